This is an optimization exercise on Yosys and OpenROAD, whose aim is small area, a short achievable clock period and few clock cycles, not a production implementation.
RTL that was checked went through simulation tests only; none was proved equivalent to the original.
Runs are listed by start time; runs that overlapped did not see each other's results, and the first one shown may already differ from the original design.
Some runs may be left out. An edit can pass the tests and still lose a function that they never use.
The RTL of run 2 was laid out without a check of its function.
No driver is modelled on the clock port, so clocking that relies on it looks cheaper here than on a real chip.
Power and IR drop assume default switching activity.

==> design.v <==
module IMC(
    clk,
    rst_n,
    IN_VALID,
    IN,
    OUT_VALID,
    OUT
    );
input           clk, rst_n, IN_VALID;
input [ 3:0]  IN;
output  reg OUT_VALID;
output  reg [13:0]  OUT;
parameter 
	s_HOLD = 4'b1111,
	s_RN_0 = 4'b0000,
	s_RN_1 = 4'b0001,
	s_RN_2 = 4'b0010,
	s_RN_3 = 4'b0011,
	s_CALC = 4'b0100,
	s_DET_INVALID = 4'b0101,
	s_ON_0 = 4'b0110,
	s_ON_1 = 4'b0111,
	s_ON_2 = 4'b1000,
	s_ON_3 = 4'b1001;
reg [3:0] current_state, next_state;
reg signed [3:0] a, b, c, d;
wire signed [8:0] det;
wire signed [13:0] e, f, g, h;
assign det = (a*d - b*c);
assign e = $signed({d, 10'b0}) / det;
assign f = -($signed({b, 10'b0}) / det);
assign g = -($signed({c, 10'b0}) / det);
assign h = $signed({a, 10'b0}) / det;
always @(posedge clk) begin
	if(~rst_n) begin
		current_state <= s_RN_0;			
	end else begin
		current_state <= next_state;
	end
end
always @(*) begin
	if(~rst_n) begin
		next_state <= s_RN_0;
	end else begin
		case (current_state)
			s_RN_0:				
				if (IN_VALID) begin
					next_state <= s_RN_1;			
				end else begin
					next_state <= s_RN_0;
				end
			s_RN_1:
				next_state <= s_RN_2;
			s_RN_2:
				next_state <= s_RN_3;				
			s_RN_3:
				next_state <= s_CALC;
			s_CALC:				
				if (det == 0) begin
					next_state <= s_DET_INVALID;	
				end else begin
					next_state <= s_ON_0;
				end
			s_DET_INVALID:
				next_state <= s_RN_0;
			s_ON_0:
				next_state <= s_ON_1;
			s_ON_1:
				next_state <= s_ON_2;
			s_ON_2:
				next_state <= s_ON_3;	
			s_ON_3:
				next_state <= s_RN_0;	
			default : next_state <= s_RN_0;
		endcase
	end
end
always @(posedge clk) begin
	OUT_VALID <= 1'b0;
	OUT <= 14'b0;
	case (current_state)
		s_RN_0:			
			a <= IN;
		s_RN_1:
			b <= IN;
		s_RN_2:
			c <= IN;			
		s_RN_3:
			d <= IN;
		s_CALC: begin				
		end
		s_DET_INVALID: begin
			OUT_VALID <= 1'b1;
			OUT <= 14'b0;
		end
		s_ON_0: begin
			OUT_VALID <= 1'b1;
			OUT <= e[13:0];
		end
		s_ON_1: begin
			OUT_VALID <= 1'b1;
			OUT <= f[13:0];				
		end				
		s_ON_2: begin
			OUT_VALID <= 1'b1;				
			OUT <= g[13:0];
		end				
		s_ON_3: begin
			OUT_VALID <= 1'b1;	
			OUT <= h[13:0];
		end
		default: begin  
			OUT_VALID <= 1'b0;
			OUT <= 0;
		end
	endcase
end
endmodule
==> run.sh <==
#!/bin/bash
# synth_recipe.tcl (not shown) runs the flow's synth.tcl, then flattens the netlist and writes it again
# the make line also repeats each setting of config.mk as NAME=value (left out here)
make -C /OpenROAD-flow-scripts/flow DESIGN_CONFIG=/design/flow/config.mk WORK_HOME=/design/flow/orfs CLKGATE_MAP_FILE= SYNTH_SCRIPT=/design/flow/synth_recipe.tcl finish
==> config.mk <==
export PLATFORM = sky130hd
export DESIGN_NAME = IMC
export DESIGN_NICKNAME = IMC
export VERILOG_FILES = /design/flow/design.v
export SDC_FILE = /design/flow/constraint.sdc
export NUM_CORES = 4
export LEC_CHECK = 0
export CAP_MARGIN = 20
export CORE_MARGIN = 2
export CORE_UTILIZATION = 40
export SLEW_MARGIN = 20
==> constraint.sdc <==
create_clock -name core_clock -period 33.0 [get_ports {clk}]
set_input_delay 6.6000 -clock core_clock [delete_from_list [all_inputs] [get_ports {clk}]]
set_output_delay 6.6000 -clock core_clock [all_outputs]
set_load 0.01 [all_outputs]
==> flow_summary.yaml, run 1 <==
global_route:
  grt_overflow: 0
  grt_max_degree: 79
  antenna_found_initial: 0
  grt_pass1_vias: 18570
  grt_pass1_wl_mm: 98.19
  grt_usage_pct: 24.23
floorplanning:
  coreArea_um2: 47450
  die_area_um2: 49570
  die_x_um: 222.7
  num_rows: 80
  chipHeight_um: 222.7
  num_io_pins: 22
  initial_utilization_pct: 40.31
clock_tree:
  worstSkewPairLatency_ps: 290
  clockBufferDepth: 2
  tritoncts: "done"
  cts_root_buf: "clkbuf_16"
  path_clk_slew_ps: 60
  clock-sinks: 35
  cts-buffers-inserted: 5
  htreeDepth: 2
cells_and_area:
  nets: 3057
  fillCellCount: 4846
  multiInputGateArea_um2: 17910
  diodes: 0
  postLayoutCoreUtil_pct: 44.63
  seq_area_um2: 860.8
  layout.cells.most_common_list: "321 x ha_1, 234 x nand2_1, 234 x nor2_1, 183 x a21oi_1, 161 x o21ai_0"
  final_common_cell: "ha_1"
  stdcell_area_um2: 21170
  areaGrowthSynthToFinish_pct: 10.72
  drive_gt1_share_pct: 10.27
setup_path:
  max_stage_delay_ps: 670
  worst-setup-path-type: "register to register"
  crit_arrival_ps: 31000
  cp_top_family: "compound AO/OA/AOI/OAI gates"
  worst-path-max-fanout: 17
  path_buf_inv: 7
  critPathMostFrequentCell: "ha_1"
  slowest_stage: "fa_2"
  required_ps: 33100
  crit_path_start_kind: "register"
  crit_path_end_kind: "register"
placed_design:
  placed_area_um2: 20510
  place.gp.congestion: 0.9358
  place_hpwl_mm: 48.55
  port_buffers: 21
synth:
  netlist.area_leader.share_pct: 21.13
  synthTopCellsByArea: "ha_1 21%, xnor2_1 6.9%, a21oi_1 4.9%, nor2_1 4.7%, nand2_1 4.6%"
  synth_edf_count: 16
  synthSimpleGateAreaFrac_pct: 21.48
  syn-mean-instance-area_um2: 7.321
  ys_seq_area_share_pct: 4.501
  synth_top_area_cell: "ha_1"
  ys_ff_latch: 35
  synth-compound-area-share_pct: 28.98
  synthArstFlopShare_pct: 0
  synth_adder_area_share_pct: 24.38
  muxShareOfSynthArea_pct: 5.241
  yosysWarnings: 1
  syn_inst: 2612
  ys.flop_type: "dfxtp_1"
  synth_top_family_by_area: "compound AO/OA/AOI/OAI gates"
  synth_cell_types: 110
  netlist_area_um2: 19120
  synth_xor_area_share_pct: 10.74
timing:
  report.final.slew_viol_count: 0
  max_freq_mhz: 32.36
  finalCritPeriodShare_pct: 93.64
  setup_viol_count_final: 0
  worstMarginPinSlew_ps: 1166
  period_needed_ps: 30900
  slew_headroom_pct: 21.55
  hold_viol: 0
  skew_ps: 7.662
status:
  status: "timing/DRC/antenna clean"
route:
  met3WireLength_mm: 2.375
  routed_wirelength_mm: 62.49
  met1_length_mm: 29.38
  ant_nets: 0
  wl_per_cell_um: 18.87
  drc: 0
  routed.top_layer: "met4"
  wl_met2_mm: 28.88
  first_pass_iters: 5
  vias: 19600
  drtIter0Drc: 1275
  viasPerCell: 5.918
job:
  maxCapViolCount: 0
min_path:
  hp-class: "register to register"
[worst register-to-register path: cells and delay by family, from the launching register on]
| family | cells | cell delay [ps] |
|---|---|---|
| XOR/XNOR | 1 | 200 |
| AO/OA/AOI/OAI | 65 | 13720 |
| buffers and inverters | 7 | 1100 |
| adder cells (fa/ha/maj) | 21 | 7320 |
| multiplexers | 1 | 380 |
| AND/OR/NAND/NOR | 39 | 7520 |
| flip-flops | 1 | 480 |
[metal layers]
metal / vias to the layer above / GRT usage (%)
li1: 9736 / -
met4: 0 / 6.950
met3: 80 / 1.322
met5: - / 0
met1: 9329 / 32.77
met2: 455 / 41.58
[through the flow]
step | cells | hold slack [ps] | TNS [ps] | worst slack, ps
floorplan | 2656 | 564.1 | 0 | 2212
global placement | 3277 | 599.2 | 0 | 1562
detailed placement | 3277 | 620.6 | 0 | 786.4
CTS | 3285 | 632.9 | 0 | 625.2
global route | 3312 | 665.0 | -367.5 | -111.4
finish | 3312 | 632.5 | 0 | 2098
[worst paths after layout]
kind                         start                to  slack [ps]  cells past startpoint
setup / recovery              a[3]           OUT[13]        2100                    134
hold reg to reg   current_state[1]  current_state[0]         630                      2
hold / removal    current_state[1]  current_state[0]         630                      2
setup reg to reg              a[3]           OUT[13]        2100                    134
[kinds of logic after synthesis]
| logic type | Yosys count |
|---|---|
| and+or+nand+nor | 853 |
| xor gates and xnor gates | 228 |
| buffers and inverters | 226 |
| other | 1 |
| DFF | 35 |
| muxes | 91 |
| AOI/OAI and AO/OA | 824 |
| adders and majority gates | 354 |
[layout make-up]
| type | instances | area share (%) |
|---|---|---|
| clock buffer | 5 | 0.5909 |
| clock inverter | 3 | 0.2068 |
| inverter | 152 | 2.730 |
| multi-input combinational | 2395 | 84.61 |
| sequential | 35 | 4.066 |
| tap | 615 | 3.634 |
| timing repair buffer | 107 | 4.160 |
[cells in the mapped netlist (all sizes together) (59+ instances only)]
cell type  count
ha           323
nor2         239
nand2        237
a21oi        190
o21ai        177
xnor2        151
inv          149
a21o         110
xor2          75
nor3          73
o21a          62
mux2          60
nand3         59
[flip-flops by register name, indices dropped and copies added (netlist names)]
name and flops:
current_state 4, d 4, OUT 14, a 4, OUT_VALID 1, b 4, c 4
[repair_timing]
item	4_1_cts	5_1_grt
resized for setup	0	63
setup endpoints to repair	0	14
hold buffers	0	0
buffers inserted	0	26
Testbench counts, summed over its fixed seeds: cycles 119,046.
Power of run 1 is not shown: default switching activity piles up to over one toggle a cycle in this logic, so the estimate is an artifact.
==> run 2: changes to the inputs <==
==> design.v (replaced) <==
module IMC(
    clk,
    rst_n,
    IN_VALID,
    IN,
    OUT_VALID,
    OUT
    );
input           clk, rst_n, IN_VALID;
input  [ 3:0]   IN;
output reg      OUT_VALID;
output reg [13:0] OUT;
localparam J1 = 3;             
localparam J2 = 4;             
localparam J3 = 10 - J1 - J2;  
reg  [3:0] t;                  
reg  signed [3:0] a, b, c, d;  
wire signed [8:0] det = a * d - b * c;
wire        dneg = det[8];
wire [6:0]  dmag = dneg ? (~det[6:0] + 7'd1) : det[6:0];
wire        nonsing = |det;
reg  [3:0] x;
always @(*) begin
    case (t[1:0])
        2'd0: x = d;
        2'd1: x = b;
        2'd2: x = c;
        default: x = a;
    endcase
end
wire [3:0] xmag = x[3] ? (~x + 4'd1) : x;
wire       xneg = x[3] ^ dneg ^ (t[1:0] == 2'd1 || t[1:0] == 2'd2);
reg  [6:0] D;                  
reg  [7:0] ra;
reg  [3+J1:0] qa;
reg  [7:0] r_s;
integer i;
always @(*) begin
    r_s = 8'd0;
    for (i = 0; i < 4 + J1; i = i + 1) begin
        r_s = {r_s[6:0], (i < 4) ? xmag[3 - i] : 1'b0};
        qa[3 + J1 - i] = (r_s >= {1'b0, dmag});
        if (qa[3 + J1 - i]) r_s = r_s - {1'b0, dmag};
    end
    ra = r_s;
end
reg  [6:0]  rA;
reg  [3+J1:0] qA;
reg         nA;
reg  [7:0] rb;
reg  [J2-1:0] qb;
reg  [7:0] s_b;
always @(*) begin
    s_b = {1'b0, rA};
    for (i = 0; i < J2; i = i + 1) begin
        s_b = {s_b[6:0], 1'b0};
        qb[J2 - 1 - i] = (s_b >= {1'b0, D});
        if (qb[J2 - 1 - i]) s_b = s_b - {1'b0, D};
    end
    rb = s_b;
end
reg  [6:0]  rB;
reg  [3+J1+J2:0] qB;
reg         nB;
reg  [J3-1:0] qc;
reg  [7:0] s_c;
always @(*) begin
    s_c = {1'b0, rB};
    for (i = 0; i < J3; i = i + 1) begin
        s_c = {s_c[6:0], 1'b0};
        qc[J3 - 1 - i] = (s_c >= {1'b0, D});
        if (qc[J3 - 1 - i]) s_c = s_c - {1'b0, D};
    end
end
wire [13:0] qmag = {qB, qc};
wire [13:0] qout = nB ? (~qmag + 14'd1) : qmag;
always @(posedge clk) begin
    if (IN_VALID) begin
        a <= b; b <= c; c <= d; d <= IN;
    end
    D  <= dmag;
    rA <= ra[6:0]; qA <= qa; nA <= xneg;
    rB <= rb[6:0]; qB <= {qA, qb}; nB <= nA;
end
always @(posedge clk) begin
    if (!rst_n) begin
        t <= 4'd0;
        OUT_VALID <= 1'b0;
        OUT <= 14'd0;
    end else begin
        OUT_VALID <= 1'b0;
        OUT <= 14'd0;
        case (t)
            4'd0: t <= IN_VALID ? 4'd1 : 4'd0;
            4'd4: begin
                t <= nonsing ? 4'd5 : 4'd0;
                OUT_VALID <= ~nonsing;
            end
            4'd6, 4'd7, 4'd8, 4'd9: begin
                t <= (t == 4'd9) ? 4'd0 : t + 4'd1;
                OUT_VALID <= 1'b1;
                OUT <= qout;
            end
            default: t <= t + 4'd1;
        endcase
    end
end
endmodule
==> run 2 against run 1 <==
  * Global-route usage decreased by 6.3 points
  * Synthesized cell count shrank 65%
  * Synthesized area shrank 57%
  * Worst setup slack improved by 13000 ps
  * First-iteration DRC count down 76%
  * Utilization grew 0.25 points
  * Largest cell class unchanged
==> flow_summary.yaml, run 2 <==
synth:
  ys_ff_latch: 76
  ys_seq_area_share_pct: 20.39
  synth-compound-area-share_pct: 18.67
  synth_top_area_cell: "ha_1"
  synth_top_cells_by_count: "116 x ha_1, 99 x inv_1, 68 x nor2_1"
  synth_top_family_by_area: "adder cells"
  synthSimpleGateAreaFrac_pct: 13.74
  netlist_area_um2: 8248
  netlist.area_leader.share_pct: 17.60
  synthArstFlopShare_pct: 0
  syn-mean-instance-area_um2: 8.946
  syn_inst: 922
  synth_xor_area_share_pct: 9.724
  yosysWarnings: 1
  synth_adder_area_share_pct: 25.85
  synthTopCellsByArea: "ha_1 18%, dfxtp_1 15%, fa_1 8.3%, edfxtp_1 5.8%, xnor2_1 5.4%"
  synthMostInstantiatedCell: "ha_1"
  muxShareOfSynthArea_pct: 6.174
  ys.flop_type: "dfxtp_1"
  synth_cell_types: 75
  synth_edf_count: 16
clock_tree:
  tritoncts: "done"
  path_clk_slew_ps: 60
  worstSkewPairLatency_ps: 350
  clock-sinks: 76
  clockBufferDepth: 2
  cts-buffers-inserted: 9
  cts_setup_buffers: 0
  ctsResizeCount: 0
  htreeDepth: 3
  ctsHoldBuffers: 0
  cts_root_buf: "clkbuf_16"
route:
  ant_nets: 0
  viasPerCell: 5.189
  drtIter0Drc: 304
  drc: 0
  routed_wirelength_mm: 18.53
  wl_per_cell_um: 15.10
  vias: 6367
  first_pass_iters: 5
cells_and_area:
  layout.cells.most_common_list: "116 x ha_1, 99 x inv_1, 68 x nor2_1, 60 x dfxtp_1, 53 x a21oi_1"
  areaGrowthSynthToFinish_pct: 10.09
  stdcell_count: 1227
  diodes: 0
  reg_top3: "OUT (14), qB (11)"
  largest_reg_flops: 14
  regMostFlops: "OUT"
  fillCellCount: 1971
  drive_gt1_share_pct: 8.464
  final_common_cell: "ha_1"
  nets: 1109
floorplanning:
  coreArea_um2: 20230
  die_x_um: 147.6
  num_io_pins: 22
  num_rows: 52
  die_area_um2: 21780
  chipHeight_um: 147.6
  initial_utilization_pct: 40.76
setup_path:
  critPathMostFrequentCell: "a21o_1"
  max_stage_delay_ps: 560
  crit_arrival_ps: 18470
  worstSetupStartpoint: "b[3]"
  crit_path_end_kind: "register"
  r2r-start: "b[3]"
  r2r_slack_ps: 14750
  r2r-end: "rA[1]"
  worst-path-max-fanout: 11
  slowest_stage: "fa_1"
  worst-setup-path-type: "register to register"
  required_ps: 33230
  crit_path_start_kind: "register"
  ff2ff_path_depth: 77
timing:
  fin_setup_tns_ps: 0
  grt_setup_unrepaired: "no"
  setup_viol_count_final: 0
  skew_ps: 9.694
  report.final.slew_viol_count: 0
  worstMarginPinSlew_ps: 834.0
  period_needed_ps: 18250
  hold_viol: 0
  timing.final.ws_setup_ps: 14750
  slew_headroom_pct: 44.23
  finalCritPeriodShare_pct: 55.29
  max_freq_mhz: 54.81
global_route:
  grt_overflow: 0
  grt_pass1_vias: 6355
  grt_pass1_wl_mm: 31.73
  grt_max_degree: 18
  grt_usage_pct: 17.93
  antenna_found_initial: 0
placed_design:
  place_hpwl_mm: 14.77
  pre_cts_ws_ps: 14540
  port_buffers: 21
  place.gp.congestion: 0.8740
  dp.cells: 1211
min_path:
  min_from: "qA[1]"
  min_to: "qB[5]"
  hp-class: "register to register"
  hold_depth: 0
status:
  status: "timing/DRC/antenna clean"
job:
  maxCapViolCount: 0
==> run 2: metal layers <==
metal | global-route usage [%] | vias to the layer above | share of wire, %
met5 | 0 | - | 0
met4 | 2.788 | 0 | 0.89
met3 | 3.241 | 16 | 3.8
met2 | 28.98 | 116 | 44
met1 | 25.53 | 2934 | 51
li1 | - | 3301 | -
==> run 2: per-stage QoR <==
step                instance area (µm²)  utilization (%)  hold WS, ps
floorplan                          8248                -        309.6
global placement                   8803            43.51        311.0
detailed placement                 8803            43.51        313.5
CTS                                9072            44.84        328.2
global route                       9080            44.87        334.5
finish                             9080            44.87        329.2
==> run 2: area by class of cell <==
class	instances	area (µm²)	area share, %
multi-input combinational	733	6125	67.45
sequential	76	1682	18.52
inverter	103	396.6	4.368
clock inverter	6	40.04	0.4410
clock buffer	10	229.0	2.522
tap	270	337.8	3.721
timing repair buffer	29	270.3	2.976
==> run 2: worst max-delay path by stage <==
stage	end	cells after the start
final	rA[1]	77
after global routing	rA[1]	77
after CTS	rA[1]	77
after detailed placement	rA[6]	77
after global placement	rA[2]	77
after floorplan	rA[1]	79
==> run 2: critical path, delay by kind of cell, from the launching register on <==
kind	cells	cell delay (ps)
and+or+nand+nor	17	2950
muxes	6	1760
adders and majority gates	12	4620
DFF	1	490
xor gates and xnor gates	1	500
AOI/OAI and AO/OA	36	7490
buffers and inverters	5	340
==> run 2: cells by family (layout without fill, tap and decap cells) <==
group	Yosys count	after routing
buf+inv	113	148
simple gates	228	228
mux	44	44
fa+ha+maj	150	150
compound gates	222	222
xor+xnor	89	89
flops	76	76
Power of run 2 is left out for the same reason.
==> run 3: changes to the inputs <==
==> design.v (replaced) <==
module IMC(
    clk,
    rst_n,
    IN_VALID,
    IN,
    OUT_VALID,
    OUT
    );
input           clk, rst_n, IN_VALID;
input  [ 3:0]   IN;
output reg      OUT_VALID;
output reg [13:0] OUT;
reg  [3:0] t;                    
reg  signed [3:0] p3, p2, p1, p0;
wire signed [8:0] det = p3 * p0 - p2 * p1;
wire [6:0]  dmag = det[8] ? (~det[6:0] + 7'd1) : det[6:0];
reg  [16:0] rom;
always @(*) begin
    case (dmag)
        7'd0: rom = 17'd0;
        7'd1: rom = 17'd65536;
        7'd2: rom = 17'd32768;
        7'd3: rom = 17'd21846;
        7'd4: rom = 17'd16384;
        7'd5: rom = 17'd13108;
        7'd6: rom = 17'd10924;
        7'd7: rom = 17'd9364;
        7'd8: rom = 17'd8192;
        7'd9: rom = 17'd7280;
        7'd10: rom = 17'd6554;
        7'd11: rom = 17'd5952;
        7'd12: rom = 17'd5462;
        7'd13: rom = 17'd5040;
        7'd14: rom = 17'd4682;
        7'd15: rom = 17'd4368;
        7'd16: rom = 17'd4096;
        7'd17: rom = 17'd3854;
        7'd18: rom = 17'd3640;
        7'd19: rom = 17'd3448;
        7'd20: rom = 17'd3278;
        7'd21: rom = 17'd3120;
        7'd22: rom = 17'd2976;
        7'd23: rom = 17'd2848;
        7'd24: rom = 17'd2732;
        7'd25: rom = 17'd2616;
        7'd26: rom = 17'd2520;
        7'd27: rom = 17'd2424;
        7'd28: rom = 17'd2342;
        7'd29: rom = 17'd2260;
        7'd30: rom = 17'd2184;
        7'd31: rom = 17'd2112;
        7'd32: rom = 17'd2048;
        7'd33: rom = 17'd1984;
        7'd34: rom = 17'd1920;
        7'd35: rom = 17'd1872;
        7'd36: rom = 17'd1820;
        7'd37: rom = 17'd1772;
        7'd38: rom = 17'd1720;
        7'd39: rom = 17'd1680;
        7'd40: rom = 17'd1639;
        7'd41: rom = 17'd1592;
        7'd42: rom = 17'd1560;
        7'd43: rom = 17'd1524;
        7'd44: rom = 17'd1488;
        7'd45: rom = 17'd1456;
        7'd46: rom = 17'd1424;
        7'd47: rom = 17'd1392;
        7'd48: rom = 17'd1366;
        7'd49: rom = 17'd1336;
        7'd50: rom = 17'd1308;
        7'd51: rom = 17'd1280;
        7'd52: rom = 17'd1260;
        7'd53: rom = 17'd1236;
        7'd54: rom = 17'd1208;
        7'd55: rom = 17'd1191;
        7'd56: rom = 17'd1172;
        7'd57: rom = 17'd1144;
        7'd58: rom = 17'd1128;
        7'd59: rom = 17'd1110;
        7'd60: rom = 17'd1088;
        7'd61: rom = 17'd1072;
        7'd62: rom = 17'd1056;
        7'd63: rom = 17'd1040;
        7'd64: rom = 17'd1024;
        7'd65: rom = 17'd1008;
        7'd66: rom = 17'd992;
        7'd67: rom = 17'd976;
        7'd68: rom = 17'd960;
        7'd69: rom = 17'd950;
        7'd70: rom = 17'd936;
        7'd71: rom = 17'd922;
        7'd72: rom = 17'd910;
        7'd73: rom = 17'd896;
        7'd74: rom = 17'd886;
        7'd75: rom = 17'd872;
        7'd76: rom = 17'd860;
        7'd77: rom = 17'd852;
        7'd78: rom = 17'd840;
        7'd79: rom = 17'd824;
        7'd80: rom = 17'd820;
        7'd81: rom = 17'd808;
        7'd82: rom = 17'd796;
        7'd83: rom = 17'd790;
        7'd84: rom = 17'd780;
        7'd85: rom = 17'd768;
        7'd86: rom = 17'd760;
        7'd87: rom = 17'd752;
        7'd88: rom = 17'd744;
        7'd89: rom = 17'd736;
        7'd90: rom = 17'd728;
        7'd91: rom = 17'd720;
        7'd92: rom = 17'd712;
        7'd93: rom = 17'd704;
        7'd94: rom = 17'd696;
        7'd95: rom = 17'd688;
        7'd96: rom = 17'd684;
        7'd97: rom = 17'd672;
        7'd98: rom = 17'd668;
        7'd99: rom = 17'd662;
        7'd100: rom = 17'd654;
        7'd101: rom = 17'd648;
        7'd102: rom = 17'd640;
        7'd103: rom = 17'd632;
        7'd104: rom = 17'd630;
        7'd105: rom = 17'd624;
        7'd106: rom = 17'd616;
        7'd107: rom = 17'd608;
        7'd108: rom = 17'd604;
        7'd109: rom = 17'd600;
        7'd110: rom = 17'd596;
        7'd111: rom = 17'd590;
        7'd112: rom = 17'd586;
        7'd113: rom = 17'd576;
        7'd114: rom = 17'd568;
        7'd115: rom = 17'd568;
        7'd116: rom = 17'd564;
        7'd117: rom = 17'd560;
        7'd118: rom = 17'd556;
        7'd119: rom = 17'd551;
        7'd120: rom = 17'd544;
        7'd121: rom = 17'd0;
        7'd122: rom = 17'd0;
        7'd123: rom = 17'd0;
        7'd124: rom = 17'd0;
        7'd125: rom = 17'd0;
        7'd126: rom = 17'd0;
        7'd127: rom = 17'd0;
        default: rom = 19'd0;
    endcase
end
reg  [16:0] R;                   
reg         sd;                  
wire [3:0]  m = p3[3] ? (~p3 + 4'd1) : p3;
wire        neg = p3[3] ^ sd ^ (t == 4'd6 || t == 4'd7);
wire [19:0] prod = m * R;
wire [19:0] prod_n = prod - {13'd0, neg, 6'd0};
wire [13:0] qout = prod_n[19:6] ^ {14{neg}};
always @(posedge clk) begin
    if (IN_VALID) begin
        p3 <= p2; p2 <= p1; p1 <= p0; p0 <= IN;
    end else begin
        p3 <= p0; p2 <= p1; p1 <= p3; p0 <= p2;
    end
    if (t == 4'd4) begin
        R  <= rom;
        sd <= det[8];
    end
end
always @(posedge clk) begin
    if (!rst_n) begin
        t <= 4'd0;
        OUT_VALID <= 1'b0;
        OUT <= 14'd0;
    end else begin
        OUT_VALID <= 1'b0;
        OUT <= 14'd0;
        case (t)
            4'd0: t <= IN_VALID ? 4'd1 : 4'd0;
            4'd4: begin
                t <= (|det) ? 4'd5 : 4'd0;
                OUT_VALID <= ~(|det);
            end
            4'd5, 4'd6, 4'd7, 4'd8: begin
                t <= (t == 4'd8) ? 4'd0 : t + 4'd1;
                OUT_VALID <= 1'b1;
                OUT <= qout;
            end
            default: t <= t + 4'd1;
        endcase
    end
end
endmodule
==> run 3 against run 2 <==
  * Critical path type is now input port to register
  * Via count is 3.4% lower
  * Maximum frequency increased by 130%
  * Still clean on timing, DRC and antenna
  * Die area decreased by 9.1%
==> flow_summary.yaml, run 3 <==
clock_tree:
  htreeDepth: 2
  cts_root_buf: "clkbuf_16"
  cts_setup_buffers: 0
  tritoncts: "done"
  ctsResizeCount: 0
  path_clk_slew_ps: 70
  clockBufferDepth: 2
  cts-buffers-inserted: 5
  worstSkewPairLatency_ps: 300
  clock-sinks: 53
  ctsHoldBuffers: 0
setup_path:
  max_stage_delay_ps: 980
  worst-setup-path-type: "input port to register"
  cp_top_family: "buffers and inverters"
  crit_chain: "clkdlybuf4s50_1 -> mux2_2"
  crit_arrival_ps: 8000
  crit_path_end_kind: "register"
  slowest_stage: "clkdlybuf4s50_1"
  required_ps: 33190
  crit_path_start_kind: "input port"
  path_buf_inv: 1
  worst-path-max-fanout: 15
synth:
  synth_top_cells_by_count: "93 x nand2_1, 87 x inv_1, 80 x ha_1"
  synth-compound-area-share_pct: 16.36
  synth_adder_area_share_pct: 28.91
  muxShareOfSynthArea_pct: 4.634
  synth_top_family_by_area: "adder cells"
  yosysWarnings: 1
  syn-mean-instance-area_um2: 8.606
  synthArstFlopShare_pct: 0
  syn_inst: 869
  synth_cell_types: 78
  netlist_area_um2: 7478
  ys_seq_area_share_pct: 16.60
  synthSimpleGateAreaFrac_pct: 17.78
  synth_top_area_cell: "fa_1"
  ys_ff_latch: 53
  synth_xor_area_share_pct: 8.081
  netlist.area_leader.share_pct: 15.53
  synth_edf_count: 18
  ys.flop_type: "dfxtp_1"
  synthMostInstantiatedCell: "nand2_1"
  synthTopCellsByArea: "fa_1 16%, ha_1 13%, dfxtp_1 9.4%, edfxtp_1 7.2%, xnor2_1 4.8%"
cells_and_area:
  diodes: 0
  final_common_cell: "nand2_1"
  drive_gt1_share_pct: 6.845
  reg_top3: "R (17), OUT (14)"
  largest_reg_flops: 17
  nets: 1006
  fillCellCount: 1878
  areaGrowthSynthToFinish_pct: 7.462
  postLayoutCoreUtil_pct: 43.40
  regMostFlops: "R"
  layout.cells.most_common_list: "93 x nand2_1, 87 x inv_1, 80 x ha_1, 58 x fa_1, 57 x nor2_1"
  stdcell_area_um2: 8036
timing:
  period_needed_ps: 7814
  worstMarginPinSlew_ps: 988.9
  grt_setup_unrepaired: "no"
  slew_headroom_pct: 33.85
  fin_setup_tns_ps: 0
  hold_viol: 0
  setup_viol_count_final: 0
  whs_ps: 403.3
  finalCritPeriodShare_pct: 23.68
  max_freq_mhz: 128.0
  skew_ps: 7.294
  report.final.slew_viol_count: 0
floorplanning:
  num_rows: 50
  num_io_pins: 22
  chipHeight_um: 140.7
  die_area_um2: 19810
  die_x_um: 140.7
  coreArea_um2: 18520
  initial_utilization_pct: 40.39
route:
  vias: 6151
  first_pass_iters: 5
  drtIter0Drc: 521
  ant_nets: 0
  viasPerCell: 5.612
  routed_wirelength_mm: 17.65
  wl_per_cell_um: 16.10
  drc: 0
job:
  maxCapViolCount: 0
global_route:
  grt_pass1_wl_mm: 29.98
  grt_overflow: 0
  antenna_found_initial: 0
  grt_pass1_vias: 5815
  grt_max_degree: 52
  grt_usage_pct: 18.40
placed_design:
  placed_area_um2: 7879
  place_hpwl_mm: 13.16
  port_buffers: 21
  place.gp.congestion: 0.8867
status:
  status: "timing/DRC/antenna clean"
min_path:
  hp-class: "register to register"
==> run 3: stage by stage <==
stage	instances	setup WS, ps
final	1096	25190
after global routing	1096	24850
after CTS	1096	25100
after detailed placement	1088	24800
after global placement	1088	24810
after floorplan	869	25400
==> run 3: cell type report <==
type | instances | area [µm²] | area share [%]
Inverter | 89 | 334.1 | 4.157
Clock inverter | 3 | 28.78 | 0.3581
Clock buffer | 5 | 125.1 | 1.557
Sequential cell | 53 | 1241 | 15.44
Tap cell | 234 | 292.8 | 3.643
Multi-Input combinational cell | 679 | 5714 | 71.10
Timing Repair Buffer | 33 | 300.3 | 3.737
==> run 3: per-layer routing <==
metal  track usage, %  vias up  wire length [µm]
met5                0        -                 0
met4            5.737        0               407
met3            2.412       31              1079
met2            29.19      210              7860
met1            26.20     2931              8303
li1                 -     2979                 -
==> run 3: logic make-up (layout without fill, tap and decap cells) <==
logic type | after synthesis | in the layout
and+or+nand+nor | 277 | 277
AOI/OAI and AO/OA | 176 | 176
adders and majority gates | 138 | 138
buffers and inverters | 137 | 130
xor gates and xnor gates | 60 | 60
DFF | 53 | 53
muxes | 28 | 28
==> run 3: path summary, 6_finish.rpt <==
path | from | endpoint | slack (ps) | cells after the start
setup reg to reg | p3[3] | R[7] | 25290 | 22
hold reg to reg | p1[0] | p2[0] | 400 | 0
hold / removal | p1[0] | p2[0] | 400 | 0
setup / recovery | IN_VALID | p0[3] | 25190 | 2
Testbench counts for the RTL of run 3, summed over its fixed seeds: cycles 118,728.
Power of run 3 is left out for the same reason.
==> run 4: changes to the inputs <==
==> design.v (replaced) <==
module IMC(
    clk,
    rst_n,
    IN_VALID,
    IN,
    OUT_VALID,
    OUT
    );
input           clk, rst_n, IN_VALID;
input  [ 3:0]   IN;
output reg      OUT_VALID;
output reg [13:0] OUT;
reg  [3:0] t;                    
reg  [3:0] p3, p2, p1, p0;
wire dt1;
wire dt2;
wire dt3;
wire dt4;
wire dt5;
wire dt6;
wire dt7;
wire dt8;
wire dt9;
wire dt10;
wire dt11;
wire dt12;
wire dt13;
wire dt14;
wire dt15;
wire dt16;
wire dt17;
wire dt18;
wire dt19;
wire dt20;
wire dt21;
wire dt22;
wire dt23;
wire dt24;
wire dt25;
wire dt26;
wire dt27;
wire dt28;
wire dt29;
wire dt30;
wire dt31;
wire dt32;
wire dt33;
wire dt34;
wire dt35;
wire dt36;
wire dt37;
wire dt38;
wire dt39;
wire dt40;
wire dt41;
wire dt42;
wire dt43;
wire dt44;
wire dt45;
wire dt46;
wire dt47;
wire dt48;
wire dt49;
wire dt50;
assign dt1 = ((p3[0] & p0[2])) ^ ((p3[1] & p0[1])) ^ ((p3[2] & p0[0]));
assign dt2 = (((p3[0] & p0[2])) & ((p3[1] & p0[1]))) | (((p3[0] & p0[2])) & ((p3[2] & p0[0]))) | (((p3[1] & p0[1])) & ((p3[2] & p0[0])));
assign dt3 = (~(p3[0] & p0[3])) ^ ((p3[1] & p0[2])) ^ ((p3[2] & p0[1]));
assign dt4 = ((~(p3[0] & p0[3])) & ((p3[1] & p0[2]))) | ((~(p3[0] & p0[3])) & ((p3[2] & p0[1]))) | (((p3[1] & p0[2])) & ((p3[2] & p0[1])));
assign dt5 = (~(p3[3] & p0[0])) ^ ((p2[0] & p1[3])) ^ (~(p2[1] & p1[2]));
assign dt6 = ((~(p3[3] & p0[0])) & ((p2[0] & p1[3]))) | ((~(p3[3] & p0[0])) & (~(p2[1] & p1[2]))) | (((p2[0] & p1[3])) & (~(p2[1] & p1[2])));
assign dt7 = (~(p3[1] & p0[3])) ^ ((p3[2] & p0[2])) ^ (~(p3[3] & p0[1]));
assign dt8 = ((~(p3[1] & p0[3])) & ((p3[2] & p0[2]))) | ((~(p3[1] & p0[3])) & (~(p3[3] & p0[1]))) | (((p3[2] & p0[2])) & (~(p3[3] & p0[1])));
assign dt9 = ((p2[1] & p1[3])) ^ (~(p2[2] & p1[2])) ^ ((p2[3] & p1[1]));
assign dt10 = (((p2[1] & p1[3])) & (~(p2[2] & p1[2]))) | (((p2[1] & p1[3])) & ((p2[3] & p1[1]))) | ((~(p2[2] & p1[2])) & ((p2[3] & p1[1])));
assign dt11 = ((p3[0] & p0[1])) ^ ((p3[1] & p0[0])) ^ (~(p2[0] & p1[1]));
assign dt12 = (((p3[0] & p0[1])) & ((p3[1] & p0[0]))) | (((p3[0] & p0[1])) & (~(p2[0] & p1[1]))) | (((p3[1] & p0[0])) & (~(p2[0] & p1[1])));
assign dt13 = (~(p2[0] & p1[2])) ^ (~(p2[1] & p1[1])) ^ (~(p2[2] & p1[0]));
assign dt14 = ((~(p2[0] & p1[2])) & (~(p2[1] & p1[1]))) | ((~(p2[0] & p1[2])) & (~(p2[2] & p1[0]))) | ((~(p2[1] & p1[1])) & (~(p2[2] & p1[0])));
assign dt15 = (~(p2[2] & p1[1])) ^ ((p2[3] & p1[0])) ^ (1'b1);
assign dt16 = ((~(p2[2] & p1[1])) & ((p2[3] & p1[0]))) | ((~(p2[2] & p1[1])) & (1'b1)) | (((p2[3] & p1[0])) & (1'b1));
assign dt17 = (dt2) ^ (dt3) ^ (dt5);
assign dt18 = ((dt2) & (dt3)) | ((dt2) & (dt5)) | ((dt3) & (dt5));
assign dt19 = (1'b1) ^ (dt4) ^ (dt6);
assign dt20 = ((1'b1) & (dt4)) | ((1'b1) & (dt6)) | ((dt4) & (dt6));
assign dt21 = (dt7) ^ (dt9) ^ (dt16);
assign dt22 = ((dt7) & (dt9)) | ((dt7) & (dt16)) | ((dt9) & (dt16));
assign dt23 = (~(p3[2] & p0[3])) ^ (~(p3[3] & p0[2])) ^ ((p2[2] & p1[3]));
assign dt24 = ((~(p3[2] & p0[3])) & (~(p3[3] & p0[2]))) | ((~(p3[2] & p0[3])) & ((p2[2] & p1[3]))) | ((~(p3[3] & p0[2])) & ((p2[2] & p1[3])));
assign dt25 = ((p2[3] & p1[2])) ^ (dt8) ^ (dt10);
assign dt26 = (((p2[3] & p1[2])) & (dt8)) | (((p2[3] & p1[2])) & (dt10)) | ((dt8) & (dt10));
assign dt27 = (1'b1) ^ (dt1) ^ (dt12);
assign dt28 = ((1'b1) & (dt1)) | ((1'b1) & (dt12)) | ((dt1) & (dt12));
assign dt29 = (dt14) ^ (dt15) ^ (dt17);
assign dt30 = ((dt14) & (dt15)) | ((dt14) & (dt17)) | ((dt15) & (dt17));
assign dt31 = (dt18) ^ (dt19) ^ (dt21);
assign dt32 = ((dt18) & (dt19)) | ((dt18) & (dt21)) | ((dt19) & (dt21));
assign dt33 = (dt20) ^ (dt22) ^ (dt23);
assign dt34 = ((dt20) & (dt22)) | ((dt20) & (dt23)) | ((dt22) & (dt23));
assign dt35 = ((p3[3] & p0[3])) ^ (~(p2[3] & p1[3])) ^ (dt24);
assign dt36 = (((p3[3] & p0[3])) & (~(p2[3] & p1[3]))) | (((p3[3] & p0[3])) & (dt24)) | ((~(p2[3] & p1[3])) & (dt24));
assign dt37 = ((p3[0] & p0[0])) ^ (~(p2[0] & p1[0])) ^ (1'b1);
assign dt38 = (((p3[0] & p0[0])) & (~(p2[0] & p1[0]))) | (((p3[0] & p0[0])) & (1'b1)) | ((~(p2[0] & p1[0])) & (1'b1));
assign dt39 = (~(p2[1] & p1[0])) ^ (1'b1) ^ (dt11);
assign dt40 = ((~(p2[1] & p1[0])) & (1'b1)) | ((~(p2[1] & p1[0])) & (dt11)) | ((1'b1) & (dt11));
assign dt41 = (dt13) ^ (dt27) ^ (dt40);
assign dt42 = ((dt13) & (dt27)) | ((dt13) & (dt40)) | ((dt27) & (dt40));
assign dt43 = (dt28) ^ (dt29) ^ (dt42);
assign dt44 = ((dt28) & (dt29)) | ((dt28) & (dt42)) | ((dt29) & (dt42));
assign dt45 = (dt30) ^ (dt31) ^ (dt44);
assign dt46 = ((dt30) & (dt31)) | ((dt30) & (dt44)) | ((dt31) & (dt44));
assign dt47 = (dt25) ^ (dt32) ^ (dt33);
assign dt48 = ((dt25) & (dt32)) | ((dt25) & (dt33)) | ((dt32) & (dt33));
assign dt49 = (dt26) ^ (dt34) ^ (dt35);
assign dt50 = ((dt26) & (dt34)) | ((dt26) & (dt35)) | ((dt34) & (dt35));
wire [7:0] det = {dt36,dt48,dt46,dt45,dt43,dt41,dt38,dt37} + {dt50,dt49,dt47,1'b0,1'b0,1'b0,dt39,1'b0};
wire [6:0]  dmag = det[7] ? (~det[6:0] + 7'd1) : det[6:0];
wire        nonsing = |det;
reg  [6:0]  D;                   
reg         sd;                  
wire [16:0] R;                   
wire rg0;
wire rg1;
wire rg2;
wire rg3;
wire rg4;
wire rg5;
wire rg6;
wire rg7;
wire rg8;
wire rg9;
wire rg10;
wire rg11;
wire rg12;
wire rg13;
wire rg14;
wire rg15;
wire rg16;
wire rg17;
wire rg18;
wire rg19;
wire rg20;
wire rg21;
wire rg22;
wire rg23;
wire rg24;
wire rg25;
wire rg26;
wire rg27;
wire rg28;
wire rg29;
wire rg30;
wire rg31;
wire rg32;
wire rg33;
wire rg34;
wire rg35;
wire rg36;
wire rg37;
wire rg38;
wire rg39;
wire rg40;
wire rg41;
wire rg42;
wire rg43;
wire rg44;
wire rg45;
wire rg46;
wire rg47;
wire rg48;
wire rg49;
wire rg50;
wire rg51;
wire rg52;
wire rg53;
wire rg54;
wire rg55;
wire rg56;
wire rg57;
wire rg58;
wire rg59;
wire rg60;
wire rg61;
wire rg62;
wire rg63;
wire rg64;
wire rg65;
wire rg66;
wire rg67;
wire rg68;
wire rg69;
wire rg70;
wire rg71;
wire rg72;
wire rg73;
wire rg74;
wire rg75;
wire rg76;
wire rg77;
wire rg78;
wire rg79;
wire rg80;
wire rg81;
wire rg82;
wire rg83;
wire rg84;
wire rg85;
wire rg86;
wire rg87;
wire rg88;
wire rg89;
wire rg90;
wire rg91;
wire rg92;
wire rg93;
wire rg94;
wire rg95;
wire rg96;
wire rg97;
wire rg98;
wire rg99;
wire rg100;
wire rg101;
wire rg102;
wire rg103;
wire rg104;
wire rg105;
wire rg106;
wire rg107;
wire rg108;
wire rg109;
wire rg110;
wire rg111;
wire rg112;
wire rg113;
wire rg114;
wire rg115;
wire rg116;
wire rg117;
wire rg118;
wire rg119;
wire rg120;
wire rg121;
wire rg122;
wire rg123;
wire rg124;
wire rg125;
wire rg126;
wire rg127;
wire rg128;
wire rg129;
wire rg130;
wire rg131;
wire rg132;
wire rg133;
wire rg134;
wire rg135;
wire rg136;
wire rg137;
wire rg138;
wire rg139;
wire rg140;
wire rg141;
wire rg142;
wire rg143;
wire rg144;
wire rg145;
wire rg146;
wire rg147;
wire rg148;
wire rg149;
wire rg150;
wire rg151;
wire rg152;
wire rg153;
wire rg154;
wire rg155;
wire rg156;
wire rg157;
wire rg158;
wire rg159;
wire rg160;
wire rg161;
wire rg162;
wire rg163;
wire rg164;
wire rg165;
wire rg166;
wire rg167;
wire rg168;
wire rg169;
wire rg170;
wire rg171;
wire rg172;
wire rg173;
wire rg174;
wire rg175;
wire rg176;
wire rg177;
wire rg178;
wire rg179;
wire rg180;
wire rg181;
wire rg182;
wire rg183;
wire rg184;
wire rg185;
wire rg186;
wire rg187;
wire rg188;
wire rg189;
wire rg190;
wire rg191;
wire rg192;
wire rg193;
wire rg194;
wire rg195;
wire rg196;
wire rg197;
wire rg198;
wire rg199;
wire rg200;
wire rg201;
wire rg202;
wire rg203;
wire rg204;
wire rg205;
wire rg206;
wire rg207;
wire rg208;
wire rg209;
wire rg210;
wire rg211;
wire rg212;
wire rg213;
wire rg214;
wire rg215;
wire rg216;
wire rg217;
wire rg218;
wire rg219;
wire rg220;
wire rg221;
wire rg222;
wire rg223;
wire rg224;
wire rg225;
wire rg226;
wire rg227;
wire rg228;
wire rg229;
wire rg230;
wire rg231;
wire rg232;
wire rg233;
wire rg234;
wire rg235;
wire rg236;
wire rg237;
wire rg238;
wire rg239;
wire rg240;
wire rg241;
wire rg242;
wire rg243;
wire rg244;
wire rg245;
wire rg246;
wire rg247;
wire rg248;
wire rg249;
wire rg250;
wire rg251;
wire rg252;
wire rg253;
wire rg254;
wire rg255;
wire rg256;
wire rg257;
wire rg258;
wire rg259;
wire rg260;
wire rg261;
wire rg262;
wire rg263;
wire rg264;
wire rg265;
wire rg266;
wire rg267;
wire rg268;
wire rg269;
wire rg270;
wire rg271;
wire rg272;
wire rg273;
wire rg274;
wire rg275;
wire rg276;
wire rg277;
wire rg278;
wire rg279;
wire rg280;
wire rg281;
wire rg282;
wire rg283;
wire rg284;
wire rg285;
wire rg286;
wire rg287;
wire rg288;
wire rg289;
wire rg290;
wire rg291;
wire rg292;
wire rg293;
wire rg294;
wire rg295;
wire rg296;
wire rg297;
wire rg298;
wire rg299;
wire rg300;
wire rg301;
wire rg302;
wire rg303;
wire rg304;
wire rg305;
wire rg306;
wire rg307;
wire rg308;
wire rg309;
wire rg310;
wire rg311;
wire rg312;
wire rg313;
wire rg314;
wire rg315;
wire rg316;
assign rg292 = ~D[4];
assign rg291 = ~D[3];
assign rg290 = D[0] | ~(D[1]);
assign rg289 = D[2] | ~(D[1]);
assign rg288 = ~(D[2] | rg290);
assign rg287 = ~(D[5] | D[6]);
assign rg286 = ~(D[4] | D[3]);
assign rg285 = rg292 & rg287;
assign rg284 = rg287 & rg286;
assign R[15] = rg288 & rg284;
assign rg283 = D[2] | D[3];
assign rg282 = ~(D[0] & D[2]);
assign rg281 = ~(D[1] | D[3]);
assign rg280 = D[0] | D[1];
assign rg279 = D[1] | D[2];
assign rg278 = ~rg279;
assign rg277 = ~(rg282 & rg281);
assign rg276 = ~(D[1] & D[2]);
assign rg275 = ~(rg291 & rg276);
assign rg274 = D[2] & rg280;
assign rg273 = rg291 & ~(rg274);
assign rg272 = D[0] | D[2];
assign rg271 = D[0] & D[1];
assign rg270 = D[2] | rg271;
assign rg269 = ~(rg273 & rg270);
assign rg268 = D[4] | rg269;
assign R[14] = rg285 & ~(rg269);
assign rg267 = ~(rg291 & rg274);
assign rg266 = D[3] & ~(D[2]);
assign rg265 = D[3] & ~(D[0]);
assign rg264 = D[0] | ~(D[3]);
assign rg263 = rg279 | rg264;
assign rg262 = ~(rg267 & rg263);
assign R[13] = rg285 & rg262;
assign rg261 = D[2] | rg280;
assign rg260 = D[3] & rg261;
assign rg259 = D[0] & ~(D[3]);
assign rg258 = ~(rg291 & rg271);
assign rg257 = ~(D[2] & rg259);
assign rg256 = rg279 & rg259;
assign rg255 = ~(rg279 & rg276);
assign rg254 = ~(rg276 & rg256);
assign rg253 = rg292 & rg254;
assign rg252 = rg292 & ~(rg260);
assign rg251 = rg260 | ~(rg253);
assign rg250 = ~(D[0] | D[3]);
assign rg249 = rg283 | rg280;
assign rg248 = ~(D[4] & rg249);
assign rg247 = rg287 & rg248;
assign R[12] = rg251 & rg247;
assign rg246 = D[4] | rg249;
assign rg245 = D[5] & rg246;
assign rg244 = ~(D[6] | rg245);
assign rg243 = D[1] | ~(D[0]);
assign rg242 = ~(rg290 & rg243);
assign rg241 = ~(rg266 & rg242);
assign rg240 = D[0] | ~(D[2]);
assign rg239 = D[3] | rg240;
assign rg238 = rg276 | ~(rg250);
assign rg237 = ~(rg241 & rg238);
assign rg236 = rg292 ? rg237 : rg249;
assign rg235 = D[5] | rg236;
assign R[11] = rg244 & rg235;
assign rg234 = rg282 & rg272;
assign rg233 = D[3] & rg234;
assign rg232 = ~(rg276 & rg233);
assign rg231 = ~(rg258 & rg232);
assign rg230 = ~(rg292 & rg231);
assign rg229 = D[4] & ~(D[3]);
assign rg228 = rg276 & rg229;
assign rg227 = ~(rg261 & rg228);
assign rg226 = rg230 & rg227;
assign rg225 = D[5] | rg226;
assign rg224 = ~(rg244 & rg225);
assign rg223 = ~(D[6] & rg246);
assign rg222 = ~(D[5] & D[6]);
assign rg221 = rg223 & rg222;
assign R[10] = rg224 & rg221;
assign rg220 = rg283 | ~(rg242);
assign rg219 = rg291 | rg279;
assign rg218 = D[2] ? D[1] : rg242;
assign rg217 = ~(D[2] & rg242);
assign rg216 = ~(rg271 & rg266);
assign rg215 = rg217 & rg216;
assign rg214 = ~(rg229 & rg218);
assign rg213 = rg292 ? rg215 : rg219;
assign rg212 = ~(rg214 & rg213);
assign rg211 = ~(rg287 & rg212);
assign rg210 = D[3] & rg279;
assign rg209 = ~(D[3] & rg270);
assign rg208 = rg292 & rg209;
assign rg207 = D[5] & ~(D[6]);
assign rg206 = rg249 & rg207;
assign rg205 = ~(rg208 & rg206);
assign rg204 = rg221 & rg205;
assign R[9] = ~(rg211 & rg204);
assign rg203 = D[2] & ~(D[1]);
assign rg202 = D[1] | ~(D[2]);
assign rg201 = D[2] ? D[1] : D[0];
assign rg200 = rg265 | rg201;
assign rg199 = ~(D[3] & rg255);
assign rg198 = ~(rg200 & rg199);
assign rg197 = ~(D[4] & rg198);
assign rg196 = D[1] & rg240;
assign rg195 = D[1] ? rg240 : D[2];
assign rg194 = ~(D[3] & rg195);
assign rg193 = ~(rg253 & rg194);
assign rg192 = rg287 & rg197;
assign rg191 = ~(rg193 & rg192);
assign rg190 = ~(rg273 & rg261);
assign rg189 = ~(rg208 & rg190);
assign rg188 = ~(D[4] & rg283);
assign rg187 = rg207 & rg188;
assign rg186 = ~(rg189 & rg187);
assign rg185 = D[4] & rg275;
assign rg184 = ~(D[5] | rg185);
assign rg183 = rg223 | ~(rg184);
assign rg182 = rg186 & rg183;
assign R[8] = ~(rg191 & rg182);
assign rg181 = ~(D[2] & rg271);
assign rg180 = ~(rg210 & rg181);
assign rg179 = ~(rg257 & rg180);
assign rg178 = rg292 & rg272;
assign rg177 = ~(rg179 & rg178);
assign rg176 = ~(rg286 & rg242);
assign rg175 = rg260 | rg188;
assign rg174 = rg176 & rg175;
assign rg173 = ~(rg177 & rg174);
assign rg172 = ~(rg207 & rg173);
assign rg171 = ~(D[3] & rg201);
assign rg170 = rg280 & rg171;
assign rg169 = rg275 & rg170;
assign rg168 = D[2] | rg264;
assign rg167 = D[3] ? rg217 : rg240;
assign rg166 = ~(rg168 & rg167);
assign rg165 = D[4] & rg287;
assign rg164 = D[4] ? rg166 : rg169;
assign rg163 = ~(rg287 & rg164);
assign rg162 = rg291 ? rg261 : rg278;
assign rg161 = ~(rg292 & rg162);
assign rg160 = ~(rg184 & rg161);
assign rg159 = ~(rg286 & rg181);
assign rg158 = ~(D[5] & rg159);
assign rg157 = D[6] & rg158;
assign rg156 = ~(rg160 & rg157);
assign rg155 = rg172 & rg163;
assign R[7] = ~(rg156 & rg155);
assign rg154 = ~(rg190 & rg180);
assign rg153 = ~(rg292 & rg154);
assign rg152 = rg291 | rg276;
assign rg151 = ~(rg185 & rg152);
assign rg150 = rg153 & rg151;
assign rg149 = D[5] | rg150;
assign rg148 = ~(D[1] & D[4]);
assign rg147 = rg188 & rg148;
assign rg146 = D[6] & ~(rg147);
assign rg145 = rg157 | rg146;
assign rg144 = ~(rg149 & rg145);
assign rg143 = D[2] ^ rg280;
assign rg142 = ~(rg280 & rg202);
assign rg141 = rg291 ? rg142 : rg143;
assign rg140 = ~(rg240 & rg210);
assign rg139 = ~(rg269 & rg140);
assign rg138 = D[5] ? rg141 : rg139;
assign rg137 = ~(rg276 & rg259);
assign rg136 = rg291 | rg242;
assign rg135 = ~(rg137 & rg136);
assign rg134 = rg283 | ~(rg271);
assign rg133 = rg233 | ~(rg134);
assign rg132 = D[5] ? rg135 : rg133;
assign rg131 = rg292 ? rg132 : rg138;
assign rg130 = D[6] | rg131;
assign R[6] = rg144 & rg130;
assign rg129 = D[5] | ~(rg176);
assign rg128 = D[3] & ~(D[4]);
assign rg127 = ~(rg196 & rg128);
assign rg126 = D[4] & rg289;
assign rg125 = ~(rg202 & rg126);
assign rg124 = ~(rg127 & rg125);
assign rg123 = rg129 | rg124;
assign rg122 = D[2] & ~(rg271);
assign rg121 = ~(rg289 & rg286);
assign rg120 = rg122 | rg121;
assign rg119 = rg128 & ~(D[2]);
assign rg118 = D[5] & ~(rg119);
assign rg117 = rg120 & rg118;
assign rg116 = ~(rg147 & rg117);
assign rg115 = D[6] & rg116;
assign rg114 = ~(rg123 & rg115);
assign rg113 = ~(rg279 & rg265);
assign rg112 = rg292 & rg113;
assign rg111 = ~(rg291 & rg217);
assign rg110 = ~(rg112 & rg111);
assign rg109 = D[2] & rg243;
assign rg108 = D[0] & ~(rg279);
assign rg107 = rg109 | rg108;
assign rg106 = D[3] | rg107;
assign rg105 = D[4] & rg136;
assign rg104 = ~(rg106 & rg105);
assign rg103 = ~(rg110 & rg104);
assign rg102 = ~(rg207 & rg103);
assign rg101 = D[0] ? D[2] : D[1];
assign rg100 = ~(D[3] & rg101);
assign rg99 = ~(rg165 & rg100);
assign rg98 = rg283 & ~(rg271);
assign rg97 = rg264 & rg98;
assign rg96 = ~(rg285 & rg97);
assign rg95 = ~(rg99 & rg96);
assign rg94 = ~(rg277 & rg95);
assign rg93 = rg114 & rg94;
assign R[5] = ~(rg102 & rg93);
assign rg92 = ~(rg229 | rg128);
assign rg91 = rg292 & ~(rg250);
assign rg90 = ~(D[2] & rg290);
assign rg89 = ~(D[3] & rg90);
assign rg88 = rg288 | rg89;
assign rg87 = ~(rg91 & rg88);
assign rg86 = rg272 | ~(rg229);
assign rg85 = rg148 & rg86;
assign rg84 = rg87 & rg85;
assign rg83 = D[5] | rg84;
assign rg82 = rg196 ? D[3] : rg92;
assign rg81 = D[5] & ~(rg82);
assign rg80 = ~(rg125 & rg81);
assign rg79 = ~(rg83 & rg80);
assign rg78 = ~(D[6] & rg79);
assign rg77 = ~(D[1] & rg234);
assign rg76 = ~(rg260 & rg77);
assign rg75 = rg292 & ~(rg256);
assign rg74 = ~(rg76 & rg75);
assign rg73 = rg243 | ~(rg283);
assign rg72 = ~(rg126 & rg73);
assign rg293 = rg287 & rg72;
assign rg294 = ~(rg74 & rg293);
assign rg295 = rg258 & rg239;
assign rg296 = ~(rg252 & rg295);
assign rg297 = rg264 & ~(rg259);
assign rg298 = ~(D[1] & rg297);
assign rg299 = D[4] & rg243;
assign rg300 = rg279 & rg299;
assign rg301 = ~(rg298 & rg300);
assign rg302 = rg207 & rg301;
assign rg303 = ~(rg296 & rg302);
assign rg304 = rg294 & rg303;
assign R[4] = ~(rg78 & rg304);
assign rg305 = ~(rg190 & rg89);
assign rg306 = ~(rg287 & rg305);
assign rg307 = ~(rg239 & rg220);
assign rg308 = ~(rg207 & rg307);
assign rg309 = ~(rg306 & rg308);
assign rg310 = ~(D[4] & rg309);
assign rg311 = ~(D[4] & rg264);
assign rg312 = rg307 | rg311;
assign rg313 = rg292 & rg276;
assign rg314 = ~(rg136 & rg313);
assign rg315 = D[6] & rg314;
assign rg316 = ~(rg312 & rg315);
assign rg0 = ~(rg222 & rg316);
assign rg1 = ~(rg282 & rg201);
assign rg2 = D[3] | rg1;
assign rg3 = rg88 & rg2;
assign rg4 = ~(rg292 & rg3);
assign rg5 = rg229 & ~(rg108);
assign rg6 = ~(rg90 & rg5);
assign rg7 = D[5] & rg6;
assign rg8 = ~(rg4 & rg7);
assign rg9 = ~(rg0 & rg8);
assign rg10 = ~(rg286 & rg122);
assign rg11 = ~(rg241 & rg10);
assign rg12 = ~(rg207 & rg11);
assign rg13 = ~(rg285 & rg283);
assign rg14 = rg290 | rg13;
assign rg15 = rg12 & rg14;
assign rg16 = rg9 & rg15;
assign R[3] = ~(rg310 & rg16);
assign rg17 = rg275 | ~(rg299);
assign rg18 = rg201 | ~(rg91);
assign rg19 = ~(rg17 & rg18);
assign rg20 = D[5] | rg19;
assign rg21 = rg291 ? rg276 : rg289;
assign rg22 = rg292 & rg243;
assign rg23 = ~(rg21 & rg22);
assign rg24 = ~(rg229 & rg109);
assign rg25 = D[5] & rg23;
assign rg26 = ~(rg24 & rg25);
assign rg27 = D[6] & rg26;
assign rg28 = ~(rg20 & rg27);
assign rg29 = ~(rg229 & rg1);
assign rg30 = ~(rg286 & rg203);
assign rg31 = D[2] | rg136;
assign rg32 = rg29 & rg30;
assign rg33 = ~(rg31 & rg32);
assign rg34 = ~(rg207 & rg33);
assign rg35 = ~(D[3] & rg142);
assign rg36 = rg277 | ~(rg272);
assign rg37 = D[4] & rg36;
assign rg38 = ~(rg35 & rg37);
assign rg39 = ~(rg265 & rg203);
assign rg40 = rg292 & rg134;
assign rg41 = rg39 & rg40;
assign rg42 = ~(rg267 & rg41);
assign rg43 = rg287 & rg38;
assign rg44 = ~(rg42 & rg43);
assign rg45 = rg28 & rg44;
assign R[2] = ~(rg34 & rg45);
assign rg46 = D[1] ? rg282 : rg272;
assign rg47 = rg92 | rg46;
assign rg48 = ~(rg268 & rg47);
assign rg49 = ~(D[5] & rg48);
assign rg50 = D[4] | ~(D[6]);
assign rg51 = D[2] ? rg259 : rg265;
assign rg52 = rg50 | rg51;
assign rg53 = D[4] & D[6];
assign rg54 = ~(rg134 & rg53);
assign rg55 = rg52 & rg54;
assign rg56 = ~(rg222 & rg55);
assign rg57 = ~(rg49 & rg56);
assign rg58 = D[3] | rg46;
assign rg59 = D[4] & rg216;
assign rg60 = ~(rg58 & rg59);
assign rg61 = ~(rg292 & rg263);
assign rg62 = D[5] & rg61;
assign rg63 = ~(rg60 & rg62);
assign rg64 = ~(rg37 & rg39);
assign rg65 = rg134 & rg112;
assign rg66 = ~(D[5] | rg65);
assign rg67 = ~(rg64 & rg66);
assign rg68 = ~(rg63 & rg67);
assign rg69 = D[6] | rg68;
assign R[1] = rg57 & rg69;
assign rg70 = rg276 | ~(rg259);
assign rg71 = D[4] ? rg70 : D[6];
assign R[0] = rg62 & ~(rg71);
assign R[16] = rg284 & rg278;
wire        res = (t != 4'd4);   
wire [3:0]  m = (p3[3] ? (~p3 + 4'd1) : p3) & {4{res}};
wire        neg = res & (p3[3] ^ sd ^ (t == 4'd6 || t == 4'd7));
wire mu1;
wire mu2;
wire mu3;
wire mu4;
wire mu5;
wire mu6;
wire mu7;
wire mu8;
wire mu9;
wire mu10;
wire mu11;
wire mu12;
wire mu13;
wire mu14;
wire mu15;
wire mu16;
wire mu17;
wire mu18;
wire mu19;
wire mu20;
wire mu21;
wire mu22;
wire mu23;
wire mu24;
wire mu25;
wire mu26;
wire mu27;
wire mu28;
wire mu29;
wire mu30;
wire mu31;
wire mu32;
wire mu33;
wire mu34;
wire mu35;
wire mu36;
wire mu37;
wire mu38;
wire mu39;
wire mu40;
wire mu41;
wire mu42;
wire mu43;
wire mu44;
wire mu45;
wire mu46;
wire mu47;
wire mu48;
wire mu49;
wire mu50;
wire mu51;
wire mu52;
wire mu53;
wire mu54;
wire mu55;
wire mu56;
wire mu57;
wire mu58;
wire mu59;
wire mu60;
assign mu1 = ((m[1] & R[5])) ^ ((m[0] & R[6])) ^ ((m[2] & R[4]) | (m[3] & R[3]));
assign mu2 = (((m[1] & R[5])) & ((m[0] & R[6]))) | (((m[1] & R[5])) & ((m[2] & R[4]) | (m[3] & R[3]))) | (((m[0] & R[6])) & ((m[2] & R[4]) | (m[3] & R[3])));
assign mu3 = ((m[1] & R[6])) ^ ((m[0] & R[7])) ^ ((m[2] & R[5]) | (m[3] & R[4]));
assign mu4 = (((m[1] & R[6])) & ((m[0] & R[7]))) | (((m[1] & R[6])) & ((m[2] & R[5]) | (m[3] & R[4]))) | (((m[0] & R[7])) & ((m[2] & R[5]) | (m[3] & R[4])));
assign mu5 = ((m[1] & R[7])) ^ ((m[0] & R[8])) ^ ((m[2] & R[6]) | (m[3] & R[5]));
assign mu6 = (((m[1] & R[7])) & ((m[0] & R[8]))) | (((m[1] & R[7])) & ((m[2] & R[6]) | (m[3] & R[5]))) | (((m[0] & R[8])) & ((m[2] & R[6]) | (m[3] & R[5])));
assign mu7 = ((m[1] & R[8])) ^ ((m[0] & R[9])) ^ ((m[2] & R[7]) | (m[3] & R[6]));
assign mu8 = (((m[1] & R[8])) & ((m[0] & R[9]))) | (((m[1] & R[8])) & ((m[2] & R[7]) | (m[3] & R[6]))) | (((m[0] & R[9])) & ((m[2] & R[7]) | (m[3] & R[6])));
assign mu9 = ((m[1] & R[9])) ^ ((m[0] & R[10])) ^ ((m[2] & R[8]) | (m[3] & R[7]));
assign mu10 = (((m[1] & R[9])) & ((m[0] & R[10]))) | (((m[1] & R[9])) & ((m[2] & R[8]) | (m[3] & R[7]))) | (((m[0] & R[10])) & ((m[2] & R[8]) | (m[3] & R[7])));
assign mu11 = ((m[1] & R[10])) ^ ((m[0] & R[11])) ^ ((m[2] & R[9]) | (m[3] & R[8]));
assign mu12 = (((m[1] & R[10])) & ((m[0] & R[11]))) | (((m[1] & R[10])) & ((m[2] & R[9]) | (m[3] & R[8]))) | (((m[0] & R[11])) & ((m[2] & R[9]) | (m[3] & R[8])));
assign mu13 = ((m[1] & R[11])) ^ ((m[0] & R[12])) ^ ((m[2] & R[10]) | (m[3] & R[9]));
assign mu14 = (((m[1] & R[11])) & ((m[0] & R[12]))) | (((m[1] & R[11])) & ((m[2] & R[10]) | (m[3] & R[9]))) | (((m[0] & R[12])) & ((m[2] & R[10]) | (m[3] & R[9])));
assign mu15 = ((m[1] & R[12])) ^ ((m[0] & R[13])) ^ ((m[2] & R[11]) | (m[3] & R[10]));
assign mu16 = (((m[1] & R[12])) & ((m[0] & R[13]))) | (((m[1] & R[12])) & ((m[2] & R[11]) | (m[3] & R[10]))) | (((m[0] & R[13])) & ((m[2] & R[11]) | (m[3] & R[10])));
assign mu17 = ((m[1] & R[13])) ^ ((m[0] & R[14])) ^ ((m[2] & R[12]) | (m[3] & R[11]));
assign mu18 = (((m[1] & R[13])) & ((m[0] & R[14]))) | (((m[1] & R[13])) & ((m[2] & R[12]) | (m[3] & R[11]))) | (((m[0] & R[14])) & ((m[2] & R[12]) | (m[3] & R[11])));
assign mu19 = ((m[1] & R[14])) ^ ((m[0] & R[15])) ^ ((m[2] & R[13]) | (m[3] & R[12]));
assign mu20 = (((m[1] & R[14])) & ((m[0] & R[15]))) | (((m[1] & R[14])) & ((m[2] & R[13]) | (m[3] & R[12]))) | (((m[0] & R[15])) & ((m[2] & R[13]) | (m[3] & R[12])));
assign mu21 = ((m[1] & R[15])) ^ ((m[0] & R[16])) ^ ((m[2] & R[14]) | (m[3] & R[13]));
assign mu22 = (((m[1] & R[15])) & ((m[0] & R[16]))) | (((m[1] & R[15])) & ((m[2] & R[14]) | (m[3] & R[13]))) | (((m[0] & R[16])) & ((m[2] & R[14]) | (m[3] & R[13])));
assign mu23 = ((m[1] & R[16])) ^ ((m[2] & R[15]) | (m[3] & R[14])) ^ (neg);
assign mu24 = (((m[1] & R[16])) & ((m[2] & R[15]) | (m[3] & R[14]))) | (((m[1] & R[16])) & (neg)) | (((m[2] & R[15]) | (m[3] & R[14])) & (neg));
assign mu25 = ((m[1] & R[1])) ^ ((m[0] & R[2])) ^ ((m[2] & R[0]));
assign mu26 = (((m[1] & R[1])) & ((m[0] & R[2]))) | (((m[1] & R[1])) & ((m[2] & R[0]))) | (((m[0] & R[2])) & ((m[2] & R[0])));
assign mu27 = ((m[1] & R[2])) ^ ((m[0] & R[3])) ^ ((m[2] & R[1]) | (m[3] & R[0]));
assign mu28 = (((m[1] & R[2])) & ((m[0] & R[3]))) | (((m[1] & R[2])) & ((m[2] & R[1]) | (m[3] & R[0]))) | (((m[0] & R[3])) & ((m[2] & R[1]) | (m[3] & R[0])));
assign mu29 = ((m[1] & R[3])) ^ ((m[0] & R[4])) ^ ((m[2] & R[2]) | (m[3] & R[1]));
assign mu30 = (((m[1] & R[3])) & ((m[0] & R[4]))) | (((m[1] & R[3])) & ((m[2] & R[2]) | (m[3] & R[1]))) | (((m[0] & R[4])) & ((m[2] & R[2]) | (m[3] & R[1])));
assign mu31 = ((m[1] & R[4])) ^ ((m[0] & R[5])) ^ ((m[2] & R[3]) | (m[3] & R[2]));
assign mu32 = (((m[1] & R[4])) & ((m[0] & R[5]))) | (((m[1] & R[4])) & ((m[2] & R[3]) | (m[3] & R[2]))) | (((m[0] & R[5])) & ((m[2] & R[3]) | (m[3] & R[2])));
assign mu33 = (neg) ^ (mu1) ^ (mu32);
assign mu34 = ((neg) & (mu1)) | ((neg) & (mu32)) | ((mu1) & (mu32));
assign mu35 = (neg) ^ (mu2) ^ (mu3);
assign mu36 = ((neg) & (mu2)) | ((neg) & (mu3)) | ((mu2) & (mu3));
assign mu37 = (neg) ^ (mu4) ^ (mu5);
assign mu38 = ((neg) & (mu4)) | ((neg) & (mu5)) | ((mu4) & (mu5));
assign mu39 = (neg) ^ (mu6) ^ (mu7);
assign mu40 = ((neg) & (mu6)) | ((neg) & (mu7)) | ((mu6) & (mu7));
assign mu41 = (neg) ^ (mu8) ^ (mu9);
assign mu42 = ((neg) & (mu8)) | ((neg) & (mu9)) | ((mu8) & (mu9));
assign mu43 = (neg) ^ (mu10) ^ (mu11);
assign mu44 = ((neg) & (mu10)) | ((neg) & (mu11)) | ((mu10) & (mu11));
assign mu45 = (neg) ^ (mu12) ^ (mu13);
assign mu46 = ((neg) & (mu12)) | ((neg) & (mu13)) | ((mu12) & (mu13));
assign mu47 = (neg) ^ (mu14) ^ (mu15);
assign mu48 = ((neg) & (mu14)) | ((neg) & (mu15)) | ((mu14) & (mu15));
assign mu49 = (neg) ^ (mu16) ^ (mu17);
assign mu50 = ((neg) & (mu16)) | ((neg) & (mu17)) | ((mu16) & (mu17));
assign mu51 = (neg) ^ (mu18) ^ (mu19);
assign mu52 = ((neg) & (mu18)) | ((neg) & (mu19)) | ((mu18) & (mu19));
assign mu53 = (neg) ^ (mu20) ^ (mu21);
assign mu54 = ((neg) & (mu20)) | ((neg) & (mu21)) | ((mu20) & (mu21));
assign mu55 = (mu22) ^ (mu23) ^ (mu54);
assign mu56 = ((mu22) & (mu23)) | ((mu22) & (mu54)) | ((mu23) & (mu54));
assign mu57 = ((m[2] & R[16]) | (m[3] & R[15])) ^ (neg) ^ (mu24);
assign mu58 = (((m[2] & R[16]) | (m[3] & R[15])) & (neg)) | (((m[2] & R[16]) | (m[3] & R[15])) & (mu24)) | ((neg) & (mu24));
assign mu59 = ((m[3] & R[16])) ^ (neg) ^ (mu58);
assign mu60 = (((m[3] & R[16])) & (neg)) | (((m[3] & R[16])) & (mu58)) | ((neg) & (mu58));
wire [19:0] prod = {mu59,mu56,mu55,mu52,mu50,mu48,mu46,mu44,mu42,mu40,mu38,mu36,mu34,mu33,mu30,mu28,mu26,mu25,(m[1] & R[0]),(m[0] & R[0])} + {1'b0,mu57,1'b0,mu53,mu51,mu49,mu47,mu45,mu43,mu41,mu39,mu37,mu35,1'b0,mu31,mu29,mu27,1'b0,(m[0] & R[1]),1'b0};
wire [13:0] qout = prod[19:6] ^ {14{neg}};
always @(posedge clk) begin
    if (IN_VALID) begin
        p3 <= p2; p2 <= p1; p1 <= p0; p0 <= IN;
    end else begin
        p3 <= p0; p2 <= p1; p1 <= p3; p0 <= p2;
    end
    if (t == 4'd4) begin
        D  <= dmag;
        sd <= det[7];
    end
    OUT <= qout;
end
always @(posedge clk) begin
    if (!rst_n) begin
        t <= 4'd0;
        OUT_VALID <= 1'b0;
    end else begin
        OUT_VALID <= 1'b0;
        case (t)
            4'd0: t <= IN_VALID ? 4'd1 : 4'd0;
            4'd4: begin
                t <= nonsing ? 4'd5 : 4'd0;
                OUT_VALID <= ~nonsing;
            end
            4'd5, 4'd6, 4'd7, 4'd8: begin
                t <= (t == 4'd8) ? 4'd0 : t + 4'd1;
                OUT_VALID <= 1'b1;
            end
            default: t <= t + 4'd1;
        endcase
    end
end
endmodule
==> run 4 against run 3 <==
  * Global-route usage increased by 1.4 points
  * Sequential share of layout area increased by 0.18 points
  * Non-clock buffer count decreased by 9
  * Worst setup slack improved by 75 ps
  * Final area decreased by 25%
  * Wire length decreased by 22%
  * Flip-flop and latch count decreased by 10
  * Maximum frequency increased by 0.97%
  * Worst hold slack improved by 1.9 ps
  * Cell count decreased by 23%
  * Register-to-register slack improved by 1400 ps
  * Synthesized area decreased by 26%
  * Critical endpoint is now OUT_VALID
==> flow_summary.yaml, run 4 <==
setup_path:
  path_buf_inv: 1
  worst-setup-path-type: "register to output port"
  crit_chain: "clkdlybuf4s50_1"
  worst-path-max-fanout: 1
  worstSetupStartpoint: "OUT_VALID"
  crit_path_end_kind: "output port"
  cp_top_family: "buffers and inverters"
  slowest_stage: "clkdlybuf4s50_1"
  required_ps: 26400
  max_stage_delay_ps: 530
  crit_path_start_kind: "register"
  crit_arrival_ps: 1140
  r2r-start: "D[1]"
route:
  first_pass_iters: 5
  viasPerCell: 5.664
  drtIter0Drc: 402
  ant_nets: 0
  vias: 4775
  routed_wirelength_mm: 13.86
  drc: 0
  wl_per_cell_um: 16.44
timing:
  whs_ps: 405.3
  finalCritPeriodShare_pct: 23.45
  skew_ps: 5.805
  period_needed_ps: 7739
  grt_setup_unrepaired: "no"
  fin_setup_tns_ps: 0
  setup_viol_count_final: 0
  worstMarginPinSlew_ps: 1036
  max_freq_mhz: 129.2
  report.final.slew_viol_count: 0
  hold_viol: 0
  slew_headroom_pct: 30.95
floorplanning:
  die_x_um: 121.4
  chipHeight_um: 121.4
  initial_utilization_pct: 41.28
  coreArea_um2: 13350
  die_area_um2: 14730
  num_io_pins: 22
  num_rows: 42
synth:
  synth-compound-area-share_pct: 18.55
  synthTopCellsByArea: "fa_1 18%, dfxtp_1 13%, ha_1 12%, xnor2_1 5.2%, nor2_1 4.8%"
  netlist_area_um2: 5510
  ys_ff_latch: 43
  yosysWarnings: 1
  synth_edf_count: 8
  synth_top_family_by_area: "adder cells"
  synth_top_area_cell: "fa_1"
  synth_xor_area_share_pct: 6.835
  synthSimpleGateAreaFrac_pct: 18.98
  ys.flop_type: "dfxtp_1"
  synthArstFlopShare_pct: 0
  muxShareOfSynthArea_pct: 3.202
  synth_top_cells_by_count: "70 x nor2_1, 64 x nand2_1, 55 x inv_1"
  syn-mean-instance-area_um2: 8.299
  synth_cell_types: 73
  synthMostInstantiatedCell: "nor2_1"
  ys_seq_area_share_pct: 17.08
  synth_adder_area_share_pct: 29.38
  netlist.area_leader.share_pct: 17.80
  syn_inst: 664
global_route:
  gr-max-usage-layer: "met2"
  antenna_found_initial: 0
  grt_max_degree: 51
  grt_usage_pct: 19.78
  use_met3_pct: 2.914
  grt.met2_usage_pct: 32.58
  grt_pass1_wl_mm: 23.18
  use_met1_pct: 26.49
  grt_overflow: 0
  grt_pass1_vias: 4681
cells_and_area:
  largest_reg_flops: 14
  drive_gt1_share_pct: 5.847
  layout.cells.most_common_list: "70 x nor2_1, 64 x nand2_1, 55 x inv_1, 51 x ha_1, 49 x fa_1"
  reg_top3: "OUT (14), D (7)"
  diodes: 0
  fillCellCount: 1340
  stdcell_area_um2: 6023
  nets: 773
  final_common_cell: "nor2_1"
  stdcell_count: 843
  areaGrowthSynthToFinish_pct: 9.310
  regMostFlops: "OUT"
placed_design:
  placed_area_um2: 5856
  port_buffers: 21
  place_hpwl_mm: 10.42
  place.gp.congestion: 0.9455
  dp.cells: 835
clock_tree:
  ctsHoldBuffers: 0
  clock-sinks: 43
  cts-buffers-inserted: 5
  cts_setup_buffers: 0
  ctsResizeCount: 0
  tritoncts: "done"
  cts_root_buf: "clkbuf_16"
  worstSkewPairLatency_ps: 300
  htreeDepth: 2
  path_clk_slew_ps: 70
  clockBufferDepth: 2
min_path:
  min_from: "p1[0]"
  hp-class: "register to register"
job:
  maxCapViolCount: 0
status:
  status: "timing/DRC/antenna clean"
-- run 4: cell count changes in the layout (fill, tap and decap cells not counted), sizes merged, moves of 12 or more --
cell	previous run	this run
nand3	16	4
and2	36	19
xnor2	45	33
ha	80	51
inv	91	58
a21oi	36	49
nand2	94	64
-- run 4: metal layers --
layer,vias up,routed length (µm)
met5,-,0
met3,30,701
met1,2323,6164
met2,138,6627
li1,2284,-
met4,0,362
-- run 4: final timing paths --
check             cells past startpoint  slack [ps]   endpoint
setup / recovery                      1       25260  OUT_VALID
hold / removal                        0         410      p2[0]
setup reg to reg                     21       26680    OUT[13]
hold reg to reg                       0         410      p2[0]
-- run 4: through the flow --
step | util [%] | setup WS, ps
final | 45.13 | 25260
after global routing | 45.13 | 25220
after CTS | 45.13 | 25240
after detailed placement | 43.87 | 25020
after global placement | 43.87 | 25060
after floorplan | - | 25400
-- run 4: layout make-up --
type | count | area (µm²) | area share [%]
Sequential cell | 43 | 940.9 | 15.62
Inverter | 58 | 217.7 | 3.614
Clock inverter | 2 | 17.52 | 0.2908
Clock buffer | 6 | 150.1 | 2.493
Timing Repair Buffer | 24 | 232.7 | 3.864
Tap cell | 176 | 220.2 | 3.656
Multi-Input combinational cell | 534 | 4244 | 70.46
-- run 4: logic make-up after synthesis --
kind of cell,count (synthesis)
AOI/OAI and AO/OA,157
DFF,43
adders and majority gates,100
and+or+nand+nor,219
muxes,15
xor gates and xnor gates,43
buffers and inverters,87
Testbench counts for the RTL of run 4, summed over its fixed seeds: cycles 118,728.
Power of run 4 is not shown: the default activity estimate is doubtful for this run.
==> run 5: changes to the inputs <==
==> design.v (replaced) <==
module IMC(
    clk,
    rst_n,
    IN_VALID,
    IN,
    OUT_VALID,
    OUT
    );
input           clk, rst_n, IN_VALID;
input  [ 3:0]   IN;
output reg      OUT_VALID;
output reg [13:0] OUT;
reg  [3:0] t;                    
reg  [3:0] p3, p2, p1, p0;
wire dt1;
wire dt2;
wire dt3;
wire dt4;
wire dt5;
wire dt6;
wire dt7;
wire dt8;
wire dt9;
wire dt10;
wire dt11;
wire dt12;
wire dt13;
wire dt14;
wire dt15;
wire dt16;
wire dt17;
wire dt18;
wire dt19;
wire dt20;
wire dt21;
wire dt22;
wire dt23;
wire dt24;
wire dt25;
wire dt26;
wire dt27;
wire dt28;
wire dt29;
wire dt30;
wire dt31;
wire dt32;
wire dt33;
wire dt34;
wire dt35;
wire dt36;
wire dt37;
wire dt38;
wire dt39;
wire dt40;
wire dt41;
wire dt42;
wire dt43;
wire dt44;
wire dt45;
wire dt46;
wire dt47;
wire dt48;
wire dt49;
wire dt50;
wire dt51;
wire dt52;
wire dt53;
wire dt54;
wire dt55;
wire dt56;
wire dt57;
wire dt58;
wire dt59;
wire dt60;
wire dt61;
wire dt62;
wire dt63;
wire dt64;
wire dt65;
wire dt66;
wire dt67;
wire dt68;
wire dt69;
wire dt70;
wire dt71;
wire dt72;
wire dt73;
wire dt74;
wire dt75;
wire dt76;
wire dt77;
wire dt78;
wire dt79;
wire dt80;
wire dt81;
wire dt82;
assign dt1 = ((p3[0] & p0[2])) ^ ((p3[1] & p0[1])) ^ ((p3[2] & p0[0]));
assign dt2 = (((p3[0] & p0[2])) & ((p3[1] & p0[1]))) | (((p3[0] & p0[2])) & ((p3[2] & p0[0]))) | (((p3[1] & p0[1])) & ((p3[2] & p0[0])));
assign dt3 = (~(p3[0] & p0[3])) ^ ((p3[1] & p0[2])) ^ ((p3[2] & p0[1]));
assign dt4 = ((~(p3[0] & p0[3])) & ((p3[1] & p0[2]))) | ((~(p3[0] & p0[3])) & ((p3[2] & p0[1]))) | (((p3[1] & p0[2])) & ((p3[2] & p0[1])));
assign dt5 = (~(p3[3] & p0[0])) ^ ((p2[0] & p1[3])) ^ (~(p2[1] & p1[2]));
assign dt6 = ((~(p3[3] & p0[0])) & ((p2[0] & p1[3]))) | ((~(p3[3] & p0[0])) & (~(p2[1] & p1[2]))) | (((p2[0] & p1[3])) & (~(p2[1] & p1[2])));
assign dt7 = (~(p3[1] & p0[3])) ^ ((p3[2] & p0[2])) ^ (~(p3[3] & p0[1]));
assign dt8 = ((~(p3[1] & p0[3])) & ((p3[2] & p0[2]))) | ((~(p3[1] & p0[3])) & (~(p3[3] & p0[1]))) | (((p3[2] & p0[2])) & (~(p3[3] & p0[1])));
assign dt9 = ((p2[1] & p1[3])) ^ (~(p2[2] & p1[2])) ^ ((p2[3] & p1[1]));
assign dt10 = (((p2[1] & p1[3])) & (~(p2[2] & p1[2]))) | (((p2[1] & p1[3])) & ((p2[3] & p1[1]))) | ((~(p2[2] & p1[2])) & ((p2[3] & p1[1])));
assign dt11 = ((p3[0] & p0[1])) ^ ((p3[1] & p0[0])) ^ (~(p2[0] & p1[1]));
assign dt12 = (((p3[0] & p0[1])) & ((p3[1] & p0[0]))) | (((p3[0] & p0[1])) & (~(p2[0] & p1[1]))) | (((p3[1] & p0[0])) & (~(p2[0] & p1[1])));
assign dt13 = (~(p2[0] & p1[2])) ^ (~(p2[1] & p1[1])) ^ (~(p2[2] & p1[0]));
assign dt14 = ((~(p2[0] & p1[2])) & (~(p2[1] & p1[1]))) | ((~(p2[0] & p1[2])) & (~(p2[2] & p1[0]))) | ((~(p2[1] & p1[1])) & (~(p2[2] & p1[0])));
assign dt15 = (~(p2[2] & p1[1])) ^ ((p2[3] & p1[0])) ^ (1'b1);
assign dt16 = ((~(p2[2] & p1[1])) & ((p2[3] & p1[0]))) | ((~(p2[2] & p1[1])) & (1'b1)) | (((p2[3] & p1[0])) & (1'b1));
assign dt17 = (dt2) ^ (dt3) ^ (dt5);
assign dt18 = ((dt2) & (dt3)) | ((dt2) & (dt5)) | ((dt3) & (dt5));
assign dt19 = (1'b1) ^ (dt4) ^ (dt6);
assign dt20 = ((1'b1) & (dt4)) | ((1'b1) & (dt6)) | ((dt4) & (dt6));
assign dt21 = (dt7) ^ (dt9) ^ (dt16);
assign dt22 = ((dt7) & (dt9)) | ((dt7) & (dt16)) | ((dt9) & (dt16));
assign dt23 = (~(p3[2] & p0[3])) ^ (~(p3[3] & p0[2])) ^ ((p2[2] & p1[3]));
assign dt24 = ((~(p3[2] & p0[3])) & (~(p3[3] & p0[2]))) | ((~(p3[2] & p0[3])) & ((p2[2] & p1[3]))) | ((~(p3[3] & p0[2])) & ((p2[2] & p1[3])));
assign dt25 = ((p2[3] & p1[2])) ^ (dt8) ^ (dt10);
assign dt26 = (((p2[3] & p1[2])) & (dt8)) | (((p2[3] & p1[2])) & (dt10)) | ((dt8) & (dt10));
assign dt27 = (1'b1) ^ (dt1) ^ (dt12);
assign dt28 = ((1'b1) & (dt1)) | ((1'b1) & (dt12)) | ((dt1) & (dt12));
assign dt29 = (dt14) ^ (dt15) ^ (dt17);
assign dt30 = ((dt14) & (dt15)) | ((dt14) & (dt17)) | ((dt15) & (dt17));
assign dt31 = (dt18) ^ (dt19) ^ (dt21);
assign dt32 = ((dt18) & (dt19)) | ((dt18) & (dt21)) | ((dt19) & (dt21));
assign dt33 = (dt20) ^ (dt22) ^ (dt23);
assign dt34 = ((dt20) & (dt22)) | ((dt20) & (dt23)) | ((dt22) & (dt23));
assign dt35 = ((p3[3] & p0[3])) ^ (~(p2[3] & p1[3])) ^ (dt24);
assign dt36 = (((p3[3] & p0[3])) & (~(p2[3] & p1[3]))) | (((p3[3] & p0[3])) & (dt24)) | ((~(p2[3] & p1[3])) & (dt24));
assign dt37 = ((p3[0] & p0[0])) ^ (~(p2[0] & p1[0])) ^ (1'b1);
assign dt38 = (((p3[0] & p0[0])) & (~(p2[0] & p1[0]))) | (((p3[0] & p0[0])) & (1'b1)) | ((~(p2[0] & p1[0])) & (1'b1));
assign dt39 = (~(p2[1] & p1[0])) ^ (1'b1) ^ (dt11);
assign dt40 = ((~(p2[1] & p1[0])) & (1'b1)) | ((~(p2[1] & p1[0])) & (dt11)) | ((1'b1) & (dt11));
assign dt41 = (dt13) ^ (dt27) ^ (dt40);
assign dt42 = ((dt13) & (dt27)) | ((dt13) & (dt40)) | ((dt27) & (dt40));
assign dt43 = (dt28) ^ (dt29) ^ (dt42);
assign dt44 = ((dt28) & (dt29)) | ((dt28) & (dt42)) | ((dt29) & (dt42));
assign dt45 = (dt30) ^ (dt31) ^ (dt44);
assign dt46 = ((dt30) & (dt31)) | ((dt30) & (dt44)) | ((dt31) & (dt44));
assign dt47 = (dt25) ^ (dt32) ^ (dt33);
assign dt48 = ((dt25) & (dt32)) | ((dt25) & (dt33)) | ((dt32) & (dt33));
assign dt49 = (dt26) ^ (dt34) ^ (dt35);
assign dt50 = ((dt26) & (dt34)) | ((dt26) & (dt35)) | ((dt34) & (dt35));
assign dt51 = (dt37) & (1'b0);
assign dt52 = (dt38) & (dt39);
assign dt53 = (dt41) & (1'b0);
assign dt54 = (dt43) & (1'b0);
assign dt55 = (dt45) & (1'b0);
assign dt56 = (dt46) & (dt47);
assign dt57 = (dt48) & (dt49);
assign dt58 = (dt36) & (dt50);
assign dt59 = (dt37) ^ (1'b0);
assign dt60 = (dt38) ^ (dt39);
assign dt61 = (dt41) ^ (1'b0);
assign dt62 = (dt43) ^ (1'b0);
assign dt63 = (dt45) ^ (1'b0);
assign dt64 = (dt46) ^ (dt47);
assign dt65 = (dt48) ^ (dt49);
assign dt66 = (dt36) ^ (dt50);
assign dt67 = (dt51) | (1'b0 & dt59);
assign dt68 = (dt51 & dt60) | (dt52) | (1'b0 & dt59 & dt60);
assign dt69 = (dt51 & dt60 & dt61) | (dt52 & dt61) | (dt53) | (1'b0 & dt59 & dt60 & dt61);
assign dt70 = (dt51 & dt60 & dt61 & dt62) | (dt52 & dt61 & dt62) | (dt53 & dt62) | (dt54) | (1'b0 & dt59 & dt60 & dt61 & dt62);
assign dt71 = dt59 ^ (1'b0);
assign dt72 = dt60 ^ (dt67);
assign dt73 = dt61 ^ (dt68);
assign dt74 = dt62 ^ (dt69);
assign dt75 = (dt55) | (dt70 & dt63);
assign dt76 = (dt55 & dt64) | (dt56) | (dt70 & dt63 & dt64);
assign dt77 = (dt55 & dt64 & dt65) | (dt56 & dt65) | (dt57) | (dt70 & dt63 & dt64 & dt65);
assign dt78 = (dt55 & dt64 & dt65 & dt66) | (dt56 & dt65 & dt66) | (dt57 & dt66) | (dt58) | (dt70 & dt63 & dt64 & dt65 & dt66);
assign dt79 = dt63 ^ (dt70);
assign dt80 = dt64 ^ (dt75);
assign dt81 = dt65 ^ (dt76);
assign dt82 = dt66 ^ (dt77);
wire [7:0] det = {dt82,dt81,dt80,dt79,dt74,dt73,dt72,dt71};
wire [6:0]  dlow = {|det[5:0], |det[4:0], |det[3:0], |det[2:0], |det[1:0], det[0], 1'b0};
wire [6:0]  dmag = det[6:0] ^ ({7{det[7]}} & dlow);
wire        nonsing = |det;
reg  [6:0]  D;                   
reg         sd;                  
wire [16:0] R;                   
wire rg0;
wire rg1;
wire rg2;
wire rg3;
wire rg4;
wire rg5;
wire rg6;
wire rg7;
wire rg8;
wire rg9;
wire rg10;
wire rg11;
wire rg12;
wire rg13;
wire rg14;
wire rg15;
wire rg16;
wire rg17;
wire rg18;
wire rg19;
wire rg20;
wire rg21;
wire rg22;
wire rg23;
wire rg24;
wire rg25;
wire rg26;
wire rg27;
wire rg28;
wire rg29;
wire rg30;
wire rg31;
wire rg32;
wire rg33;
wire rg34;
wire rg35;
wire rg36;
wire rg37;
wire rg38;
wire rg39;
wire rg40;
wire rg41;
wire rg42;
wire rg43;
wire rg44;
wire rg45;
wire rg46;
wire rg47;
wire rg48;
wire rg49;
wire rg50;
wire rg51;
wire rg52;
wire rg53;
wire rg54;
wire rg55;
wire rg56;
wire rg57;
wire rg58;
wire rg59;
wire rg60;
wire rg61;
wire rg62;
wire rg63;
wire rg64;
wire rg65;
wire rg66;
wire rg67;
wire rg68;
wire rg69;
wire rg70;
wire rg71;
wire rg72;
wire rg73;
wire rg74;
wire rg75;
wire rg76;
wire rg77;
wire rg78;
wire rg79;
wire rg80;
wire rg81;
wire rg82;
wire rg83;
wire rg84;
wire rg85;
wire rg86;
wire rg87;
wire rg88;
wire rg89;
wire rg90;
wire rg91;
wire rg92;
wire rg93;
wire rg94;
wire rg95;
wire rg96;
wire rg97;
wire rg98;
wire rg99;
wire rg100;
wire rg101;
wire rg102;
wire rg103;
wire rg104;
wire rg105;
wire rg106;
wire rg107;
wire rg108;
wire rg109;
wire rg110;
wire rg111;
wire rg112;
wire rg113;
wire rg114;
wire rg115;
wire rg116;
wire rg117;
wire rg118;
wire rg119;
wire rg120;
wire rg121;
wire rg122;
wire rg123;
wire rg124;
wire rg125;
wire rg126;
wire rg127;
wire rg128;
wire rg129;
wire rg130;
wire rg131;
wire rg132;
wire rg133;
wire rg134;
wire rg135;
wire rg136;
wire rg137;
wire rg138;
wire rg139;
wire rg140;
wire rg141;
wire rg142;
wire rg143;
wire rg144;
wire rg145;
wire rg146;
wire rg147;
wire rg148;
wire rg149;
wire rg150;
wire rg151;
wire rg152;
wire rg153;
wire rg154;
wire rg155;
wire rg156;
wire rg157;
wire rg158;
wire rg159;
wire rg160;
wire rg161;
wire rg162;
wire rg163;
wire rg164;
wire rg165;
wire rg166;
wire rg167;
wire rg168;
wire rg169;
wire rg170;
wire rg171;
wire rg172;
wire rg173;
wire rg174;
wire rg175;
wire rg176;
wire rg177;
wire rg178;
wire rg179;
wire rg180;
wire rg181;
wire rg182;
wire rg183;
wire rg184;
wire rg185;
wire rg186;
wire rg187;
wire rg188;
wire rg189;
wire rg190;
wire rg191;
wire rg192;
wire rg193;
wire rg194;
wire rg195;
wire rg196;
wire rg197;
wire rg198;
wire rg199;
wire rg200;
wire rg201;
wire rg202;
wire rg203;
wire rg204;
wire rg205;
wire rg206;
wire rg207;
wire rg208;
wire rg209;
wire rg210;
wire rg211;
wire rg212;
wire rg213;
wire rg214;
wire rg215;
wire rg216;
wire rg217;
wire rg218;
wire rg219;
wire rg220;
wire rg221;
wire rg222;
wire rg223;
wire rg224;
wire rg225;
wire rg226;
wire rg227;
wire rg228;
wire rg229;
wire rg230;
wire rg231;
wire rg232;
wire rg233;
wire rg234;
wire rg235;
wire rg236;
wire rg237;
wire rg238;
wire rg239;
wire rg240;
wire rg241;
wire rg242;
wire rg243;
wire rg244;
wire rg245;
wire rg246;
wire rg247;
wire rg248;
wire rg249;
wire rg250;
wire rg251;
wire rg252;
wire rg253;
wire rg254;
wire rg255;
wire rg256;
wire rg257;
wire rg258;
wire rg259;
wire rg260;
wire rg261;
wire rg262;
wire rg263;
wire rg264;
wire rg265;
wire rg266;
wire rg267;
wire rg268;
wire rg269;
wire rg270;
wire rg271;
wire rg272;
wire rg273;
wire rg274;
wire rg275;
wire rg276;
wire rg277;
wire rg278;
wire rg279;
wire rg280;
wire rg281;
wire rg282;
wire rg283;
wire rg284;
wire rg285;
wire rg286;
wire rg287;
wire rg288;
wire rg289;
wire rg290;
wire rg291;
wire rg292;
wire rg293;
wire rg294;
wire rg295;
wire rg296;
wire rg297;
wire rg298;
wire rg299;
wire rg300;
wire rg301;
wire rg302;
wire rg303;
wire rg304;
wire rg305;
wire rg306;
wire rg307;
wire rg308;
wire rg309;
wire rg310;
wire rg311;
wire rg312;
wire rg313;
wire rg314;
wire rg315;
wire rg316;
wire rg317;
wire rg318;
wire rg319;
wire rg320;
wire rg321;
wire rg322;
wire rg323;
wire rg324;
wire rg325;
wire rg326;
wire rg327;
wire rg328;
wire rg329;
wire rg330;
assign rg306 = ~D[2];
assign rg305 = ~D[1];
assign rg304 = ~(D[4] | D[5]);
assign rg303 = ~(D[5] | D[6]);
assign rg302 = rg304 & ~(D[6]);
assign rg301 = D[0] | ~(D[1]);
assign rg300 = ~(D[3] | D[2]);
assign rg299 = D[1] & ~(D[2]);
assign rg298 = D[3] | D[0];
assign rg297 = rg299 & ~(rg298);
assign rg296 = ~(D[3] | D[4]);
assign R[15] = rg302 & rg297;
assign rg295 = D[0] & D[1];
assign rg294 = D[2] | rg295;
assign rg293 = D[0] | D[1];
assign rg292 = ~(D[2] & rg293);
assign rg291 = D[0] & ~(D[2]);
assign rg290 = ~(D[1] & rg291);
assign rg289 = D[0] | ~(D[2]);
assign rg288 = D[2] & ~(rg293);
assign rg287 = rg290 & ~(rg288);
assign rg286 = D[3] | rg287;
assign R[14] = rg302 & ~(rg286);
assign rg285 = D[2] | ~(D[3]);
assign rg284 = D[2] | D[1];
assign rg283 = D[3] & ~(D[0]);
assign rg282 = rg293 | rg285;
assign rg281 = D[2] & D[1];
assign rg280 = ~(D[2] & D[1]);
assign rg279 = D[3] | rg280;
assign rg278 = D[0] & ~(D[3]);
assign rg277 = D[2] & D[0];
assign rg276 = ~(D[2] & rg278);
assign rg275 = D[3] | rg292;
assign rg274 = ~(rg282 & rg275);
assign R[13] = rg302 & rg274;
assign rg273 = ~(D[3] | D[1]);
assign rg272 = ~(D[3] | rg281);
assign rg271 = rg280 & rg278;
assign rg270 = D[3] | ~(rg295);
assign rg269 = ~(rg284 & rg278);
assign rg268 = rg281 | rg269;
assign rg267 = D[0] | rg284;
assign rg266 = D[3] & rg267;
assign rg265 = ~(D[4] | rg266);
assign rg264 = ~(rg268 & rg265);
assign rg263 = rg300 & ~(rg293);
assign rg262 = rg263 | ~(D[4]);
assign rg261 = rg303 & rg262;
assign R[12] = rg264 & rg261;
assign rg260 = D[4] | ~(rg263);
assign rg259 = D[5] & rg260;
assign rg258 = ~(D[6] | rg259);
assign rg257 = D[1] | ~(D[0]);
assign rg256 = rg301 & rg257;
assign rg255 = rg285 | rg256;
assign rg254 = rg298 | rg280;
assign rg253 = rg304 & rg254;
assign rg252 = ~(rg255 & rg253);
assign rg251 = D[4] & ~(D[5]);
assign rg250 = ~(rg263 & rg251);
assign rg249 = rg252 & rg250;
assign R[11] = rg258 & rg249;
assign rg248 = ~(rg304 & rg263);
assign rg247 = ~(D[6] & rg248);
assign rg246 = rg291 | ~(rg289);
assign rg245 = D[3] & rg280;
assign rg244 = ~(rg246 & rg245);
assign rg243 = ~(rg270 & rg244);
assign rg242 = ~(rg304 & rg243);
assign rg241 = rg272 & rg267;
assign rg240 = ~(rg251 & rg241);
assign rg239 = rg242 & rg240;
assign rg238 = ~(rg258 & rg239);
assign R[10] = rg247 & rg238;
assign rg237 = ~(D[4] | rg263);
assign rg236 = ~(D[3] & rg294);
assign rg235 = rg237 & rg236;
assign rg234 = ~(D[5] & rg235);
assign rg233 = D[2] & ~(rg295);
assign rg232 = D[2] & ~(rg256);
assign rg231 = rg295 ? rg285 : rg292;
assign rg230 = rg231 | ~(rg304);
assign rg229 = ~(D[3] | rg291);
assign rg228 = D[1] | rg291;
assign rg227 = rg284 | ~(rg298);
assign rg226 = ~(D[1] & rg229);
assign rg225 = ~(rg227 & rg226);
assign rg224 = ~(rg251 & rg225);
assign rg223 = rg230 & rg224;
assign rg222 = ~(rg234 & rg223);
assign R[9] = D[6] ? rg248 : rg222;
assign rg221 = ~(rg284 & rg280);
assign rg220 = D[0] | ~(rg284);
assign rg219 = D[0] ? D[2] : rg221;
assign rg218 = ~(D[3] | rg219);
assign rg217 = ~(D[4] | rg218);
assign rg216 = ~(rg236 & rg217);
assign rg215 = rg300 | ~(D[4]);
assign rg214 = D[5] & rg215;
assign rg213 = ~(rg216 & rg214);
assign rg212 = D[3] & rg284;
assign rg211 = D[0] | rg280;
assign rg210 = ~(rg212 & rg211);
assign rg209 = ~(rg268 & rg210);
assign rg208 = ~(rg304 & rg209);
assign rg207 = ~(D[3] & rg221);
assign rg206 = D[2] ? D[1] : D[0];
assign rg205 = rg283 | rg206;
assign rg204 = rg251 & rg205;
assign rg203 = ~(rg207 & rg204);
assign rg202 = rg208 & rg203;
assign rg201 = ~(rg213 & rg202);
assign rg200 = D[4] & ~(rg272);
assign rg199 = ~(D[5] | rg200);
assign rg198 = rg260 & rg199;
assign R[8] = D[6] ? rg198 : rg201;
assign rg197 = rg266 | rg215;
assign rg196 = ~(D[0] & rg281);
assign rg195 = rg236 | ~(rg196);
assign rg194 = D[3] | rg256;
assign rg193 = rg276 & rg194;
assign rg192 = rg195 & rg193;
assign rg191 = D[4] | rg192;
assign rg190 = ~(rg197 & rg191);
assign rg189 = ~(D[5] & rg190);
assign rg188 = D[3] | rg289;
assign rg187 = D[3] & ~(rg291);
assign rg186 = D[2] & rg301;
assign rg185 = ~(D[2] & rg256);
assign rg184 = ~(rg187 & rg185);
assign rg183 = ~(rg188 & rg184);
assign rg182 = ~(rg251 & rg183);
assign rg181 = ~(rg304 & rg293);
assign rg180 = D[3] ? rg206 : rg280;
assign rg179 = rg181 | rg180;
assign rg178 = rg182 & rg179;
assign rg177 = rg189 & rg178;
assign rg176 = D[6] | rg177;
assign rg175 = rg212 | ~(rg237);
assign rg174 = ~(rg199 & rg175);
assign rg173 = ~(rg296 & rg196);
assign rg172 = ~(D[5] & rg173);
assign rg171 = D[6] & rg172;
assign rg170 = ~(rg174 & rg171);
assign R[7] = ~(rg176 & rg170);
assign rg169 = ~(rg212 & rg196);
assign rg168 = ~(rg217 & rg169);
assign rg167 = D[4] & rg279;
assign rg166 = rg167 & ~(rg245);
assign rg165 = ~(D[5] | rg166);
assign rg164 = ~(rg168 & rg165);
assign rg163 = D[3] | rg284;
assign rg162 = ~(D[4] & rg163);
assign rg161 = rg172 | ~(rg162);
assign rg160 = D[6] & rg161;
assign rg159 = ~(rg164 & rg160);
assign rg158 = D[3] ? rg219 : rg228;
assign rg157 = ~(D[4] & rg158);
assign rg156 = ~(D[3] & rg257);
assign rg155 = ~(D[3] & rg256);
assign rg154 = ~(D[4] | rg271);
assign rg153 = ~(rg155 & rg154);
assign rg152 = D[5] & rg157;
assign rg151 = ~(rg153 & rg152);
assign rg150 = ~(rg289 & rg212);
assign rg149 = ~(rg286 & rg150);
assign rg148 = ~(rg251 & rg149);
assign rg147 = D[3] | rg299;
assign rg146 = rg304 & rg246;
assign rg145 = rg147 & rg146;
assign rg144 = ~(D[6] | rg145);
assign rg143 = rg148 & rg144;
assign rg142 = ~(rg151 & rg143);
assign R[6] = rg159 & rg142;
assign rg141 = rg306 ? rg257 : D[0];
assign rg140 = ~(rg272 & rg141);
assign rg139 = D[4] & rg140;
assign rg138 = ~(rg155 & rg139);
assign rg137 = D[3] | rg232;
assign rg136 = rg284 & rg283;
assign rg135 = ~(D[4] | rg136);
assign rg134 = ~(rg137 & rg135);
assign rg133 = ~(rg138 & rg134);
assign rg132 = ~(D[5] & rg133);
assign rg131 = rg304 & rg156;
assign rg130 = ~(rg137 & rg131);
assign rg129 = ~(rg293 & rg187);
assign rg128 = rg277 | ~(rg273);
assign rg127 = rg251 & rg128;
assign rg126 = ~(rg129 & rg127);
assign rg125 = rg130 & rg126;
assign rg124 = rg132 & rg125;
assign rg123 = D[6] | rg124;
assign rg122 = rg233 | rg147;
assign rg121 = rg285 & rg122;
assign rg120 = D[4] | rg121;
assign rg119 = D[5] & rg162;
assign rg118 = ~(rg120 & rg119);
assign rg117 = D[1] & rg289;
assign rg116 = ~(D[3] & rg117);
assign rg115 = rg194 & rg116;
assign rg114 = ~(rg304 & rg115);
assign rg113 = rg251 & ~(rg221);
assign rg112 = D[6] & ~(rg113);
assign rg111 = rg114 & rg112;
assign rg110 = ~(rg118 & rg111);
assign R[5] = ~(rg123 & rg110);
assign rg109 = rg270 & rg188;
assign rg108 = ~(rg265 & rg109);
assign rg107 = ~(D[3] & rg220);
assign rg106 = D[0] | ~(rg300);
assign rg105 = D[4] & rg106;
assign rg104 = rg194 & rg105;
assign rg103 = ~(rg107 & rg104);
assign rg102 = D[5] & rg103;
assign rg101 = ~(rg108 & rg102);
assign rg100 = ~(rg293 & rg280);
assign rg99 = D[5] | rg100;
assign rg98 = ~(rg162 | rg99);
assign rg97 = ~(D[6] | rg98);
assign rg96 = ~(D[3] & rg186);
assign rg95 = rg269 & rg96;
assign rg94 = ~(rg255 & rg95);
assign rg93 = ~(rg304 & rg94);
assign rg92 = rg97 & rg93;
assign rg91 = ~(rg101 & rg92);
assign rg90 = D[3] | rg221;
assign rg89 = ~(D[4] & rg90);
assign rg88 = rg117 | ~(rg296);
assign rg87 = D[5] & rg88;
assign rg86 = rg89 & rg87;
assign rg85 = ~(rg116 & rg86);
assign rg307 = ~(D[2] ^ rg301);
assign rg308 = ~(D[3] & rg307);
assign rg309 = D[3] ? rg307 : D[0];
assign rg310 = ~(rg304 & rg298);
assign rg311 = ~(rg304 & rg309);
assign rg312 = ~(rg305 & rg106);
assign rg313 = ~(rg251 & rg312);
assign rg314 = D[6] & rg313;
assign rg315 = rg311 & rg314;
assign rg316 = ~(rg85 & rg315);
assign R[4] = rg91 & rg316;
assign rg317 = ~(rg229 & rg211);
assign rg318 = rg308 & rg317;
assign rg319 = D[4] | rg318;
assign rg320 = D[4] & ~(D[3]);
assign rg321 = ~(rg257 & rg320);
assign rg322 = rg186 | rg321;
assign rg323 = ~(rg319 & rg322);
assign rg324 = ~(D[5] & rg323);
assign rg325 = ~(rg280 & rg155);
assign rg326 = ~(rg304 & rg325);
assign rg327 = D[6] & rg326;
assign rg328 = rg306 ? rg194 : rg298;
assign rg329 = rg283 | ~(rg328);
assign rg330 = ~(rg251 & rg329);
assign rg0 = rg327 & rg330;
assign rg1 = ~(rg324 & rg0);
assign rg2 = rg328 | ~(D[4]);
assign rg3 = ~(rg296 & rg233);
assign rg4 = rg255 & rg3;
assign rg5 = ~(rg2 & rg4);
assign rg6 = ~(D[5] & rg5);
assign rg7 = D[3] ? rg186 : rg219;
assign rg8 = rg7 | ~(rg251);
assign rg9 = ~(rg301 | rg300);
assign rg10 = rg304 & rg9;
assign rg11 = ~(D[6] | rg10);
assign rg12 = rg8 & rg11;
assign rg13 = ~(rg6 & rg12);
assign R[3] = rg1 & rg13;
assign rg14 = rg320 & ~(rg291);
assign rg15 = ~(rg211 & rg14);
assign rg16 = ~(D[1] | D[4]);
assign rg17 = ~(rg296 & rg288);
assign rg18 = rg306 & ~(rg155);
assign rg19 = ~(rg15 & rg17);
assign rg20 = rg18 | rg19;
assign rg21 = ~(D[5] & rg20);
assign rg22 = ~(rg300 & rg295);
assign rg23 = ~(D[3] & rg288);
assign rg24 = rg275 & rg23;
assign rg25 = ~(rg22 & rg24);
assign rg26 = ~(rg304 & rg25);
assign rg27 = ~(rg273 & rg246);
assign rg28 = ~(rg305 & rg187);
assign rg29 = ~(rg27 & rg28);
assign rg30 = rg251 & rg29;
assign rg31 = ~(D[6] | rg30);
assign rg32 = rg26 & rg31;
assign rg33 = ~(rg21 & rg32);
assign rg34 = rg272 & rg257;
assign rg35 = D[3] & rg100;
assign rg36 = ~(rg34 | rg35);
assign rg37 = D[4] | rg36;
assign rg38 = rg306 | rg321;
assign rg39 = ~(rg37 & rg38);
assign rg40 = ~(D[5] & rg39);
assign rg41 = ~(rg251 & rg34);
assign rg42 = rg206 | rg310;
assign rg43 = D[6] & rg42;
assign rg44 = rg41 & rg43;
assign rg45 = ~(rg40 & rg44);
assign R[2] = rg33 & rg45;
assign rg46 = D[0] ? rg280 : rg284;
assign rg47 = D[3] ? rg46 : rg287;
assign rg48 = D[4] | ~(rg47);
assign rg49 = D[5] & rg262;
assign rg50 = ~(rg48 & rg49);
assign rg51 = D[2] ? rg278 : rg283;
assign rg52 = ~(rg304 & rg51);
assign rg53 = rg251 & ~(rg22);
assign rg54 = rg277 & rg320;
assign rg55 = ~(D[5] & rg54);
assign rg56 = D[6] & rg55;
assign rg57 = rg52 & ~(rg53);
assign rg58 = rg56 & rg57;
assign rg59 = ~(rg50 & rg58);
assign rg60 = ~(rg16 & rg51);
assign rg61 = D[3] ? rg290 : rg46;
assign rg62 = rg61 | ~(D[4]);
assign rg63 = ~(rg60 & rg62);
assign rg64 = ~(D[5] & rg63);
assign rg65 = rg287 | ~(D[3]);
assign rg66 = ~(rg27 & rg65);
assign rg67 = ~(rg251 & rg66);
assign rg68 = rg136 | ~(rg22);
assign rg69 = rg304 & rg68;
assign rg70 = ~(D[6] | rg69);
assign rg71 = rg67 & rg70;
assign rg72 = ~(rg64 & rg71);
assign R[1] = rg59 & rg72;
assign rg73 = ~(rg254 & rg23);
assign rg74 = ~(rg304 & rg73);
assign rg75 = ~(rg56 & rg74);
assign rg76 = D[3] | rg257;
assign rg77 = rg282 & rg76;
assign rg78 = D[4] | rg77;
assign rg79 = ~(rg117 & rg14);
assign rg80 = ~(rg78 & rg79);
assign rg81 = D[5] & rg80;
assign rg82 = rg282 | ~(rg251);
assign rg83 = D[6] | ~(rg82);
assign rg84 = rg81 | rg83;
assign R[0] = rg75 & rg84;
assign R[16] = rg302 & ~(rg163);
wire        res = (t != 4'd4);   
wire [3:0]  xlow = {|p3[2:0], |p3[1:0], p3[0], 1'b0};
wire [3:0]  m = (p3 ^ ({4{p3[3]}} & xlow)) & {4{res}};
wire        neg = res & (p3[3] ^ sd ^ (t == 4'd6 || t == 4'd7));
wire        s8 = m[3] | (m[2] & m[1] & m[0]);
wire        s4 = m[2] ^ (m[1] & m[0]);
wire        s1 = m[0];
wire        s2 = m[1] & ~m[0];
wire        n0 = m[1] & m[0];
wire mu1;
wire mu2;
wire mu3;
wire mu4;
wire mu5;
wire mu6;
wire mu7;
wire mu8;
wire mu9;
wire mu10;
wire mu11;
wire mu12;
wire mu13;
wire mu14;
wire mu15;
wire mu16;
wire mu17;
wire mu18;
wire mu19;
wire mu20;
wire mu21;
wire mu22;
wire mu23;
wire mu24;
wire mu25;
wire mu26;
wire mu27;
wire mu28;
wire mu29;
wire mu30;
wire mu31;
wire mu32;
wire mu33;
wire mu34;
wire mu35;
wire mu36;
wire mu37;
wire mu38;
wire mu39;
wire mu40;
wire mu41;
wire mu42;
wire mu43;
wire mu44;
wire mu45;
wire mu46;
wire mu47;
wire mu48;
wire mu49;
wire mu50;
wire mu51;
wire mu52;
wire mu53;
wire mu54;
wire mu55;
wire mu56;
wire mu57;
wire mu58;
wire mu59;
wire mu60;
wire mu61;
wire mu62;
wire mu63;
wire mu64;
wire mu65;
wire mu66;
wire mu67;
wire mu68;
wire mu69;
wire mu70;
wire mu71;
wire mu72;
wire mu73;
wire mu74;
wire mu75;
wire mu76;
wire mu77;
wire mu78;
wire mu79;
wire mu80;
wire mu81;
wire mu82;
wire mu83;
wire mu84;
wire mu85;
wire mu86;
wire mu87;
wire mu88;
wire mu89;
wire mu90;
wire mu91;
wire mu92;
wire mu93;
wire mu94;
wire mu95;
wire mu96;
wire mu97;
wire mu98;
wire mu99;
wire mu100;
wire mu101;
wire mu102;
wire mu103;
wire mu104;
wire mu105;
wire mu106;
wire mu107;
wire mu108;
assign mu1 = ((((s1 & R[6]) | (s2 & R[5])) ^ n0)) ^ ((s4 & R[4]) | (s8 & R[3])) ^ (neg);
assign mu2 = (((((s1 & R[6]) | (s2 & R[5])) ^ n0)) & ((s4 & R[4]) | (s8 & R[3]))) | (((((s1 & R[6]) | (s2 & R[5])) ^ n0)) & (neg)) | (((s4 & R[4]) | (s8 & R[3])) & (neg));
assign mu3 = ((((s1 & R[7]) | (s2 & R[6])) ^ n0)) ^ ((s4 & R[5]) | (s8 & R[4])) ^ (neg);
assign mu4 = (((((s1 & R[7]) | (s2 & R[6])) ^ n0)) & ((s4 & R[5]) | (s8 & R[4]))) | (((((s1 & R[7]) | (s2 & R[6])) ^ n0)) & (neg)) | (((s4 & R[5]) | (s8 & R[4])) & (neg));
assign mu5 = ((((s1 & R[8]) | (s2 & R[7])) ^ n0)) ^ ((s4 & R[6]) | (s8 & R[5])) ^ (neg);
assign mu6 = (((((s1 & R[8]) | (s2 & R[7])) ^ n0)) & ((s4 & R[6]) | (s8 & R[5]))) | (((((s1 & R[8]) | (s2 & R[7])) ^ n0)) & (neg)) | (((s4 & R[6]) | (s8 & R[5])) & (neg));
assign mu7 = ((((s1 & R[9]) | (s2 & R[8])) ^ n0)) ^ ((s4 & R[7]) | (s8 & R[6])) ^ (neg);
assign mu8 = (((((s1 & R[9]) | (s2 & R[8])) ^ n0)) & ((s4 & R[7]) | (s8 & R[6]))) | (((((s1 & R[9]) | (s2 & R[8])) ^ n0)) & (neg)) | (((s4 & R[7]) | (s8 & R[6])) & (neg));
assign mu9 = ((((s1 & R[10]) | (s2 & R[9])) ^ n0)) ^ ((s4 & R[8]) | (s8 & R[7])) ^ (neg);
assign mu10 = (((((s1 & R[10]) | (s2 & R[9])) ^ n0)) & ((s4 & R[8]) | (s8 & R[7]))) | (((((s1 & R[10]) | (s2 & R[9])) ^ n0)) & (neg)) | (((s4 & R[8]) | (s8 & R[7])) & (neg));
assign mu11 = ((((s1 & R[11]) | (s2 & R[10])) ^ n0)) ^ ((s4 & R[9]) | (s8 & R[8])) ^ (neg);
assign mu12 = (((((s1 & R[11]) | (s2 & R[10])) ^ n0)) & ((s4 & R[9]) | (s8 & R[8]))) | (((((s1 & R[11]) | (s2 & R[10])) ^ n0)) & (neg)) | (((s4 & R[9]) | (s8 & R[8])) & (neg));
assign mu13 = ((((s1 & R[12]) | (s2 & R[11])) ^ n0)) ^ ((s4 & R[10]) | (s8 & R[9])) ^ (neg);
assign mu14 = (((((s1 & R[12]) | (s2 & R[11])) ^ n0)) & ((s4 & R[10]) | (s8 & R[9]))) | (((((s1 & R[12]) | (s2 & R[11])) ^ n0)) & (neg)) | (((s4 & R[10]) | (s8 & R[9])) & (neg));
assign mu15 = ((((s1 & R[13]) | (s2 & R[12])) ^ n0)) ^ ((s4 & R[11]) | (s8 & R[10])) ^ (neg);
assign mu16 = (((((s1 & R[13]) | (s2 & R[12])) ^ n0)) & ((s4 & R[11]) | (s8 & R[10]))) | (((((s1 & R[13]) | (s2 & R[12])) ^ n0)) & (neg)) | (((s4 & R[11]) | (s8 & R[10])) & (neg));
assign mu17 = ((((s1 & R[14]) | (s2 & R[13])) ^ n0)) ^ ((s4 & R[12]) | (s8 & R[11])) ^ (neg);
assign mu18 = (((((s1 & R[14]) | (s2 & R[13])) ^ n0)) & ((s4 & R[12]) | (s8 & R[11]))) | (((((s1 & R[14]) | (s2 & R[13])) ^ n0)) & (neg)) | (((s4 & R[12]) | (s8 & R[11])) & (neg));
assign mu19 = ((((s1 & R[15]) | (s2 & R[14])) ^ n0)) ^ ((s4 & R[13]) | (s8 & R[12])) ^ (neg);
assign mu20 = (((((s1 & R[15]) | (s2 & R[14])) ^ n0)) & ((s4 & R[13]) | (s8 & R[12]))) | (((((s1 & R[15]) | (s2 & R[14])) ^ n0)) & (neg)) | (((s4 & R[13]) | (s8 & R[12])) & (neg));
assign mu21 = ((((s1 & R[16]) | (s2 & R[15])) ^ n0)) ^ ((s4 & R[14]) | (s8 & R[13])) ^ (neg);
assign mu22 = (((((s1 & R[16]) | (s2 & R[15])) ^ n0)) & ((s4 & R[14]) | (s8 & R[13]))) | (((((s1 & R[16]) | (s2 & R[15])) ^ n0)) & (neg)) | (((s4 & R[14]) | (s8 & R[13])) & (neg));
assign mu23 = ((((s2 & R[16])) ^ n0)) ^ ((s4 & R[15]) | (s8 & R[14])) ^ (neg);
assign mu24 = (((((s2 & R[16])) ^ n0)) & ((s4 & R[15]) | (s8 & R[14]))) | (((((s2 & R[16])) ^ n0)) & (neg)) | (((s4 & R[15]) | (s8 & R[14])) & (neg));
assign mu25 = (n0) ^ ((s4 & R[16]) | (s8 & R[15])) ^ (neg);
assign mu26 = ((n0) & ((s4 & R[16]) | (s8 & R[15]))) | ((n0) & (neg)) | (((s4 & R[16]) | (s8 & R[15])) & (neg));
assign mu27 = (n0) ^ ((s8 & R[16])) ^ (neg);
assign mu28 = ((n0) & ((s8 & R[16]))) | ((n0) & (neg)) | (((s8 & R[16])) & (neg));
assign mu29 = ((((s1 & R[0])) ^ n0)) & (1'b0);
assign mu30 = ((((s1 & R[1]) | (s2 & R[0])) ^ n0)) & (1'b0);
assign mu31 = ((((s1 & R[2]) | (s2 & R[1])) ^ n0)) & ((s4 & R[0]));
assign mu32 = ((((s1 & R[3]) | (s2 & R[2])) ^ n0)) & ((s4 & R[1]) | (s8 & R[0]));
assign mu33 = ((((s1 & R[4]) | (s2 & R[3])) ^ n0)) & ((s4 & R[2]) | (s8 & R[1]));
assign mu34 = ((((s1 & R[5]) | (s2 & R[4])) ^ n0)) & ((s4 & R[3]) | (s8 & R[2]));
assign mu35 = (mu1) & (1'b0);
assign mu36 = (mu2) & (mu3);
assign mu37 = (mu4) & (mu5);
assign mu38 = (mu6) & (mu7);
assign mu39 = (mu8) & (mu9);
assign mu40 = (mu10) & (mu11);
assign mu41 = (mu12) & (mu13);
assign mu42 = (mu14) & (mu15);
assign mu43 = (mu16) & (mu17);
assign mu44 = (mu18) & (mu19);
assign mu45 = (mu20) & (mu21);
assign mu46 = (mu22) & (mu23);
assign mu47 = (mu24) & (mu25);
assign mu48 = (mu26) & (mu27);
assign mu49 = ((((s1 & R[0])) ^ n0)) ^ (1'b0);
assign mu50 = ((((s1 & R[1]) | (s2 & R[0])) ^ n0)) ^ (1'b0);
assign mu51 = ((((s1 & R[2]) | (s2 & R[1])) ^ n0)) ^ ((s4 & R[0]));
assign mu52 = ((((s1 & R[3]) | (s2 & R[2])) ^ n0)) ^ ((s4 & R[1]) | (s8 & R[0]));
assign mu53 = ((((s1 & R[4]) | (s2 & R[3])) ^ n0)) ^ ((s4 & R[2]) | (s8 & R[1]));
assign mu54 = ((((s1 & R[5]) | (s2 & R[4])) ^ n0)) ^ ((s4 & R[3]) | (s8 & R[2]));
assign mu55 = (mu1) ^ (1'b0);
assign mu56 = (mu2) ^ (mu3);
assign mu57 = (mu4) ^ (mu5);
assign mu58 = (mu6) ^ (mu7);
assign mu59 = (mu8) ^ (mu9);
assign mu60 = (mu10) ^ (mu11);
assign mu61 = (mu12) ^ (mu13);
assign mu62 = (mu14) ^ (mu15);
assign mu63 = (mu16) ^ (mu17);
assign mu64 = (mu18) ^ (mu19);
assign mu65 = (mu20) ^ (mu21);
assign mu66 = (mu22) ^ (mu23);
assign mu67 = (mu24) ^ (mu25);
assign mu68 = (mu26) ^ (mu27);
assign mu69 = (mu29) | (n0 & mu49);
assign mu70 = (mu29 & mu50) | (mu30) | (n0 & mu49 & mu50);
assign mu71 = (mu29 & mu50 & mu51) | (mu30 & mu51) | (mu31) | (n0 & mu49 & mu50 & mu51);
assign mu72 = (mu29 & mu50 & mu51 & mu52) | (mu30 & mu51 & mu52) | (mu31 & mu52) | (mu32) | (n0 & mu49 & mu50 & mu51 & mu52);
assign mu73 = mu49 ^ (n0);
assign mu74 = mu50 ^ (mu69);
assign mu75 = mu51 ^ (mu70);
assign mu76 = mu52 ^ (mu71);
assign mu77 = (mu33) | (mu72 & mu53);
assign mu78 = (mu33 & mu54) | (mu34) | (mu72 & mu53 & mu54);
assign mu79 = (mu33 & mu54 & mu55) | (mu34 & mu55) | (mu35) | (mu72 & mu53 & mu54 & mu55);
assign mu80 = (mu33 & mu54 & mu55 & mu56) | (mu34 & mu55 & mu56) | (mu35 & mu56) | (mu36) | (mu72 & mu53 & mu54 & mu55 & mu56);
assign mu81 = mu53 ^ (mu72);
assign mu82 = mu54 ^ (mu77);
assign mu83 = mu55 ^ (mu78);
assign mu84 = mu56 ^ (mu79);
assign mu85 = (mu37) | (mu80 & mu57);
assign mu86 = (mu37 & mu58) | (mu38) | (mu80 & mu57 & mu58);
assign mu87 = (mu37 & mu58 & mu59) | (mu38 & mu59) | (mu39) | (mu80 & mu57 & mu58 & mu59);
assign mu88 = (mu37 & mu58 & mu59 & mu60) | (mu38 & mu59 & mu60) | (mu39 & mu60) | (mu40) | (mu80 & mu57 & mu58 & mu59 & mu60);
assign mu89 = mu57 ^ (mu80);
assign mu90 = mu58 ^ (mu85);
assign mu91 = mu59 ^ (mu86);
assign mu92 = mu60 ^ (mu87);
assign mu93 = (mu41) | (mu88 & mu61);
assign mu94 = (mu41 & mu62) | (mu42) | (mu88 & mu61 & mu62);
assign mu95 = (mu41 & mu62 & mu63) | (mu42 & mu63) | (mu43) | (mu88 & mu61 & mu62 & mu63);
assign mu96 = (mu41 & mu62 & mu63 & mu64) | (mu42 & mu63 & mu64) | (mu43 & mu64) | (mu44) | (mu88 & mu61 & mu62 & mu63 & mu64);
assign mu97 = mu61 ^ (mu88);
assign mu98 = mu62 ^ (mu93);
assign mu99 = mu63 ^ (mu94);
assign mu100 = mu64 ^ (mu95);
assign mu101 = (mu45) | (mu96 & mu65);
assign mu102 = (mu45 & mu66) | (mu46) | (mu96 & mu65 & mu66);
assign mu103 = (mu45 & mu66 & mu67) | (mu46 & mu67) | (mu47) | (mu96 & mu65 & mu66 & mu67);
assign mu104 = (mu45 & mu66 & mu67 & mu68) | (mu46 & mu67 & mu68) | (mu47 & mu68) | (mu48) | (mu96 & mu65 & mu66 & mu67 & mu68);
assign mu105 = mu65 ^ (mu96);
assign mu106 = mu66 ^ (mu101);
assign mu107 = mu67 ^ (mu102);
assign mu108 = mu68 ^ (mu103);
wire [19:0] prod = {mu108,mu107,mu106,mu105,mu100,mu99,mu98,mu97,mu92,mu91,mu90,mu89,mu84,mu83,mu82,mu81,mu76,mu75,mu74,mu73};
wire [13:0] qout = prod[19:6] ^ {14{neg}};
wire        shift = ~t[2] & ~t[3];  
always @(posedge clk) begin
    if (shift) begin
        p3 <= p2; p2 <= p1; p1 <= p0; p0 <= IN;
    end else begin
        p3 <= p0; p2 <= p1; p1 <= p3; p0 <= p2;
    end
    if (t == 4'd4) begin
        D  <= dmag;
        sd <= det[7];
    end
    OUT <= qout;
end
always @(posedge clk) begin
    if (!rst_n) begin
        t <= 4'd0;
        OUT_VALID <= 1'b0;
    end else begin
        OUT_VALID <= 1'b0;
        case (t)
            4'd0: t <= IN_VALID ? 4'd1 : 4'd0;
            4'd4: begin
                t <= nonsing ? 4'd5 : 4'd0;
                OUT_VALID <= ~nonsing;
            end
            4'd5, 4'd6, 4'd7, 4'd8: begin
                t <= (t == 4'd8) ? 4'd0 : t + 4'd1;
                OUT_VALID <= 1'b1;
            end
            default: t <= t + 4'd1;
        endcase
    end
end
endmodule
--- a/config.mk
+++ b/config.mk
@@ -5,6 +5,7 @@
 export SDC_FILE = /design/flow/constraint.sdc
 export NUM_CORES = 4
 export LEC_CHECK = 0
+export ABC_AREA = 1
 export CAP_MARGIN = 20
 export CORE_MARGIN = 2
 export CORE_UTILIZATION = 40
==> run 5 against run 4 <==
  * Count of clock-buffer cells in the layout is the same
  * Non-clock buffer count is the same
  * Utilization shrank 0.65 points
  * Global-route usage shrank 0.35 points
  * Synthesized area shrank 3.0%
  * Critical path type unchanged
  * Maximum frequency is essentially flat
  * Wire length shrank 1.6%
==> flow_summary.yaml, run 5 <==
floorplanning:
  die_area_um2: 14300
  die_x_um: 119.6
  coreArea_um2: 13140
  initial_utilization_pct: 40.67
  num_rows: 42
  num_io_pins: 22
  chipHeight_um: 119.6
cells_and_area:
  postLayoutCoreUtil_pct: 44.48
  regMostFlops: "OUT"
  layout.cells.most_common_list: "149 x nand2_1, 122 x inv_1, 65 x nor2_1, 49 x ha_1"
  fillCellCount: 1375
  nets: 838
  drive_gt1_share_pct: 5.898
  areaGrowthSynthToFinish_pct: 9.368
  stdcell_area_um2: 5843
  final_common_cell: "nand2_1"
  stdcell_count: 922
  reg_top3: "OUT (14), D (7)"
  diodes: 0
  largest_reg_flops: 14
timing:
  finalCritPeriodShare_pct: 23.43
  slew_headroom_pct: 35.49
  fin_setup_tns_ps: 0
  skew_ps: 3.166
  setup_viol_count_final: 0
  worstMarginPinSlew_ps: 964.0
  max_freq_mhz: 129.3
  report.final.slew_viol_count: 0
  grt_setup_unrepaired: "no"
  timing.final.ws_setup_ps: 25270
  period_needed_ps: 7733
  hold_viol: 0
route:
  routed_wirelength_mm: 13.64
  drtIter0Drc: 434
  drc: 0
  wl_per_cell_um: 14.79
  ant_nets: 0
  first_pass_iters: 7
  vias: 5002
  viasPerCell: 5.425
min_path:
  hold_depth: 0
  hp-class: "register to register"
  min_from: "p1[0]"
clock_tree:
  tritoncts: "done"
  clockBufferDepth: 2
  ctsHoldBuffers: 0
  cts-buffers-inserted: 5
  cts_setup_buffers: 0
  path_clk_slew_ps: 60
  cts_root_buf: "clkbuf_16"
  htreeDepth: 2
  clock-sinks: 43
  ctsResizeCount: 0
  worstSkewPairLatency_ps: 290
setup_path:
  ff2ff_path_depth: 33
  crit_chain: "clkdlybuf4s50_1"
  path_depth: 1
  crit_path_start_kind: "register"
  required_ps: 26400
  crit_path_end_kind: "output port"
  cp_top_family: "buffers and inverters"
  worstSetupStartpoint: "OUT_VALID"
  worst-path-max-fanout: 1
  crit_arrival_ps: 1130
  worst-setup-path-type: "register to output port"
  r2r-start: "D[2]"
  max_stage_delay_ps: 530
  slowest_stage: "clkdlybuf4s50_1"
  path_buf_inv: 1
synth:
  ys.flop_type: "dfxtp_1"
  ys_ff_latch: 43
  netlist_area_um2: 5343
  ys_seq_area_share_pct: 17.61
  synth_top_area_cell: "fa_1"
  synth_cell_types: 48
  syn_inst: 737
  syn-mean-instance-area_um2: 7.249
  synthTopCellsByArea: "fa_1 14%, dfxtp_1 13%, ha_1 11%, nand2_1 10%, inv_1 8.6%"
  yosysWarnings: 1
  synthMostInstantiatedCell: "nand2_1"
  synth_top_cells_by_count: "149 x nand2_1, 122 x inv_1, 66 x nor2_1"
  synthArstFlopShare_pct: 0
  synth_edf_count: 8
  netlist.area_leader.share_pct: 13.86
status:
  status: "timing/DRC/antenna clean"
placed_design:
  dp.cells: 914
  port_buffers: 21
  place.gp.congestion: 1.006
  placed_area_um2: 5674
  place_hpwl_mm: 10.53
  pre_cts_ws_ps: 25520
global_route:
  grt_usage_pct: 19.43
  grt_pass1_vias: 4852
  grt_pass1_wl_mm: 22.63
  antenna_found_initial: 0
  grt_max_degree: 32
  grt_overflow: 0
power:
  p_leak_nw: 2.862
  power.density_nw_per_um2: 70.48
  ir_worst_vdd_mv: 0.04258
job:
  maxCapViolCount: 0
run 5: cell count changes in the layout (fill, tap and decap cells not counted), moves of 11 or more:
cell,before,now
fa_1,49,37
nand2_1,64,149
nor3_1,15,4
nor2b_1,12,0
xor2_1,10,24
xnor2_1,33,12
nand3_1,4,39
and2_1,19,0
a21oi_1,48,32
inv_1,55,122
run 5: power by group:
group | internal (mW) | leakage, nW | switching [mW]
combinational | 0.122 | 2.42 | 0.148
clock | 0.0330 | 0.0786 | 0.0229
sequential | 0.0784 | 0.366 | 0.00755
total | 0.233 | 2.86 | 0.179
run 5: path summary, 6_finish.rpt:
| path | to | slack (ps) |
|---|---|---|
| max | OUT_VALID | 25270 |
| min | p2[0] | 410 |
| max reg2reg | OUT[13] | 26000 |
| min reg2reg | p2[0] | 410 |
run 5: cells by family after synthesis:
family                   count (synthesis)  synth area share, %
adder cells (fa/ha/maj)                 86                25.34
XOR/XNOR                                36                5.902
AND/OR/NAND/NOR                        283                23.07
AO/OA/AOI/OAI                          129                14.92
buffers and inverters                  151                11.26
multiplexers                             9                1.897
flip-flops                              43                17.61
run 5: stage by stage:
stage / hold WS [ps] / total power [mW]
after detailed placement: 409.4 / 0.3605
after floorplan: 375.8 / 0.2981
after global routing: 429.5 / 0.4563
after global placement: 403.5 / 0.3532
after CTS: 414.6 / 0.4180
final: 412.3 / 0.4118
run 5: final cells by class:
type                            instances  area (µm²)  share of cell area, %
Tap cell                              176       220.2                  3.769
Multi-Input combinational cell        543        3802                  65.08
Timing Repair Buffer                   24       232.7                  3.983
Inverter                              128       480.5                  8.223
Clock buffer                            6       150.1                  2.570
Clock inverter                          2       16.27                 0.2784
Sequential cell                        43       940.9                  16.10
run 5: layer usage:
| layer | vias to the layer above | wire length, µm | track usage [%] | share of wire, % |
|---|---|---|---|---|
| li1 | 2403 | - | - | - |
| met1 | 2310 | 5809 | 24.44 | 43 |
| met2 | 239 | 6274 | 32.18 | 46 |
| met3 | 50 | 994 | 3.565 | 7.3 |
| met4 | 0 | 560 | 9.265 | 4.1 |
| met5 | - | 0 | 0 | 0 |
Testbench counts for the RTL of run 5, summed over its fixed seeds: cycles 118,728.
==> run 6: changes to the inputs <==
==> flow/run.sh (new file) <==
#!/bin/bash
# Layout flow: the standard synthesis, then the combinational logic between
# the (unchanged) flip-flops is mapped again by ABC for area; the rest is the
# standard ORFS layout, with the port buffers made of buf_2 cells.
set -euo pipefail
HERE=$(pwd)
F=$HERE/flow
LIB=$FLOW_HOME/platforms/sky130hd/lib/sky130_fd_sc_hd__tt_025C_1v80.lib
RES=$HERE/orfs/results/sky130hd/IMC/base
YOSYS=$FLOW_HOME/../tools/install/yosys/bin/yosys
[[ -x $YOSYS ]] || YOSYS=yosys

# 1. standard synthesis
bash standard.sh synth > synth.log 2>&1

# 2. re-map the combinational logic
cp $RES/1_2_yosys.v $HERE/standard_netlist.v
{
  echo "read_liberty -ignore_miss_func $LIB"
  echo "blackbox $(tr '\n' ' ' < $F/seq_cells.txt)"
  echo "read_verilog $HERE/standard_netlist.v"
  echo "hierarchy -top $FLOW_TOP"
  echo "flatten"
  echo "hierarchy -top $FLOW_TOP"
  echo "opt -purge"
  echo "abc -liberty $LIB -script $F/area.abc $(sed 's/^/-dont_use /' $F/dont_use.txt | tr '\n' ' ')"
  echo "opt_clean -purge"
  echo "hilomap -singleton -hicell sky130_fd_sc_hd__conb_1 HI -locell sky130_fd_sc_hd__conb_1 LO"
  echo "splitnets"
  echo "opt_clean -purge"
  echo "stat -liberty $LIB"
  echo "write_verilog -noattr -noexpr -nohex -nodec $HERE/resynth.v"
} > $HERE/resynth.ys
$YOSYS -s $HERE/resynth.ys > resynth.log 2>&1
cp $HERE/resynth.v $RES/1_2_yosys.v
rm -f $RES/1_synth.odb $RES/1_synth.sdc
touch $RES/1_2_yosys.v

# 3. the standard layout from the new netlist
bash standard.sh BUFFER_PORTS_ARGS="-buffer_cell sky130_fd_sc_hd__buf_2" finish > layout.log 2>&1
==> flow/area.abc (new file) <==
strash
dc2
dch -f
amap
==> flow/dont_use.txt (new file) <==
sky130_fd_sc_hd__lpflow_bleeder_1
sky130_fd_sc_hd__lpflow_clkbufkapwr_1
sky130_fd_sc_hd__lpflow_clkbufkapwr_16
sky130_fd_sc_hd__lpflow_clkbufkapwr_2
sky130_fd_sc_hd__lpflow_clkbufkapwr_4
sky130_fd_sc_hd__lpflow_clkbufkapwr_8
sky130_fd_sc_hd__lpflow_clkinvkapwr_1
sky130_fd_sc_hd__lpflow_clkinvkapwr_16
sky130_fd_sc_hd__lpflow_clkinvkapwr_2
sky130_fd_sc_hd__lpflow_clkinvkapwr_4
sky130_fd_sc_hd__lpflow_clkinvkapwr_8
sky130_fd_sc_hd__lpflow_decapkapwr_12
sky130_fd_sc_hd__lpflow_decapkapwr_3
sky130_fd_sc_hd__lpflow_decapkapwr_4
sky130_fd_sc_hd__lpflow_decapkapwr_6
sky130_fd_sc_hd__lpflow_decapkapwr_8
sky130_fd_sc_hd__lpflow_inputiso0n_1
sky130_fd_sc_hd__lpflow_inputiso0p_1
sky130_fd_sc_hd__lpflow_inputiso1n_1
sky130_fd_sc_hd__lpflow_inputiso1p_1
sky130_fd_sc_hd__lpflow_inputisolatch_1
sky130_fd_sc_hd__lpflow_isobufsrc_1
sky130_fd_sc_hd__lpflow_isobufsrc_16
sky130_fd_sc_hd__lpflow_isobufsrc_2
sky130_fd_sc_hd__lpflow_isobufsrc_4
sky130_fd_sc_hd__lpflow_isobufsrc_8
sky130_fd_sc_hd__lpflow_isobufsrckapwr_16
sky130_fd_sc_hd__lpflow_lsbuf_lh_hl_isowell_tap_1
sky130_fd_sc_hd__lpflow_lsbuf_lh_hl_isowell_tap_2
sky130_fd_sc_hd__lpflow_lsbuf_lh_hl_isowell_tap_4
sky130_fd_sc_hd__lpflow_lsbuf_lh_isowell_4
sky130_fd_sc_hd__lpflow_lsbuf_lh_isowell_tap_1
sky130_fd_sc_hd__lpflow_lsbuf_lh_isowell_tap_2
sky130_fd_sc_hd__lpflow_lsbuf_lh_isowell_tap_4
sky130_fd_sc_hd__probe_p_8
sky130_fd_sc_hd__probec_p_8
==> flow/seq_cells.txt (new file) <==
sky130_fd_sc_hd__dfbbn_1
sky130_fd_sc_hd__dfbbn_2
sky130_fd_sc_hd__dfbbp_1
sky130_fd_sc_hd__dfrbp_1
sky130_fd_sc_hd__dfrbp_2
sky130_fd_sc_hd__dfrtn_1
sky130_fd_sc_hd__dfrtp_1
sky130_fd_sc_hd__dfrtp_2
sky130_fd_sc_hd__dfrtp_4
sky130_fd_sc_hd__dfsbp_1
sky130_fd_sc_hd__dfsbp_2
sky130_fd_sc_hd__dfstp_1
sky130_fd_sc_hd__dfstp_2
sky130_fd_sc_hd__dfstp_4
sky130_fd_sc_hd__dfxbp_1
sky130_fd_sc_hd__dfxbp_2
sky130_fd_sc_hd__dfxtp_1
sky130_fd_sc_hd__dfxtp_2
sky130_fd_sc_hd__dfxtp_4
sky130_fd_sc_hd__dlclkp_1
sky130_fd_sc_hd__dlclkp_2
sky130_fd_sc_hd__dlclkp_4
sky130_fd_sc_hd__dlrbn_1
sky130_fd_sc_hd__dlrbn_2
sky130_fd_sc_hd__dlrbp_1
sky130_fd_sc_hd__dlrbp_2
sky130_fd_sc_hd__dlrtn_1
sky130_fd_sc_hd__dlrtn_2
sky130_fd_sc_hd__dlrtn_4
sky130_fd_sc_hd__dlrtp_1
sky130_fd_sc_hd__dlrtp_2
sky130_fd_sc_hd__dlrtp_4
sky130_fd_sc_hd__dlxbn_1
sky130_fd_sc_hd__dlxbn_2
sky130_fd_sc_hd__dlxbp_1
sky130_fd_sc_hd__dlxtn_1
sky130_fd_sc_hd__dlxtn_2
sky130_fd_sc_hd__dlxtn_4
sky130_fd_sc_hd__dlxtp_1
sky130_fd_sc_hd__edfxbp_1
sky130_fd_sc_hd__edfxtp_1
sky130_fd_sc_hd__lpflow_inputisolatch_1
sky130_fd_sc_hd__sdfbbn_1
sky130_fd_sc_hd__sdfbbn_2
sky130_fd_sc_hd__sdfbbp_1
sky130_fd_sc_hd__sdfrbp_1
sky130_fd_sc_hd__sdfrbp_2
sky130_fd_sc_hd__sdfrtn_1
sky130_fd_sc_hd__sdfrtp_1
sky130_fd_sc_hd__sdfrtp_2
sky130_fd_sc_hd__sdfrtp_4
sky130_fd_sc_hd__sdfsbp_1
sky130_fd_sc_hd__sdfsbp_2
sky130_fd_sc_hd__sdfstp_1
sky130_fd_sc_hd__sdfstp_2
sky130_fd_sc_hd__sdfstp_4
sky130_fd_sc_hd__sdfxbp_1
sky130_fd_sc_hd__sdfxbp_2
sky130_fd_sc_hd__sdfxtp_1
sky130_fd_sc_hd__sdfxtp_2
sky130_fd_sc_hd__sdfxtp_4
sky130_fd_sc_hd__sdlclkp_1
sky130_fd_sc_hd__sdlclkp_2
sky130_fd_sc_hd__sdlclkp_4
sky130_fd_sc_hd__sedfxbp_1
sky130_fd_sc_hd__sedfxbp_2
sky130_fd_sc_hd__sedfxtp_1
sky130_fd_sc_hd__sedfxtp_2
sky130_fd_sc_hd__sedfxtp_4
==> standard.sh (new file) <==
#!/bin/bash
# synth_recipe.tcl (not shown) runs the flow's synth.tcl, then flattens the netlist and writes it again
# the make line also repeats each setting of config.mk as NAME=value (left out here)
make -C /OpenROAD-flow-scripts/flow DESIGN_CONFIG=/design/flow/config.mk WORK_HOME=/design/flow/orfs CLKGATE_MAP_FILE= SYNTH_SCRIPT=/design/flow/synth_recipe.tcl "${@:-finish}"
--- a/config.mk
+++ b/config.mk
@@ -5,8 +5,7 @@
 export SDC_FILE = /design/flow/constraint.sdc
 export NUM_CORES = 4
 export LEC_CHECK = 0
-export ABC_AREA = 1
 export CAP_MARGIN = 20
 export CORE_MARGIN = 2
-export CORE_UTILIZATION = 40
+export CORE_UTILIZATION = 70
 export SLEW_MARGIN = 20
removed: run.sh
==> run 6 against run 5 <==
  * Critical path depth up 33
  * Synthesized area down 12%
  * Critical endpoint is now OUT[13]
  * First-iteration DRC count up 91%
  * Critical path type is now register to register
  * Global-route usage rose by 19 points
  * Largest cell class unchanged
  * Flip-flop and latch count unchanged
  * Clock skew grew 9.5 ps
  * Count of clock-buffer cells in the layout decreased by 1
  * Non-clock buffer count unchanged
  * Still clean on timing, DRC and antenna
  * Sequential share of layout area increased by 2.5 points
==> flow_summary.yaml, run 6 <==
status:
  status: "timing/DRC/antenna clean"
setup_path:
  worst-path-max-fanout: 27
  required_ps: 33200
  crit_path_end_kind: "register"
  max_stage_delay_ps: 930
  slowest_stage: "edfxtp_1"
  critPathMostFrequentCell: "nor2_1"
  worst-setup-path-type: "register to register"
  crit_path_start_kind: "register"
  crit_arrival_ps: 7630
timing:
  skew_ps: 12.67
  grt_setup_unrepaired: "no"
  setup_viol_count_final: 0
  hold_viol: 0
  report.final.slew_viol_count: 0
  fin_setup_tns_ps: 0
  worstMarginPinSlew_ps: 1019
  whs_ps: 362.5
  max_freq_mhz: 134.5
  finalCritPeriodShare_pct: 22.52
  slew_headroom_pct: 31.78
  period_needed_ps: 7432
cells_and_area:
  drive_gt1_share_pct: 3.837
  stdcell_area_um2: 5049
  reg_top3: "OUT (14), D (7)"
  regMostFlops: "OUT"
  layout.cells.most_common_list: "248 x nor2_1, 100 x o21ai_0, 91 x clkinv_1, 89 x nand2_1, 72 x a21oi_1"
  nets: 866
  final_common_cell: "nor2_1"
  diodes: 0
  largest_reg_flops: 14
  areaGrowthSynthToFinish_pct: 7.171
min_path:
  hp-class: "register to register"
clock_tree:
  cts_setup_buffers: 0
  cts-buffers-inserted: 5
  worstSkewPairLatency_ps: 310
  tritoncts: "done"
  path_clk_slew_ps: 100
  htreeDepth: 2
  clockBufferDepth: 2
  ctsResizeCount: 0
  ctsHoldBuffers: 0
  cts_root_buf: "clkbuf_8"
  clock-sinks: 43
global_route:
  gr-max-usage-layer: "met2"
  grt_pass1_vias: 5481
  grt.met2_usage_pct: 62.72
  grt_max_degree: 36
  grt_usage_pct: 38.81
  grt_pass1_wl_mm: 23.71
  antenna_found_initial: 0
  use_met1_pct: 46.36
  grt_overflow: 0
  use_met3_pct: 10.39
floorplanning:
  num_rows: 29
  die_area_um2: 7402
  die_x_um: 86.04
  initial_utilization_pct: 73.35
  chipHeight_um: 86.04
  num_io_pins: 22
  coreArea_um2: 6422
route:
  drtIter0Drc: 829
  vias: 6169
  first_pass_iters: 12
  viasPerCell: 6.584
  routed_wirelength_mm: 14.23
  wl_per_cell_um: 15.19
  drc: 0
  ant_nets: 0
placed_design:
  place_hpwl_mm: 10.23
  place.gp.congestion: 1.246
  port_buffers: 21
  placed_area_um2: 4954
job:
  maxCapViolCount: 0
synth:
  netlist_area_um2: 4711
  yosysWarnings: 1
  syn_inst: 828
  syn-mean-instance-area_um2: 5.689
-- run 6: layout make-up --
type                            count  area [µm²]
Sequential cell                    43       940.9
Clock inverter                      3       26.28
Multi-Input combinational cell    694        3447
Tap cell                           77       96.34
Timing Repair Buffer               24       127.6
Clock buffer                        5       68.82
Fill cell                         529        1374
Inverter                           91       341.6
-- run 6: per-stage QoR --
stage	setup WS (ps)	instances	util (%)
6_report	25570	937	78.61
5_1_grt	24880	937	78.61
4_1_cts	25630	937	78.61
3_5_place_dp	25410	929	77.13
3_3_place_gp	25490	929	77.13
2_1_floorplan	25660	828	-
-- run 6: worst paths after layout --
path         startpoint  endpoint  slack (ps)  cells after the start
max reg2reg        D[3]   OUT[13]       25570                     34
max                D[3]   OUT[13]       25570                     34
min               p1[1]     p2[1]         360                      0
min reg2reg       p1[1]     p2[1]         360                      0
-- run 6: metal layers --
metal  part of all wire, %  vias to the layer above  wire length (µm)
met5                     0                        -                 0
met4                   7.1                        0              1009
met3                    12                      128              1702
met2                    43                      460              6100
met1                    38                     2558              5417
li1                      -                     3023                 -
-- run 6: worst max-delay path: cells and delay by family (launching register included) --
kind	cells	cell delay (ps)
compound gates	14	2940
flops	1	930
simple gates	17	2290
buf+inv	3	1190
Power of run 6 is not shown: the default activity estimate is doubtful for this run.
==> run 7: changes to the inputs <==
--- a/config.mk
+++ b/config.mk
@@ -8,4 +8,5 @@
 export CAP_MARGIN = 20
 export CORE_MARGIN = 2
 export CORE_UTILIZATION = 70
+export CTS_BUF_LIST = sky130_fd_sc_hd__clkbuf_8
 export SLEW_MARGIN = 20
==> run 7 against run 6 <==
  * Global-route usage stayed put
  * Still clean
  * Flip-flop and latch count stayed put
  * Worst hold slack stayed put
  * Utilization stayed put
  * Sequential share of layout area stayed put
  * Final area stayed put
  * Count of clock-buffer cells in the layout stayed put
==> flow_summary.yaml, run 7 <==
cells_and_area:
  nets: 866
  drive_gt1_share_pct: 3.837
  largest_reg_flops: 14
  areaGrowthSynthToFinish_pct: 7.171
  final_common_cell: "nor2_1"
  reg_top3: "OUT (14), D (7)"
  stdcell_count: 937
  layout.cells.most_common_list: "248 x nor2_1, 100 x o21ai_0, 91 x clkinv_1, 89 x nand2_1, 72 x a21oi_1"
  regMostFlops: "OUT"
  diodes: 0
timing:
  max_freq_mhz: 134.5
  report.final.slew_viol_count: 0
  hold_viol: 0
  grt_setup_unrepaired: "no"
  finalCritPeriodShare_pct: 22.52
  setup_viol_count_final: 0
  period_needed_ps: 7432
  slew_headroom_pct: 31.78
  worstMarginPinSlew_ps: 1019
  fin_setup_tns_ps: 0
  skew_ps: 12.67
min_path:
  hp-class: "register to register"
  min_from: "p1[1]"
setup_path:
  max_stage_delay_ps: 930
  crit_arrival_ps: 7630
  r2r-start: "D[3]"
  worst-path-max-fanout: 27
  critPathMostFrequentCell: "nor2_1"
  crit_path_start_kind: "register"
  slowest_stage: "edfxtp_1"
  worst-setup-path-type: "register to register"
  worstSetupStartpoint: "D[3]"
  required_ps: 33200
  crit_path_end_kind: "register"
floorplanning:
  num_rows: 29
  die_area_um2: 7402
  num_io_pins: 22
  coreArea_um2: 6422
  initial_utilization_pct: 73.35
  chipHeight_um: 86.04
  die_x_um: 86.04
route:
  viasPerCell: 6.584
  drtIter0Drc: 829
  ant_nets: 0
  drc: 0
  routed_wirelength_mm: 14.23
  vias: 6169
  first_pass_iters: 12
  wl_per_cell_um: 15.19
clock_tree:
  tritoncts: "done"
  ctsResizeCount: 0
  htreeDepth: 2
  cts_setup_buffers: 0
  cts-buffers-inserted: 5
  worstSkewPairLatency_ps: 310
  cts_root_buf: "clkbuf_8"
  clockBufferDepth: 2
  ctsHoldBuffers: 0
  clock-sinks: 43
  path_clk_slew_ps: 100
global_route:
  grt_overflow: 0
  grt_usage_pct: 38.81
  grt_pass1_wl_mm: 23.71
  antenna_found_initial: 0
  grt_pass1_vias: 5481
  grt_max_degree: 36
placed_design:
  place_hpwl_mm: 10.23
  dp.cells: 929
  place.gp.congestion: 1.246
  port_buffers: 21
status:
  status: "timing/DRC/antenna clean"
synth:
  syn_inst: 828
  yosysWarnings: 1
  syn-mean-instance-area_um2: 5.689
  netlist_area_um2: 4711
job:
  maxCapViolCount: 0
[run 7: final cells by class]
class	instances	area, µm²
clock buffers	5	68.82
clock inverters	3	26.28
fillers	529	1374
inverters	91	341.6
multi-input cells	694	3447
flip-flops and latches	43	940.9
well taps	77	96.34
repair buffers	24	127.6
[run 7: path summary, 6_finish.rpt]
check             endpoint  slack, ps  depth (start not counted)
hold / removal       p2[1]        360                          0
hold reg to reg      p2[1]        360                          0
setup reg to reg   OUT[13]      25570                         34
setup / recovery   OUT[13]      25570                         34
[run 7: critical path: cells and delay by family, from the launching register on]
kind,cells,cell delay (ps)
AOI/OAI and AO/OA,14,2940
buffers and inverters,3,1190
DFF,1,930
and+or+nand+nor,17,2290
[run 7: per-layer routing]
layer | vias to the layer above | global-route usage [%] | part of all wire (%)
met5 | - | 0 | 0
met4 | 0 | 22.08 | 7.1
met3 | 128 | 10.39 | 12
met2 | 460 | 62.72 | 43
met1 | 2558 | 46.36 | 38
li1 | 3023 | - | -
[run 7: through the flow]
stage                     area [µm²]  util, %  hold slack [ps]  worst slack (ps)
final                           5049    78.61            362.5             25570
after global routing            5049    78.61            375.2             24880
after CTS                       5049    78.61            362.1             25630
after detailed placement        4954    77.13            351.0             25410
after global placement          4954    77.13            342.6             25490
after floorplan                 4711        -            338.0             25660
Power of run 7 is not shown: the default activity estimate is doubtful for this run.
==> run 8: changes to the inputs <==
--- a/config.mk
+++ b/config.mk
@@ -7,6 +7,5 @@
 export LEC_CHECK = 0
 export CAP_MARGIN = 20
 export CORE_MARGIN = 2
-export CORE_UTILIZATION = 70
-export CTS_BUF_LIST = sky130_fd_sc_hd__clkbuf_8
+export CORE_UTILIZATION = 40
 export SLEW_MARGIN = 20
==> run 8 against run 7 <==
  * Worst hold slack got worse by 6.0 ps
  * Sequential share of layout area shrank 0.66 points
  * Global-route usage down 15 points
  * Register-to-register slack better by 360 ps
  * Flip-flop and latch count is the same
  * Cell count grew 7.3%
  * Clock skew fell by 1.3 ps
  * Non-clock buffer count rose by 2
  * Largest cell class unchanged
  * Critical endpoint is now OUT[10]
  * Worst setup slack gained 96 ps
  * Final area grew 3.7%
==> flow_summary.yaml, run 8 <==
cells_and_area:
  final_common_cell: "nor2_1"
  regMostFlops: "OUT"
  areaGrowthSynthToFinish_pct: 11.10
  diodes: 0
  largest_reg_flops: 14
  stdcell_area_um2: 5234
  nets: 868
  reg_top3: "OUT (14), D (7)"
  drive_gt1_share_pct: 4.060
  postLayoutCoreUtil_pct: 45.64
  layout.cells.most_common_list: "248 x nor2_1, 100 x o21ai_0, 91 x clkinv_1, 89 x nand2_1, 72 x a21oi_1"
min_path:
  min_to: "p2[2]"
  hold_depth: 0
  min_from: "p1[2]"
  hp-class: "register to register"
timing:
  setup_viol_count_final: 0
  slew_headroom_pct: 39.35
  hold_viol: 0
  worstMarginPinSlew_ps: 900.3
  period_needed_ps: 7336
  max_freq_mhz: 136.3
  report.final.slew_viol_count: 0
  finalCritPeriodShare_pct: 22.23
  fin_setup_tns_ps: 0
  grt_setup_unrepaired: "no"
  skew_ps: 11.34
floorplanning:
  coreArea_um2: 11470
  num_io_pins: 22
  die_area_um2: 12660
  initial_utilization_pct: 41.08
  num_rows: 39
  chipHeight_um: 112.5
  die_x_um: 112.5
global_route:
  use_met3_pct: 4.050
  grt_overflow: 0
  use_met1_pct: 32.32
  grt_max_degree: 36
  gr-max-usage-layer: "met2"
  grt_pass1_wl_mm: 24.64
  grt_usage_pct: 23.73
  antenna_found_initial: 0
  grt.met2_usage_pct: 37.47
  grt_pass1_vias: 5145
job:
  maxCapViolCount: 0
route:
  routed_wirelength_mm: 14.83
  drc: 0
  wl_per_cell_um: 14.75
  vias: 5827
  ant_nets: 0
  first_pass_iters: 8
  viasPerCell: 5.798
  drtIter0Drc: 658
setup_path:
  cp_top_family: "flip-flops"
  crit_path_end_kind: "output port"
  max_stage_delay_ps: 320
  crit_arrival_ps: 740
  r2r_slack_ps: 25930
  r2r-end: "OUT[12]"
  required_ps: 26400
  ff2ff_path_depth: 35
  crit_chain: "buf_2"
  r2r-start: "D[0]"
  worst-setup-path-type: "register to output port"
  path_buf_inv: 1
  slowest_stage: "dfxtp_1"
  crit_path_start_kind: "register"
  worst-path-max-fanout: 1
clock_tree:
  htreeDepth: 2
  clockBufferDepth: 2
  cts-buffers-inserted: 5
  cts_root_buf: "clkbuf_16"
  path_clk_slew_ps: 60
  ctsHoldBuffers: 0
  ctsResizeCount: 0
  worstSkewPairLatency_ps: 300
  cts_setup_buffers: 0
  tritoncts: "done"
  clock-sinks: 43
placed_design:
  port_buffers: 21
  place_hpwl_mm: 11.24
  placed_area_um2: 5051
  place.gp.congestion: 0.9843
synth:
  netlist_area_um2: 4711
  syn_inst: 828
  yosysWarnings: 1
  syn-mean-instance-area_um2: 5.689
status:
  status: "timing/DRC/antenna clean"
## run 8: per-layer routing
layer	wire length [µm]	up-vias	part of all wire [%]
met4	509	0	3.4
met1	6546	2489	44
met3	1338	45	9.0
li1	-	3020	-
met2	6435	273	43
met5	0	-	0
## run 8: area by class of cell
cell class / count / area [µm²]
clock buffers: 7 / 175.2
clock inverters: 1 / 7.507
fillers: 1232 / 6233
inverters: 91 / 341.6
multi-input cells: 694 / 3447
flip-flops and latches: 43 / 940.9
well taps: 143 / 178.9
repair buffers: 26 / 142.6
## run 8: worst max-delay path by stage
stage | start | end | slack [ps] | cells past startpoint
3_5_place_dp | rst_n | t[3] | 25420 | 5
5_1_grt | D[0] | OUT[13] | 25260 | 35
2_1_floorplan | rst_n | t[3] | 25660 | 4
6_report | OUT[10] | OUT[10] | 25660 | 1
4_1_cts | OUT[10] | OUT[10] | 25640 | 1
3_3_place_gp | rst_n | t[3] | 25470 | 5
## run 8: metrics by stage
| stage | std cells | hold WS, ps | setup slack, ps |
|---|---|---|---|
| CTS | 1005 | 358.1 | 25640 |
| detailed placement | 997 | 349.3 | 25420 |
| finish | 1005 | 356.5 | 25660 |
| global placement | 997 | 345.1 | 25470 |
| floorplan | 828 | 338.0 | 25660 |
| global route | 1005 | 370.4 | 25260 |
Power of run 8 is not shown: the default activity estimate is doubtful for this run.
==> run 9: changes to the inputs <==
--- a/design.v
+++ b/design.v
@@ -62,38 +62,6 @@
 wire dt48;
 wire dt49;
 wire dt50;
-wire dt51;
-wire dt52;
-wire dt53;
-wire dt54;
-wire dt55;
-wire dt56;
-wire dt57;
-wire dt58;
-wire dt59;
-wire dt60;
-wire dt61;
-wire dt62;
-wire dt63;
-wire dt64;
-wire dt65;
-wire dt66;
-wire dt67;
-wire dt68;
-wire dt69;
-wire dt70;
-wire dt71;
-wire dt72;
-wire dt73;
-wire dt74;
-wire dt75;
-wire dt76;
-wire dt77;
-wire dt78;
-wire dt79;
-wire dt80;
-wire dt81;
-wire dt82;
 assign dt1 = ((p3[0] & p0[2])) ^ ((p3[1] & p0[1])) ^ ((p3[2] & p0[0]));
 assign dt2 = (((p3[0] & p0[2])) & ((p3[1] & p0[1]))) | (((p3[0] & p0[2])) & ((p3[2] & p0[0]))) | (((p3[1] & p0[1])) & ((p3[2] & p0[0])));
 assign dt3 = (~(p3[0] & p0[3])) ^ ((p3[1] & p0[2])) ^ ((p3[2] & p0[1]));
@@ -144,39 +112,7 @@
 assign dt48 = ((dt25) & (dt32)) | ((dt25) & (dt33)) | ((dt32) & (dt33));
 assign dt49 = (dt26) ^ (dt34) ^ (dt35);
 assign dt50 = ((dt26) & (dt34)) | ((dt26) & (dt35)) | ((dt34) & (dt35));
-assign dt51 = (dt37) & (1'b0);
-assign dt52 = (dt38) & (dt39);
-assign dt53 = (dt41) & (1'b0);
-assign dt54 = (dt43) & (1'b0);
-assign dt55 = (dt45) & (1'b0);
-assign dt56 = (dt46) & (dt47);
-assign dt57 = (dt48) & (dt49);
-assign dt58 = (dt36) & (dt50);
-assign dt59 = (dt37) ^ (1'b0);
-assign dt60 = (dt38) ^ (dt39);
-assign dt61 = (dt41) ^ (1'b0);
-assign dt62 = (dt43) ^ (1'b0);
-assign dt63 = (dt45) ^ (1'b0);
-assign dt64 = (dt46) ^ (dt47);
-assign dt65 = (dt48) ^ (dt49);
-assign dt66 = (dt36) ^ (dt50);
-assign dt67 = (dt51) | (1'b0 & dt59);
-assign dt68 = (dt51 & dt60) | (dt52) | (1'b0 & dt59 & dt60);
-assign dt69 = (dt51 & dt60 & dt61) | (dt52 & dt61) | (dt53) | (1'b0 & dt59 & dt60 & dt61);
-assign dt70 = (dt51 & dt60 & dt61 & dt62) | (dt52 & dt61 & dt62) | (dt53 & dt62) | (dt54) | (1'b0 & dt59 & dt60 & dt61 & dt62);
-assign dt71 = dt59 ^ (1'b0);
-assign dt72 = dt60 ^ (dt67);
-assign dt73 = dt61 ^ (dt68);
-assign dt74 = dt62 ^ (dt69);
-assign dt75 = (dt55) | (dt70 & dt63);
-assign dt76 = (dt55 & dt64) | (dt56) | (dt70 & dt63 & dt64);
-assign dt77 = (dt55 & dt64 & dt65) | (dt56 & dt65) | (dt57) | (dt70 & dt63 & dt64 & dt65);
-assign dt78 = (dt55 & dt64 & dt65 & dt66) | (dt56 & dt65 & dt66) | (dt57 & dt66) | (dt58) | (dt70 & dt63 & dt64 & dt65 & dt66);
-assign dt79 = dt63 ^ (dt70);
-assign dt80 = dt64 ^ (dt75);
-assign dt81 = dt65 ^ (dt76);
-assign dt82 = dt66 ^ (dt77);
-wire [7:0] det = {dt82,dt81,dt80,dt79,dt74,dt73,dt72,dt71};
+wire [7:0] det = {dt36,dt48,dt46,dt45,dt43,dt41,dt38,dt37} + {dt50,dt49,dt47,1'b0,1'b0,1'b0,dt39,1'b0};
 wire [6:0]  dlow = {|det[5:0], |det[4:0], |det[3:0], |det[2:0], |det[1:0], det[0], 1'b0};
 wire [6:0]  dmag = det[6:0] ^ ({7{det[7]}} & dlow);
 wire        nonsing = |det;
@@ -951,144 +887,88 @@
 wire mu78;
 wire mu79;
 wire mu80;
-wire mu81;
-wire mu82;
-wire mu83;
-wire mu84;
-wire mu85;
-wire mu86;
-wire mu87;
-wire mu88;
-wire mu89;
-wire mu90;
-wire mu91;
-wire mu92;
-wire mu93;
-wire mu94;
-wire mu95;
-wire mu96;
-wire mu97;
-wire mu98;
-wire mu99;
-wire mu100;
-wire mu101;
-wire mu102;
-wire mu103;
-wire mu104;
-wire mu105;
-wire mu106;
-wire mu107;
-wire mu108;
-assign mu1 = ((((s1 & R[6]) | (s2 & R[5])) ^ n0)) ^ ((s4 & R[4]) | (s8 & R[3])) ^ (neg);
-assign mu2 = (((((s1 & R[6]) | (s2 & R[5])) ^ n0)) & ((s4 & R[4]) | (s8 & R[3]))) | (((((s1 & R[6]) | (s2 & R[5])) ^ n0)) & (neg)) | (((s4 & R[4]) | (s8 & R[3])) & (neg));
-assign mu3 = ((((s1 & R[7]) | (s2 & R[6])) ^ n0)) ^ ((s4 & R[5]) | (s8 & R[4])) ^ (neg);
-assign mu4 = (((((s1 & R[7]) | (s2 & R[6])) ^ n0)) & ((s4 & R[5]) | (s8 & R[4]))) | (((((s1 & R[7]) | (s2 & R[6])) ^ n0)) & (neg)) | (((s4 & R[5]) | (s8 & R[4])) & (neg));
-assign mu5 = ((((s1 & R[8]) | (s2 & R[7])) ^ n0)) ^ ((s4 & R[6]) | (s8 & R[5])) ^ (neg);
-assign mu6 = (((((s1 & R[8]) | (s2 & R[7])) ^ n0)) & ((s4 & R[6]) | (s8 & R[5]))) | (((((s1 & R[8]) | (s2 & R[7])) ^ n0)) & (neg)) | (((s4 & R[6]) | (s8 & R[5])) & (neg));
-assign mu7 = ((((s1 & R[9]) | (s2 & R[8])) ^ n0)) ^ ((s4 & R[7]) | (s8 & R[6])) ^ (neg);
-assign mu8 = (((((s1 & R[9]) | (s2 & R[8])) ^ n0)) & ((s4 & R[7]) | (s8 & R[6]))) | (((((s1 & R[9]) | (s2 & R[8])) ^ n0)) & (neg)) | (((s4 & R[7]) | (s8 & R[6])) & (neg));
-assign mu9 = ((((s1 & R[10]) | (s2 & R[9])) ^ n0)) ^ ((s4 & R[8]) | (s8 & R[7])) ^ (neg);
-assign mu10 = (((((s1 & R[10]) | (s2 & R[9])) ^ n0)) & ((s4 & R[8]) | (s8 & R[7]))) | (((((s1 & R[10]) | (s2 & R[9])) ^ n0)) & (neg)) | (((s4 & R[8]) | (s8 & R[7])) & (neg));
-assign mu11 = ((((s1 & R[11]) | (s2 & R[10])) ^ n0)) ^ ((s4 & R[9]) | (s8 & R[8])) ^ (neg);
-assign mu12 = (((((s1 & R[11]) | (s2 & R[10])) ^ n0)) & ((s4 & R[9]) | (s8 & R[8]))) | (((((s1 & R[11]) | (s2 & R[10])) ^ n0)) & (neg)) | (((s4 & R[9]) | (s8 & R[8])) & (neg));
-assign mu13 = ((((s1 & R[12]) | (s2 & R[11])) ^ n0)) ^ ((s4 & R[10]) | (s8 & R[9])) ^ (neg);
-assign mu14 = (((((s1 & R[12]) | (s2 & R[11])) ^ n0)) & ((s4 & R[10]) | (s8 & R[9]))) | (((((s1 & R[12]) | (s2 & R[11])) ^ n0)) & (neg)) | (((s4 & R[10]) | (s8 & R[9])) & (neg));
-assign mu15 = ((((s1 & R[13]) | (s2 & R[12])) ^ n0)) ^ ((s4 & R[11]) | (s8 & R[10])) ^ (neg);
-assign mu16 = (((((s1 & R[13]) | (s2 & R[12])) ^ n0)) & ((s4 & R[11]) | (s8 & R[10]))) | (((((s1 & R[13]) | (s2 & R[12])) ^ n0)) & (neg)) | (((s4 & R[11]) | (s8 & R[10])) & (neg));
-assign mu17 = ((((s1 & R[14]) | (s2 & R[13])) ^ n0)) ^ ((s4 & R[12]) | (s8 & R[11])) ^ (neg);
-assign mu18 = (((((s1 & R[14]) | (s2 & R[13])) ^ n0)) & ((s4 & R[12]) | (s8 & R[11]))) | (((((s1 & R[14]) | (s2 & R[13])) ^ n0)) & (neg)) | (((s4 & R[12]) | (s8 & R[11])) & (neg));
-assign mu19 = ((((s1 & R[15]) | (s2 & R[14])) ^ n0)) ^ ((s4 & R[13]) | (s8 & R[12])) ^ (neg);
-assign mu20 = (((((s1 & R[15]) | (s2 & R[14])) ^ n0)) & ((s4 & R[13]) | (s8 & R[12]))) | (((((s1 & R[15]) | (s2 & R[14])) ^ n0)) & (neg)) | (((s4 & R[13]) | (s8 & R[12])) & (neg));
-assign mu21 = ((((s1 & R[16]) | (s2 & R[15])) ^ n0)) ^ ((s4 & R[14]) | (s8 & R[13])) ^ (neg);
-assign mu22 = (((((s1 & R[16]) | (s2 & R[15])) ^ n0)) & ((s4 & R[14]) | (s8 & R[13]))) | (((((s1 & R[16]) | (s2 & R[15])) ^ n0)) & (neg)) | (((s4 & R[14]) | (s8 & R[13])) & (neg));
-assign mu23 = ((((s2 & R[16])) ^ n0)) ^ ((s4 & R[15]) | (s8 & R[14])) ^ (neg);
-assign mu24 = (((((s2 & R[16])) ^ n0)) & ((s4 & R[15]) | (s8 & R[14]))) | (((((s2 & R[16])) ^ n0)) & (neg)) | (((s4 & R[15]) | (s8 & R[14])) & (neg));
-assign mu25 = (n0) ^ ((s4 & R[16]) | (s8 & R[15])) ^ (neg);
-assign mu26 = ((n0) & ((s4 & R[16]) | (s8 & R[15]))) | ((n0) & (neg)) | (((s4 & R[16]) | (s8 & R[15])) & (neg));
-assign mu27 = (n0) ^ ((s8 & R[16])) ^ (neg);
-assign mu28 = ((n0) & ((s8 & R[16]))) | ((n0) & (neg)) | (((s8 & R[16])) & (neg));
-assign mu29 = ((((s1 & R[0])) ^ n0)) & (1'b0);
-assign mu30 = ((((s1 & R[1]) | (s2 & R[0])) ^ n0)) & (1'b0);
-assign mu31 = ((((s1 & R[2]) | (s2 & R[1])) ^ n0)) & ((s4 & R[0]));
-assign mu32 = ((((s1 & R[3]) | (s2 & R[2])) ^ n0)) & ((s4 & R[1]) | (s8 & R[0]));
-assign mu33 = ((((s1 & R[4]) | (s2 & R[3])) ^ n0)) & ((s4 & R[2]) | (s8 & R[1]));
-assign mu34 = ((((s1 & R[5]) | (s2 & R[4])) ^ n0)) & ((s4 & R[3]) | (s8 & R[2]));
-assign mu35 = (mu1) & (1'b0);
-assign mu36 = (mu2) & (mu3);
-assign mu37 = (mu4) & (mu5);
-assign mu38 = (mu6) & (mu7);
-assign mu39 = (mu8) & (mu9);
-assign mu40 = (mu10) & (mu11);
-assign mu41 = (mu12) & (mu13);
-assign mu42 = (mu14) & (mu15);
-assign mu43 = (mu16) & (mu17);
-assign mu44 = (mu18) & (mu19);
-assign mu45 = (mu20) & (mu21);
-assign mu46 = (mu22) & (mu23);
-assign mu47 = (mu24) & (mu25);
-assign mu48 = (mu26) & (mu27);
-assign mu49 = ((((s1 & R[0])) ^ n0)) ^ (1'b0);
-assign mu50 = ((((s1 & R[1]) | (s2 & R[0])) ^ n0)) ^ (1'b0);
-assign mu51 = ((((s1 & R[2]) | (s2 & R[1])) ^ n0)) ^ ((s4 & R[0]));
-assign mu52 = ((((s1 & R[3]) | (s2 & R[2])) ^ n0)) ^ ((s4 & R[1]) | (s8 & R[0]));
-assign mu53 = ((((s1 & R[4]) | (s2 & R[3])) ^ n0)) ^ ((s4 & R[2]) | (s8 & R[1]));
-assign mu54 = ((((s1 & R[5]) | (s2 & R[4])) ^ n0)) ^ ((s4 & R[3]) | (s8 & R[2]));
-assign mu55 = (mu1) ^ (1'b0);
-assign mu56 = (mu2) ^ (mu3);
-assign mu57 = (mu4) ^ (mu5);
-assign mu58 = (mu6) ^ (mu7);
-assign mu59 = (mu8) ^ (mu9);
-assign mu60 = (mu10) ^ (mu11);
-assign mu61 = (mu12) ^ (mu13);
-assign mu62 = (mu14) ^ (mu15);
-assign mu63 = (mu16) ^ (mu17);
-assign mu64 = (mu18) ^ (mu19);
-assign mu65 = (mu20) ^ (mu21);
-assign mu66 = (mu22) ^ (mu23);
-assign mu67 = (mu24) ^ (mu25);
-assign mu68 = (mu26) ^ (mu27);
-assign mu69 = (mu29) | (n0 & mu49);
-assign mu70 = (mu29 & mu50) | (mu30) | (n0 & mu49 & mu50);
-assign mu71 = (mu29 & mu50 & mu51) | (mu30 & mu51) | (mu31) | (n0 & mu49 & mu50 & mu51);
-assign mu72 = (mu29 & mu50 & mu51 & mu52) | (mu30 & mu51 & mu52) | (mu31 & mu52) | (mu32) | (n0 & mu49 & mu50 & mu51 & mu52);
-assign mu73 = mu49 ^ (n0);
-assign mu74 = mu50 ^ (mu69);
-assign mu75 = mu51 ^ (mu70);
-assign mu76 = mu52 ^ (mu71);
-assign mu77 = (mu33) | (mu72 & mu53);
-assign mu78 = (mu33 & mu54) | (mu34) | (mu72 & mu53 & mu54);
-assign mu79 = (mu33 & mu54 & mu55) | (mu34 & mu55) | (mu35) | (mu72 & mu53 & mu54 & mu55);
-assign mu80 = (mu33 & mu54 & mu55 & mu56) | (mu34 & mu55 & mu56) | (mu35 & mu56) | (mu36) | (mu72 & mu53 & mu54 & mu55 & mu56);
-assign mu81 = mu53 ^ (mu72);
-assign mu82 = mu54 ^ (mu77);
-assign mu83 = mu55 ^ (mu78);
-assign mu84 = mu56 ^ (mu79);
-assign mu85 = (mu37) | (mu80 & mu57);
-assign mu86 = (mu37 & mu58) | (mu38) | (mu80 & mu57 & mu58);
-assign mu87 = (mu37 & mu58 & mu59) | (mu38 & mu59) | (mu39) | (mu80 & mu57 & mu58 & mu59);
-assign mu88 = (mu37 & mu58 & mu59 & mu60) | (mu38 & mu59 & mu60) | (mu39 & mu60) | (mu40) | (mu80 & mu57 & mu58 & mu59 & mu60);
-assign mu89 = mu57 ^ (mu80);
-assign mu90 = mu58 ^ (mu85);
-assign mu91 = mu59 ^ (mu86);
-assign mu92 = mu60 ^ (mu87);
-assign mu93 = (mu41) | (mu88 & mu61);
-assign mu94 = (mu41 & mu62) | (mu42) | (mu88 & mu61 & mu62);
-assign mu95 = (mu41 & mu62 & mu63) | (mu42 & mu63) | (mu43) | (mu88 & mu61 & mu62 & mu63);
-assign mu96 = (mu41 & mu62 & mu63 & mu64) | (mu42 & mu63 & mu64) | (mu43 & mu64) | (mu44) | (mu88 & mu61 & mu62 & mu63 & mu64);
-assign mu97 = mu61 ^ (mu88);
-assign mu98 = mu62 ^ (mu93);
-assign mu99 = mu63 ^ (mu94);
-assign mu100 = mu64 ^ (mu95);
-assign mu101 = (mu45) | (mu96 & mu65);
-assign mu102 = (mu45 & mu66) | (mu46) | (mu96 & mu65 & mu66);
-assign mu103 = (mu45 & mu66 & mu67) | (mu46 & mu67) | (mu47) | (mu96 & mu65 & mu66 & mu67);
-assign mu104 = (mu45 & mu66 & mu67 & mu68) | (mu46 & mu67 & mu68) | (mu47 & mu68) | (mu48) | (mu96 & mu65 & mu66 & mu67 & mu68);
-assign mu105 = mu65 ^ (mu96);
-assign mu106 = mu66 ^ (mu101);
-assign mu107 = mu67 ^ (mu102);
-assign mu108 = mu68 ^ (mu103);
-wire [19:0] prod = {mu108,mu107,mu106,mu105,mu100,mu99,mu98,mu97,mu92,mu91,mu90,mu89,mu84,mu83,mu82,mu81,mu76,mu75,mu74,mu73};
-wire [13:0] qout = prod[19:6] ^ {14{neg}};
+assign mu1 = ((((s1 & R[0])) ^ n0)) & (1'b0);
+assign mu2 = ((((s1 & R[1]) | (s2 & R[0])) ^ n0)) & (1'b0);
+assign mu3 = ((((s1 & R[2]) | (s2 & R[1])) ^ n0)) & ((s4 & R[0]));
+assign mu4 = ((((s1 & R[3]) | (s2 & R[2])) ^ n0)) & ((s4 & R[1]) | (s8 & R[0]));
+assign mu5 = ((((s1 & R[4]) | (s2 & R[3])) ^ n0)) & ((s4 & R[2]) | (s8 & R[1]));
+assign mu6 = ((((s1 & R[5]) | (s2 & R[4])) ^ n0)) & ((s4 & R[3]) | (s8 & R[2]));
+assign mu7 = ((((s1 & R[6]) | (s2 & R[5])) ^ n0)) & ((s4 & R[4]) | (s8 & R[3]));
+assign mu8 = ((((s1 & R[7]) | (s2 & R[6])) ^ n0)) & ((s4 & R[5]) | (s8 & R[4]));
+assign mu9 = ((((s1 & R[8]) | (s2 & R[7])) ^ n0)) & ((s4 & R[6]) | (s8 & R[5]));
+assign mu10 = ((((s1 & R[9]) | (s2 & R[8])) ^ n0)) & ((s4 & R[7]) | (s8 & R[6]));
+assign mu11 = ((((s1 & R[10]) | (s2 & R[9])) ^ n0)) & ((s4 & R[8]) | (s8 & R[7]));
+assign mu12 = ((((s1 & R[11]) | (s2 & R[10])) ^ n0)) & ((s4 & R[9]) | (s8 & R[8]));
+assign mu13 = ((((s1 & R[12]) | (s2 & R[11])) ^ n0)) & ((s4 & R[10]) | (s8 & R[9]));
+assign mu14 = ((((s1 & R[13]) | (s2 & R[12])) ^ n0)) & ((s4 & R[11]) | (s8 & R[10]));
+assign mu15 = ((((s1 & R[14]) | (s2 & R[13])) ^ n0)) & ((s4 & R[12]) | (s8 & R[11]));
+assign mu16 = ((((s1 & R[15]) | (s2 & R[14])) ^ n0)) & ((s4 & R[13]) | (s8 & R[12]));
+assign mu17 = ((((s1 & R[16]) | (s2 & R[15])) ^ n0)) & ((s4 & R[14]) | (s8 & R[13]));
+assign mu18 = ((((s2 & R[16])) ^ n0)) & ((s4 & R[15]) | (s8 & R[14]));
+assign mu19 = (n0) & ((s4 & R[16]) | (s8 & R[15]));
+assign mu20 = (n0) & ((s8 & R[16]));
+assign mu21 = ((((s1 & R[0])) ^ n0)) ^ (1'b0);
+assign mu22 = ((((s1 & R[1]) | (s2 & R[0])) ^ n0)) ^ (1'b0);
+assign mu23 = ((((s1 & R[2]) | (s2 & R[1])) ^ n0)) ^ ((s4 & R[0]));
+assign mu24 = ((((s1 & R[3]) | (s2 & R[2])) ^ n0)) ^ ((s4 & R[1]) | (s8 & R[0]));
+assign mu25 = ((((s1 & R[4]) | (s2 & R[3])) ^ n0)) ^ ((s4 & R[2]) | (s8 & R[1]));
+assign mu26 = ((((s1 & R[5]) | (s2 & R[4])) ^ n0)) ^ ((s4 & R[3]) | (s8 & R[2]));
+assign mu27 = ((((s1 & R[6]) | (s2 & R[5])) ^ n0)) ^ ((s4 & R[4]) | (s8 & R[3]));
+assign mu28 = ((((s1 & R[7]) | (s2 & R[6])) ^ n0)) ^ ((s4 & R[5]) | (s8 & R[4]));
+assign mu29 = ((((s1 & R[8]) | (s2 & R[7])) ^ n0)) ^ ((s4 & R[6]) | (s8 & R[5]));
+assign mu30 = ((((s1 & R[9]) | (s2 & R[8])) ^ n0)) ^ ((s4 & R[7]) | (s8 & R[6]));
+assign mu31 = ((((s1 & R[10]) | (s2 & R[9])) ^ n0)) ^ ((s4 & R[8]) | (s8 & R[7]));
+assign mu32 = ((((s1 & R[11]) | (s2 & R[10])) ^ n0)) ^ ((s4 & R[9]) | (s8 & R[8]));
+assign mu33 = ((((s1 & R[12]) | (s2 & R[11])) ^ n0)) ^ ((s4 & R[10]) | (s8 & R[9]));
+assign mu34 = ((((s1 & R[13]) | (s2 & R[12])) ^ n0)) ^ ((s4 & R[11]) | (s8 & R[10]));
+assign mu35 = ((((s1 & R[14]) | (s2 & R[13])) ^ n0)) ^ ((s4 & R[12]) | (s8 & R[11]));
+assign mu36 = ((((s1 & R[15]) | (s2 & R[14])) ^ n0)) ^ ((s4 & R[13]) | (s8 & R[12]));
+assign mu37 = ((((s1 & R[16]) | (s2 & R[15])) ^ n0)) ^ ((s4 & R[14]) | (s8 & R[13]));
+assign mu38 = ((((s2 & R[16])) ^ n0)) ^ ((s4 & R[15]) | (s8 & R[14]));
+assign mu39 = (n0) ^ ((s4 & R[16]) | (s8 & R[15]));
+assign mu40 = (n0) ^ ((s8 & R[16]));
+assign mu41 = (mu1) | (n0 & mu21);
+assign mu42 = (mu1 & mu22) | (mu2) | (n0 & mu21 & mu22);
+assign mu43 = (mu1 & mu22 & mu23) | (mu2 & mu23) | (mu3) | (n0 & mu21 & mu22 & mu23);
+assign mu44 = mu21 ^ (n0);
+assign mu45 = mu22 ^ (mu41);
+assign mu46 = mu23 ^ (mu42);
+assign mu47 = (mu4) | (mu43 & mu24);
+assign mu48 = (mu4 & mu25) | (mu5) | (mu43 & mu24 & mu25);
+assign mu49 = (mu4 & mu25 & mu26) | (mu5 & mu26) | (mu6) | (mu43 & mu24 & mu25 & mu26);
+assign mu50 = mu24 ^ (mu43);
+assign mu51 = mu25 ^ (mu47);
+assign mu52 = mu26 ^ (mu48);
+assign mu53 = (mu7) | (mu49 & mu27);
+assign mu54 = (mu7 & mu28) | (mu8) | (mu49 & mu27 & mu28);
+assign mu55 = (mu7 & mu28 & mu29) | (mu8 & mu29) | (mu9) | (mu49 & mu27 & mu28 & mu29);
+assign mu56 = mu27 ^ (mu49);
+assign mu57 = mu28 ^ (mu53);
+assign mu58 = mu29 ^ (mu54);
+assign mu59 = (mu10) | (mu55 & mu30);
+assign mu60 = (mu10 & mu31) | (mu11) | (mu55 & mu30 & mu31);
+assign mu61 = (mu10 & mu31 & mu32) | (mu11 & mu32) | (mu12) | (mu55 & mu30 & mu31 & mu32);
+assign mu62 = mu30 ^ (mu55);
+assign mu63 = mu31 ^ (mu59);
+assign mu64 = mu32 ^ (mu60);
+assign mu65 = (mu13) | (mu61 & mu33);
+assign mu66 = (mu13 & mu34) | (mu14) | (mu61 & mu33 & mu34);
+assign mu67 = (mu13 & mu34 & mu35) | (mu14 & mu35) | (mu15) | (mu61 & mu33 & mu34 & mu35);
+assign mu68 = mu33 ^ (mu61);
+assign mu69 = mu34 ^ (mu65);
+assign mu70 = mu35 ^ (mu66);
+assign mu71 = (mu16) | (mu67 & mu36);
+assign mu72 = (mu16 & mu37) | (mu17) | (mu67 & mu36 & mu37);
+assign mu73 = (mu16 & mu37 & mu38) | (mu17 & mu38) | (mu18) | (mu67 & mu36 & mu37 & mu38);
+assign mu74 = mu36 ^ (mu67);
+assign mu75 = mu37 ^ (mu71);
+assign mu76 = mu38 ^ (mu72);
+assign mu77 = (mu19) | (mu73 & mu39);
+assign mu78 = (mu19 & mu40) | (mu20) | (mu73 & mu39 & mu40);
+assign mu79 = mu39 ^ (mu73);
+assign mu80 = mu40 ^ (mu77);
+wire [19:0] prod = {mu80,mu79,mu76,mu75,mu74,mu70,mu69,mu68,mu64,mu63,mu62,mu58,mu57,mu56,mu52,mu51,mu50,mu46,mu45,mu44};
+wire [13:0] qout = (prod[19:6] ^ {14{neg}}) + {13'd0, neg};
 wire        shift = ~t[2] & ~t[3];  
 always @(posedge clk) begin
     if (shift) begin
==> run 9 against run 8 <==
  * Flip-flop and latch count is the same
  * Critical path depth grew 28
  * Utilization shrank 1.1 points
  * Cell count shrank 6.4%
  * Worst setup slack lost 210 ps
  * Wire length grew 5.6%
  * Count of clock-buffer cells in the layout shrank 2
  * Worst hold slack gained 29 ps
  * Die area shrank 6.4%
  * Register-to-register slack lost 480 ps
  * Final area shrank 8.1%
  * Critical endpoint is now OUT[12]
==> flow_summary.yaml, run 9 <==
status:
  status: "timing/DRC/antenna clean"
floorplanning:
  coreArea_um2: 10790
  num_rows: 38
  chipHeight_um: 108.9
  initial_utilization_pct: 40.76
  die_area_um2: 11850
  num_io_pins: 22
  die_x_um: 108.9
timing:
  max_freq_mhz: 132.5
  whs_ps: 385.1
  worstMarginPinSlew_ps: 935.5
  period_needed_ps: 7547
  slew_headroom_pct: 37.44
  fin_setup_tns_ps: 0
  skew_ps: 6.623
  grt_setup_unrepaired: "no"
  hold_viol: 0
  timing.final.ws_setup_ps: 25450
  report.final.slew_viol_count: 0
  finalCritPeriodShare_pct: 22.87
  setup_viol_count_final: 0
global_route:
  grt_max_degree: 23
  grt.met2_usage_pct: 42.50
  grt_usage_pct: 26.83
  grt_pass1_wl_mm: 24.94
  use_met3_pct: 3.586
  grt_pass1_vias: 5095
  antenna_found_initial: 0
  grt_overflow: 0
  use_met1_pct: 35.35
  gr-max-usage-layer: "met2"
placed_design:
  place.gp.congestion: 1.054
  dp.cells: 933
  place_hpwl_mm: 12.15
  placed_area_um2: 4717
  port_buffers: 21
  pre_cts_ws_ps: 25580
setup_path:
  r2r_slack_ps: 25450
  r2r-end: "OUT[12]"
  ff2ff_path_depth: 29
  cp_top_family: "compound AO/OA/AOI/OAI gates"
  required_ps: 33190
  worst-setup-path-type: "register to register"
  slowest_stage: "edfxtp_1"
  crit_arrival_ps: 7740
  crit_path_end_kind: "register"
  max_stage_delay_ps: 900
  critPathMostFrequentCell: "nor2_1"
  worst-path-max-fanout: 22
  crit_path_start_kind: "register"
  r2r-start: "D[3]"
  path_buf_inv: 2
cells_and_area:
  areaGrowthSynthToFinish_pct: 9.329
  layout.cells.most_common_list: "209 x nor2_1, 111 x o21ai_0, 97 x nand2_1, 79 x clkinv_1, 62 x a21oi_1"
  final_common_cell: "nor2_1"
  fillCellCount: 1151
  drive_gt1_share_pct: 4.245
  reg_top3: "OUT (14), D (7)"
  diodes: 0
  postLayoutCoreUtil_pct: 44.56
  seq_area_um2: 940.9
  nets: 807
  multiInputGateArea_um2: 3162
  stdcell_count: 941
  stdcell_area_um2: 4810
  regMostFlops: "OUT"
  largest_reg_flops: 14
route:
  viasPerCell: 6.071
  ant_nets: 0
  first_pass_iters: 9
  routed_wirelength_mm: 15.66
  drc: 0
  drtIter0Drc: 511
  wl_per_cell_um: 16.64
  vias: 5713
min_path:
  min_to: "p2[0]"
  hp-class: "register to register"
  hold_depth: 0
  min_from: "p1[0]"
synth:
  syn-mean-instance-area_um2: 5.736
  syn_inst: 767
  yosysWarnings: 1
  netlist_area_um2: 4399
clock_tree:
  cts-buffers-inserted: 5
  cts_setup_buffers: 0
  htreeDepth: 2
  clockBufferDepth: 2
  ctsResizeCount: 0
  cts_root_buf: "clkbuf_8"
  ctsHoldBuffers: 0
  worstSkewPairLatency_ps: 310
  clock-sinks: 43
  tritoncts: "done"
  path_clk_slew_ps: 100
power:
  total_power_uw: 431.5
  power.density_nw_per_um2: 89.71
  ir_worst_vdd_mv: 0.08201
  p_leak_nw: 1.698
job:
  maxCapViolCount: 0
## run 9: layer usage
metal	vias to the layer above	wire length (µm)
li1	2831	-
met4	0	748
met1	2513	6886
met2	303	6716
met3	66	1309
met5	-	0
## run 9: cell type report
cell class              instances  area share (%)
clock buffers                   5           1.431
clock inverters                 3          0.4943
inverters                      79           6.165
multi-input cells             645           65.74
flip-flops and latches         43           19.56
well taps                     140           3.642
repair buffers                 26           2.966
## run 9: worst max-delay path by stage
stage / to / startpoint / cells past startpoint
final: OUT[12] / D[3] / 29
after global routing: OUT[12] / D[2] / 30
after CTS: OUT[8] / OUT[8] / 1
after detailed placement: t[3] / rst_n / 4
after global placement: t[3] / rst_n / 4
after floorplan: t[3] / rst_n / 3
## run 9: power breakdown
| group | total, mW | internal, mW | switching, mW |
|---|---|---|---|
| clock | 0.0371 | 0.0152 | 0.0219 |
| sequential | 0.0879 | 0.0770 | 0.0109 |
| combinational | 0.307 | 0.0989 | 0.208 |
| total | 0.431 | 0.191 | 0.240 |
Testbench counts for the RTL of run 9, summed over its fixed seeds: cycles 118,728.
==> run 10: changes to the inputs <==
--- a/config.mk
+++ b/config.mk
@@ -8,4 +8,6 @@
 export CAP_MARGIN = 20
 export CORE_MARGIN = 2
 export CORE_UTILIZATION = 40
+export CTS_CLUSTER_DIAMETER = 200
+export CTS_CLUSTER_SIZE = 50
 export SLEW_MARGIN = 20
==> run 10 against run 9 <==
  * Worst setup slack is the same
  * Worst hold slack unchanged
  * Count of clock-buffer cells in the layout unchanged
  * Die area is the same
  * Power is the same
  * Cell count stayed put
  * Register-to-register slack barely moved
  * Combinational power is essentially flat
  * Non-clock buffer count unchanged
  * Final area is the same
  * Synthesized cell count is the same
  * Critical endpoint unchanged
  * Largest power group unchanged
==> flow_summary.yaml, run 10 <==
power:
  combPwrFrac_pct: 71.0
  p_leak_nw: 1.698
  p_switching_uw: 240.4
  p_int_uw: 191.1
  p_clk_share_pct: 8.6
  power.density_nw_per_um2: 89.71
  total_power_uw: 431.5
  ir_worst_vdd_mv: 0.08201
  pwr-share-seq_pct: 20.4
  swShare_pct: 55.71
cells_and_area:
  diodes: 0
  reg_top3: "OUT (14), D (7)"
  layout.cells.most_common_list: "209 x nor2_1, 111 x o21ai_0, 97 x nand2_1, 79 x clkinv_1, 62 x a21oi_1"
  nets: 807
  fillCellCount: 1151
  areaGrowthSynthToFinish_pct: 9.329
  final_common_cell: "nor2_1"
  multiInputGateArea_um2: 3162
  regMostFlops: "OUT"
  drive_gt1_share_pct: 4.245
  seq_area_um2: 940.9
  largest_reg_flops: 14
setup_path:
  crit_path_start_kind: "register"
  crit_path_end_kind: "register"
  crit_arrival_ps: 7740
  critPathMostFrequentCell: "nor2_1"
  worst-path-max-fanout: 22
  slowest_stage: "edfxtp_1"
  max_stage_delay_ps: 900
  required_ps: 33190
  worst-setup-path-type: "register to register"
route:
  vias: 5713
  first_pass_iters: 9
  drtIter0Drc: 511
  wl_per_cell_um: 16.64
  routed_wirelength_mm: 15.66
  viasPerCell: 6.071
  ant_nets: 0
  drc: 0
timing:
  finalCritPeriodShare_pct: 22.87
  setup_viol_count_final: 0
  fin_setup_tns_ps: 0
  worstMarginPinSlew_ps: 935.5
  period_needed_ps: 7547
  max_freq_mhz: 132.5
  grt_setup_unrepaired: "no"
  slew_headroom_pct: 37.44
  skew_ps: 6.623
  report.final.slew_viol_count: 0
  hold_viol: 0
floorplanning:
  initial_utilization_pct: 40.76
  die_area_um2: 11850
  num_io_pins: 22
  die_x_um: 108.9
  coreArea_um2: 10790
  chipHeight_um: 108.9
  num_rows: 38
global_route:
  grt_pass1_wl_mm: 24.94
  grt_overflow: 0
  antenna_found_initial: 0
  grt_usage_pct: 26.83
  grt_max_degree: 23
  grt_pass1_vias: 5095
synth:
  syn-mean-instance-area_um2: 5.736
  yosysWarnings: 1
  syn_inst: 767
  netlist_area_um2: 4399
min_path:
  hp-class: "register to register"
clock_tree:
  clock-sinks: 43
  ctsHoldBuffers: 0
  tritoncts: "done"
  cts_setup_buffers: 0
  htreeDepth: 2
  ctsResizeCount: 0
  worstSkewPairLatency_ps: 310
  clockBufferDepth: 2
  cts_root_buf: "clkbuf_8"
  path_clk_slew_ps: 100
  cts-buffers-inserted: 5
placed_design:
  port_buffers: 21
  place.gp.congestion: 1.054
  place_hpwl_mm: 12.15
status:
  status: "timing/DRC/antenna clean"
job:
  maxCapViolCount: 0
[run 10: cell counts in the layout (fill, tap and decap cells not counted)]
No cell type changed its count.
[run 10: critical path: cells and delay by family (launching register included)]
family / cells / cell delay [ps]
simple gates: 12 / 2440
compound gates: 15 / 3010
flops: 1 / 900
buf+inv: 2 / 1070
[run 10: final timing paths]
check / from / to / slack [ps] / depth (start not counted)
worst min-delay path: p1[0] / p2[0] / 390 / 0
worst min register to register: p1[0] / p2[0] / 390 / 0
worst max register to register: D[3] / OUT[12] / 25450 / 29
worst max-delay path: D[3] / OUT[12] / 25450 / 29
[run 10: cell type report]
| type | count | share of cell area (%) |
|---|---|---|
| inverters | 79 | 6.165 |
| clock buffers | 5 | 1.431 |
| well taps | 140 | 3.642 |
| clock inverters | 3 | 0.4943 |
| flip-flops and latches | 43 | 19.56 |
| multi-input cells | 645 | 65.74 |
| repair buffers | 26 | 2.966 |
[run 10: metal layers]
metal	share of wire, %	wire [µm]	GRT usage (%)	up-vias
met4	4.8	748	14.19	0
li1	-	-	-	2831
met5	0	0	0	-
met1	44	6886	35.35	2513
met3	8.4	1309	3.586	66
met2	43	6716	42.50	303
[run 10: through the flow]
step | area, µm² | hold slack (ps) | setup WS [ps] | instances | util (%)
3_5_place_dp | 4717 | 371.2 | 25580 | 933 | 43.71
5_1_grt | 4810 | 395.0 | 24820 | 941 | 44.56
3_3_place_gp | 4717 | 366.5 | 25710 | 933 | 43.71
4_1_cts | 4810 | 385.6 | 25620 | 941 | 44.56
6_report | 4810 | 385.1 | 25450 | 941 | 44.56
2_1_floorplan | 4399 | 350.8 | 25860 | 767 | -
[run 10: power by group through the flow]
| stage | registers [mW] | logic, mW | clock network [mW] |
|---|---|---|---|
| 5_1_grt | 0.0895 | 0.353 | 0.0392 |
| 6_report | 0.0879 | 0.307 | 0.0371 |
| 3_5_place_dp | 0.0887 | 0.301 | 0 |
| 4_1_cts | 0.0876 | 0.302 | 0.0371 |
| 3_3_place_gp | 0.0890 | 0.296 | 0 |
| 2_1_floorplan | 0.0908 | 0.223 | 0 |
==> run 11: changes to the inputs <==
==> config.mk (replaced) <==
export PLATFORM = sky130hd
export DESIGN_NAME = IMC
export DESIGN_NICKNAME = IMC
export VERILOG_FILES = /design/flow/design.v
export SDC_FILE = /design/flow/constraint.sdc
export NUM_CORES = 4
export LEC_CHECK = 0
export CAP_MARGIN = 70
export CORE_MARGIN = 2
export CORE_UTILIZATION = 40
export SLEW_MARGIN = 70
==> run 11 against run 10 <==
  * Still clean
  * Die area stayed put
  * Synthesized area stayed put
  * Sequential share of layout area is 1.4 points lower
  * Non-clock buffer count is 15 higher
  * Via count is 1.1% higher
==> flow_summary.yaml, run 11 <==
status:
  status: "timing/DRC/antenna clean"
synth:
  syn-mean-instance-area_um2: 5.736
  syn_inst: 767
  netlist_area_um2: 4399
  yosysWarnings: 1
power:
  p_leak_nw: 1.818
  ir_worst_vdd_mv: 0.07900
  power.density_nw_per_um2: 86.70
  total_power_uw: 448.9
setup_path:
  crit_chain: "buf_2"
  cp_top_family: "flip-flops"
  worst-setup-path-type: "register to output port"
  required_ps: 26400
  slowest_stage: "dfxtp_1"
  crit_path_end_kind: "output port"
  crit_path_start_kind: "register"
  path_buf_inv: 1
  crit_arrival_ps: 770
  max_stage_delay_ps: 340
  worst-path-max-fanout: 1
placed_design:
  pre_cts_ws_ps: 25600
  place_hpwl_mm: 12.62
  place.gp.congestion: 1.054
  port_buffers: 21
floorplanning:
  die_x_um: 108.9
  initial_utilization_pct: 40.76
  coreArea_um2: 10790
  chipHeight_um: 108.9
  die_area_um2: 11850
  num_rows: 38
  num_io_pins: 22
route:
  routed_wirelength_mm: 15.97
  first_pass_iters: 6
  drc: 0
  vias: 5776
  drtIter0Drc: 434
  wl_per_cell_um: 16.71
  viasPerCell: 6.042
  ant_nets: 0
cells_and_area:
  drive_gt1_share_pct: 11.40
  areaGrowthSynthToFinish_pct: 17.69
  nets: 822
  diodes: 0
  largest_reg_flops: 14
  layout.cells.most_common_list: "196 x nor2_1, 103 x o21ai_0, 97 x nand2_1, 74 x clkinv_1, 62 x a21oi_1"
  regMostFlops: "OUT"
  final_common_cell: "nor2_1"
  reg_top3: "OUT (14), D (7)"
clock_tree:
  tritoncts: "done"
  ctsHoldBuffers: 0
  cts-buffers-inserted: 5
  cts_root_buf: "clkbuf_8"
  clockBufferDepth: 2
  clock-sinks: 43
  ctsResizeCount: 0
  htreeDepth: 2
  cts_setup_buffers: 0
  worstSkewPairLatency_ps: 300
  path_clk_slew_ps: 90
global_route:
  grt_pass1_wl_mm: 26.05
  grt_usage_pct: 27.82
  grt_overflow: 0
  grt_max_degree: 23
  grt_pass1_vias: 5197
  antenna_found_initial: 0
timing:
  hold_viol: 0
  skew_ps: 7.735
  setup_viol_count_final: 0
  worstMarginPinSlew_ps: 447.2
  timing.final.ws_setup_ps: 25630
  grt_setup_unrepaired: "no"
  fin_setup_tns_ps: 0
  finalCritPeriodShare_pct: 22.33
  period_needed_ps: 7367
  slew_headroom_pct: 70.16
  report.final.slew_viol_count: 0
  max_freq_mhz: 135.7
  whs_ps: 383.3
min_path:
  hp-class: "register to register"
job:
  maxCapViolCount: 0
-- run 11: final cells by class --
type                    instances  area, µm²
clock buffers                   5      68.82
clock inverters                 3      20.02
well taps                     140      175.2
repair buffers                 41      232.7
multi-input cells             645       3435
fillers                      1135       5615
inverters                      79      305.3
flip-flops and latches         43      940.9
-- run 11: final timing paths --
path	startpoint	to	slack, ps	depth (start not counted)
max	OUT[8]	OUT[8]	25630	1
min	p1[0]	p2[0]	380	0
max reg2reg	D[0]	OUT[12]	26430	33
min reg2reg	p1[0]	p2[0]	380	0
-- run 11: per-layer routing --
| metal | track usage (%) | share of wire [%] | vias to the layer above |
|---|---|---|---|
| met4 | 12.45 | 5.4 | 0 |
| li1 | - | - | 2862 |
| met5 | 0 | 0 | - |
| met3 | 3.467 | 6.6 | 78 |
| met2 | 45.25 | 44 | 279 |
| met1 | 36.77 | 44 | 2557 |
-- run 11: through the flow --
step / std cells / util, % / cell area (µm²)
after floorplan: 767 / - / 4399
final: 956 / 47.97 / 5177
after detailed placement: 946 / 46.10 / 4976
after CTS: 954 / 46.93 / 5065
after global placement: 933 / 43.71 / 4717
after global routing: 956 / 47.97 / 5177
-- run 11: power by group --
group	switching (mW)	total, mW	internal (mW)
Clock	0.0198	0.0345	0.0148
Sequential	0.00899	0.0859	0.0769
Combinational	0.220	0.328	0.108
Total	0.249	0.449	0.200
==> run 12: changes to the inputs <==
--- a/design.v
+++ b/design.v
@@ -450,354 +450,366 @@
 wire rg328;
 wire rg329;
 wire rg330;
-assign rg306 = ~D[2];
-assign rg305 = ~D[1];
-assign rg304 = ~(D[4] | D[5]);
-assign rg303 = ~(D[5] | D[6]);
-assign rg302 = rg304 & ~(D[6]);
-assign rg301 = D[0] | ~(D[1]);
-assign rg300 = ~(D[3] | D[2]);
-assign rg299 = D[1] & ~(D[2]);
-assign rg298 = D[3] | D[0];
-assign rg297 = rg299 & ~(rg298);
-assign rg296 = ~(D[3] | D[4]);
-assign R[15] = rg302 & rg297;
-assign rg295 = D[0] & D[1];
-assign rg294 = D[2] | rg295;
-assign rg293 = D[0] | D[1];
-assign rg292 = ~(D[2] & rg293);
-assign rg291 = D[0] & ~(D[2]);
-assign rg290 = ~(D[1] & rg291);
-assign rg289 = D[0] | ~(D[2]);
-assign rg288 = D[2] & ~(rg293);
-assign rg287 = rg290 & ~(rg288);
-assign rg286 = D[3] | rg287;
-assign R[14] = rg302 & ~(rg286);
-assign rg285 = D[2] | ~(D[3]);
-assign rg284 = D[2] | D[1];
-assign rg283 = D[3] & ~(D[0]);
-assign rg282 = rg293 | rg285;
-assign rg281 = D[2] & D[1];
-assign rg280 = ~(D[2] & D[1]);
-assign rg279 = D[3] | rg280;
-assign rg278 = D[0] & ~(D[3]);
-assign rg277 = D[2] & D[0];
-assign rg276 = ~(D[2] & rg278);
-assign rg275 = D[3] | rg292;
-assign rg274 = ~(rg282 & rg275);
-assign R[13] = rg302 & rg274;
-assign rg273 = ~(D[3] | D[1]);
-assign rg272 = ~(D[3] | rg281);
-assign rg271 = rg280 & rg278;
-assign rg270 = D[3] | ~(rg295);
-assign rg269 = ~(rg284 & rg278);
-assign rg268 = rg281 | rg269;
-assign rg267 = D[0] | rg284;
-assign rg266 = D[3] & rg267;
-assign rg265 = ~(D[4] | rg266);
-assign rg264 = ~(rg268 & rg265);
-assign rg263 = rg300 & ~(rg293);
-assign rg262 = rg263 | ~(D[4]);
-assign rg261 = rg303 & rg262;
-assign R[12] = rg264 & rg261;
-assign rg260 = D[4] | ~(rg263);
-assign rg259 = D[5] & rg260;
-assign rg258 = ~(D[6] | rg259);
-assign rg257 = D[1] | ~(D[0]);
-assign rg256 = rg301 & rg257;
-assign rg255 = rg285 | rg256;
-assign rg254 = rg298 | rg280;
-assign rg253 = rg304 & rg254;
-assign rg252 = ~(rg255 & rg253);
-assign rg251 = D[4] & ~(D[5]);
-assign rg250 = ~(rg263 & rg251);
-assign rg249 = rg252 & rg250;
-assign R[11] = rg258 & rg249;
-assign rg248 = ~(rg304 & rg263);
-assign rg247 = ~(D[6] & rg248);
-assign rg246 = rg291 | ~(rg289);
-assign rg245 = D[3] & rg280;
-assign rg244 = ~(rg246 & rg245);
-assign rg243 = ~(rg270 & rg244);
-assign rg242 = ~(rg304 & rg243);
-assign rg241 = rg272 & rg267;
-assign rg240 = ~(rg251 & rg241);
-assign rg239 = rg242 & rg240;
-assign rg238 = ~(rg258 & rg239);
-assign R[10] = rg247 & rg238;
-assign rg237 = ~(D[4] | rg263);
-assign rg236 = ~(D[3] & rg294);
-assign rg235 = rg237 & rg236;
-assign rg234 = ~(D[5] & rg235);
-assign rg233 = D[2] & ~(rg295);
-assign rg232 = D[2] & ~(rg256);
-assign rg231 = rg295 ? rg285 : rg292;
-assign rg230 = rg231 | ~(rg304);
-assign rg229 = ~(D[3] | rg291);
-assign rg228 = D[1] | rg291;
-assign rg227 = rg284 | ~(rg298);
-assign rg226 = ~(D[1] & rg229);
-assign rg225 = ~(rg227 & rg226);
-assign rg224 = ~(rg251 & rg225);
-assign rg223 = rg230 & rg224;
-assign rg222 = ~(rg234 & rg223);
-assign R[9] = D[6] ? rg248 : rg222;
-assign rg221 = ~(rg284 & rg280);
-assign rg220 = D[0] | ~(rg284);
-assign rg219 = D[0] ? D[2] : rg221;
-assign rg218 = ~(D[3] | rg219);
-assign rg217 = ~(D[4] | rg218);
-assign rg216 = ~(rg236 & rg217);
-assign rg215 = rg300 | ~(D[4]);
-assign rg214 = D[5] & rg215;
-assign rg213 = ~(rg216 & rg214);
-assign rg212 = D[3] & rg284;
-assign rg211 = D[0] | rg280;
-assign rg210 = ~(rg212 & rg211);
-assign rg209 = ~(rg268 & rg210);
-assign rg208 = ~(rg304 & rg209);
-assign rg207 = ~(D[3] & rg221);
-assign rg206 = D[2] ? D[1] : D[0];
-assign rg205 = rg283 | rg206;
-assign rg204 = rg251 & rg205;
-assign rg203 = ~(rg207 & rg204);
-assign rg202 = rg208 & rg203;
-assign rg201 = ~(rg213 & rg202);
-assign rg200 = D[4] & ~(rg272);
-assign rg199 = ~(D[5] | rg200);
-assign rg198 = rg260 & rg199;
-assign R[8] = D[6] ? rg198 : rg201;
-assign rg197 = rg266 | rg215;
-assign rg196 = ~(D[0] & rg281);
-assign rg195 = rg236 | ~(rg196);
-assign rg194 = D[3] | rg256;
-assign rg193 = rg276 & rg194;
-assign rg192 = rg195 & rg193;
-assign rg191 = D[4] | rg192;
-assign rg190 = ~(rg197 & rg191);
-assign rg189 = ~(D[5] & rg190);
-assign rg188 = D[3] | rg289;
-assign rg187 = D[3] & ~(rg291);
-assign rg186 = D[2] & rg301;
-assign rg185 = ~(D[2] & rg256);
-assign rg184 = ~(rg187 & rg185);
-assign rg183 = ~(rg188 & rg184);
-assign rg182 = ~(rg251 & rg183);
-assign rg181 = ~(rg304 & rg293);
-assign rg180 = D[3] ? rg206 : rg280;
-assign rg179 = rg181 | rg180;
-assign rg178 = rg182 & rg179;
-assign rg177 = rg189 & rg178;
-assign rg176 = D[6] | rg177;
-assign rg175 = rg212 | ~(rg237);
-assign rg174 = ~(rg199 & rg175);
-assign rg173 = ~(rg296 & rg196);
-assign rg172 = ~(D[5] & rg173);
-assign rg171 = D[6] & rg172;
-assign rg170 = ~(rg174 & rg171);
-assign R[7] = ~(rg176 & rg170);
-assign rg169 = ~(rg212 & rg196);
-assign rg168 = ~(rg217 & rg169);
-assign rg167 = D[4] & rg279;
-assign rg166 = rg167 & ~(rg245);
-assign rg165 = ~(D[5] | rg166);
-assign rg164 = ~(rg168 & rg165);
-assign rg163 = D[3] | rg284;
-assign rg162 = ~(D[4] & rg163);
-assign rg161 = rg172 | ~(rg162);
-assign rg160 = D[6] & rg161;
-assign rg159 = ~(rg164 & rg160);
-assign rg158 = D[3] ? rg219 : rg228;
-assign rg157 = ~(D[4] & rg158);
-assign rg156 = ~(D[3] & rg257);
-assign rg155 = ~(D[3] & rg256);
-assign rg154 = ~(D[4] | rg271);
-assign rg153 = ~(rg155 & rg154);
-assign rg152 = D[5] & rg157;
-assign rg151 = ~(rg153 & rg152);
-assign rg150 = ~(rg289 & rg212);
-assign rg149 = ~(rg286 & rg150);
-assign rg148 = ~(rg251 & rg149);
-assign rg147 = D[3] | rg299;
-assign rg146 = rg304 & rg246;
-assign rg145 = rg147 & rg146;
-assign rg144 = ~(D[6] | rg145);
-assign rg143 = rg148 & rg144;
-assign rg142 = ~(rg151 & rg143);
-assign R[6] = rg159 & rg142;
-assign rg141 = rg306 ? rg257 : D[0];
-assign rg140 = ~(rg272 & rg141);
-assign rg139 = D[4] & rg140;
-assign rg138 = ~(rg155 & rg139);
-assign rg137 = D[3] | rg232;
-assign rg136 = rg284 & rg283;
-assign rg135 = ~(D[4] | rg136);
-assign rg134 = ~(rg137 & rg135);
-assign rg133 = ~(rg138 & rg134);
-assign rg132 = ~(D[5] & rg133);
-assign rg131 = rg304 & rg156;
-assign rg130 = ~(rg137 & rg131);
-assign rg129 = ~(rg293 & rg187);
-assign rg128 = rg277 | ~(rg273);
-assign rg127 = rg251 & rg128;
-assign rg126 = ~(rg129 & rg127);
-assign rg125 = rg130 & rg126;
-assign rg124 = rg132 & rg125;
-assign rg123 = D[6] | rg124;
-assign rg122 = rg233 | rg147;
-assign rg121 = rg285 & rg122;
-assign rg120 = D[4] | rg121;
-assign rg119 = D[5] & rg162;
-assign rg118 = ~(rg120 & rg119);
-assign rg117 = D[1] & rg289;
-assign rg116 = ~(D[3] & rg117);
-assign rg115 = rg194 & rg116;
-assign rg114 = ~(rg304 & rg115);
-assign rg113 = rg251 & ~(rg221);
-assign rg112 = D[6] & ~(rg113);
-assign rg111 = rg114 & rg112;
-assign rg110 = ~(rg118 & rg111);
-assign R[5] = ~(rg123 & rg110);
-assign rg109 = rg270 & rg188;
-assign rg108 = ~(rg265 & rg109);
-assign rg107 = ~(D[3] & rg220);
-assign rg106 = D[0] | ~(rg300);
-assign rg105 = D[4] & rg106;
-assign rg104 = rg194 & rg105;
-assign rg103 = ~(rg107 & rg104);
-assign rg102 = D[5] & rg103;
-assign rg101 = ~(rg108 & rg102);
-assign rg100 = ~(rg293 & rg280);
-assign rg99 = D[5] | rg100;
-assign rg98 = ~(rg162 | rg99);
-assign rg97 = ~(D[6] | rg98);
-assign rg96 = ~(D[3] & rg186);
-assign rg95 = rg269 & rg96;
-assign rg94 = ~(rg255 & rg95);
-assign rg93 = ~(rg304 & rg94);
-assign rg92 = rg97 & rg93;
-assign rg91 = ~(rg101 & rg92);
-assign rg90 = D[3] | rg221;
-assign rg89 = ~(D[4] & rg90);
-assign rg88 = rg117 | ~(rg296);
-assign rg87 = D[5] & rg88;
-assign rg86 = rg89 & rg87;
-assign rg85 = ~(rg116 & rg86);
-assign rg307 = ~(D[2] ^ rg301);
-assign rg308 = ~(D[3] & rg307);
-assign rg309 = D[3] ? rg307 : D[0];
-assign rg310 = ~(rg304 & rg298);
-assign rg311 = ~(rg304 & rg309);
-assign rg312 = ~(rg305 & rg106);
-assign rg313 = ~(rg251 & rg312);
-assign rg314 = D[6] & rg313;
-assign rg315 = rg311 & rg314;
-assign rg316 = ~(rg85 & rg315);
-assign R[4] = rg91 & rg316;
-assign rg317 = ~(rg229 & rg211);
-assign rg318 = rg308 & rg317;
-assign rg319 = D[4] | rg318;
-assign rg320 = D[4] & ~(D[3]);
-assign rg321 = ~(rg257 & rg320);
-assign rg322 = rg186 | rg321;
-assign rg323 = ~(rg319 & rg322);
-assign rg324 = ~(D[5] & rg323);
-assign rg325 = ~(rg280 & rg155);
-assign rg326 = ~(rg304 & rg325);
-assign rg327 = D[6] & rg326;
-assign rg328 = rg306 ? rg194 : rg298;
-assign rg329 = rg283 | ~(rg328);
-assign rg330 = ~(rg251 & rg329);
-assign rg0 = rg327 & rg330;
-assign rg1 = ~(rg324 & rg0);
-assign rg2 = rg328 | ~(D[4]);
-assign rg3 = ~(rg296 & rg233);
-assign rg4 = rg255 & rg3;
-assign rg5 = ~(rg2 & rg4);
-assign rg6 = ~(D[5] & rg5);
-assign rg7 = D[3] ? rg186 : rg219;
-assign rg8 = rg7 | ~(rg251);
-assign rg9 = ~(rg301 | rg300);
-assign rg10 = rg304 & rg9;
-assign rg11 = ~(D[6] | rg10);
-assign rg12 = rg8 & rg11;
-assign rg13 = ~(rg6 & rg12);
-assign R[3] = rg1 & rg13;
-assign rg14 = rg320 & ~(rg291);
-assign rg15 = ~(rg211 & rg14);
-assign rg16 = ~(D[1] | D[4]);
-assign rg17 = ~(rg296 & rg288);
-assign rg18 = rg306 & ~(rg155);
-assign rg19 = ~(rg15 & rg17);
-assign rg20 = rg18 | rg19;
-assign rg21 = ~(D[5] & rg20);
-assign rg22 = ~(rg300 & rg295);
-assign rg23 = ~(D[3] & rg288);
-assign rg24 = rg275 & rg23;
-assign rg25 = ~(rg22 & rg24);
-assign rg26 = ~(rg304 & rg25);
-assign rg27 = ~(rg273 & rg246);
-assign rg28 = ~(rg305 & rg187);
-assign rg29 = ~(rg27 & rg28);
-assign rg30 = rg251 & rg29;
-assign rg31 = ~(D[6] | rg30);
-assign rg32 = rg26 & rg31;
-assign rg33 = ~(rg21 & rg32);
-assign rg34 = rg272 & rg257;
-assign rg35 = D[3] & rg100;
-assign rg36 = ~(rg34 | rg35);
-assign rg37 = D[4] | rg36;
-assign rg38 = rg306 | rg321;
-assign rg39 = ~(rg37 & rg38);
-assign rg40 = ~(D[5] & rg39);
-assign rg41 = ~(rg251 & rg34);
-assign rg42 = rg206 | rg310;
-assign rg43 = D[6] & rg42;
-assign rg44 = rg41 & rg43;
-assign rg45 = ~(rg40 & rg44);
-assign R[2] = rg33 & rg45;
-assign rg46 = D[0] ? rg280 : rg284;
-assign rg47 = D[3] ? rg46 : rg287;
-assign rg48 = D[4] | ~(rg47);
-assign rg49 = D[5] & rg262;
-assign rg50 = ~(rg48 & rg49);
-assign rg51 = D[2] ? rg278 : rg283;
-assign rg52 = ~(rg304 & rg51);
-assign rg53 = rg251 & ~(rg22);
-assign rg54 = rg277 & rg320;
-assign rg55 = ~(D[5] & rg54);
-assign rg56 = D[6] & rg55;
-assign rg57 = rg52 & ~(rg53);
-assign rg58 = rg56 & rg57;
-assign rg59 = ~(rg50 & rg58);
-assign rg60 = ~(rg16 & rg51);
-assign rg61 = D[3] ? rg290 : rg46;
-assign rg62 = rg61 | ~(D[4]);
-assign rg63 = ~(rg60 & rg62);
-assign rg64 = ~(D[5] & rg63);
-assign rg65 = rg287 | ~(D[3]);
-assign rg66 = ~(rg27 & rg65);
-assign rg67 = ~(rg251 & rg66);
-assign rg68 = rg136 | ~(rg22);
-assign rg69 = rg304 & rg68;
-assign rg70 = ~(D[6] | rg69);
-assign rg71 = rg67 & rg70;
-assign rg72 = ~(rg64 & rg71);
-assign R[1] = rg59 & rg72;
-assign rg73 = ~(rg254 & rg23);
-assign rg74 = ~(rg304 & rg73);
-assign rg75 = ~(rg56 & rg74);
-assign rg76 = D[3] | rg257;
-assign rg77 = rg282 & rg76;
-assign rg78 = D[4] | rg77;
-assign rg79 = ~(rg117 & rg14);
-assign rg80 = ~(rg78 & rg79);
-assign rg81 = D[5] & rg80;
-assign rg82 = rg282 | ~(rg251);
-assign rg83 = D[6] | ~(rg82);
-assign rg84 = rg81 | rg83;
-assign R[0] = rg75 & rg84;
-assign R[16] = rg302 & ~(rg163);
+wire rg331;
+wire rg332;
+wire rg333;
+wire rg334;
+wire rg335;
+wire rg336;
+assign rg312 = ~D[5];
+assign rg311 = ~D[3];
+assign rg310 = D[0] | ~(D[1]);
+assign rg309 = ~(D[4] | D[5]);
+assign rg308 = ~(D[5] | D[6]);
+assign rg307 = rg308 & ~(D[4]);
+assign rg306 = D[2] | D[3];
+assign rg305 = D[1] & ~(D[2]);
+assign rg304 = ~(D[0] | D[3]);
+assign rg303 = rg305 & rg304;
+assign rg302 = D[0] | ~(rg305);
+assign rg301 = ~(D[4] | D[3]);
+assign R[15] = rg307 & rg303;
+assign rg300 = D[0] | ~(D[2]);
+assign rg299 = D[0] & ~(D[2]);
+assign rg298 = D[2] | ~(D[0]);
+assign rg297 = ~(rg300 & rg298);
+assign rg296 = D[1] & D[2];
+assign rg295 = D[1] | D[2];
+assign rg294 = rg296 | ~(rg295);
+assign rg293 = rg311 & ~(rg294);
+assign rg292 = D[0] & D[1];
+assign rg291 = rg311 & ~(rg296);
+assign rg290 = D[0] & D[2];
+assign rg289 = ~(rg297 & rg293);
+assign R[14] = rg307 & ~(rg289);
+assign rg288 = D[0] | D[1];
+assign rg287 = D[3] & ~(D[2]);
+assign rg286 = D[0] | ~(D[3]);
+assign rg285 = rg288 | ~(rg287);
+assign rg284 = D[2] & ~(D[3]);
+assign rg283 = ~rg284;
+assign rg282 = ~(rg311 & rg296);
+assign rg281 = D[0] & ~(D[3]);
+assign rg280 = ~(rg311 & rg290);
+assign rg279 = rg288 & rg284;
+assign rg278 = rg288 ? rg284 : rg287;
+assign R[13] = rg307 & rg278;
+assign rg277 = rg304 & ~(rg295);
+assign rg276 = D[0] | D[2];
+assign rg275 = D[0] | rg295;
+assign rg274 = D[4] & ~(D[3]);
+assign rg273 = ~(D[4] & rg277);
+assign rg272 = D[3] & rg295;
+assign rg271 = ~(D[0] & D[3]);
+assign rg270 = ~(D[3] & rg275);
+assign rg269 = rg294 | ~(rg281);
+assign rg268 = ~(rg270 & rg269);
+assign rg267 = D[4] ? rg277 : rg268;
+assign R[12] = rg308 & rg267;
+assign rg266 = ~(rg304 & rg296);
+assign rg265 = D[0] & ~(D[1]);
+assign rg264 = rg310 & ~(rg265);
+assign rg263 = rg264 | ~(rg287);
+assign rg262 = D[4] | ~(rg263);
+assign rg261 = rg262 | ~(rg266);
+assign rg260 = ~(rg273 & rg261);
+assign rg259 = ~(rg312 & rg260);
+assign rg258 = D[4] | ~(rg277);
+assign rg257 = D[5] & rg258;
+assign rg256 = ~(D[6] | rg257);
+assign R[11] = rg259 & rg256;
+assign rg255 = rg309 & rg277;
+assign rg254 = D[6] & rg258;
+assign rg253 = rg255 | ~(D[6]);
+assign rg252 = D[1] | ~(D[3]);
+assign rg251 = D[3] & ~(rg296);
+assign rg250 = ~(rg297 & rg251);
+assign rg249 = ~(D[1] & rg281);
+assign rg248 = ~(rg250 & rg249);
+assign rg247 = ~(rg309 & rg248);
+assign rg246 = D[4] & ~(D[5]);
+assign rg245 = rg291 & rg246;
+assign rg244 = ~(rg275 & rg245);
+assign rg243 = rg256 & rg244;
+assign rg242 = ~(rg247 & rg243);
+assign R[10] = rg253 & rg242;
+assign rg241 = D[1] | ~(rg287);
+assign rg240 = D[1] | rg299;
+assign rg239 = rg311 & rg240;
+assign rg238 = ~(D[0] & rg305);
+assign rg237 = rg239 & rg238;
+assign rg236 = ~(rg239 & rg238);
+assign rg235 = ~(rg241 & rg236);
+assign rg234 = D[2] & ~(rg292);
+assign rg233 = D[2] & ~(rg264);
+assign rg232 = D[1] & D[3];
+assign rg231 = ~(rg292 & rg287);
+assign rg230 = rg233 | ~(rg231);
+assign rg229 = D[4] ? rg235 : rg230;
+assign rg228 = ~(rg308 & rg229);
+assign rg227 = rg276 & rg272;
+assign rg226 = D[5] & ~(D[4]);
+assign rg225 = rg227 | ~(rg226);
+assign rg224 = rg277 | rg225;
+assign rg223 = D[6] ? rg255 : rg224;
+assign R[9] = ~(rg228 & rg223);
+assign rg222 = D[0] ? D[2] : rg294;
+assign rg221 = D[3] | rg222;
+assign rg220 = ~(D[4] | rg227);
+assign rg219 = ~(rg221 & rg220);
+assign rg218 = D[4] & rg306;
+assign rg217 = D[5] & ~(rg218);
+assign rg216 = ~(rg219 & rg217);
+assign rg215 = ~(D[3] & rg294);
+assign rg214 = D[2] ? D[1] : D[0];
+assign rg213 = rg214 | ~(rg286);
+assign rg212 = rg246 & rg213;
+assign rg211 = ~(rg215 & rg212);
+assign rg210 = ~(rg296 & rg271);
+assign rg209 = rg309 & ~(rg304);
+assign rg208 = rg295 & rg210;
+assign rg207 = ~(rg209 & rg208);
+assign rg206 = rg211 & rg207;
+assign rg205 = rg216 & rg206;
+assign rg204 = D[6] | rg205;
+assign rg203 = rg312 & rg291;
+assign rg202 = rg309 | rg203;
+assign rg201 = ~(rg254 & rg202);
+assign R[8] = ~(rg204 & rg201);
+assign rg200 = D[5] & ~(D[6]);
+assign rg199 = ~(rg270 & rg218);
+assign rg198 = ~(D[2] & rg292);
+assign rg197 = ~(rg227 & rg198);
+assign rg196 = D[3] | rg264;
+assign rg195 = rg280 & rg196;
+assign rg194 = rg197 & rg195;
+assign rg193 = D[4] | rg194;
+assign rg192 = ~(rg199 & rg193);
+assign rg191 = ~(rg200 & rg192);
+assign rg190 = rg300 | ~(rg274);
+assign rg189 = D[4] & D[3];
+assign rg188 = D[2] ? rg264 : D[0];
+assign rg187 = rg188 | ~(rg189);
+assign rg186 = ~(rg190 & rg187);
+assign rg185 = ~(rg308 & rg186);
+assign rg184 = rg295 ? D[3] : rg304;
+assign rg183 = D[4] | rg184;
+assign rg182 = ~(rg202 & rg183);
+assign rg181 = ~(rg301 & rg198);
+assign rg180 = ~(D[5] & rg181);
+assign rg179 = D[6] & rg180;
+assign rg178 = ~(rg182 & rg179);
+assign rg177 = D[3] & rg302;
+assign rg176 = ~(D[2] & rg265);
+assign rg175 = ~(rg177 & rg176);
+assign rg174 = rg307 & ~(rg291);
+assign rg173 = ~(rg175 & rg174);
+assign rg172 = rg178 & rg173;
+assign rg171 = rg185 & rg172;
+assign R[7] = ~(rg191 & rg171);
+assign rg170 = D[3] | rg295;
+assign rg169 = D[4] & D[6];
+assign rg168 = rg170 & rg169;
+assign rg167 = rg179 | rg168;
+assign rg166 = ~(rg272 & rg198);
+assign rg165 = rg221 & rg166;
+assign rg164 = rg282 & ~(rg251);
+assign rg163 = D[4] ? rg164 : rg165;
+assign rg162 = D[5] | rg163;
+assign rg161 = ~(rg167 & rg162);
+assign rg160 = ~(rg300 & rg272);
+assign rg159 = D[4] & rg160;
+assign rg158 = ~(rg289 & rg159);
+assign rg157 = D[3] | rg305;
+assign rg156 = rg297 & rg157;
+assign rg155 = D[4] | rg156;
+assign rg154 = rg312 & rg155;
+assign rg153 = ~(rg158 & rg154);
+assign rg152 = D[4] & D[5];
+assign rg151 = D[3] ? rg222 : rg240;
+assign rg150 = rg152 & ~(rg151);
+assign rg149 = ~(D[3] & rg264);
+assign rg148 = rg296 | ~(rg281);
+assign rg147 = ~(rg149 & rg148);
+assign rg146 = rg226 & rg147;
+assign rg145 = ~(rg150 | rg146);
+assign rg144 = ~(rg153 & rg145);
+assign rg143 = D[6] | rg144;
+assign R[6] = rg161 & rg143;
+assign rg142 = ~(rg300 & rg232);
+assign rg141 = ~(rg196 & rg142);
+assign rg140 = rg234 | rg157;
+assign rg139 = rg287 | ~(rg140);
+assign rg138 = ~(rg226 & rg139);
+assign rg137 = ~(rg170 & rg152);
+assign rg136 = ~(D[4] & rg294);
+assign rg135 = D[4] ? rg294 : rg141;
+assign rg134 = ~(rg312 & rg135);
+assign rg133 = rg138 & rg137;
+assign rg132 = ~(rg134 & rg133);
+assign rg131 = ~(D[6] & rg132);
+assign rg130 = ~(rg306 & rg265);
+assign rg129 = rg266 & rg130;
+assign rg128 = D[4] | rg129;
+assign rg127 = rg310 & rg189;
+assign rg126 = rg290 | ~(rg127);
+assign rg125 = D[1] | rg290;
+assign rg124 = ~(rg274 & rg125);
+assign rg123 = rg126 & rg124;
+assign rg122 = ~(rg128 & rg123);
+assign rg121 = ~(rg308 & rg122);
+assign rg120 = ~(rg311 & rg265);
+assign rg119 = ~(rg284 & rg265);
+assign rg118 = rg265 ? rg283 : rg306;
+assign rg117 = D[4] & rg118;
+assign rg116 = ~(rg149 & rg117);
+assign rg115 = rg271 & rg241;
+assign rg114 = D[4] | rg115;
+assign rg113 = ~(rg301 & rg233);
+assign rg112 = rg114 & rg113;
+assign rg111 = ~(rg116 & rg112);
+assign rg110 = ~(rg200 & rg111);
+assign rg109 = rg121 & rg110;
+assign R[5] = ~(rg131 & rg109);
+assign rg108 = ~(D[2] & rg310);
+assign rg107 = rg177 & rg108;
+assign rg106 = ~(rg304 | rg107);
+assign rg105 = D[4] | rg106;
+assign rg104 = D[3] | rg276;
+assign rg103 = D[4] & rg104;
+assign rg102 = D[1] | ~(rg103);
+assign rg101 = rg312 & rg102;
+assign rg100 = ~(rg105 & rg101);
+assign rg99 = ~(D[4] | rg292);
+assign rg98 = rg99 & ~(rg305);
+assign rg97 = ~(D[3] & rg305);
+assign rg96 = ~(D[3] ^ rg98);
+assign rg95 = D[5] & rg136;
+assign rg94 = ~(rg96 & rg95);
+assign rg93 = ~(rg100 & rg94);
+assign rg92 = ~(D[6] & rg93);
+assign rg91 = ~(rg295 & rg281);
+assign rg90 = rg311 | rg108;
+assign rg89 = ~(rg91 & rg90);
+assign rg88 = rg262 | rg89;
+assign rg87 = D[4] & ~(rg305);
+assign rg86 = ~(rg130 & rg87);
+assign rg85 = rg308 & rg86;
+assign rg313 = ~(rg88 & rg85);
+assign rg314 = rg196 & rg115;
+assign rg315 = ~(rg103 & rg314);
+assign rg316 = ~(rg276 & rg120);
+assign rg317 = ~(D[4] | rg232);
+assign rg318 = ~(rg316 & rg317);
+assign rg319 = rg200 & rg318;
+assign rg320 = ~(rg315 & rg319);
+assign rg321 = rg313 & rg320;
+assign R[4] = ~(rg92 & rg321);
+assign rg322 = ~(D[4] | rg296);
+assign rg323 = ~(rg149 & rg322);
+assign rg324 = ~(D[4] & rg286);
+assign rg325 = ~(rg323 & rg324);
+assign rg326 = D[2] ? D[0] : rg264;
+assign rg327 = rg326 | ~(rg274);
+assign rg328 = ~(rg325 & rg327);
+assign rg329 = ~(rg312 & rg328);
+assign rg330 = rg274 & ~(rg265);
+assign rg331 = ~(rg108 & rg330);
+assign rg332 = rg312 | rg331;
+assign rg333 = rg276 | ~(rg252);
+assign rg334 = ~(rg108 & rg333);
+assign rg335 = ~(rg226 & rg334);
+assign rg336 = rg332 & rg335;
+assign rg0 = ~(rg329 & rg336);
+assign rg1 = ~(D[6] & rg0);
+assign rg2 = ~(D[3] & rg108);
+assign rg3 = D[4] & rg2;
+assign rg4 = ~(rg221 & rg3);
+assign rg5 = rg306 & ~(rg310);
+assign rg6 = D[4] | rg5;
+assign rg7 = rg308 & rg6;
+assign rg8 = ~(rg4 & rg7);
+assign rg9 = ~(rg284 & rg99);
+assign rg10 = rg263 & rg9;
+assign rg11 = ~(rg327 & rg10);
+assign rg12 = ~(rg200 & rg11);
+assign rg13 = rg8 & rg12;
+assign R[3] = ~(rg1 & rg13);
+assign rg14 = rg214 | ~(rg209);
+assign rg15 = D[5] ? rg284 : rg291;
+assign rg16 = ~(D[4] & rg15);
+assign rg17 = rg226 & rg97;
+assign rg18 = ~(rg282 & rg17);
+assign rg19 = rg16 & rg18;
+assign rg20 = rg265 | rg19;
+assign rg21 = ~(rg14 & rg20);
+assign rg22 = ~(D[6] & rg21);
+assign rg23 = D[2] | rg149;
+assign rg24 = ~(D[1] & rg297);
+assign rg25 = D[4] | ~(rg300);
+assign rg26 = rg311 & rg25;
+assign rg27 = ~(rg24 & rg26);
+assign rg28 = ~(rg23 & rg27);
+assign rg29 = ~(rg200 & rg28);
+assign rg30 = D[1] | rg300;
+assign rg31 = rg300 | rg252;
+assign rg32 = ~(rg305 & rg281);
+assign rg33 = ~(D[4] | rg279);
+assign rg34 = rg31 & rg32;
+assign rg35 = ~(rg33 & rg34);
+assign rg36 = rg297 | ~(rg274);
+assign rg37 = ~(rg240 & rg189);
+assign rg38 = rg308 & rg37;
+assign rg39 = rg35 & rg38;
+assign rg40 = ~(rg36 & rg39);
+assign rg41 = rg29 & rg40;
+assign R[2] = ~(rg22 & rg41);
+assign rg42 = ~(rg299 & rg252);
+assign rg43 = D[4] & rg30;
+assign rg44 = rg298 & rg295;
+assign rg45 = ~(rg301 & rg44);
+assign rg46 = ~(rg42 & rg43);
+assign rg47 = rg45 & rg46;
+assign rg48 = rg312 & rg114;
+assign rg49 = ~(rg47 & rg48);
+assign rg50 = ~(rg290 & rg232);
+assign rg51 = rg285 & rg50;
+assign rg52 = ~(rg119 & rg51);
+assign rg53 = rg226 & rg52;
+assign rg54 = ~(rg231 & rg140);
+assign rg55 = ~(rg152 & rg54);
+assign rg56 = ~(D[6] | rg53);
+assign rg57 = rg49 & rg56;
+assign rg58 = ~(rg55 & rg57);
+assign rg59 = D[0] | ~(rg287);
+assign rg60 = rg280 & rg59;
+assign rg61 = D[4] ? rg32 : rg60;
+assign rg62 = ~(rg290 & rg274);
+assign rg63 = D[4] | rg50;
+assign rg64 = rg273 & rg63;
+assign rg65 = rg62 & rg64;
+assign rg66 = D[5] ? rg65 : rg61;
+assign rg67 = ~(rg289 & rg59);
+assign rg68 = ~(rg226 & rg67);
+assign rg69 = D[6] & rg66;
+assign rg70 = ~(rg68 & rg69);
+assign R[1] = rg58 & rg70;
+assign rg71 = rg237 & rg152;
+assign rg72 = ~(D[6] | rg71);
+assign rg73 = ~(rg120 & rg51);
+assign rg74 = ~(rg226 & rg73);
+assign rg75 = ~(rg294 & rg127);
+assign rg76 = ~(rg63 & rg75);
+assign rg77 = ~(rg312 & rg76);
+assign rg78 = rg74 & rg77;
+assign rg79 = ~(rg72 & rg78);
+assign rg80 = ~(rg282 & rg31);
+assign rg81 = ~(rg309 & rg80);
+assign rg82 = rg312 | rg62;
+assign rg83 = D[6] & rg82;
+assign rg84 = ~(rg81 & rg83);
+assign R[0] = rg79 & rg84;
+assign R[16] = rg307 & ~(rg170);
 wire        res = (t != 4'd4);   
 wire [3:0]  xlow = {|p3[2:0], |p3[1:0], p3[0], 1'b0};
 wire [3:0]  m = (p3 ^ ({4{p3[3]}} & xlow)) & {4{res}};
--- a/flow/run.sh
+++ b/flow/run.sh
@@ -23,7 +23,7 @@
   echo "flatten"
   echo "hierarchy -top $FLOW_TOP"
   echo "opt -purge"
-  echo "abc -liberty $LIB -script $F/area.abc $(sed 's/^/-dont_use /' $F/dont_use.txt | tr '\n' ' ')"
+  echo "abc -liberty $LIB -D 7000 -script $F/area.abc $(sed 's/^/-dont_use /' $F/dont_use.txt | tr '\n' ' ')"
   echo "opt_clean -purge"
   echo "hilomap -singleton -hicell sky130_fd_sc_hd__conb_1 HI -locell sky130_fd_sc_hd__conb_1 LO"
   echo "splitnets"
==> flow/area.abc (replaced) <==
strash
dc2
dch -f
amap
topo
buffer -c
upsize -c
dnsize -c
--- a/config.mk
+++ b/config.mk
@@ -5,7 +5,7 @@
 export SDC_FILE = /design/flow/constraint.sdc
 export NUM_CORES = 4
 export LEC_CHECK = 0
-export CAP_MARGIN = 70
+export CAP_MARGIN = 20
 export CORE_MARGIN = 2
 export CORE_UTILIZATION = 40
-export SLEW_MARGIN = 70
+export SLEW_MARGIN = 20
==> run 12 against run 11 <==
  * Clock power is 79% higher
  * Synthesized cell count is 4.6% higher
  * Die area is 13% higher
  * Maximum frequency is 0.40% higher
  * Synthesized area is 14% higher
  * Utilization is 3.0 points lower
  * Power is 23% lower
  * Largest power group unchanged
  * Highest routed layer unchanged
==> flow_summary.yaml, run 12 <==
status:
  status: "timing/DRC/antenna clean"
synth:
  netlist_area_um2: 4997
  yosysWarnings: 1
  syn-mean-instance-area_um2: 6.231
  syn_inst: 802
power:
  ir_worst_vdd_mv: 0.05225
  p_switching_uw: 164.2
  combPwrFrac_pct: 60.3
  p_clk_share_pct: 17.8
  power.density_nw_per_um2: 63.52
  swShare_pct: 47.43
  p_int_uw: 182.1
  p_leak_nw: 2.140
  pwr-share-seq_pct: 21.8
setup_path:
  crit_arrival_ps: 740
  cp_top_family: "flip-flops"
  path_buf_inv: 1
  r2r_slack_ps: 26760
  crit_path_start_kind: "register"
  worst-path-max-fanout: 1
  crit_chain: "buf_2"
  slowest_stage: "dfxtp_1"
  required_ps: 26400
  max_stage_delay_ps: 320
  worst-setup-path-type: "register to output port"
  crit_path_end_kind: "output port"
cells_and_area:
  fillCellCount: 1285
  final_common_cell: "nor2_1"
  stdcell_count: 986
  areaGrowthSynthToFinish_pct: 9.089
  reg_top3: "OUT (14), D (7)"
  drive_gt1_share_pct: 13.81
  largest_reg_flops: 14
  regMostFlops: "OUT"
  nets: 824
  layout.cells.most_common_list: "189 x nor2_1, 84 x nand2_1, 81 x o21ai_0, 64 x a21oi_1, 59 x inv_1"
  diodes: 0
route:
  met1_length_mm: 7.203
  first_pass_iters: 5
  routed_wirelength_mm: 15.87
  ant_nets: 0
  drc: 0
  drtIter0Drc: 471
  wl_per_cell_um: 16.10
  wl_met2_mm: 7.122
  met3WireLength_um: 838
  routed.top_layer: "met4"
  vias: 5640
  viasPerCell: 5.720
timing:
  hold_viol: 0
  worstMarginPinSlew_ps: 1121
  fin_setup_tns_ps: 0
  setup_viol_count_final: 0
  grt_setup_unrepaired: "no"
  report.final.slew_viol_count: 0
  max_freq_mhz: 136.3
  skew_ps: 5.903
  period_needed_ps: 7338
  slew_headroom_pct: 25.26
  finalCritPeriodShare_pct: 22.24
global_route:
  grt_pass1_vias: 4984
  grt_pass1_wl_mm: 26.00
  grt_max_degree: 33
  antenna_found_initial: 0
  grt_usage_pct: 24.60
  grt_overflow: 0
placed_design:
  dp.cells: 978
  port_buffers: 21
  place.gp.congestion: 0.9821
  place_hpwl_mm: 12.52
clock_tree:
  clock-sinks: 43
  cts-buffers-inserted: 5
  cts_root_buf: "clkbuf_16"
  path_clk_slew_ps: 60
  clockBufferDepth: 2
  htreeDepth: 2
  ctsResizeCount: 0
  tritoncts: "done"
  ctsHoldBuffers: 0
  cts_setup_buffers: 0
  worstSkewPairLatency_ps: 290
job:
  maxCapViolCount: 0
floorplanning:
  initial_utilization_pct: 41.26
  die_x_um: 115.8
  die_area_um2: 13400
  num_io_pins: 22
  coreArea_um2: 12110
  chipHeight_um: 115.8
  num_rows: 40
min_path:
  hp-class: "register to register"
## run 12: cell type report
cell class	instances	area, µm²	share of cell area (%)
tap	168	210.2	3.856
inverter	84	361.6	6.633
timing repair buffer	24	127.6	2.341
clock inverter	1	30.03	0.5508
multi-input combinational	659	3627	66.54
clock buffer	7	153.9	2.823
sequential	43	940.9	17.26
## run 12: power groups by stage
stage               clock network (mW)  logic [mW]  registers, mW
finish                          0.0618       0.209         0.0756
global route                    0.0649       0.239         0.0770
CTS                             0.0627       0.208         0.0755
detailed placement                   0       0.207         0.0765
global placement                     0       0.204         0.0762
floorplan                            0       0.158         0.0810
## run 12: metrics by stage
stage	worst slack, ps	utilization (%)	total power [mW]	hold WS [ps]	instance area [µm²]
2_1_floorplan	25780	-	0.2390	330.8	4997
3_3_place_gp	25630	43.46	0.2801	357.2	5264
3_5_place_dp	25620	43.46	0.2839	344.7	5264
4_1_cts	25650	44.98	0.3465	362.6	5448
5_1_grt	25630	45.01	0.3807	372.1	5451
6_report	25660	45.01	0.3463	361.7	5451
## run 12: path summary, 6_finish.rpt
path,to,start,cells past startpoint
setup reg to reg,OUT[13],D[2],35
hold / removal,p2[1],p1[1],0
hold reg to reg,p2[1],p1[1],0
setup / recovery,OUT[11],OUT[11],1
## run 12: layer usage
layer  vias up  track usage (%)
met5         -                0
met4         0            11.83
met3        48            3.504
met2       210            38.71
met1      2519            33.21
li1       2863                -
Testbench counts for the RTL of run 12, summed over its fixed seeds: cycles 118,728.
==> run 13: changes to the inputs <==
==> design.v: back to that of run 9 <==
--- a/flow/run.sh
+++ b/flow/run.sh
@@ -23,7 +23,7 @@
   echo "flatten"
   echo "hierarchy -top $FLOW_TOP"
   echo "opt -purge"
-  echo "abc -liberty $LIB -D 7000 -script $F/area.abc $(sed 's/^/-dont_use /' $F/dont_use.txt | tr '\n' ' ')"
+  echo "abc -liberty $LIB -D 6000 -script $F/area.abc $(sed 's/^/-dont_use /' $F/dont_use.txt | tr '\n' ' ')"
   echo "opt_clean -purge"
   echo "hilomap -singleton -hicell sky130_fd_sc_hd__conb_1 HI -locell sky130_fd_sc_hd__conb_1 LO"
   echo "splitnets"
==> run 13 against run 12 <==
  * Global-route usage shrank 0.30 points
  * Count of clock-buffer cells in the layout unchanged
  * Synthesized cell count decreased by 3.0%
  * Combinational power increased by 48%
  * Flip-flop and latch count did not move
  * Largest cell class unchanged
==> flow_summary.yaml, run 13 <==
route:
  wl_per_cell_um: 16.38
  routed_wirelength_mm: 15.43
  ant_nets: 0
  drc: 0
  viasPerCell: 5.980
  drtIter0Drc: 723
  first_pass_iters: 7
  vias: 5633
timing:
  max_freq_mhz: 136.5
  period_needed_ps: 7328
  grt_setup_unrepaired: "no"
  report.final.slew_viol_count: 0
  setup_viol_count_final: 0
  fin_setup_tns_ps: 0
  hold_viol: 0
  skew_ps: 5.747
  finalCritPeriodShare_pct: 22.21
  worstMarginPinSlew_ps: 1048
  slew_headroom_pct: 29.39
cells_and_area:
  postLayoutCoreUtil_pct: 44.50
  reg_top3: "OUT (14), D (7)"
  nets: 805
  areaGrowthSynthToFinish_pct: 8.710
  diodes: 0
  final_common_cell: "nor2_1"
  layout.cells.most_common_list: "190 x nor2_1, 106 x o21ai_0, 97 x nand2_1, 68 x inv_1, 58 x a21oi_1"
  regMostFlops: "OUT"
  largest_reg_flops: 14
  drive_gt1_share_pct: 9.637
setup_path:
  required_ps: 26400
  worst-setup-path-type: "register to output port"
  crit_path_end_kind: "output port"
  crit_chain: "buf_2"
  path_buf_inv: 1
  crit_path_start_kind: "register"
  cp_top_family: "flip-flops"
  max_stage_delay_ps: 320
  worst-path-max-fanout: 1
  slowest_stage: "dfxtp_1"
  crit_arrival_ps: 730
synth:
  syn_inst: 778
  yosysWarnings: 1
  netlist_area_um2: 4654
  syn-mean-instance-area_um2: 5.983
clock_tree:
  clock-sinks: 43
  tritoncts: "done"
  path_clk_slew_ps: 60
  htreeDepth: 2
  worstSkewPairLatency_ps: 290
  ctsResizeCount: 0
  ctsHoldBuffers: 0
  cts_root_buf: "clkbuf_16"
  cts-buffers-inserted: 5
  clockBufferDepth: 2
  cts_setup_buffers: 0
global_route:
  antenna_found_initial: 0
  grt_overflow: 0
  use_met3_pct: 3.157
  grt_max_degree: 23
  grt_usage_pct: 24.30
  grt_pass1_wl_mm: 25.02
  grt.met2_usage_pct: 39.64
  use_met1_pct: 31.20
  gr-max-usage-layer: "met2"
  grt_pass1_vias: 5141
placed_design:
  place_hpwl_mm: 11.93
  place.gp.congestion: 1.007
  port_buffers: 21
floorplanning:
  num_rows: 39
  chipHeight_um: 111.9
  die_x_um: 111.9
  initial_utilization_pct: 40.94
  num_io_pins: 22
  coreArea_um2: 11370
  die_area_um2: 12510
power:
  total_power_uw: 450.9
  power.density_nw_per_um2: 89.12
  ir_worst_vdd_mv: 0.06532
  p_leak_nw: 2.024
status:
  status: "timing/DRC/antenna clean"
job:
  maxCapViolCount: 0
min_path:
  hp-class: "register to register"
-- run 13: worst paths after layout --
check | startpoint | end | slack [ps] | depth (start not counted)
min | p1[2] | p2[2] | 370 | 0
max reg2reg | D[3] | OUT[12] | 26570 | 23
max | OUT[10] | OUT[10] | 25670 | 1
min reg2reg | p1[2] | p2[2] | 370 | 0
-- run 13: worst reg2reg max path: stages, from the launching register on --
cell	delay, ps
edfxtp_1	920
inv_2	400
nor2_1	620
a2111oi_0	300
nor4_2	580
inv_2	70
a222oi_1	420
a221o_1	230
o221ai_1	130
a21oi_2	230
nor2_1	70
a21oi_2	160
a211oi_2	110
nor2_2	140
o21ai_2	90
o31ai_1	250
nand2_1	160
nor4_1	490
a41oi_1	130
nor3b_1	250
and3b_1	210
or2_4	130
o21ai_2	50
o21ai_0	210
-- run 13: power breakdown --
part | internal, mW | switching (mW)
Combinational | 0.103 | 0.206
Sequential | 0.0771 | 0.0113
Clock | 0.0322 | 0.0210
-- run 13: metal layers --
layer / share of wire (%) / routed length [µm]
met1: 44 / 6763
met2: 45 / 6885
met3: 7.4 / 1135
met4: 4.2 / 645
met5: 0 / 0
-- run 13: cell type report --
cell class / count / area [µm²]
fillers: 1211 / 6310
multi-input cells: 645 / 3321
well taps: 143 / 178.9
inverters: 79 / 331.6
flip-flops and latches: 43 / 940.9
clock buffers: 7 / 152.6
clock inverters: 1 / 7.507
repair buffers: 24 / 127.6
-- run 13: through the flow --
stage               worst slack, ps  instances  hold WS, ps  instance area, µm²
finish                        25670        942        370.6                5060
global route                  25650        942        381.0                5060
CTS                           25650        942        373.4                5060
detailed placement            25650        934        365.9                4900
global placement              25700        934        365.2                4900
floorplan                     25850        778        343.9                4654
Testbench counts for the RTL of run 13, summed over its fixed seeds: cycles 118,728.
==> run 14: changes to the inputs <==
--- a/flow/run.sh
+++ b/flow/run.sh
@@ -23,7 +23,7 @@
   echo "flatten"
   echo "hierarchy -top $FLOW_TOP"
   echo "opt -purge"
-  echo "abc -liberty $LIB -D 6000 -script $F/area.abc $(sed 's/^/-dont_use /' $F/dont_use.txt | tr '\n' ' ')"
+  echo "abc -liberty $LIB -script $F/area.abc $(sed 's/^/-dont_use /' $F/dont_use.txt | tr '\n' ' ')"
   echo "opt_clean -purge"
   echo "hilomap -singleton -hicell sky130_fd_sc_hd__conb_1 HI -locell sky130_fd_sc_hd__conb_1 LO"
   echo "splitnets"
==> flow/area.abc (replaced) <==
strash
dc2
dch -f
amap
topo
buffer -c
upsize -D 4500
dnsize -D 4500
==> run 14 against run 13 <==
  * Power is 5.9% lower
  * Combinational power is 2% lower
  * Count of clock-buffer cells in the layout is 1 lower
  * Highest routed layer unchanged
  * Register-to-register slack worse by 540 ps
  * Critical path type unchanged
==> flow_summary.yaml, run 14 <==
status:
  status: "timing/DRC/antenna clean"
route:
  wl_per_cell_um: 16.47
  routed_wirelength_mm: 15.52
  viasPerCell: 5.926
  wl_met2_mm: 6.820
  routed.top_layer: "met4"
  drc: 0
  ant_nets: 0
  met3WireLength_mm: 1.311
  first_pass_iters: 10
  vias: 5582
  met1_length_mm: 6.670
  drtIter0Drc: 414
timing:
  worstMarginPinSlew_ps: 1011
  slew_headroom_pct: 31.92
  skew_ps: 7.007
  period_needed_ps: 7341
  fin_setup_tns_ps: 0
  max_freq_mhz: 136.2
  hold_viol: 0
  report.final.slew_viol_count: 0
  timing.final.ws_setup_ps: 25660
  grt_setup_unrepaired: "no"
  finalCritPeriodShare_pct: 22.25
  setup_viol_count_final: 0
clock_tree:
  htreeDepth: 2
  cts_root_buf: "clkbuf_8"
  path_clk_slew_ps: 80
  tritoncts: "done"
  worstSkewPairLatency_ps: 300
  ctsResizeCount: 0
  clockBufferDepth: 2
  cts_setup_buffers: 0
  cts-buffers-inserted: 5
  clock-sinks: 43
  ctsHoldBuffers: 0
setup_path:
  crit_chain: "buf_2"
  required_ps: 26400
  crit_arrival_ps: 740
  cp_top_family: "flip-flops"
  slowest_stage: "dfxtp_1"
  crit_path_end_kind: "output port"
  worst-setup-path-type: "register to output port"
  max_stage_delay_ps: 320
  worst-path-max-fanout: 1
  crit_path_start_kind: "register"
  path_buf_inv: 1
power:
  pwr-share-seq_pct: 20.4
  swShare_pct: 54.37
  p_switching_uw: 230.7
  p_int_uw: 193.6
  ir_worst_vdd_mv: 0.05197
  p_clk_share_pct: 8.6
  combPwrFrac_pct: 71.1
  p_leak_nw: 1.982
  power.density_nw_per_um2: 87.71
  total_power_uw: 424.4
cells_and_area:
  reg_top3: "OUT (14), D (7)"
  nets: 808
  diodes: 0
  regMostFlops: "OUT"
  final_common_cell: "nor2_1"
  stdcell_count: 942
  layout.cells.most_common_list: "207 x nor2_1, 111 x o21ai_0, 97 x nand2_1, 76 x inv_1, 62 x a21oi_1"
  drive_gt1_share_pct: 5.362
  areaGrowthSynthToFinish_pct: 8.532
  largest_reg_flops: 14
global_route:
  antenna_found_initial: 0
  grt_usage_pct: 26.97
  grt_overflow: 0
  grt_pass1_vias: 5159
  grt_pass1_wl_mm: 25.55
  grt_max_degree: 23
floorplanning:
  chipHeight_um: 109.6
  num_io_pins: 22
  initial_utilization_pct: 41.12
  die_x_um: 109.6
  num_rows: 38
  coreArea_um2: 10840
  die_area_um2: 12010
synth:
  syn_inst: 778
  netlist_area_um2: 4458
  yosysWarnings: 1
  syn-mean-instance-area_um2: 5.730
placed_design:
  place_hpwl_mm: 11.92
  port_buffers: 21
  place.gp.congestion: 1.020
  dp.cells: 934
  pre_cts_ws_ps: 25650
job:
  maxCapViolCount: 0
min_path:
  hp-class: "register to register"
[run 14: cell types whose count changed in the layout (fill, tap and decap cells not counted), moves of 3 or more]
cell / delta
o21ai_0: +5
a21oi_2: -4
clkbuf_16: -5
buf_4: +3
nor2_4: -6
clkbuf_8: +4
o21ai_1: -3
nor2_1: +17
nor2_2: -10
inv_2: -3
inv_1: +8
a21oi_1: +4
[run 14: stage by stage]
step                      area [µm²]  utilization (%)  hold slack [ps]
after floorplan                 4458                -            343.9
after global placement          4740            43.72            364.6
after detailed placement        4740            43.72            365.7
after CTS                       4838            44.63            378.3
after global routing            4838            44.63            382.4
final                           4838            44.63            373.1
[run 14: per-layer routing]
layer  vias up  global-route usage, %
li1       2810                      -
met1      2397                  35.55
met2       315                  42.77
met3        60                  4.031
met4         0                  13.56
met5         -                      0
[run 14: worst paths after layout]
kind	startpoint	to	slack, ps	depth (start not counted)
max reg2reg	D[0]	OUT[12]	26030	32
min reg2reg	p1[2]	p2[2]	370	0
max	OUT[1]	OUT[1]	25660	1
min	p1[2]	p2[2]	370	0
[run 14: power groups by stage]
stage	sequential (mW)	clock, mW	combinational, mW
floorplan	0.0905	0	0.225
global placement	0.0870	0	0.291
detailed placement	0.0873	0	0.297
CTS	0.0862	0.0372	0.299
global route	0.0883	0.0394	0.354
finish	0.0865	0.0363	0.302
[run 14: layout make-up]
type	count	area, µm²
fillers	1181	6002
multi-input cells	645	3177
flip-flops and latches	43	940.9
inverters	79	296.5
well taps	140	175.2
repair buffers	27	150.1
clock buffers	6	82.58
clock inverters	2	16.27
==> run 15: changes to the inputs <==
==> flow/area.abc (replaced) <==
strash
&get -n
&deepsyn -J 50
&put
dch -f
amap
topo
buffer -c
upsize -D 4500
dnsize -D 4500
==> run 15 against run 14 <==
  * Largest cell class unchanged
  * Via count decreased by 10%
  * Register-to-register slack improved by 80 ps
  * Worst setup slack got worse by 0.70 ps
  * Maximum frequency about the same
  * Sequential power decreased by 19%
==> flow_summary.yaml, run 15 <==
floorplanning:
  coreArea_um2: 10140
  num_io_pins: 22
  initial_utilization_pct: 40.55
  die_x_um: 105.4
  die_area_um2: 11110
  chipHeight_um: 105.4
  num_rows: 37
job:
  maxCapViolCount: 0
power:
  total_power_uw: 232.2
  ir_worst_vdd_mv: 0.04951
  p_leak_nw: 1.869
  power.density_nw_per_um2: 51.72
cells_and_area:
  reg_top3: "OUT (14), D (7)"
  nets: 723
  diodes: 0
  layout.cells.most_common_list: "195 x nor2_1, 73 x nand2_1, 70 x a21oi_1, 69 x inv_1, 64 x o21ai_0"
  fillCellCount: 1052
  regMostFlops: "OUT"
  drive_gt1_share_pct: 6.974
  final_common_cell: "nor2_1"
  stdcell_area_um2: 4489
  areaGrowthSynthToFinish_pct: 9.191
  largest_reg_flops: 14
setup_path:
  crit_path_start_kind: "register"
  crit_chain: "buf_2"
  path_buf_inv: 1
  worstSetupStartpoint: "OUT[9]"
  r2r-start: "D[4]"
  endpoint: "OUT[9]"
  slowest_stage: "dfxtp_1"
  required_ps: 26400
  path_depth: 1
  worst-setup-path-type: "register to output port"
  crit_path_end_kind: "output port"
  max_stage_delay_ps: 320
  cp_top_family: "flip-flops"
  ff2ff_path_depth: 35
  crit_arrival_ps: 740
  r2r_slack_ps: 26110
  worst-path-max-fanout: 1
  r2r-end: "OUT[13]"
route:
  first_pass_iters: 5
  routed.top_layer: "met4"
  drtIter0Drc: 387
  ant_nets: 0
  drc: 0
  met3WireLength_mm: 1.110
  wl_met2_mm: 5.869
  routed_wirelength_mm: 13.43
  vias: 5023
  wl_per_cell_um: 15.75
  met1_length_mm: 5.500
  viasPerCell: 5.889
clock_tree:
  clock-sinks: 43
  ctsHoldBuffers: 0
  cts-buffers-inserted: 5
  htreeDepth: 2
  ctsResizeCount: 0
  tritoncts: "done"
  path_clk_slew_ps: 100
  cts_root_buf: "clkbuf_8"
  worstSkewPairLatency_ps: 300
  cts_setup_buffers: 0
  clockBufferDepth: 2
global_route:
  antenna_found_initial: 0
  grt_pass1_vias: 4531
  grt_max_degree: 20
  grt_overflow: 0
  grt_usage_pct: 24.06
  grt_pass1_wl_mm: 21.60
min_path:
  hp-class: "register to register"
synth:
  syn_inst: 690
  yosysWarnings: 1
  syn-mean-instance-area_um2: 5.959
  netlist_area_um2: 4111
timing:
  skew_ps: 13.85
  finalCritPeriodShare_pct: 22.25
  report.final.slew_viol_count: 0
  slew_headroom_pct: 44.40
  period_needed_ps: 7342
  fin_setup_tns_ps: 0
  hold_viol: 0
  setup_viol_count_final: 0
  worstMarginPinSlew_ps: 813.0
  grt_setup_unrepaired: "no"
  max_freq_mhz: 136.2
placed_design:
  place.gp.congestion: 1.048
  place_hpwl_mm: 10.47
  placed_area_um2: 4397
  port_buffers: 21
status:
  status: "timing/DRC/antenna clean"
-- run 15: routing by layer --
metal	global-route usage, %	vias to the layer above
met2	36.91	258
met1	29.84	2183
met4	17.90	0
met5	0	-
met3	4.515	74
li1	-	2508
-- run 15: worst min-delay path by stage --
stage	from	to	slack, ps	cells after the start
3_5_place_dp	p1[2]	p2[2]	350	0
3_3_place_gp	p1[2]	p2[2]	350	0
2_1_floorplan	p1[2]	p2[2]	330	0
4_1_cts	p1[2]	p2[2]	360	0
5_1_grt	p1[2]	p2[2]	370	0
6_report	p1[2]	p2[2]	370	0
-- run 15: layout make-up --
cell class	count	area, µm²	area share [%]
Multi-Input combinational cell	563	2854	63.57
Sequential cell	43	940.9	20.96
Inverter	77	289.0	6.438
Tap cell	136	170.2	3.790
Timing Repair Buffer	26	142.6	3.177
Clock buffer	5	68.82	1.533
Clock inverter	3	23.77	0.5295
-- run 15: power by group --
group	total (mW)	switching [mW]	internal, mW	leakage (nW)
registers	0.0698	0.00368	0.0661	0.366
logic	0.127	0.0815	0.0452	1.46
clock network	0.0357	0.0205	0.0152	0.0408
-- run 15: metrics by stage --
step | setup WS, ps | hold WS, ps | cells | util (%)
floorplan | 25900 | 330.8 | 690 | -
global placement | 25730 | 351.6 | 845 | 43.37
detailed placement | 25760 | 347.4 | 845 | 43.37
CTS | 25640 | 363.1 | 853 | 44.28
global route | 25490 | 374.7 | 853 | 44.28
finish | 25660 | 365.1 | 853 | 44.28
==> run 16: changes to the inputs <==
==> design.v: back to that of run 12 <==
==> run 16 against run 15 <==
  * Sequential share of layout area rose by 0.52 points
  * Clock power down 7.3%
  * Critical path type unchanged
  * Utilization grew 0.54 points
  * Clock skew down 1.4 ps
  * Still clean on timing, DRC and antenna
  * Flip-flop and latch count did not move
  * Count of clock-buffer cells in the layout is 1 higher
  * Synthesized area shrank 1.9%
  * Worst hold slack gained 17 ps
==> flow_summary.yaml, run 16 <==
clock_tree:
  clockBufferDepth: 2
  clock-sinks: 43
  cts-buffers-inserted: 5
  tritoncts: "done"
  cts_root_buf: "clkbuf_8"
  cts_setup_buffers: 0
  htreeDepth: 2
  ctsHoldBuffers: 0
  path_clk_slew_ps: 80
  worstSkewPairLatency_ps: 300
  ctsResizeCount: 0
power:
  p_int_uw: 130.0
  p_switching_uw: 107.7
  combPwrFrac_pct: 56.0
  pwr-share-seq_pct: 30.1
  swShare_pct: 45.31
  p_leak_nw: 1.815
  total_power_uw: 237.7
  ir_worst_vdd_mv: 0.03359
  power.density_nw_per_um2: 54.27
  p_clk_share_pct: 13.9
cells_and_area:
  nets: 715
  drive_gt1_share_pct: 5.219
  final_common_cell: "nor2_1"
  layout.cells.most_common_list: "203 x nor2_1, 74 x inv_1, 72 x a21oi_1, 68 x o21ai_0, 59 x nand2_1"
  postLayoutCoreUtil_pct: 44.82
  stdcell_count: 842
  areaGrowthSynthToFinish_pct: 8.659
  regMostFlops: "OUT"
  fillCellCount: 1060
  largest_reg_flops: 14
  reg_top3: "OUT (14), D (7)"
  diodes: 0
placed_design:
  place.gp.congestion: 0.9644
  place_hpwl_mm: 10.38
  port_buffers: 21
  dp.cells: 834
route:
  routed_wirelength_mm: 13.45
  wl_per_cell_um: 15.98
  vias: 4942
  drc: 0
  first_pass_iters: 5
  ant_nets: 0
  drtIter0Drc: 380
  viasPerCell: 5.869
global_route:
  antenna_found_initial: 0
  grt_pass1_wl_mm: 21.47
  grt_overflow: 0
  grt_max_degree: 19
  grt_pass1_vias: 4429
  grt_usage_pct: 24.26
timing:
  fin_setup_tns_ps: 0
  finalCritPeriodShare_pct: 22.22
  slew_headroom_pct: 38.93
  max_freq_mhz: 136.4
  whs_ps: 381.7
  setup_viol_count_final: 0
  hold_viol: 0
  report.final.slew_viol_count: 0
  period_needed_ps: 7334
  grt_setup_unrepaired: "no"
  skew_ps: 12.48
  worstMarginPinSlew_ps: 904.2
synth:
  syn-mean-instance-area_um2: 5.894
  syn_inst: 684
  netlist_area_um2: 4031
  yosysWarnings: 1
setup_path:
  required_ps: 26400
  worst-setup-path-type: "register to output port"
  path_depth: 1
  slowest_stage: "dfxtp_1"
  max_stage_delay_ps: 320
  worst-path-max-fanout: 1
  crit_path_start_kind: "register"
  r2r-start: "D[4]"
  crit_arrival_ps: 730
  cp_top_family: "flip-flops"
  ff2ff_path_depth: 42
  r2r_slack_ps: 26020
  crit_chain: "buf_2"
  crit_path_end_kind: "output port"
  endpoint: "OUT[8]"
  worstSetupStartpoint: "OUT[8]"
  r2r-end: "OUT[12]"
  path_buf_inv: 1
floorplanning:
  chipHeight_um: 104.4
  die_area_um2: 10900
  num_io_pins: 22
  coreArea_um2: 9774
  die_x_um: 104.4
  num_rows: 36
  initial_utilization_pct: 41.24
min_path:
  hp-class: "register to register"
  hold_depth: 0
status:
  status: "timing/DRC/antenna clean"
job:
  maxCapViolCount: 0
==> run 16: cell types whose count changed in the layout (fill, tap and decap cells not counted), sizes merged, moves of 3 or more <==
cell	delta
a21o	-6
o21ai	+7
o22a	+3
o221ai	+3
nand2	-14
a31oi	-4
nand3	+5
nor2	+8
clkinv	+4
a22oi	-4
o21a	+6
nor3	-6
o22ai	+7
==> run 16: worst min-delay path by stage <==
stage / from / slack (ps) / endpoint
3_5_place_dp: p1[1] / 370 / p2[1]
5_1_grt: p1[1] / 390 / p2[1]
2_1_floorplan: p1[2] / 350 / p2[2]
6_report: p1[1] / 380 / p2[1]
4_1_cts: p1[1] / 380 / p2[1]
3_3_place_gp: p1[1] / 370 / p2[1]
==> run 16: layout make-up <==
| cell class | count | area [µm²] | area share [%] |
|---|---|---|---|
| Sequential cell | 43 | 940.9 | 21.48 |
| Inverter | 80 | 300.3 | 6.855 |
| Tap cell | 133 | 166.4 | 3.799 |
| Clock buffer | 6 | 72.57 | 1.657 |
| Clock inverter | 2 | 11.26 | 0.2571 |
| Timing Repair Buffer | 24 | 127.6 | 2.913 |
| Multi-Input combinational cell | 554 | 2761 | 63.04 |
==> run 16: routing by layer <==
| metal | track usage, % | part of all wire [%] | vias to the layer above |
|---|---|---|---|
| li1 | - | - | 2481 |
| met1 | 29.43 | 41 | 2188 |
| met2 | 40.52 | 47 | 225 |
| met3 | 4.261 | 7.9 | 48 |
| met4 | 13.32 | 4.3 | 0 |
| met5 | 0 | 0 | - |
==> run 16: metrics by stage <==
step,worst slack (ps),instance area [µm²]
5_1_grt,25080,4380
3_5_place_dp,25740,4297
6_report,25670,4380
2_1_floorplan,25900,4031
3_3_place_gp,25750,4297
4_1_cts,25650,4380
==> run 16: power by group through the flow <==
stage | sequential, mW | clock [mW] | combinational, mW
floorplan | 0.0763 | 0 | 0.0979
global placement | 0.0725 | 0 | 0.130
detailed placement | 0.0726 | 0 | 0.132
CTS | 0.0714 | 0.0345 | 0.132
global route | 0.0726 | 0.0361 | 0.153
finish | 0.0715 | 0.0331 | 0.133
Testbench counts for the RTL of run 16, summed over its fixed seeds: cycles 118,728.
==> run 17: changes to the inputs <==
--- a/config.mk
+++ b/config.mk
@@ -7,5 +7,5 @@
 export LEC_CHECK = 0
 export CAP_MARGIN = 20
 export CORE_MARGIN = 2
-export CORE_UTILIZATION = 40
+export CORE_UTILIZATION = 55
 export SLEW_MARGIN = 20
==> run 17 against run 16 <==
  * Maximum frequency fell by 0.23%
  * Utilization rose by 15 points
  * First-iteration DRC count rose by 65%
  * Worst setup slack got worse by 17 ps
  * Power rose by 1.9%
  * Via count rose by 3.4%
  * Clock skew fell by 5.0 ps
  * Cell count fell by 4.3%
  * Die area fell by 26%
  * Global-route usage rose by 8.7 points
  * Sequential share of layout area rose by 0.26 points
  * Non-clock buffer count fell by 2
  * Critical path type unchanged
  * Critical endpoint is now OUT[1]
  * Highest routed layer unchanged
==> flow_summary.yaml, run 17 <==
status:
  status: "timing/DRC/antenna clean"
placed_design:
  placed_area_um2: 4239
  place.gp.congestion: 1.048
  place_hpwl_mm: 10.09
  port_buffers: 21
global_route:
  grt_overflow: 0
  grt_max_degree: 19
  grt_usage_pct: 32.97
  antenna_found_initial: 0
  grt_pass1_wl_mm: 20.77
  grt_pass1_vias: 4419
cells_and_area:
  layout.cells.most_common_list: "203 x nor2_1, 74 x inv_1, 72 x a21oi_1, 68 x o21ai_0, 59 x nand2_1"
  stdcell_area_um2: 4328
  largest_reg_flops: 14
  reg_top3: "OUT (14), D (7)"
  areaGrowthSynthToFinish_pct: 7.356
  fillCellCount: 702
  diodes: 0
  nets: 713
  drive_gt1_share_pct: 5.092
  final_common_cell: "nor2_1"
  regMostFlops: "OUT"
timing:
  setup_viol_count_final: 0
  skew_ps: 7.462
  worstMarginPinSlew_ps: 915.1
  report.final.slew_viol_count: 0
  slew_headroom_pct: 38.77
  grt_setup_unrepaired: "no"
  hold_viol: 0
  finalCritPeriodShare_pct: 22.27
  fin_setup_tns_ps: 0
  max_freq_mhz: 136.0
  period_needed_ps: 7351
setup_path:
  worst-path-max-fanout: 1
  slowest_stage: "dfxtp_1"
  crit_path_end_kind: "output port"
  crit_chain: "buf_2"
  path_buf_inv: 1
  crit_path_start_kind: "register"
  crit_arrival_ps: 750
  required_ps: 26400
  max_stage_delay_ps: 340
  cp_top_family: "flip-flops"
  worst-setup-path-type: "register to output port"
power:
  pwr-share-seq_pct: 29.7
  p_int_uw: 130.0
  p_leak_nw: 1.804
  p_clk_share_pct: 14.3
  ir_worst_vdd_mv: 0.04735
  power.density_nw_per_um2: 55.95
  total_power_uw: 242.1
  p_switching_uw: 112.2
  swShare_pct: 46.32
  combPwrFrac_pct: 56.0
synth:
  syn-mean-instance-area_um2: 5.894
  yosysWarnings: 1
  syn_inst: 684
  netlist_area_um2: 4031
floorplanning:
  num_rows: 31
  num_io_pins: 22
  initial_utilization_pct: 56.18
  die_area_um2: 8031
  coreArea_um2: 7176
  chipHeight_um: 89.62
  die_x_um: 89.62
route:
  drtIter0Drc: 626
  vias: 5111
  ant_nets: 0
  wl_per_cell_um: 16.46
  first_pass_iters: 6
  drc: 0
  viasPerCell: 6.341
  routed_wirelength_mm: 13.27
clock_tree:
  cts_setup_buffers: 0
  worstSkewPairLatency_ps: 300
  cts_root_buf: "clkbuf_8"
  path_clk_slew_ps: 90
  ctsResizeCount: 0
  cts-buffers-inserted: 5
  tritoncts: "done"
  htreeDepth: 2
  ctsHoldBuffers: 0
  clock-sinks: 43
  clockBufferDepth: 2
min_path:
  hp-class: "register to register"
job:
  maxCapViolCount: 0
[run 17: stage by stage]
step           hold slack [ps]  util (%)  setup WS (ps)  cells
4_1_cts                  381.7     60.30          25640    806
3_5_place_dp             375.1     59.08          25740    798
5_1_grt                  385.7     60.31          24950    806
6_report                 384.5     60.31          25650    806
3_3_place_gp             362.0     59.08          25760    798
2_1_floorplan            351.0         -          25900    684
[run 17: metal layers]
layer  wire [µm]  vias to the layer above  track usage [%]
li1            -                     2478                -
met1        5296                     2297            41.49
met2        6368                      284            55.88
met3        1128                       52            5.119
met4         476                        0            14.11
met5           0                        -                0
[run 17: final cells by class]
type | instances | area, µm² | area share [%]
Tap cell | 99 | 123.9 | 2.862
Multi-Input combinational cell | 554 | 2763 | 63.83
Timing Repair Buffer | 22 | 112.6 | 2.602
Inverter | 80 | 300.3 | 6.938
Clock buffer | 5 | 68.82 | 1.590
Clock inverter | 3 | 18.77 | 0.4337
Sequential cell | 43 | 940.9 | 21.74
[run 17: power by group through the flow]
stage          Clock (mW)  Sequential, mW  Combinational [mW]
5_1_grt            0.0375          0.0733               0.152
3_5_place_dp            0          0.0731               0.133
3_3_place_gp            0          0.0723               0.127
2_1_floorplan           0          0.0763              0.0979
6_report           0.0345          0.0720               0.136
4_1_cts            0.0351          0.0719               0.133
[run 17: final timing paths]
check          from       to  slack (ps)  depth (start not counted)
max          OUT[1]   OUT[1]       25650                          1
min           p1[2]    p2[2]         380                          0
max reg2reg    D[4]  OUT[12]       25800                         43
min reg2reg   p1[2]    p2[2]         380                          0
==> run 18: changes to the inputs <==
--- a/flow/run.sh
+++ b/flow/run.sh
@@ -1,7 +1,8 @@
 #!/bin/bash
 # Layout flow: the standard synthesis, then the combinational logic between
 # the (unchanged) flip-flops is mapped again by ABC for area; the rest is the
-# standard ORFS layout, with the port buffers made of buf_2 cells.
+# standard ORFS layout, with the port buffers made of buf_2 cells and the root
+# level of the clock tree dropped (flow/post_cts.tcl).
 set -euo pipefail
 HERE=$(pwd)
 F=$HERE/flow
@@ -37,4 +38,4 @@
 touch $RES/1_2_yosys.v
 
 # 3. the standard layout from the new netlist
-bash standard.sh BUFFER_PORTS_ARGS="-buffer_cell sky130_fd_sc_hd__buf_2" finish > layout.log 2>&1
+bash standard.sh BUFFER_PORTS_ARGS="-buffer_cell sky130_fd_sc_hd__buf_2" POST_CTS_TCL=$F/post_cts.tcl finish > layout.log 2>&1
==> flow/post_cts.tcl (new file) <==
set block [ord::get_db_block]
set clk_net [$block findNet clk]
set roots {}
foreach it [$clk_net getITerms] {
  set inst [$it getInst]
  if {[string match *clkbuf* [[$inst getMaster] getName]]} { lappend roots $inst }
}
if {[llength $roots] == 1} {
  set root [lindex $roots 0]
  set root_out [[$root findITerm X] getNet]
  set leaves {}
  set others 0
  foreach it [$root_out getITerms] {
    set inst [$it getInst]
    if {$inst eq $root} continue
    if {[string match *clkbuf* [[$inst getMaster] getName]]} { lappend leaves $inst } else { incr others }
  }
  if {[llength $leaves] >= 1 && [llength $leaves] <= 4 && $others == 0} {
    foreach inst $leaves {
      set a [$inst findITerm A]
      $a disconnect
      $a connect $clk_net
    }
    [$root findITerm A] disconnect
    odb::dbInst_destroy $root
    odb::dbNet_destroy $root_out
    puts "post_cts: clock port now drives [llength $leaves] leaf buffers directly"
    estimate_parasitics -placement
  } else {
    puts "post_cts: tree left as built ([llength $leaves] leaves, $others other loads)"
  }
}
--- a/config.mk
+++ b/config.mk
@@ -7,5 +7,5 @@
 export LEC_CHECK = 0
 export CAP_MARGIN = 20
 export CORE_MARGIN = 2
-export CORE_UTILIZATION = 55
+export CORE_UTILIZATION = 40
 export SLEW_MARGIN = 20
==> run 18 against run 17 <==
  * Still clean
  * Sequential share of layout area fell by 0.19 points
  * Synthesized area did not move
  * First-iteration DRC count fell by 40%
  * Utilization fell by 16 points
  * Clock skew rose by 4.3 ps
  * Flip-flop and latch count did not move
  * Critical path depth did not move
  * Final area rose by 0.90%
  * Non-clock buffer count rose by 2
  * Sequential power fell by 0.7%
  * Clock power fell by about 20%
  * Critical path type unchanged
  * Largest power group unchanged
  * Highest routed layer unchanged
==> flow_summary.yaml, run 18 <==
status:
  status: "timing/DRC/antenna clean"
route:
  routed_wirelength_mm: 13.45
  drtIter0Drc: 374
  ant_nets: 0
  first_pass_iters: 8
  wl_per_cell_um: 15.99
  vias: 4919
  viasPerCell: 5.849
  drc: 0
floorplanning:
  die_x_um: 104.4
  num_io_pins: 22
  chipHeight_um: 104.4
  coreArea_um2: 9774
  initial_utilization_pct: 41.24
  die_area_um2: 10900
  num_rows: 36
setup_path:
  crit_path_start_kind: "register"
  worst-path-max-fanout: 1
  path_buf_inv: 1
  max_stage_delay_ps: 320
  cp_top_family: "flip-flops"
  crit_path_end_kind: "output port"
  crit_arrival_ps: 580
  worst-setup-path-type: "register to output port"
  crit_chain: "buf_2"
  slowest_stage: "dfxtp_1"
  required_ps: 26400
timing:
  setup_viol_count_final: 0
  grt_setup_unrepaired: "no"
  worstMarginPinSlew_ps: 912.3
  slew_headroom_pct: 38.95
  report.final.slew_viol_count: 0
  period_needed_ps: 7184
  skew_ps: 11.71
  finalCritPeriodShare_pct: 21.77
  fin_setup_tns_ps: 0
  hold_viol: 0
  max_freq_mhz: 139.2
power:
  p_leak_nw: 1.808
  ir_worst_vdd_mv: 0.03354
  total_power_uw: 232.2
  power.density_nw_per_um2: 53.17
clock_tree:
  path_clk_slew_ps: 80
  tritoncts: "done"
  clock-sinks: 43
  worstSkewPairLatency_ps: 150
cells_and_area:
  layout.cells.most_common_list: "203 x nor2_1, 74 x inv_1, 72 x a21oi_1, 68 x o21ai_0, 59 x nand2_1"
  diodes: 0
  final_common_cell: "nor2_1"
  reg_top3: "OUT (14), D (7)"
  areaGrowthSynthToFinish_pct: 8.318
  regMostFlops: "OUT"
  drive_gt1_share_pct: 5.085
  nets: 714
  largest_reg_flops: 14
synth:
  netlist_area_um2: 4031
  syn-mean-instance-area_um2: 5.894
  syn_inst: 684
  yosysWarnings: 1
global_route:
  grt_overflow: 0
  grt_pass1_vias: 4419
  antenna_found_initial: 0
  grt_max_degree: 19
  grt_usage_pct: 23.99
  grt_pass1_wl_mm: 21.40
job:
  maxCapViolCount: 0
placed_design:
  place_hpwl_mm: 10.38
  port_buffers: 21
  place.gp.congestion: 0.9644
min_path:
  hp-class: "register to register"
run 18: per-layer routing:
layer / global-route usage (%) / up-vias / share of wire (%)
li1: - / 2480 / -
met1: 29.43 / 2154 / 41
met2: 40.52 / 230 / 46
met3: 3.697 / 55 / 7.6
met4: 12.16 / 0 / 4.7
met5: 0 / - / 0
run 18: stage by stage:
step / cell area, µm² / setup slack [ps] / instances / utilization, % / hold WS, ps
after floorplan: 4031 / 25900 / 684 / - / 351.0
after global placement: 4297 / 25750 / 834 / 43.96 / 369.1
after detailed placement: 4297 / 25740 / 834 / 43.96 / 366.4
after global routing: 4367 / 25080 / 841 / 44.67 / 390.5
final: 4367 / 25820 / 841 / 44.67 / 381.2
run 18: report_power, final:
part,switching [mW],internal [mW],leakage (nW)
registers,0.00422,0.0673,0.366
logic,0.0851,0.0479,1.40
clock network,0.0154,0.0123,0.0383
run 18: area by class of cell:
cell class	instances	area, µm²
clock buffers	5	58.81
multi-input cells	554	2761
repair buffers	24	127.6
clock inverters	2	11.26
inverters	80	300.3
flip-flops and latches	43	940.9
fillers	1060	5408
well taps	133	166.4
run 18: worst paths after layout:
kind	from	to	slack, ps	cells after the start
worst max-delay path	OUT[8]	OUT[8]	25820	1
worst min-delay path	p1[1]	p2[1]	380	0
worst max register to register	D[4]	OUT[12]	26070	42
worst min register to register	p1[1]	p2[1]	380	0

-- afterwards: timing with drivers on the ports --
How much do the figures lean on ideal ports? The routed layouts below were timed once more, with nothing changed but the port constraints.
Step 1 assumes that a clkbuf_16 drives the clock port and a buf_2 every other input.
Step 2 adds t to the input delays and takes it off the output delays; t is the mean of the earliest and latest rising clock arrival at the registers after step 1. Input paths then give back, and output paths get back, about the clock's delay inside the block.
a / b / c = no drivers / after step 1 / after step 2; a / b = the first two.
run | shift t [ns] | setup slack, ns | hold slack, ns | latest minus earliest clock arrival (ns) | worst register clock-pin slew, ns
run 1 | 0.336 | 2.098 / 2.098 / 2.098 | 0.632 / 0.632 / 0.632 | 0.008 / 0.007 | 0.06 / 0.06
run 2 | 0.377 | 14.754 / 14.754 / 14.754 | 0.329 / 0.329 / 0.329 | 0.009 / 0.010 | 0.07 / 0.07
run 3 | 0.338 | 25.186 / 25.204 / 24.867 | 0.403 / 0.403 / 0.403 | 0.008 / 0.007 | 0.07 / 0.07
run 4 | 0.329 | 25.261 / 25.224 / 25.015 | 0.405 / 0.405 / 0.405 | 0.005 / 0.006 | 0.07 / 0.07
run 5 | 0.326 | 25.266 / 25.230 / 25.524 | 0.412 / 0.412 / 0.412 | 0.004 / 0.004 | 0.07 / 0.07
run 6 | 0.336 | 25.568 / 25.568 / 25.419 | 0.363 / 0.363 / 0.363 | 0.012 / 0.012 | 0.10 / 0.10
run 7 | 0.336 | 25.568 / 25.568 / 25.419 | 0.363 / 0.363 / 0.363 | 0.012 / 0.012 | 0.10 / 0.10
run 8 | 0.331 | 25.664 / 25.625 / 25.428 | 0.356 / 0.356 / 0.356 | 0.011 / 0.012 | 0.07 / 0.07
run 9 | 0.340 | 25.453 / 25.453 / 25.453 | 0.385 / 0.385 / 0.385 | 0.006 / 0.006 | 0.10 / 0.10
run 10 | 0.340 | 25.453 / 25.453 / 25.453 | 0.385 / 0.385 / 0.385 | 0.006 / 0.006 | 0.10 / 0.10
run 11 | 0.333 | 25.633 / 25.599 / 25.574 | 0.383 / 0.383 / 0.383 | 0.008 / 0.008 | 0.09 / 0.09
run 12 | 0.326 | 25.662 / 25.624 / 25.608 | 0.362 / 0.362 / 0.362 | 0.006 / 0.005 | 0.07 / 0.07
run 13 | 0.322 | 25.671 / 25.635 / 25.617 | 0.371 / 0.371 / 0.371 | 0.006 / 0.007 | 0.06 / 0.06
run 14 | 0.334 | 25.659 / 25.626 / 25.633 | 0.373 / 0.373 / 0.373 | 0.007 / 0.007 | 0.09 / 0.09
run 15 | 0.330 | 25.658 / 25.624 / 25.764 | 0.365 / 0.365 / 0.365 | 0.014 / 0.014 | 0.10 / 0.10
run 16 | 0.321 | 25.666 / 25.637 / 25.757 | 0.382 / 0.382 / 0.382 | 0.012 / 0.013 | 0.09 / 0.09
run 17 | 0.326 | 25.649 / 25.615 / 25.748 | 0.385 / 0.385 / 0.385 | 0.007 / 0.007 | 0.09 / 0.09
run 18 | 0.195 | 25.816 / 25.763 / 25.756 | 0.381 / 0.381 / 0.381 | 0.011 / 0.011 | 0.09 / 0.09
After both steps setup and hold are still met in every run listed. The setup slack of run 3, which loses most, moves by +0.018 ns with the drivers and by -0.319 ns with both steps.
